Context: an optimization exercise on an open-source flow, tuned for small area and a short achievable clock period. The choices shown serve that exercise and are no tape-out recipe. The RTL was checked by simulation tests, not by an equivalence proof against the original design. Runs are listed by start time; runs that overlapped did not see each other's results, and the first one shown may already differ from the original design. Not every run is shown, and edits may drop behaviour that the tests do not exercise. Power figures rest on the tool's default switching activity, not on a simulated workload.

## flow/config.mk

```make
export PLATFORM = sky130hd
export DESIGN_NAME = gemm_arr
export DESIGN_NICKNAME = gemm_arr
export VERILOG_FILES = /design/flow/design.v
export SDC_FILE = /design/flow/constraint.sdc
export NUM_CORES = 4
export LEC_CHECK = 0
export CAP_MARGIN = 20
export CORE_MARGIN = 2
export CORE_UTILIZATION = 40
export SLEW_MARGIN = 20
```

## flow/design.v

```verilog
module bf16_class # (
    parameter NUM_WIDTH = 16,
    parameter EXP_WIDTH = 8,
    parameter SIG_WIDTH = 7,
    parameter FLAG_WIDTH = 4
) (
    input [NUM_WIDTH-1:0] i_data,
    output [FLAG_WIDTH-1:0] o_flag,
    output [SIG_WIDTH-1:0] o_sig,
    output signed [EXP_WIDTH-1:0] o_exp_out,
    output o_sign
);
wire signed [EXP_WIDTH-1:0] o_exp;
wire nan, zero, inf, norm;
assign o_sign = i_data[NUM_WIDTH-1];
assign o_exp = i_data[NUM_WIDTH-2:SIG_WIDTH];
assign o_sig = i_data[SIG_WIDTH-1:0];
assign nan = &o_exp && |o_sig;
assign zero = &(~o_exp);
assign inf = &o_exp && &(~o_sig);
assign norm = ~nan && ~zero && ~inf;
assign o_flag = {nan, zero, inf, norm};
assign o_exp_out = o_exp - 'd127;
endmodule
(*use_dsp = "yes"*) module bf16_mul # (
    parameter EXP_WIDTH = 8,
    parameter SIG_WIDTH = 7,
    parameter FLAG_WIDTH = 4
) (
    input [EXP_WIDTH+SIG_WIDTH:0] i_data_a,
    input [EXP_WIDTH+SIG_WIDTH:0] i_data_b,
    output reg [EXP_WIDTH+SIG_WIDTH:0] o_data,
    output reg [FLAG_WIDTH-1:0] o_flag
);
wire [FLAG_WIDTH-1:0] flag_a, flag_b;
wire signed [EXP_WIDTH-1:0] exp_a, exp_b;
wire [SIG_WIDTH-1:0] sig_a, sig_b;
wire sign_a, sign_b;
reg sign;
reg [2*SIG_WIDTH+1:0] sig_raw;
reg [SIG_WIDTH-1:0] sig;
reg signed [EXP_WIDTH+1:0] exp_raw, exp, exp_out;
bf16_class m_class_a (
    i_data_a,
    flag_a,
    sig_a,
    exp_a,
    sign_a
);
bf16_class m_class_b (
    i_data_b,
    flag_b,
    sig_b,
    exp_b,
    sign_b
);
always @(*) begin
    o_flag = 4'b0000;
    o_data = 'd0;
    sig_raw = 'd0; sig = 'd0;
    exp_raw = 'd0; exp = 'd0; exp_out = 'd0;
    sign = i_data_a[15]^i_data_b[15];
    if(flag_a[3] | flag_b[3]) begin
        o_data = {16'b0_11111111_1000000};
        o_flag[3] = 1'b1;
    end
    else if(flag_a[2] | flag_b[2]) begin
        if(flag_a[1] | flag_b[1]) begin
            o_data = {16'b1_11111111_1000000};
            o_flag[3] = 1'b1;
        end
        else begin
            o_data = {sign, 15'b00000000_0000000};
            o_flag[2] = 1'b1;
        end
    end  
    else if(flag_a[1] | flag_b[1]) begin
        o_data = {sign, 15'b11111111_0000000};
        o_flag[1] = 1'b1;
    end
    else begin
        exp_raw = exp_a + exp_b;  
        sig_raw = {1'b1, sig_a} * {1'b1, sig_b};  
        if(sig_raw[15] == 1'b1) begin
            sig = sig_raw[14:8];
            exp = exp_raw + 'd1;
        end
        else begin
            sig = sig_raw[13:7];
            exp = exp_raw;
        end
        if(exp < -126) begin
            o_data = {sign, 15'b00000000_0000000};
            o_flag[2] = 1'b1;
        end
        else if(exp > 127) begin
            o_data = {sign, 15'b11111111_0000000};
            o_flag[1] = 1'b1;
        end
        else begin
            exp_out = exp + 127;
            o_data = {sign, exp_out[7:0], sig[6:0]};
            o_flag[0] = 1'b1;
        end
    end
end
endmodule
module bf16_add #(
    parameter EXP_WIDTH = 8,
    parameter SIG_WIDTH = 7, 
    parameter FLAG_WIDTH = 4
) (
    input [EXP_WIDTH+SIG_WIDTH:0] i_data_a,
    input [EXP_WIDTH+SIG_WIDTH:0] i_data_b,
    output reg [EXP_WIDTH+SIG_WIDTH:0] o_data,
    output reg [FLAG_WIDTH-1:0] o_flag
);
wire [FLAG_WIDTH-1:0] flag_a, flag_b;
wire signed [EXP_WIDTH-1:0] exp_a, exp_b;
wire [SIG_WIDTH-1:0] sig_a, sig_b;
wire sign_a, sign_b;
bf16_class m_class_a (
    i_data_a,
    flag_a,
    sig_a,
    exp_a,
    sign_a
);
bf16_class m_class_b (
    i_data_b,
    flag_b,
    sig_b,
    exp_b,
    sign_b
);
reg [SIG_WIDTH-1:0] sig_augend, sig_addend, sig_norm;
reg signed [EXP_WIDTH:0] exp_augend, exp_addend, exp_norm;
reg sign_augend, sign_addend;
reg signed [EXP_WIDTH+1:0] shift_count;
reg [SIG_WIDTH:0] sig_sum;
reg sub;
reg signed [SIG_WIDTH+2:0] adder_op_a;
reg signed [SIG_WIDTH+2:0] adder_op_b;
reg signed [SIG_WIDTH+2:0] adder_out;
always @(*) begin
    o_flag = 4'b0000;
    o_data = 'd0;
    sig_augend = 'd0; sig_addend = 'd0; sig_norm = 'd0;
    exp_augend = 'd0; exp_addend = 'd0; exp_norm = 'd0;
    sign_augend = 1'b0; sign_addend = 1'b0; shift_count = 'd0;
    sig_sum = 'd0;
    adder_op_a = 'd0; adder_op_b = 'd0; adder_out = 'd0;
    sub = sign_a^sign_b;
    if(flag_a[3] | flag_b[3]) begin
        o_data = flag_b[3] ? i_data_b : i_data_a;
        o_flag[3] = 1'b1;
    end
    else if(flag_a[2] & flag_b[2]) begin
        o_data = {sign_a&sign_b, 15'b0000000_00000000};
        o_flag[2] = 1'b1; 
    end
    else if(flag_a[2] | flag_b[2]) begin
        o_data = flag_b[2] ? i_data_a : i_data_b;
        o_flag[2] = 1'b1; 
    end
    else if(flag_a[1] | flag_b[1]) begin
        if(flag_a[1] & flag_b[1] && sign_a^sign_b) begin
            o_data = {sign_a^sign_b, 15'b11111111_1000000};
            o_flag[3] = 1'b1;
        end
        else begin
            o_data = flag_a[1] ? i_data_a : i_data_b;
            o_flag[1] = 1'b1;
        end
    end
    else begin
        if(i_data_a[14:0] < i_data_b[14:0]) begin
            sig_augend = sig_b;
            sig_addend = sig_a;
            exp_augend = exp_b;
            exp_addend = exp_a;
            sign_augend = sign_b;
            sign_addend = sign_a;
            shift_count = exp_b - exp_a;
        end
        else begin
            sig_augend = sig_a;
            sig_addend = sig_b;
            exp_augend = exp_a;
            exp_addend = exp_b;
            sign_augend = sign_a;
            sign_addend = sign_b;
            shift_count = exp_a - exp_b;
        end
        adder_op_a = {1'b1, sig_augend, 1'b0};
        adder_op_b = ({1'b1, sig_addend, 1'b0} >> shift_count);
        adder_out = adder_op_a + adder_op_b;
        if(!sub) begin  
            if(adder_out[SIG_WIDTH+2]) begin
                exp_norm = exp_augend+'d128;
                o_data = {sign_augend, exp_norm[EXP_WIDTH-1:0], adder_out[SIG_WIDTH+1:2]};
            end
            else begin
                exp_norm = exp_augend+'d127;
                o_data = {sign_augend, exp_norm[EXP_WIDTH-1:0], adder_out[SIG_WIDTH:1]};
            end
            if(exp_norm[EXP_WIDTH-1:0] == 8'b11111111) begin
                o_data[SIG_WIDTH-1:0] = 7'b0000000;
                o_flag[1] = 1'b1;
            end
            else 
                o_flag[0] = 1'b1;        
        end
        else begin         
            adder_out = adder_op_a - adder_op_b;
            sig_norm = 'd0;
            if(adder_out[8]) begin
                sig_norm[6:0] = adder_out[7:1];
                exp_norm = exp_augend + 'd127;
            end
            else if(adder_out[7]) begin
                sig_norm[6:0] = adder_out[6:0];
                exp_norm = exp_augend + 'd126;
            end
            else if(adder_out[6]) begin
                sig_norm[6:1] = adder_out[5:0];
                exp_norm = exp_augend + 'd125;
            end
            else if(adder_out[5]) begin
                sig_norm[6:2] = adder_out[4:0];
                exp_norm = exp_augend + 'd124;
            end
            else if(adder_out[4]) begin
                sig_norm[6:3] = adder_out[3:0];
                exp_norm = exp_augend + 'd123;
            end
            else if(adder_out[3]) begin
                sig_norm[6:4] = adder_out[2:0];
                exp_norm = exp_augend + 'd122;
            end
            else if(adder_out[2]) begin
                sig_norm[6:5] = adder_out[1:0];
                exp_norm = exp_augend + 'd121;
            end
            else if(adder_out[1]) begin
                sig_norm[6] = adder_out[0];
                exp_norm = exp_augend + 'd120;
            end
            else if(adder_out[0]) begin
                sig_norm = 'd0;
                exp_norm = exp_augend + 'd119;
            end
            else begin
                sig_norm = 'd0;
                exp_norm = 'd0;
                sign_augend = 0;
            end
            o_data = {sign_augend, exp_norm[EXP_WIDTH-1:0], sig_norm[SIG_WIDTH-1:0]};
            if(exp_norm[EXP_WIDTH-1:0] == 8'b00000000) begin
                o_data[SIG_WIDTH-1:0] = 7'b0000000;
                o_flag[2] = 1'b1;
            end
            else 
                o_flag[0] = 1'b1;
        end
    end
end
endmodule
module gemm_pe #(
    parameter DATA_WIDTH = 16,
    parameter FLAG_WIDTH = 4
) (
    input i_clk,
    input i_rst,
    input i_valid,
    input [DATA_WIDTH-1:0] i_data_x,
    input [DATA_WIDTH-1:0] i_data_w,
    output reg [DATA_WIDTH-1:0] o_data_x,
    output reg [DATA_WIDTH-1:0] o_data_w,
    output reg [DATA_WIDTH-1:0] o_data_acc,
    output reg [FLAG_WIDTH-1:0] o_flag_acc
);
wire [DATA_WIDTH-1:0] o_mul_data, o_add_data;
wire [FLAG_WIDTH-1:0] o_mul_flag, o_add_flag;
bf16_mul m_mul(
    .i_data_a(i_data_x),
    .i_data_b(i_data_w),
    .o_data(o_mul_data),
    .o_flag(o_mul_flag)
);
bf16_add m_add(
    .i_data_a(o_data_acc),
    .i_data_b(o_mul_data),
    .o_data(o_add_data),
    .o_flag(o_add_flag)
);
always @(posedge i_clk) begin
    if(i_rst) begin
        o_data_acc <= 'd0;
        o_flag_acc <= 'd0;
        o_data_x <= 'd0;
        o_data_w <= 'd0;
    end
    else if(i_valid) begin
        o_data_acc <= o_add_data;
        o_flag_acc <= o_add_flag;
        o_data_x <= i_data_x;
        o_data_w <= i_data_w;
    end
end
endmodule
module gemm_arr #(
    parameter ROWS = 4,
    parameter COLS = 4,
    parameter N_ROWS = 2,  
    parameter N_COLS = 2,  
    parameter DATA_WIDTH = 16,
    parameter FLAG_WIDTH = 4
) (
    input i_clk,
    input i_rst,
    input i_valid,
    input [COLS*DATA_WIDTH-1:0] i_data_w,
    input [ROWS*DATA_WIDTH-1:0] i_data_x,
    input [N_COLS-1:0] i_addr,
    output [ROWS*DATA_WIDTH-1:0] o_data_acc,  
    output [ROWS*FLAG_WIDTH-1:0] o_data_flag
);
    wire [DATA_WIDTH-1:0] conn_w [ROWS*COLS-1:0]; 
    wire [DATA_WIDTH-1:0] conn_x [ROWS*COLS-1:0];
    wire [ROWS*DATA_WIDTH-1:0] conn_acc [COLS-1:0];  
    wire [ROWS*FLAG_WIDTH-1:0] conn_flag [COLS-1:0];
    genvar i;
    genvar j;
    generate
        for(i=0; i<ROWS; i=i+1) begin
            for(j=0; j<COLS; j=j+1) begin
                if(i==0 && j==0) begin
                    gemm_pe m_pe (
                        .i_clk(i_clk),
                        .i_rst(i_rst),
                        .i_valid(i_valid),
                        .i_data_x(i_data_x[ROWS*DATA_WIDTH-1:(ROWS-1)*DATA_WIDTH]),  
                        .i_data_w(i_data_w[COLS*DATA_WIDTH-1:(COLS-1)*DATA_WIDTH]),  
                        .o_data_x(conn_x[0]),
                        .o_data_w(conn_w[0]),
                        .o_data_acc(conn_acc[0][ROWS*DATA_WIDTH-1:(ROWS-1)*DATA_WIDTH]),  
                        .o_flag_acc(conn_flag[0][ROWS*FLAG_WIDTH-1:(ROWS-1)*FLAG_WIDTH])
                    );
                end
                else if(i==0) begin
                    gemm_pe m_pe (
                        .i_clk(i_clk),
                        .i_rst(i_rst),
                        .i_valid(i_valid),
                        .i_data_x(conn_x[j-1]),
                        .i_data_w(i_data_w[(COLS-j)*DATA_WIDTH-1:(COLS-1-j)*DATA_WIDTH]),   
                        .o_data_x(conn_x[j]),
                        .o_data_w(conn_w[j]),
                        .o_data_acc(conn_acc[j][ROWS*DATA_WIDTH-1:(ROWS-1)*DATA_WIDTH]),
                        .o_flag_acc(conn_flag[j][ROWS*FLAG_WIDTH-1:(ROWS-1)*FLAG_WIDTH])
                    );
                end
                else if(j==0) begin
                    gemm_pe m_pe (
                        .i_clk(i_clk),
                        .i_rst(i_rst),
                        .i_valid(i_valid),
                        .i_data_x(i_data_x[(ROWS-i)*DATA_WIDTH-1:(ROWS-1-i)*DATA_WIDTH]),  
                        .i_data_w(conn_w[(i-1)*COLS]),
                        .o_data_x(conn_x[i*COLS]),
                        .o_data_w(conn_w[i*COLS]),
                        .o_data_acc(conn_acc[0][(ROWS-i)*DATA_WIDTH-1:(ROWS-1-i)*DATA_WIDTH]),
                        .o_flag_acc(conn_flag[0][(ROWS-i)*FLAG_WIDTH-1:(ROWS-1-i)*FLAG_WIDTH])
                    );
                end
                else begin
                    gemm_pe m_pe (
                        .i_clk(i_clk),
                        .i_rst(i_rst),
                        .i_valid(i_valid),
                        .i_data_x(conn_x[i*COLS+j-1]),
                        .i_data_w(conn_w[(i-1)*COLS+j]),
                        .o_data_x(conn_x[i*COLS+j]),
                        .o_data_w(conn_w[i*COLS+j]),
                        .o_data_acc(conn_acc[j][(ROWS-i)*DATA_WIDTH-1:(ROWS-1-i)*DATA_WIDTH]),
                        .o_flag_acc(conn_flag[j][(ROWS-i)*FLAG_WIDTH-1:(ROWS-1-i)*FLAG_WIDTH])
                    );
                end
            end
        end
    endgenerate
    assign o_data_acc = conn_acc[i_addr];
    assign o_data_flag = conn_flag[i_addr];
endmodule
```

## flow/run.sh

```bash
#!/bin/bash
# synth_recipe.tcl (not shown) runs the flow's synth.tcl, then flattens the netlist and writes it again
# the make line also repeats each setting of config.mk as NAME=value (left out here)
make -C /OpenROAD-flow-scripts/flow DESIGN_CONFIG=/design/flow/config.mk WORK_HOME=/design/flow/orfs CLKGATE_MAP_FILE= SYNTH_SCRIPT=/design/flow/synth_recipe.tcl finish
```

## flow/constraint.sdc

```tcl
create_clock -name core_clock -period 16.0 [get_ports {i_clk}]
set_input_delay 3.2000 -clock core_clock [delete_from_list [all_inputs] [get_ports {i_clk}]]
set_output_delay 3.2000 -clock core_clock [all_outputs]
set_load 0.01 [all_outputs]
```

==> results of run 1 <==
==> sequential cells by signal, summed over array words and instances, names as in the netlist <==
signal	count
genblk1.genblk1.genblk1.genblk1.m_pe.o_data_x	32
genblk1.genblk1.genblk1.m_pe.o_data_x	16
genblk1.genblk1.genblk1.m_pe.o_data_w	16
genblk1.genblk1.genblk1.m_pe.o_data_acc	16
genblk1.genblk1.genblk1.genblk1.m_pe.o_flag_acc	12
genblk1.genblk1.genblk1.genblk1.genblk1.m_pe.o_data_acc	192
genblk1.genblk1.genblk1.genblk1.m_pe.o_data_acc	48
genblk1.genblk1.genblk1.genblk1.genblk1.m_pe.o_data_x	144
genblk1.genblk1.genblk1.genblk1.genblk1.m_pe.o_data_w	128
genblk1.genblk1.genblk1.genblk1.m_pe.o_data_w	48
genblk1.genblk1.genblk1.m_pe.o_flag_acc	4
genblk1.genblk1.genblk1.genblk1.genblk1.m_pe.o_flag_acc	48
==> cell usage after synthesis, types with 94 or more instances <==
cell                       instances
sky130_fd_sc_hd__a211o_1         105
sky130_fd_sc_hd__a211oi_1        308
sky130_fd_sc_hd__a21o_1          431
sky130_fd_sc_hd__a21oi_1        1511
sky130_fd_sc_hd__a22oi_1          94
sky130_fd_sc_hd__a311oi_1         94
sky130_fd_sc_hd__a31oi_1         317
sky130_fd_sc_hd__and2_1          738
sky130_fd_sc_hd__and3_1          269
sky130_fd_sc_hd__buf_1           136
sky130_fd_sc_hd__clkbuf_1        978
sky130_fd_sc_hd__dfxtp_1         704
sky130_fd_sc_hd__fa_1            640
sky130_fd_sc_hd__ha_1           1744
sky130_fd_sc_hd__inv_1          2030
sky130_fd_sc_hd__mux2_2          115
sky130_fd_sc_hd__mux2i_1         787
sky130_fd_sc_hd__mux4_2          105
sky130_fd_sc_hd__nand2_1        2035
sky130_fd_sc_hd__nand2b_1        236
sky130_fd_sc_hd__nand3_1         780
sky130_fd_sc_hd__nand4_1         259
sky130_fd_sc_hd__nor2_1         2348
sky130_fd_sc_hd__nor2b_1         193
sky130_fd_sc_hd__nor3_1          688
sky130_fd_sc_hd__nor4_1          231
sky130_fd_sc_hd__o211ai_1        315
sky130_fd_sc_hd__o21a_1          164
sky130_fd_sc_hd__o21ai_0        1335
sky130_fd_sc_hd__o221ai_1        126
sky130_fd_sc_hd__o22ai_1         137
sky130_fd_sc_hd__o31ai_1         158
sky130_fd_sc_hd__or2_2           148
sky130_fd_sc_hd__or3_1           167
sky130_fd_sc_hd__xnor2_1         844
sky130_fd_sc_hd__xor2_1          530
==> worst min-delay path by stage <==
stage,startpoint,end,slack (ns),cells after the start
3_5_place_dp,flip-flop,flip-flop,0.44,2
6_report,flip-flop,flip-flop,0.46,2
4_1_cts,flip-flop,flip-flop,0.46,2
5_1_grt,flip-flop,flip-flop,0.48,2
3_3_place_gp,flip-flop,flip-flop,0.44,2
2_1_floorplan,flip-flop,flip-flop,0.41,2
==> routing by layer <==
layer  vias to the layer above  track usage (%)  part of all wire, %
met2                      7594            46.72                   43
li1                      87590                -                    -
met4                        28            12.27                  4.6
met1                     88890            42.05                   44
met5                         -                0                0.025
met3                      1272            4.580                  8.1
==> repair_timing <==
item,CTS,global route
setup buffers,0,7
gates resized for setup,0,87
endpoints found under the setup margin,0,120
hold buffers,0,0
==> per-stage QoR <==
stage	setup TNS [ns]	cells	cell area, µm²	hold WS, ns	setup WS [ns]
2_1_floorplan	0	23810	170800	0.4145	0.05823
3_3_place_gp	-0.6729	30330	189700	0.4356	-0.1953
3_5_place_dp	-3.980	30330	189800	0.4366	-0.3149
4_1_cts	0	30510	193300	0.4587	0.5287
5_1_grt	-0.3303	30530	193700	0.4789	-0.1707
6_report	0	30550	193700	0.4569	0.6086
==> worst min-delay path, delay by kind of cell, from the launching register on <==
family | cells | cell delay, ns
DFF | 1 | 0.32
and+or+nand+nor | 1 | 0.05
AOI/OAI and AO/OA | 1 | 0.05
==> area by class of cell <==
class / instances / share of cell area [%]
clock buffers: 120 / 1.410
well taps: 5663 / 3.657
multi-input cells: 19840 / 74.80
clock inverters: 61 / 0.3707
inverters: 2056 / 3.987
flip-flops and latches: 704 / 7.275
repair buffers: 2073 / 8.468
diodes: 26 / 0.03358
==> cell families after synthesis <==
logic type,count (synthesis),synth area share (%)
compound gates,6497,25.67
simple gates,8552,24.47
xor+xnor,1389,7.236
fa+ha+maj,2394,20.33
buf+inv,3258,7.251
mux,1011,6.791
flops,704,8.251
==> results.json, run 1 <==
{
  "path_clk_slew_ns": 0.06,
  "grt_max_degree": 103,
  "most-common-layout-cells": "sky130_fd_sc_hd__nor2_1, sky130_fd_sc_hd__nand2_1, sky130_fd_sc_hd__inv_1",
  "post_drt_antenna_nets": 0,
  "crit_top_cell": "sky130_fd_sc_hd__buf_4",
  "r2r_slack_ns": 0.69,
  "sequential_cell_area_um2": 14090,
  "setup-violations-final": 0,
  "final_util_pct": 45.66,
  "slew-limit-headroom_pct": 23.80,
  "critPathBufInv": 15,
  "drive_gt1_share_pct": 11.24,
  "tritoncts": "yes",
  "cp_num_cells": 55,
  "clock-skew-final_ns": 0.05413,
  "setup.worst_path.start_class": "primary input",
  "grt_setup_unrepaired": "yes",
  "outcome": "no timing/DRC/antenna violations",
  "final_net_count": 27300,
  "initial_utilization_pct": 40.25,
  "row_count": 239,
  "finalHoldViolations": 0,
  "post_synth.cell_area_avg_um2": 7.175,
  "route.detailed.drc": 0,
  "crit_fanout": 24,
  "synth-edff-count": 0,
  "boundaryPins": 213,
  "cap_violations": 0,
  "hold_class": "reg -> reg",
  "place.port_buffers": 212,
  "die_h_um": 657.5,
  "drv_slew": 0,
  "yosys.area.top_type": "sky130_fd_sc_hd__ha_1",
  "antenna_found_initial": 55,
  "routed_via_density": 6.068,
  "clock_sink_count": 704,
  "fraction_of_registers_with_async_set_or_reset_after_synthesis_pct": 0,
  "cts-root-buf": "sky130_fd_sc_hd__clkbuf_16",
  "totalWireLength_um": 689200,
  "worst_r2r_path_depth": 57,
  "multiInputGateArea_um2": 144900,
  "syn_to_layout_area_delta_pct": 13.42,
  "synth_top_flop_cell": "sky130_fd_sc_hd__dfxtp_1",
  "seq_area_frac_synth_pct": 8.251,
  "routedWlPerCell_um": 22.56,
  "synthesis.instances": 23810,
  "critPathSlowestCell": "sky130_fd_sc_hd__fa_1",
  "chipWidth_um": 657.5,
  "critical_path_class": "in -> reg",
  "core_region_area_um2": 424300,
  "synth_largest_type_area_fraction_pct": 12.78,
  "critPathLaunch": "i_data_w[36]",
  "tritoncts.num_buffers": 102,
  "synthesis.area_um2": 170800,
  "worstSetupEndpointType": "flip-flop",
  "ys_seq_elements": 704,
  "ctsHtreeMaxLevel": 3,
  "detailedRoute.firstPassIterationCount": 9,
  "vias": 185400,
  "final_min_period_over_clock_period_pct": 96.20,
  "critical_path_arrival_ns": 16.07,
  "critical_path_required_time_ns": 16.68,
  "grt_remaining_overflow": 0,
  "layout_commonest_cell": "sky130_fd_sc_hd__nor2_1",
  "worst_slew_pin_slew_ns": 1.125,
  "dpl.hpwl_um": 558900,
  "groute.usage.overall_pct": 30.30,
  "global_placement_routability_congestion": 1.015,
  "cpLargestDelayFamily": "compound AO/OA/AOI/OAI gates",
  "dr.first_iter.drc_count": 19260,
  "filler_cell_count": 43280,
  "grt_pass1_wl_um": 1046000,
  "synth_area_leaders": "sky130_fd_sc_hd__ha_1, sky130_fd_sc_hd__dfxtp_1, sky130_fd_sc_hd__fa_1",
  "yosys.cell_types.count": 139,
  "synth_warnings": 4,
  "postSynthNetCount": 26320,
  "fin_crit_period_ns": 15.39,
  "cpPeakStageDelay_ns": 0.57,
  "floorplan.die_area_um2": 432300,
  "clockBufferDepth": 4,
  "grt_pass1_vias": 171800,
  "max_clock_freq_ghz": 0.06497,
  "worst_skew_pair.late_latency_ns": 0.89
}
Power of run 1 is not shown: default switching activity piles up to over one toggle a cycle in this logic, so the estimate is an artifact.
==> inputs of run 2 (changes only) <==
==> flow/design.v (replaced) <==
module bf16_class (
    input  [15:0] i_data,
    output        o_zero,
    output        o_max,    
    output        o_nan,
    output        o_inf
);
assign o_zero = ~|i_data[14:7];
assign o_max  = &i_data[14:7];
assign o_nan  = o_max & (|i_data[6:0]);
assign o_inf  = o_max & ~(|i_data[6:0]);
endmodule
module bf16_mul (
    input  [15:0] i_data_a,
    input  [15:0] i_data_b,
    output [15:0] o_data,
    output        o_nan,
    output        o_zero,
    output        o_inf
);
wire za, ma, na, ia, zb, mb, nb, ib;
bf16_class m_ca (.i_data(i_data_a), .o_zero(za), .o_max(ma), .o_nan(na), .o_inf(ia));
bf16_class m_cb (.i_data(i_data_b), .o_zero(zb), .o_max(mb), .o_nan(nb), .o_inf(ib));
wire        sign = i_data_a[15] ^ i_data_b[15];
wire [15:0] m    = {1'b1, i_data_a[6:0]} * {1'b1, i_data_b[6:0]};
wire        c    = m[15];
wire [6:0]  frac = c ? m[14:8] : m[13:7];
wire [9:0]  esum = {2'b0, i_data_a[14:7]} + {2'b0, i_data_b[14:7]} + {9'b0, c};
wire        uf   = esum < 10'd128;
wire        of   = esum > 10'd381;
wire [7:0]  eout = esum[7:0] + 8'd129;
wire any_nan  = na | nb;
wire any_zero = za | zb;
wire any_inf  = ia | ib;
assign o_nan  = any_nan | (any_zero & any_inf);
assign o_zero = ~any_nan & any_zero & ~any_inf | ~any_nan & ~any_zero & ~any_inf & uf;
assign o_inf  = ~any_nan & ~any_zero & (any_inf | of);
assign o_data = any_nan  ? 16'h7FC0 :
                any_zero ? (any_inf ? 16'hFFC0 : {sign, 15'd0}) :
                any_inf  ? {sign, 8'hFF, 7'd0} :
                uf       ? {sign, 15'd0} :
                of       ? {sign, 8'hFF, 7'd0} :
                           {sign, eout, frac};
endmodule
module bf16_add (
    input  [15:0] i_data_a,
    input  [15:0] i_data_b,
    output reg [15:0] o_data,
    output reg [3:0]  o_flag
);
wire za, ma, na, ia, zb, mb, nb, ib;
bf16_class m_ca (.i_data(i_data_a), .o_zero(za), .o_max(ma), .o_nan(na), .o_inf(ia));
bf16_class m_cb (.i_data(i_data_b), .o_zero(zb), .o_max(mb), .o_nan(nb), .o_inf(ib));
wire sa = i_data_a[15], sb = i_data_b[15];
wire swap = i_data_a[14:0] < i_data_b[14:0];
wire [15:0] big   = swap ? i_data_b : i_data_a;
wire [15:0] sml = swap ? i_data_a : i_data_b;
wire [7:0]  d     = big[14:7] - sml[14:7];
wire [8:0]  opa   = {1'b1, big[6:0], 1'b0};
wire [8:0]  opb   = (d > 8'd8) ? 9'd0 : ({1'b1, sml[6:0], 1'b0} >> d[3:0]);
wire        sub   = sa ^ sb;
wire [9:0]  sum   = opa + opb;
wire [7:0]  e_add = big[14:7] + {7'd0, sum[9]};
wire [6:0]  f_add = sum[9] ? sum[8:2] : sum[7:1];
wire        add_inf = &e_add;
wire [8:0]  diff  = opa - opb;
reg  [3:0]  lz;
always @(*) begin
    casez (diff)
        9'b1????????: lz = 4'd0;
        9'b01???????: lz = 4'd1;
        9'b001??????: lz = 4'd2;
        9'b0001?????: lz = 4'd3;
        9'b00001????: lz = 4'd4;
        9'b000001???: lz = 4'd5;
        9'b0000001??: lz = 4'd6;
        9'b00000001?: lz = 4'd7;
        default:      lz = 4'd8;
    endcase
end
wire [8:0]  dnorm = diff << lz;
wire [7:0]  e_sub = big[14:7] - {4'd0, lz};
wire        cancel = ~|diff;
wire        sub_zero = cancel | ~|e_sub;
always @(*) begin
    o_flag = 4'b0000;
    if (na | nb) begin
        o_data = nb ? i_data_b : i_data_a;
        o_flag[3] = 1'b1;
    end else if (za & zb) begin
        o_data = {sa & sb, 15'd0};
        o_flag[2] = 1'b1;
    end else if (za | zb) begin
        o_data = zb ? i_data_a : i_data_b;
        o_flag[2] = 1'b1;
    end else if (ia | ib) begin
        if (ia & ib & sub) begin
            o_data = 16'hFFC0;
            o_flag[3] = 1'b1;
        end else begin
            o_data = ia ? i_data_a : i_data_b;
            o_flag[1] = 1'b1;
        end
    end else if (!sub) begin
        o_data = {big[15], e_add, add_inf ? 7'd0 : f_add};
        o_flag[1] = add_inf;
        o_flag[0] = ~add_inf;
    end else begin
        o_data = cancel ? 16'd0 : sub_zero ? {big[15], 15'd0} : {big[15], e_sub, dnorm[7:1]};
        o_flag[2] = sub_zero;
        o_flag[0] = ~sub_zero;
    end
end
endmodule
module gemm_pe #(
    parameter DATA_WIDTH = 16,
    parameter FLAG_WIDTH = 4
) (
    input i_clk,
    input i_rst,
    input i_valid,
    input [DATA_WIDTH-1:0] i_data_x,
    input [DATA_WIDTH-1:0] i_data_w,
    output reg [DATA_WIDTH-1:0] o_data_x,
    output reg [DATA_WIDTH-1:0] o_data_w,
    output reg [DATA_WIDTH-1:0] o_data_acc,
    output reg [FLAG_WIDTH-1:0] o_flag_acc
);
wire [15:0] mul_data, add_data;
wire [3:0]  add_flag;
wire        mul_nan, mul_zero, mul_inf;
bf16_mul m_mul (
    .i_data_a(i_data_x),
    .i_data_b(i_data_w),
    .o_data(mul_data),
    .o_nan(mul_nan),
    .o_zero(mul_zero),
    .o_inf(mul_inf)
);
bf16_add m_add (
    .i_data_a(o_data_acc),
    .i_data_b(mul_data),
    .o_data(add_data),
    .o_flag(add_flag)
);
always @(posedge i_clk) begin
    if (i_rst) begin
        o_data_acc <= 16'd0;
        o_flag_acc <= 4'd0;
    end else if (i_valid) begin
        o_data_acc <= add_data;
        o_flag_acc <= add_flag;
    end
end
always @(posedge i_clk) begin
    if (i_rst) begin
        o_data_x[15:7] <= 9'd0;
        o_data_w[15:7] <= 9'd0;
    end else if (i_valid) begin
        o_data_x[15:7] <= i_data_x[15:7];
        o_data_w[15:7] <= i_data_w[15:7];
    end
end
always @(posedge i_clk) begin
    if (i_valid) begin
        o_data_x[6:0] <= i_data_x[6:0];
        o_data_w[6:0] <= i_data_w[6:0];
    end
end
endmodule
module gemm_arr #(
    parameter ROWS = 4,
    parameter COLS = 4,
    parameter N_ROWS = 2,  
    parameter N_COLS = 2,  
    parameter DATA_WIDTH = 16,
    parameter FLAG_WIDTH = 4
) (
    input i_clk,
    input i_rst,
    input i_valid,
    input [COLS*DATA_WIDTH-1:0] i_data_w,
    input [ROWS*DATA_WIDTH-1:0] i_data_x,
    input [N_COLS-1:0] i_addr,
    output [ROWS*DATA_WIDTH-1:0] o_data_acc,  
    output [ROWS*FLAG_WIDTH-1:0] o_data_flag
);
    wire [DATA_WIDTH-1:0] conn_w [ROWS*COLS-1:0]; 
    wire [DATA_WIDTH-1:0] conn_x [ROWS*COLS-1:0];
    wire [ROWS*DATA_WIDTH-1:0] conn_acc [COLS-1:0];  
    wire [ROWS*FLAG_WIDTH-1:0] conn_flag [COLS-1:0];
    genvar i;
    genvar j;
    generate
        for(i=0; i<ROWS; i=i+1) begin
            for(j=0; j<COLS; j=j+1) begin
                if(i==0 && j==0) begin
                    gemm_pe m_pe (
                        .i_clk(i_clk),
                        .i_rst(i_rst),
                        .i_valid(i_valid),
                        .i_data_x(i_data_x[ROWS*DATA_WIDTH-1:(ROWS-1)*DATA_WIDTH]),  
                        .i_data_w(i_data_w[COLS*DATA_WIDTH-1:(COLS-1)*DATA_WIDTH]),  
                        .o_data_x(conn_x[0]),
                        .o_data_w(conn_w[0]),
                        .o_data_acc(conn_acc[0][ROWS*DATA_WIDTH-1:(ROWS-1)*DATA_WIDTH]),  
                        .o_flag_acc(conn_flag[0][ROWS*FLAG_WIDTH-1:(ROWS-1)*FLAG_WIDTH])
                    );
                end
                else if(i==0) begin
                    gemm_pe m_pe (
                        .i_clk(i_clk),
                        .i_rst(i_rst),
                        .i_valid(i_valid),
                        .i_data_x(conn_x[j-1]),
                        .i_data_w(i_data_w[(COLS-j)*DATA_WIDTH-1:(COLS-1-j)*DATA_WIDTH]),   
                        .o_data_x(conn_x[j]),
                        .o_data_w(conn_w[j]),
                        .o_data_acc(conn_acc[j][ROWS*DATA_WIDTH-1:(ROWS-1)*DATA_WIDTH]),
                        .o_flag_acc(conn_flag[j][ROWS*FLAG_WIDTH-1:(ROWS-1)*FLAG_WIDTH])
                    );
                end
                else if(j==0) begin
                    gemm_pe m_pe (
                        .i_clk(i_clk),
                        .i_rst(i_rst),
                        .i_valid(i_valid),
                        .i_data_x(i_data_x[(ROWS-i)*DATA_WIDTH-1:(ROWS-1-i)*DATA_WIDTH]),  
                        .i_data_w(conn_w[(i-1)*COLS]),
                        .o_data_x(conn_x[i*COLS]),
                        .o_data_w(conn_w[i*COLS]),
                        .o_data_acc(conn_acc[0][(ROWS-i)*DATA_WIDTH-1:(ROWS-1-i)*DATA_WIDTH]),
                        .o_flag_acc(conn_flag[0][(ROWS-i)*FLAG_WIDTH-1:(ROWS-1-i)*FLAG_WIDTH])
                    );
                end
                else begin
                    gemm_pe m_pe (
                        .i_clk(i_clk),
                        .i_rst(i_rst),
                        .i_valid(i_valid),
                        .i_data_x(conn_x[i*COLS+j-1]),
                        .i_data_w(conn_w[(i-1)*COLS+j]),
                        .o_data_x(conn_x[i*COLS+j]),
                        .o_data_w(conn_w[i*COLS+j]),
                        .o_data_acc(conn_acc[j][(ROWS-i)*DATA_WIDTH-1:(ROWS-1-i)*DATA_WIDTH]),
                        .o_flag_acc(conn_flag[j][(ROWS-i)*FLAG_WIDTH-1:(ROWS-1-i)*FLAG_WIDTH])
                    );
                end
            end
        end
    endgenerate
    assign o_data_acc = conn_acc[i_addr];
    assign o_data_flag = conn_flag[i_addr];
endmodule
==> results.json, run 2 <==
{
  "layout_commonest_cell": "sky130_fd_sc_hd__buf_4",
  "synth_warnings": 3,
  "r2r_slack_ns": 0.65,
  "cap_violations": 0,
  "synth-edff-count": 168,
  "ctsHtreeMaxLevel": 3,
  "synthesis.area_um2": 132900,
  "hold_class": "reg -> reg",
  "cts-root-buf": "sky130_fd_sc_hd__clkbuf_16",
  "drv_slew": 0,
  "yosys.area.top_type": "sky130_fd_sc_hd__ha_1",
  "fraction_of_registers_with_async_set_or_reset_after_synthesis_pct": 0,
  "setup.worst_path.start_class": "primary input",
  "max_clock_freq_ghz": 0.05972,
  "dpl.hpwl_um": 431600,
  "final.hold.worst_slack_ns": 0.4649,
  "yosys.cell_types.count": 136,
  "place.port_buffers": 212,
  "boundaryPins": 213,
  "critical_path_arrival_ns": 17.42,
  "final_net_count": 22140,
  "groute.usage.overall_pct": 30.24,
  "critical_path_required_time_ns": 16.68,
  "ys_seq_elements": 704,
  "cpLargestDelayFamily": "compound AO/OA/AOI/OAI gates",
  "floorplan.die_area_um2": 336800,
  "grt_setup_unrepaired": "yes",
  "tritoncts": "yes",
  "final_min_period_over_clock_period_pct": 104.7,
  "chipWidth_um": 580.4,
  "global_placement_routability_congestion": 0.9856,
  "synth_top_flop_cell": "sky130_fd_sc_hd__dfxtp_1",
  "totalWireLength_um": 536000,
  "fin_crit_period_ns": 16.74,
  "postSynthNetCount": 19670,
  "crit_fanout": 5,
  "clockBufferDepth": 3,
  "worst_r2r_path_depth": 64,
  "core_region_area_um2": 330500,
  "route.detailed.drc": 0,
  "critical_path_class": "in -> reg",
  "critPathSlowestCell": "sky130_fd_sc_hd__fa_1",
  "grt_remaining_overflow": 0,
  "path_clk_slew_ns": 0.07,
  "synthesis.instances": 17610,
  "vias": 144600,
  "violations": "setup timing",
  "setup-violations-final": 56,
  "antenna_found_initial": 66,
  "layout_setup_ws_ns": -0.7442,
  "die_h_um": 580.4,
  "grt_max_degree": 120,
  "drive_gt1_share_pct": 24.18,
  "finalHoldViolations": 0,
  "reg_top3": "genblk1.genblk1.genblk1.genblk1.genblk1.m_pe.o_data_acc: 192 flops, genblk1.genblk1.genblk1.genblk1.genblk1.m_pe.o_data_x: 144 flops, genblk1.genblk1.genblk1.genblk1.genblk1.m_pe.o_data_w: 128 flops",
  "worst_skew_pair.late_latency_ns": 0.79,
  "clock_sink_count": 704,
  "routedWlPerCell_um": 21.83,
  "post_drt_antenna_nets": 0,
  "grt_pass1_vias": 137500,
  "synth_area_leaders": "sky130_fd_sc_hd__ha_1, sky130_fd_sc_hd__fa_1, sky130_fd_sc_hd__dfxtp_1",
  "cpPeakStageDelay_ns": 0.54,
  "clock-skew-final_ns": 0.03743,
  "most-common-layout-cells": "sky130_fd_sc_hd__buf_4, sky130_fd_sc_hd__inv_1, sky130_fd_sc_hd__nor2_1",
  "synth_largest_type_area_fraction_pct": 12.05,
  "whs_path_depth": 2,
  "regMostFlops": "genblk1.genblk1.genblk1.genblk1.genblk1.m_pe.o_data_acc",
  "largest_register_ff_count": 192,
  "detailedRoute.firstPassIterationCount": 6,
  "seq_area_frac_synth_pct": 11.87,
  "tritoncts.num_buffers": 96,
  "row_count": 211,
  "grt_pass1_wl_um": 810400,
  "slew-limit-headroom_pct": 17.22,
  "worstSetupEndpointType": "flip-flop",
  "ys_top_cells_by_count": "sky130_fd_sc_hd__inv_1, sky130_fd_sc_hd__nor2_1, sky130_fd_sc_hd__nand2_1, sky130_fd_sc_hd__ha_1, sky130_fd_sc_hd__a21oi_1",
  "syn_to_layout_area_delta_pct": 28.59,
  "crit_top_cell": "sky130_fd_sc_hd__a21o_1",
  "worst_slew_pin_slew_ns": 1.233,
  "critPathBufInv": 12,
  "outcome": "complete, but fails checks",
  "post_synth.cell_area_avg_um2": 7.544,
  "post-synth-top-count-cell": "sky130_fd_sc_hd__inv_1",
  "dr.first_iter.drc_count": 12510,
  "routed_via_density": 5.890,
  "initial_utilization_pct": 40.20
}
-- run 2: cell count changes in the layout (fill, tap and decap cells not counted), sizes merged, moves of 357 or more --
cell,previous run,this run
o21ai,1393,1018
nand2,2037,1448
nand3,780,423
xnor2,846,391
nor2,2351,1679
buf,1864,2844
a21oi,1527,1095
ha,1744,1280
-- run 2: cells by family (layout without fill, tap and decap cells) --
kind of cell             Yosys count  count (layout)  share of synthesized area (%)
adder cells (fa/ha/maj)         1921            1921                          21.70
other                              0              20                              0
buffers and inverters           2428            4982                          6.930
flip-flops                       704             704                          11.87
XOR/XNOR                         679             679                          4.498
AND/OR/NAND/NOR                 6452            6452                          24.35
AO/OA/AOI/OAI                   4681            4681                          23.95
multiplexers                     748             748                          6.689
-- run 2: cell type report --
type	count	area, µm²
sequential	704	15780
clock buffer	122	2738
antenna	20	50.05
timing repair buffer	3019	23790
tap	4366	5463
clock inverter	58	605.6
inverter	1783	6719
fill	31970	159700
multi-input combinational	14480	115700
-- run 2: tightest hold or removal path: stages (launching register included) --
cell and delay, ns:
sky130_fd_sc_hd__dfxtp_1 0.31, sky130_fd_sc_hd__nand2_1 0.06, sky130_fd_sc_hd__a21oi_1 0.05
-- run 2: how the worst max path moves through the flow --
stage / start / to / slack, ns / cells after the start
floorplan: i_data_w[2] / flip-flop / -1.45 / 71
global placement: i_data_w[6] / flip-flop / -2.54 / 70
detailed placement: i_data_w[6] / flip-flop / -2.48 / 69
CTS: i_data_w[2] / flip-flop / -0.52 / 69
global route: i_data_w[2] / flip-flop / -1.39 / 71
finish: i_data_w[2] / flip-flop / -0.74 / 71
-- run 2: through the flow --
stage          TNS, ns  cells  worst slack (ns)  utilization [%]  instance area (µm²)
2_1_floorplan   -66.00  17610            -1.447                -               135500
3_3_place_gp   -193.05  23890            -2.545            47.82               158100
3_5_place_dp   -204.02  23890            -2.478            47.83               158100
4_1_cts         -11.76  24260           -0.5249            49.79               164600
5_1_grt         -81.12  24540            -1.391            51.69               170800
6_report        -11.81  24550           -0.7442            51.69               170900
-- run 2: metal layers --
metal	part of all wire, %	GRT usage [%]	vias up
met1	42	38.73	69450
met3	7.7	5.624	1117
met2	46	49.76	5259
met5	0.052	0	-
met4	4.7	12.46	46
li1	-	-	68750
-- run 2: timing repair --
item,CTS,global route
setup buffers,196,312
pin swaps,352,651
endpoints found under the hold margin,0,0
gates resized for setup,502,1020
hold buffers,0,0
cloned,0,0
endpoints found under the setup margin,150,279
Power of run 2 is left out for the same reason.
==> inputs of run 3 (changes only) <==
==> flow/design.v (replaced) <==
module bf16_class (
    input  [15:0] i_data,
    output        o_zero,
    output        o_nan,
    output        o_inf
);
wire emax = &i_data[14:7];
wire fnz  = |i_data[6:0];
assign o_zero = ~|i_data[14:7];
assign o_nan  = emax & fnz;
assign o_inf  = emax & ~fnz;
endmodule
module bf16_sigmul (
    input  [6:0]  a,
    input  [6:0]  b,
    output [15:0] p
);
wire t1 = (a[0] & b[6]) ^ (a[1] & b[5]);
wire t2 = (a[0] & b[6]) & (a[1] & b[5]);
wire t3 = a[0] ^ (a[1] & b[6]) ^ (a[2] & b[5]);
wire t4 = (a[0] & (a[1] & b[6])) | ((a[2] & b[5]) & (a[0] ^ (a[1] & b[6])));
wire t5 = (a[3] & b[4]) ^ (a[4] & b[3]);
wire t6 = (a[3] & b[4]) & (a[4] & b[3]);
wire t7 = a[1] ^ (a[2] & b[6]) ^ (a[3] & b[5]);
wire t8 = (a[1] & (a[2] & b[6])) | ((a[3] & b[5]) & (a[1] ^ (a[2] & b[6])));
wire t9 = (a[4] & b[4]) ^ (a[5] & b[3]);
wire t10 = (a[4] & b[4]) & (a[5] & b[3]);
wire t11 = a[2] ^ (a[3] & b[6]) ^ (a[4] & b[5]);
wire t12 = (a[2] & (a[3] & b[6])) | ((a[4] & b[5]) & (a[2] ^ (a[3] & b[6])));
wire t13 = (a[0] & b[4]) ^ (a[1] & b[3]);
wire t14 = (a[0] & b[4]) & (a[1] & b[3]);
wire t15 = (a[0] & b[5]) ^ (a[1] & b[4]) ^ (a[2] & b[3]);
wire t16 = ((a[0] & b[5]) & (a[1] & b[4])) | ((a[2] & b[3]) & ((a[0] & b[5]) ^ (a[1] & b[4])));
wire t17 = (a[3] & b[2]) ^ (a[4] & b[1]);
wire t18 = (a[3] & b[2]) & (a[4] & b[1]);
wire t19 = t1 ^ (a[2] & b[4]) ^ (a[3] & b[3]);
wire t20 = (t1 & (a[2] & b[4])) | ((a[3] & b[3]) & (t1 ^ (a[2] & b[4])));
wire t21 = (a[4] & b[2]) ^ (a[5] & b[1]) ^ (a[6] & b[0]);
wire t22 = ((a[4] & b[2]) & (a[5] & b[1])) | ((a[6] & b[0]) & ((a[4] & b[2]) ^ (a[5] & b[1])));
wire t23 = t2 ^ t3 ^ t5;
wire t24 = (t2 & t3) | (t5 & (t2 ^ t3));
wire t25 = (a[5] & b[2]) ^ (a[6] & b[1]) ^ b[0];
wire t26 = ((a[5] & b[2]) & (a[6] & b[1])) | (b[0] & ((a[5] & b[2]) ^ (a[6] & b[1])));
wire t27 = t4 ^ t6 ^ t7;
wire t28 = (t4 & t6) | (t7 & (t4 ^ t6));
wire t29 = t9 ^ (a[6] & b[2]) ^ b[1];
wire t30 = (t9 & (a[6] & b[2])) | (b[1] & (t9 ^ (a[6] & b[2])));
wire t31 = t8 ^ t10 ^ t11;
wire t32 = (t8 & t10) | (t11 & (t8 ^ t10));
wire t33 = (a[5] & b[4]) ^ (a[6] & b[3]) ^ b[2];
wire t34 = ((a[5] & b[4]) & (a[6] & b[3])) | (b[2] & ((a[5] & b[4]) ^ (a[6] & b[3])));
wire t35 = t12 ^ a[3] ^ (a[4] & b[6]);
wire t36 = (t12 & a[3]) | ((a[4] & b[6]) & (t12 ^ a[3]));
wire t37 = (a[5] & b[5]) ^ (a[6] & b[4]) ^ b[3];
wire t38 = ((a[5] & b[5]) & (a[6] & b[4])) | (b[3] & ((a[5] & b[5]) ^ (a[6] & b[4])));
wire t39 = a[4] ^ (a[5] & b[6]) ^ (a[6] & b[5]);
wire t40 = (a[4] & (a[5] & b[6])) | ((a[6] & b[5]) & (a[4] ^ (a[5] & b[6])));
wire t41 = (a[0] & b[3]) ^ (a[1] & b[2]);
wire t42 = (a[0] & b[3]) & (a[1] & b[2]);
wire t43 = t13 ^ (a[2] & b[2]) ^ (a[3] & b[1]);
wire t44 = (t13 & (a[2] & b[2])) | ((a[3] & b[1]) & (t13 ^ (a[2] & b[2])));
wire t45 = t14 ^ t15 ^ t17;
wire t46 = (t14 & t15) | (t17 & (t14 ^ t15));
wire t47 = t16 ^ t18 ^ t19;
wire t48 = (t16 & t18) | (t19 & (t16 ^ t18));
wire t49 = t20 ^ t22 ^ t23;
wire t50 = (t20 & t22) | (t23 & (t20 ^ t22));
wire t51 = t24 ^ t26 ^ t27;
wire t52 = (t24 & t26) | (t27 & (t24 ^ t26));
wire t53 = t28 ^ t30 ^ t31;
wire t54 = (t28 & t30) | (t31 & (t28 ^ t30));
wire t55 = t32 ^ t34 ^ t35;
wire t56 = (t32 & t34) | (t35 & (t32 ^ t34));
wire t57 = t36 ^ t38 ^ t39;
wire t58 = (t36 & t38) | (t39 & (t36 ^ t38));
wire t59 = t40 ^ a[5] ^ (a[6] & b[6]);
wire t60 = (t40 & a[5]) | ((a[6] & b[6]) & (t40 ^ a[5]));
wire t61 = (a[0] & b[2]) ^ (a[1] & b[1]);
wire t62 = (a[0] & b[2]) & (a[1] & b[1]);
wire t63 = t41 ^ (a[2] & b[1]) ^ (a[3] & b[0]);
wire t64 = (t41 & (a[2] & b[1])) | ((a[3] & b[0]) & (t41 ^ (a[2] & b[1])));
wire t65 = t42 ^ t43 ^ (a[4] & b[0]);
wire t66 = (t42 & t43) | ((a[4] & b[0]) & (t42 ^ t43));
wire t67 = t44 ^ t45 ^ (a[5] & b[0]);
wire t68 = (t44 & t45) | ((a[5] & b[0]) & (t44 ^ t45));
wire t69 = t46 ^ t47 ^ t21;
wire t70 = (t46 & t47) | (t21 & (t46 ^ t47));
wire t71 = t48 ^ t49 ^ t25;
wire t72 = (t48 & t49) | (t25 & (t48 ^ t49));
wire t73 = t50 ^ t51 ^ t29;
wire t74 = (t50 & t51) | (t29 & (t50 ^ t51));
wire t75 = t52 ^ t53 ^ t33;
wire t76 = (t52 & t53) | (t33 & (t52 ^ t53));
wire t77 = t54 ^ t55 ^ t37;
wire t78 = (t54 & t55) | (t37 & (t54 ^ t55));
wire t79 = t56 ^ t57 ^ b[4];
wire t80 = (t56 & t57) | (b[4] & (t56 ^ t57));
wire t81 = t58 ^ t59 ^ b[5];
wire t82 = (t58 & t59) | (b[5] & (t58 ^ t59));
wire t83 = t60 ^ a[6] ^ b[6];
wire t84 = (t60 & a[6]) | (b[6] & (t60 ^ a[6]));
wire [15:0] r0 = {1'b0, t84, t82, t80, t78, t76, t74, t72, t70, t68, t66, t64, t62, t61, (a[0] & b[1]), (a[0] & b[0])};
wire [15:0] r1 = {1'b0, 1'b1, t83, t81, t79, t77, t75, t73, t71, t69, t67, t65, t63, (a[2] & b[0]), (a[1] & b[0]), 1'b0};
assign p = r0 + r1;
endmodule
module bf16_add_far (
    input  [9:0]  i_x,
    input  [9:0]  i_y,
    input         i_sub,
    output [6:0]  o_frac,
    output [1:0]  o_pos      
);
wire [11:0] rx = {1'b0, i_x, i_sub} + {i_sub, i_y ^ {10{i_sub}}, i_sub};
wire [10:0] r  = rx[11:1];
assign o_pos  = r[10] ? 2'd3 : r[9] ? 2'd2 : r[8] ? 2'd1 : 2'd0;
assign o_frac = r[10] ? r[9:3] : r[9] ? r[8:2] : r[8] ? r[7:1] : r[6:0];
endmodule
module bf16_add_near (
    input  [9:0]  i_x,
    input  [9:0]  i_y,
    output [6:0]  o_frac,
    output [3:0]  o_lz,      
    output        o_neg,     
    output        o_zero     
);
wire [10:0] d1 = {1'b0, i_x} - {1'b0, i_y};
wire [10:0] d2 = {1'b0, i_y} - {1'b0, i_x};
assign o_neg = d1[10];
wire [9:0]  r  = o_neg ? d2[9:0] : d1[9:0];
bf16_norm10 m_norm (.i_r(r), .o_frac(o_frac), .o_lz(o_lz), .o_zero(o_zero));
endmodule
module bf16_add_single (
    input  [9:0]  i_x,
    input  [9:0]  i_y,
    input         i_sub,
    output [6:0]  o_frac,
    output [3:0]  o_lz,      
    output        o_neg,
    output        o_zero
);
wire [11:0] rx = {1'b0, i_x, i_sub} + {i_sub, i_y ^ {10{i_sub}}, i_sub};
wire [10:0] d  = rx[11:1];
assign o_neg = i_sub & d[10];
wire [10:0] r  = o_neg ? (~d + 11'd1) : d;
reg  [3:0]  lz;
always @(*) begin
    casez (r)
        11'b1??????????: lz = 4'd0;
        11'b01?????????: lz = 4'd1;
        11'b001????????: lz = 4'd2;
        11'b0001???????: lz = 4'd3;
        11'b00001??????: lz = 4'd4;
        11'b000001?????: lz = 4'd5;
        11'b0000001????: lz = 4'd6;
        11'b00000001???: lz = 4'd7;
        11'b000000001??: lz = 4'd8;
        11'b0000000001?: lz = 4'd9;
        default:         lz = 4'd10;
    endcase
end
wire [10:0] rs = r << lz;
assign o_lz   = lz;
assign o_frac = rs[9:3];
assign o_zero = ~|r;
endmodule
module bf16_norm10 (
    input  [9:0]  i_r,
    output [6:0]  o_frac,
    output [3:0]  o_lz,
    output        o_zero
);
reg  [3:0]  lz;
always @(*) begin
    casez (i_r)
        10'b1?????????: lz = 4'd0;
        10'b01????????: lz = 4'd1;
        10'b001???????: lz = 4'd2;
        10'b0001??????: lz = 4'd3;
        10'b00001?????: lz = 4'd4;
        10'b000001????: lz = 4'd5;
        10'b0000001???: lz = 4'd6;
        10'b00000001??: lz = 4'd7;
        10'b000000001?: lz = 4'd8;
        10'b0000000001: lz = 4'd9;
        default:        lz = 4'd10;
    endcase
end
wire [9:0]  rs = i_r << lz;
assign o_lz   = lz;
assign o_frac = rs[8:2];
assign o_zero = ~|i_r;
endmodule
module bf16_fma #(
    parameter FAST = 1       
) (
    input  [15:0] i_x,
    input  [15:0] i_w,
    input  [15:0] i_acc,
    output reg [15:0] o_data,
    output reg [3:0]  o_flag
);
wire [15:0] x = i_x, w = i_w, a = i_acc;
wire xz, xn, xi, wz, wn, wi, az, an, ai;
bf16_class m_cx (.i_data(x), .o_zero(xz), .o_nan(xn), .o_inf(xi));
bf16_class m_cw (.i_data(w), .o_zero(wz), .o_nan(wn), .o_inf(wi));
bf16_class m_ca (.i_data(a), .o_zero(az), .o_nan(an), .o_inf(ai));
wire        sa  = a[15];
wire [7:0]  ea  = a[14:7];
wire [8:0]  ma  = {1'b1, a[6:0], 1'b0};
wire        ps  = x[15] ^ w[15];
wire        sub = sa ^ ps;
wire [15:0] m;
bf16_sigmul m_sig (.a(x[6:0]), .b(w[6:0]), .p(m));
wire        c   = m[15];
wire [9:0]  W   = {m[15:8], m[7] & ~c, 1'b0};
wire [8:0]  esum = {1'b0, x[14:7]} + {1'b0, w[14:7]};
wire [7:0]  pe0  = esum[7:0] + 8'd129;             
wire        uf   = c ? (esum < 9'd127) : (esum < 9'd128);
wire        of   = c ? (esum > 9'd380) : (esum > 9'd381);
wire        p_any_nan  = xn | wn;
wire        p_any_zero = xz | wz;
wire        p_any_inf  = xi | wi;
wire        p_nan  = p_any_nan | (p_any_zero & p_any_inf);
wire        p_zero = ~p_nan & (p_any_zero | (~p_any_inf & uf));
wire        p_inf  = ~p_nan & ~p_any_zero & (p_any_inf | of);
wire [15:0] p_nan_val = {~p_any_nan, 15'h7FC0};
wire [15:0] p_inf_val = {ps, 8'hFF, 7'd0};
wire [9:0]  t0   = {2'b0, ea} + 10'd127 - {1'b0, esum};
wire        tneg = t0[9];
wire        fra  = ~tneg & ~az;
wire [7:0]  base = fra ? ea : pe0;                 
wire        shz  = |t0[8:4] | (t0[3] & |t0[2:1]);
wire [9:0]  ysh  = shz ? 10'd0 : (W >> t0[3:0]);
wire [9:0]  nt   = ~t0;                            
wire        shz2 = |nt[8:3] | az;
wire [8:0]  ash  = shz2 ? 9'd0 : ({1'b0, ma[8:1]} >> nt[2:0]);
wire [9:0]  ysm  = {1'b0, ash[8:1], ash[0] & ~c};
wire [9:0]  fx   = fra ? {1'b0, ma} : W;
wire [9:0]  fy   = fra ? ysh : ysm;
wire        sx   = fra ? sa : ps;                  
wire        near_t = c ? (t0 == 10'd0 || t0 == 10'd1 || t0 == 10'd2)
                       : (t0 == 10'h3FF || t0 == 10'd0 || t0 == 10'd1);
wire        near   = sub & ~az & near_t;
reg  [15:0] s_data;
reg         s_inf, s_zero;
generate
    if (FAST) begin : g_fast
        wire [6:0] f_far;
        wire [1:0] p_far;
        bf16_add_far m_far (.i_x(fx), .i_y(fy), .i_sub(sub), .o_frac(f_far), .o_pos(p_far));
        wire [7:0] e_far    = base + {{6{p_far == 2'd0}}, p_far - 2'd1};
        wire       far_inf  = ~sub & (&e_far);
        wire       far_zero = sub & ~|e_far;
        wire [9:0] nx = tneg ? W : {1'b0, ma};
        wire [9:0] ny = tneg ? {2'b0, ma[8:1]} : t0[1] ? {2'b0, W[9:2]} : t0[0] ? {1'b0, W[9:1]} : W;
        wire [6:0] f_near;
        wire [3:0] lz_near;
        wire       n_neg, n_cancel;
        bf16_add_near m_near (.i_x(nx), .i_y(ny), .o_frac(f_near), .o_lz(lz_near),
                              .o_neg(n_neg), .o_zero(n_cancel));
        wire [7:0] e_near    = base + 8'd1 - {4'd0, lz_near};
        wire       near_zero = n_cancel | ~|e_near;
        wire       s_near    = (tneg ? ps : sa) ^ n_neg;
        always @(*) begin
            if (near) begin
                s_inf  = 1'b0;
                s_zero = near_zero;
                s_data = near_zero ? {s_near & ~n_cancel, 15'd0} : {s_near, e_near, f_near};
            end else begin
                s_inf  = far_inf;
                s_zero = far_zero;
                s_data = far_inf ? {sx, 8'hFF, 7'd0} : far_zero ? {sx, 15'd0} : {sx, e_far, f_far};
            end
        end
    end else begin : g_small
        wire [6:0] f_s;
        wire [3:0] lz_s;
        wire       s_neg, s_cancel;
        bf16_add_single m_add (.i_x(fx), .i_y(fy), .i_sub(sub), .o_frac(f_s), .o_lz(lz_s),
                               .o_neg(s_neg), .o_zero(s_cancel));
        wire [7:0] e_s   = base + 8'd2 - {4'd0, lz_s};
        wire       sgn   = sx ^ s_neg;
        wire       zr    = sub & (s_cancel | ~|e_s);
        wire       inf   = ~sub & (&e_s);
        always @(*) begin
            s_inf  = inf;
            s_zero = zr;
            s_data = inf ? {sgn, 8'hFF, 7'd0} : zr ? {sgn & ~s_cancel, 15'd0} : {sgn, e_s, f_s};
        end
    end
endgenerate
always @(*) begin
    if (p_nan) begin
        o_data = p_nan_val;
        o_flag = 4'b1000;
    end else if (an) begin
        o_data = a;
        o_flag = 4'b1000;
    end else if (p_zero) begin
        o_data = az ? {sa & ps, 15'd0} : a;
        o_flag = 4'b0100;
    end else if (ai & p_inf & sub) begin
        o_data = 16'hFFC0;
        o_flag = 4'b1000;
    end else if (ai) begin
        o_data = a;
        o_flag = 4'b0010;
    end else if (p_inf) begin
        o_data = p_inf_val;
        o_flag = az ? 4'b0100 : 4'b0010;
    end else if (az) begin
        o_data = s_data;
        o_flag = 4'b0100;
    end else begin
        o_data = s_data;
        o_flag = {1'b0, s_zero, s_inf, ~s_zero & ~s_inf};
    end
end
endmodule
module gemm_pe #(
    parameter FAST = 1,           
    parameter DATA_WIDTH = 16,
    parameter FLAG_WIDTH = 4
) (
    input i_clk,
    input i_rst,
    input i_valid,
    input [DATA_WIDTH-1:0] i_data_x,
    input [DATA_WIDTH-1:0] i_data_w,
    output reg [DATA_WIDTH-1:0] o_data_x,
    output reg [DATA_WIDTH-1:0] o_data_w,
    output reg [DATA_WIDTH-1:0] o_data_acc,
    output reg [FLAG_WIDTH-1:0] o_flag_acc
);
wire [15:0] n_data;
wire [3:0]  n_flag;
bf16_fma #(.FAST(FAST)) m_fma (
    .i_x(i_data_x), .i_w(i_data_w), .i_acc(o_data_acc),
    .o_data(n_data), .o_flag(n_flag)
);
always @(posedge i_clk) begin
    if (i_rst) begin
        o_data_acc <= 16'd0;
        o_flag_acc <= 4'd0;
    end else if (i_valid) begin
        o_data_acc <= n_data;
        o_flag_acc <= n_flag;
    end
end
always @(posedge i_clk) begin
    if (i_rst) begin
        o_data_x[15:7] <= 9'd0;
        o_data_w[15:7] <= 9'd0;
    end else if (i_valid) begin
        o_data_x[15:7] <= i_data_x[15:7];
        o_data_w[15:7] <= i_data_w[15:7];
    end
end
always @(posedge i_clk) begin
    if (i_valid) begin
        o_data_x[6:0] <= i_data_x[6:0];
        o_data_w[6:0] <= i_data_w[6:0];
    end
end
endmodule
module gemm_arr #(
    parameter ROWS = 4,
    parameter COLS = 4,
    parameter N_ROWS = 2,  
    parameter N_COLS = 2,  
    parameter DATA_WIDTH = 16,
    parameter FLAG_WIDTH = 4
) (
    input i_clk,
    input i_rst,
    input i_valid,
    input [COLS*DATA_WIDTH-1:0] i_data_w,
    input [ROWS*DATA_WIDTH-1:0] i_data_x,
    input [N_COLS-1:0] i_addr,
    output [ROWS*DATA_WIDTH-1:0] o_data_acc,  
    output [ROWS*FLAG_WIDTH-1:0] o_data_flag
);
    wire [DATA_WIDTH-1:0] conn_w [ROWS*COLS-1:0]; 
    wire [DATA_WIDTH-1:0] conn_x [ROWS*COLS-1:0];
    wire [ROWS*DATA_WIDTH-1:0] conn_acc [COLS-1:0];  
    wire [ROWS*FLAG_WIDTH-1:0] conn_flag [COLS-1:0];
    genvar i;
    genvar j;
    generate
        for(i=0; i<ROWS; i=i+1) begin
            for(j=0; j<COLS; j=j+1) begin
                if(i==0 && j==0) begin
                    gemm_pe m_pe (
                        .i_clk(i_clk),
                        .i_rst(i_rst),
                        .i_valid(i_valid),
                        .i_data_x(i_data_x[ROWS*DATA_WIDTH-1:(ROWS-1)*DATA_WIDTH]),  
                        .i_data_w(i_data_w[COLS*DATA_WIDTH-1:(COLS-1)*DATA_WIDTH]),  
                        .o_data_x(conn_x[0]),
                        .o_data_w(conn_w[0]),
                        .o_data_acc(conn_acc[0][ROWS*DATA_WIDTH-1:(ROWS-1)*DATA_WIDTH]),  
                        .o_flag_acc(conn_flag[0][ROWS*FLAG_WIDTH-1:(ROWS-1)*FLAG_WIDTH])
                    );
                end
                else if(i==0) begin
                    gemm_pe m_pe (
                        .i_clk(i_clk),
                        .i_rst(i_rst),
                        .i_valid(i_valid),
                        .i_data_x(conn_x[j-1]),
                        .i_data_w(i_data_w[(COLS-j)*DATA_WIDTH-1:(COLS-1-j)*DATA_WIDTH]),   
                        .o_data_x(conn_x[j]),
                        .o_data_w(conn_w[j]),
                        .o_data_acc(conn_acc[j][ROWS*DATA_WIDTH-1:(ROWS-1)*DATA_WIDTH]),
                        .o_flag_acc(conn_flag[j][ROWS*FLAG_WIDTH-1:(ROWS-1)*FLAG_WIDTH])
                    );
                end
                else if(j==0) begin
                    gemm_pe m_pe (
                        .i_clk(i_clk),
                        .i_rst(i_rst),
                        .i_valid(i_valid),
                        .i_data_x(i_data_x[(ROWS-i)*DATA_WIDTH-1:(ROWS-1-i)*DATA_WIDTH]),  
                        .i_data_w(conn_w[(i-1)*COLS]),
                        .o_data_x(conn_x[i*COLS]),
                        .o_data_w(conn_w[i*COLS]),
                        .o_data_acc(conn_acc[0][(ROWS-i)*DATA_WIDTH-1:(ROWS-1-i)*DATA_WIDTH]),
                        .o_flag_acc(conn_flag[0][(ROWS-i)*FLAG_WIDTH-1:(ROWS-1-i)*FLAG_WIDTH])
                    );
                end
                else begin
                    gemm_pe #(.FAST(0)) m_pe (
                        .i_clk(i_clk),
                        .i_rst(i_rst),
                        .i_valid(i_valid),
                        .i_data_x(conn_x[i*COLS+j-1]),
                        .i_data_w(conn_w[(i-1)*COLS+j]),
                        .o_data_x(conn_x[i*COLS+j]),
                        .o_data_w(conn_w[i*COLS+j]),
                        .o_data_acc(conn_acc[j][(ROWS-i)*DATA_WIDTH-1:(ROWS-1-i)*DATA_WIDTH]),
                        .o_flag_acc(conn_flag[j][(ROWS-i)*FLAG_WIDTH-1:(ROWS-1-i)*FLAG_WIDTH])
                    );
                end
            end
        end
    endgenerate
    assign o_data_acc = conn_acc[i_addr];
    assign o_data_flag = conn_flag[i_addr];
endmodule
==> results.json, run 3 <==
{
  "outcome": "no timing/DRC/antenna violations",
  "cpPeakStageDelay_ns": 0.67,
  "dr_wl_met3_um": 32020,
  "row_count": 203,
  "synthesis.instances": 16180,
  "tritoncts.num_buffers": 91,
  "final_net_count": 18090,
  "yosys.area.top_type": "sky130_fd_sc_hd__ha_1",
  "drv_slew": 0,
  "cts-root-buf": "sky130_fd_sc_hd__clkbuf_16",
  "place.port_buffers": 212,
  "postCtsSetupRepairBufs": 0,
  "antenna_found_initial": 34,
  "critical_path_required_time_ns": 16.69,
  "most-common-layout-cells": "sky130_fd_sc_hd__inv_1, sky130_fd_sc_hd__nor2_1, sky130_fd_sc_hd__nand2_1",
  "final_min_period_over_clock_period_pct": 91.90,
  "worstSetupEndpointType": "flip-flop",
  "initial_utilization_pct": 40.20,
  "fin_crit_period_ns": 14.70,
  "ys_seq_elements": 704,
  "met2_wirelength_um": 185800,
  "reg_top3": "genblk1.genblk1.genblk1.genblk1.genblk1.m_pe.o_data_acc: 192 flops, genblk1.genblk1.genblk1.genblk1.genblk1.m_pe.o_data_x: 144 flops, genblk1.genblk1.genblk1.genblk1.genblk1.m_pe.o_data_w: 128 flops",
  "synth_warnings": 7,
  "critical_path_class": "in -> reg",
  "cpLargestDelayFamily": "compound AO/OA/AOI/OAI gates",
  "detailedRoute.firstPassIterationCount": 6,
  "non_filler_instance_count_after_layout": 20270,
  "regMostFlops": "genblk1.genblk1.genblk1.genblk1.genblk1.m_pe.o_data_acc",
  "core_region_area_um2": 305800,
  "r2r_slack_ns": 1.48,
  "synthesis.area_um2": 122900,
  "fraction_of_registers_with_async_set_or_reset_after_synthesis_pct": 0,
  "synth_area_leaders": "sky130_fd_sc_hd__ha_1, sky130_fd_sc_hd__fa_1, sky130_fd_sc_hd__dfxtp_1",
  "grt_remaining_overflow": 0,
  "grt_max_degree": 126,
  "worst_slew_pin_slew_ns": 1.151,
  "detail_route.wirelength.met1_um": 192500,
  "max_clock_freq_ghz": 0.06801,
  "post_synth.cell_area_avg_um2": 7.596,
  "crit_fanout": 12,
  "synth_largest_type_area_fraction_pct": 12.71,
  "post-synth-top-count-cell": "sky130_fd_sc_hd__inv_1",
  "critPathBufInv": 8,
  "critPathSlowestCell": "sky130_fd_sc_hd__a311oi_1",
  "ys_top_cells_by_count": "sky130_fd_sc_hd__inv_1, sky130_fd_sc_hd__nor2_1, sky130_fd_sc_hd__nand2_1, sky130_fd_sc_hd__ha_1, sky130_fd_sc_hd__a21oi_1",
  "grt_pass1_vias": 110400,
  "yosys.cell_types.count": 138,
  "filler_cell_count": 31550,
  "setup-violations-final": 0,
  "synth_top_flop_cell": "sky130_fd_sc_hd__dfxtp_1",
  "post_drt_antenna_nets": 0,
  "setup.worst_path.start_class": "primary input",
  "postSynthNetCount": 18190,
  "layout_commonest_cell": "sky130_fd_sc_hd__inv_1",
  "groute.usage.overall_pct": 26.47,
  "dr.max_layer_used": "met5",
  "routedWlPerCell_um": 20.98,
  "holdBufCountCts": 0,
  "synth-edff-count": 168,
  "floorplan.die_area_um2": 311800,
  "tritoncts": "yes",
  "critical_path_arrival_ns": 15.40,
  "global_placement_routability_congestion": 0.9660,
  "path_clk_slew_ns": 0.06,
  "cts_resized": 0,
  "chipWidth_um": 558.4,
  "hold_class": "reg -> reg",
  "seq_area_frac_synth_pct": 12.83,
  "ctsHtreeMaxLevel": 3,
  "routed_via_density": 5.815,
  "finalHoldViolations": 0,
  "worst_skew_pair.late_latency_ns": 0.80,
  "dpl.hpwl_um": 343400,
  "die_h_um": 558.4,
  "clock_sink_count": 704,
  "grt_pass1_wl_um": 654900,
  "dr.first_iter.drc_count": 10220,
  "drive_gt1_share_pct": 4.736,
  "route.detailed.drc": 0,
  "clock-skew-final_ns": 0.06087,
  "slew-limit-headroom_pct": 22.71,
  "crit_top_cell": "sky130_fd_sc_hd__a21oi_1",
  "cap_violations": 0,
  "vias": 117900,
  "totalWireLength_um": 425100,
  "place_inst": 20090,
  "setup-tns-final_ns": 0,
  "boundaryPins": 213,
  "grt_setup_unrepaired": "no",
  "clockBufferDepth": 3,
  "final.hold.worst_slack_ns": 0.4616,
  "syn_to_layout_area_delta_pct": 7.780,
  "largest_register_ff_count": 192
}
## run 3: cell count changes in the layout (fill, tap and decap cells not counted), moves of 121 or more
cell / previous run / this run
sky130_fd_sc_hd__nand2_1: 1412 / 1629
sky130_fd_sc_hd__buf_4: 2685 / 146
sky130_fd_sc_hd__nand3_1: 382 / 251
sky130_fd_sc_hd__a21oi_1: 941 / 1100
sky130_fd_sc_hd__and2_1: 617 / 374
sky130_fd_sc_hd__buf_6: 122 / 1
sky130_fd_sc_hd__xnor2_1: 359 / 590
## run 3: final cells by class
type / count / area, µm² / area share [%]
multi-input cells: 13140 / 98400 / 74.27
flip-flops and latches: 704 / 15780 / 11.91
inverters: 1782 / 6693 / 5.052
well taps: 4100 / 5130 / 3.872
repair buffers: 359 / 3259 / 2.460
clock buffers: 116 / 2555 / 1.928
clock inverters: 53 / 649.4 / 0.4901
diodes: 12 / 30.03 / 0.02267
## run 3: cells by family (layout without fill, tap and decap cells)
group                    Yosys count  after routing  synth area share, %
AO/OA/AOI/OAI                   4029           4029                21.58
XOR/XNOR                         940            940                6.755
other                              0             12                    0
multiplexers                     775            775                7.480
AND/OR/NAND/NOR                 5518           5518                21.21
adder cells (fa/ha/maj)         1878           1878                22.96
buffers and inverters           2339           2310                7.187
flip-flops                       704            704                12.83
## run 3: per-layer routing
layer	track usage (%)	up-vias
met1	36.69	56350
met5	0	-
met2	41.76	3964
li1	-	56860
met3	4.273	648
met4	8.370	26
## run 3: final timing paths
check | from | end | cells past startpoint
setup / recovery | i_data_w[22] | flip-flop | 50
hold / removal | flip-flop | flip-flop | 2
setup reg to reg | flip-flop | flip-flop | 50
hold reg to reg | flip-flop | flip-flop | 2
## run 3: worst register-to-register path: cells and delay by family (launching register included)
| kind | cells | cell delay [ns] |
|---|---|---|
| DFF | 1 | 0.67 |
| and+or+nand+nor | 9 | 2.28 |
| buffers and inverters | 5 | 0.82 |
| AOI/OAI and AO/OA | 23 | 6.10 |
| adders and majority gates | 10 | 3.69 |
| xor gates and xnor gates | 3 | 0.83 |
## run 3: through the flow
step	setup slack (ns)	cell area, µm²	utilization, %
detailed placement	0.6638	129300	42.27
global route	0.3775	132500	43.32
CTS	1.477	132500	43.31
floorplan	2.607	122900	-
global placement	0.7939	129200	42.26
finish	1.297	132500	43.32
Power of run 3 is left out for the same reason.
==> inputs of run 4 (changes only) <==
--- a/flow/config.mk
+++ b/flow/config.mk
@@ -8,4 +8,5 @@
 export CAP_MARGIN = 20
 export CORE_MARGIN = 2
 export CORE_UTILIZATION = 40
+export SETUP_SLACK_MARGIN = 4
 export SLEW_MARGIN = 20
==> results.json, run 4 <==
{
  "outcome": "no timing/DRC/antenna violations",
  "final_net_count": 18900,
  "synthesis.area_um2": 122900,
  "tritoncts": "yes",
  "groute.usage.overall_pct": 27.15,
  "largest_register_ff_count": 192,
  "synthesis.instances": 16180,
  "totalWireLength_um": 444900,
  "worst_skew_pair.late_latency_ns": 0.78,
  "postSynthNetCount": 18190,
  "fin_crit_period_ns": 12.33,
  "whs_path_depth": 2,
  "synth-edff-count": 168,
  "post_drt_antenna_nets": 0,
  "routedWlPerCell_um": 21.10,
  "global_placement_routability_congestion": 0.9636,
  "r2r_slack_ns": 4.50,
  "die_h_um": 558.4,
  "grt_pass1_wl_um": 673900,
  "routed_via_density": 5.851,
  "syn_to_layout_area_delta_pct": 20.07,
  "critPathSlowestCell": "sky130_fd_sc_hd__fa_1",
  "synth_top_flop_cell": "sky130_fd_sc_hd__dfxtp_1",
  "yosys.cell_types.count": 138,
  "slew-limit-headroom_pct": 21.49,
  "crit_top_cell": "sky130_fd_sc_hd__a21oi_2",
  "most-common-layout-cells": "sky130_fd_sc_hd__inv_1, sky130_fd_sc_hd__nand2_1, sky130_fd_sc_hd__nor2_1",
  "dpl.hpwl_um": 343400,
  "grt_setup_unrepaired": "yes",
  "setup.worst_path.start_class": "primary input",
  "clock-skew-final_ns": 0.04671,
  "clockBufferDepth": 3,
  "post_synth.cell_area_avg_um2": 7.596,
  "antenna_found_initial": 35,
  "reg_top3": "genblk1.genblk1.genblk1.genblk1.genblk1.m_pe.o_data_acc: 192 flops, genblk1.genblk1.genblk1.genblk1.genblk1.m_pe.o_data_x: 144 flops, genblk1.genblk1.genblk1.genblk1.genblk1.m_pe.o_data_w: 128 flops",
  "setup-tns-final_ns": 0,
  "ctsHtreeMaxLevel": 3,
  "synth_warnings": 7,
  "fraction_of_registers_with_async_set_or_reset_after_synthesis_pct": 0,
  "regMostFlops": "genblk1.genblk1.genblk1.genblk1.genblk1.m_pe.o_data_acc",
  "detailedRoute.firstPassIterationCount": 7,
  "setup-violations-final": 0,
  "finalHoldViolations": 0,
  "place.port_buffers": 212,
  "yosys.area.top_type": "sky130_fd_sc_hd__ha_1",
  "ys_top_cells_by_count": "sky130_fd_sc_hd__inv_1, sky130_fd_sc_hd__nor2_1, sky130_fd_sc_hd__nand2_1, sky130_fd_sc_hd__ha_1, sky130_fd_sc_hd__a21oi_1",
  "critical_path_class": "in -> reg",
  "synth_area_leaders": "sky130_fd_sc_hd__ha_1, sky130_fd_sc_hd__fa_1, sky130_fd_sc_hd__dfxtp_1",
  "critical_path_required_time_ns": 16.63,
  "grt_pass1_vias": 115000,
  "cts-root-buf": "sky130_fd_sc_hd__clkbuf_16",
  "clock_sink_count": 704,
  "seq_area_frac_synth_pct": 12.83,
  "worst_r2r_path_depth": 57,
  "floorplan.die_area_um2": 311800,
  "cpPeakStageDelay_ns": 0.53,
  "vias": 123400,
  "row_count": 203,
  "cap_violations": 0,
  "chipWidth_um": 558.4,
  "final_min_period_over_clock_period_pct": 77.06,
  "hold_class": "reg -> reg",
  "worstSetupEndpointType": "flip-flop",
  "tritoncts.num_buffers": 93,
  "layout_commonest_cell": "sky130_fd_sc_hd__inv_1",
  "synth_largest_type_area_fraction_pct": 12.71,
  "grt_remaining_overflow": 0,
  "core_region_area_um2": 305800,
  "critPathLaunch": "i_data_w[21]",
  "drive_gt1_share_pct": 17.57,
  "path_clk_slew_ns": 0.06,
  "boundaryPins": 213,
  "critical_path_arrival_ns": 12.96,
  "worst_slew_pin_slew_ns": 1.168,
  "initial_utilization_pct": 40.20,
  "route.detailed.drc": 0,
  "dr.first_iter.drc_count": 11060,
  "drv_slew": 0,
  "ys_seq_elements": 704,
  "max_clock_freq_ghz": 0.08110,
  "grt_max_degree": 120,
  "post-synth-top-count-cell": "sky130_fd_sc_hd__inv_1",
  "crit_fanout": 6
}
## run 4: cell counts after synthesis
No cell type changed its count.
## run 4: how the worst max path moves through the flow
stage | cells past startpoint | slack, ns | end
floorplan | 51 | 3.54 | flip-flop
global placement | 43 | 1.37 | flip-flop
detailed placement | 43 | 1.27 | flip-flop
CTS | 52 | 3.92 | flip-flop
global route | 56 | 3.27 | flip-flop
finish | 52 | 3.67 | flip-flop
## run 4: cells by family after synthesis
| group | Yosys count | share of synthesized area, % |
|---|---|---|
| muxes | 775 | 7.480 |
| buffers and inverters | 2339 | 7.187 |
| adders and majority gates | 1878 | 22.96 |
| and+or+nand+nor | 5518 | 21.21 |
| DFF | 704 | 12.83 |
| xor gates and xnor gates | 940 | 6.755 |
| AOI/OAI and AO/OA | 4029 | 21.58 |
## run 4: area by class of cell
cell class / instances / area [µm²]
fill: 30080 / 158200
timing repair buffer: 1166 / 9658
sequential: 704 / 15780
clock buffer: 120 / 2629
multi-input combinational: 13150 / 106900
inverter: 1782 / 6773
clock inverter: 55 / 689.4
tap: 4100 / 5130
antenna: 15 / 37.54
## run 4: layer usage
metal  GRT usage (%)  routed length (µm)  up-vias
li1                -                   -    58560
met1           36.96              193200    59270
met2           43.91              200700     4654
met3           4.077               34470      885
met4           8.556               16390       18
met5               0                 127        -
## run 4: stage by stage
step | utilization [%] | std cells | area [µm²] | hold slack, ns | setup slack [ns]
after CTS | 45.68 | 20620 | 139700 | 0.4623 | 3.922
after detailed placement | 42.74 | 20060 | 130700 | 0.4572 | 1.269
after global routing | 48.25 | 21070 | 147600 | 0.4799 | 3.273
final | 48.26 | 21090 | 147600 | 0.4634 | 3.670
after floorplan | - | 16180 | 124800 | 0.4206 | 3.539
after global placement | 42.74 | 20060 | 130700 | 0.4487 | 1.370
## run 4: what timing repair did
item                                    4_1_cts  5_1_grt
hold buffers                                  0        0
resized for setup                           787     1097
cloned                                        4        3
pin swaps                                   311      727
buffers inserted                            378      448
endpoints found under the setup margin      288      285
## run 4: critical path: cells and delay by family
family / cells / cell delay (ns)
AOI/OAI and AO/OA: 21 / 3.50
xor gates and xnor gates: 2 / 0.32
adders and majority gates: 8 / 2.72
buffers and inverters: 9 / 0.71
muxes: 2 / 0.54
and+or+nand+nor: 10 / 1.92
Power of run 4 is left out for the same reason.
==> inputs of run 5 (changes only) <==
--- a/flow/design.v
+++ b/flow/design.v
@@ -103,48 +103,79 @@
 wire [15:0] r1 = {1'b0, 1'b1, t83, t81, t79, t77, t75, t73, t71, t69, t67, t65, t63, (a[2] & b[0]), (a[1] & b[0]), 1'b0};
 assign p = r0 + r1;
 endmodule
+module bf16_mul (
+    input  [15:0] i_data_a,
+    input  [15:0] i_data_b,
+    output [15:0] o_data
+);
+wire za, na, ia, zb, nb, ib;
+bf16_class m_ca (.i_data(i_data_a), .o_zero(za), .o_nan(na), .o_inf(ia));
+bf16_class m_cb (.i_data(i_data_b), .o_zero(zb), .o_nan(nb), .o_inf(ib));
+wire        ps   = i_data_a[15] ^ i_data_b[15];
+wire [15:0] m;
+bf16_sigmul m_sig (.a(i_data_a[6:0]), .b(i_data_b[6:0]), .p(m));
+wire        c    = m[15];
+wire [6:0]  pf   = c ? m[14:8] : m[13:7];
+wire [8:0]  esum = {1'b0, i_data_a[14:7]} + {1'b0, i_data_b[14:7]};
+wire [7:0]  pe0  = esum[7:0] + 8'd129;
+wire [7:0]  pe1  = esum[7:0] + 8'd130;
+wire        uf   = c ? (esum < 9'd127) : (esum < 9'd128);
+wire        of   = c ? (esum > 9'd380) : (esum > 9'd381);
+wire        any_nan  = na | nb;
+wire        any_zero = za | zb;
+wire        any_inf  = ia | ib;
+assign o_data = any_nan  ? 16'h7FC0 :
+                any_zero ? (any_inf ? 16'hFFC0 : {ps, 15'd0}) :
+                any_inf  ? {ps, 8'hFF, 7'd0} :
+                uf       ? {ps, 15'd0} :
+                of       ? {ps, 8'hFF, 7'd0} :
+                           {ps, c ? pe1 : pe0, pf};
+endmodule
 module bf16_add_far (
     input  [9:0]  i_x,
     input  [9:0]  i_y,
     input         i_sub,
-    output [6:0]  o_frac,
-    output [1:0]  o_pos      
+    output [10:0] o_r
 );
 wire [11:0] rx = {1'b0, i_x, i_sub} + {i_sub, i_y ^ {10{i_sub}}, i_sub};
-wire [10:0] r  = rx[11:1];
-assign o_pos  = r[10] ? 2'd3 : r[9] ? 2'd2 : r[8] ? 2'd1 : 2'd0;
-assign o_frac = r[10] ? r[9:3] : r[9] ? r[8:2] : r[8] ? r[7:1] : r[6:0];
+assign o_r = rx[11:1];
 endmodule
 module bf16_add_near (
     input  [9:0]  i_x,
     input  [9:0]  i_y,
-    output [6:0]  o_frac,
-    output [3:0]  o_lz,      
-    output        o_neg,     
-    output        o_zero     
+    output [9:0]  o_r,       
+    output        o_neg      
 );
 wire [10:0] d1 = {1'b0, i_x} - {1'b0, i_y};
 wire [10:0] d2 = {1'b0, i_y} - {1'b0, i_x};
 assign o_neg = d1[10];
-wire [9:0]  r  = o_neg ? d2[9:0] : d1[9:0];
-bf16_norm10 m_norm (.i_r(r), .o_frac(o_frac), .o_lz(o_lz), .o_zero(o_zero));
+assign o_r   = o_neg ? d2[9:0] : d1[9:0];
 endmodule
 module bf16_add_single (
     input  [9:0]  i_x,
     input  [9:0]  i_y,
     input         i_sub,
-    output [6:0]  o_frac,
-    output [3:0]  o_lz,      
-    output        o_neg,
-    output        o_zero
+    output [10:0] o_r,       
+    output        o_neg
 );
 wire [11:0] rx = {1'b0, i_x, i_sub} + {i_sub, i_y ^ {10{i_sub}}, i_sub};
 wire [10:0] d  = rx[11:1];
 assign o_neg = i_sub & d[10];
-wire [10:0] r  = o_neg ? (~d + 11'd1) : d;
+assign o_r   = o_neg ? (~d + 11'd1) : d;
+endmodule
+module bf16_acc_norm (
+    input         i_final,
+    input         i_fz,
+    input         i_sign,
+    input         i_sub,
+    input  [7:0]  i_base,
+    input  [10:0] i_r,
+    output [15:0] o_data,
+    output [2:0]  o_flag
+);
 reg  [3:0]  lz;
 always @(*) begin
-    casez (r)
+    casez (i_r)
         11'b1??????????: lz = 4'd0;
         11'b01?????????: lz = 4'd1;
         11'b001????????: lz = 4'd2;
@@ -158,37 +189,20 @@
         default:         lz = 4'd10;
     endcase
 end
-wire [10:0] rs = r << lz;
-assign o_lz   = lz;
-assign o_frac = rs[9:3];
-assign o_zero = ~|r;
-endmodule
-module bf16_norm10 (
-    input  [9:0]  i_r,
-    output [6:0]  o_frac,
-    output [3:0]  o_lz,
-    output        o_zero
-);
-reg  [3:0]  lz;
-always @(*) begin
-    casez (i_r)
-        10'b1?????????: lz = 4'd0;
-        10'b01????????: lz = 4'd1;
-        10'b001???????: lz = 4'd2;
-        10'b0001??????: lz = 4'd3;
-        10'b00001?????: lz = 4'd4;
-        10'b000001????: lz = 4'd5;
-        10'b0000001???: lz = 4'd6;
-        10'b00000001??: lz = 4'd7;
-        10'b000000001?: lz = 4'd8;
-        10'b0000000001: lz = 4'd9;
-        default:        lz = 4'd10;
-    endcase
-end
-wire [9:0]  rs = i_r << lz;
-assign o_lz   = lz;
-assign o_frac = rs[8:2];
-assign o_zero = ~|i_r;
+wire [10:0] rs     = i_r << lz;
+wire [6:0]  frac   = rs[9:3];
+wire [7:0]  e      = i_base + 8'd2 - {4'd0, lz};    
+wire        cancel = ~|i_r;
+wire        inf    = ~i_sub & (&e);
+wire        zero   = i_sub & (cancel | ~|e);
+assign o_data = i_final ? {i_sign, i_base, i_r[6:0]} :
+                inf     ? {i_sign, 8'hFF, 7'd0} :
+                zero    ? {i_sign & ~cancel, 15'd0} :
+                          {i_sign, e, frac};
+assign o_flag = i_final ? i_r[9:7] :
+                i_fz    ? 3'b100 :
+                inf     ? 3'b010 :
+                zero    ? 3'b100 : 3'b001;
 endmodule
 module bf16_fma #(
     parameter FAST = 1       
@@ -196,19 +210,13 @@
     input  [15:0] i_x,
     input  [15:0] i_w,
     input  [15:0] i_acc,
-    output reg [15:0] o_data,
-    output reg [3:0]  o_flag
+    output [22:0] o_state    
 );
 wire [15:0] x = i_x, w = i_w, a = i_acc;
-wire xz, xn, xi, wz, wn, wi, az, an, ai;
+wire xz, xn, xi, wz, wn, wi;
 bf16_class m_cx (.i_data(x), .o_zero(xz), .o_nan(xn), .o_inf(xi));
 bf16_class m_cw (.i_data(w), .o_zero(wz), .o_nan(wn), .o_inf(wi));
-bf16_class m_ca (.i_data(a), .o_zero(az), .o_nan(an), .o_inf(ai));
-wire        sa  = a[15];
-wire [7:0]  ea  = a[14:7];
-wire [8:0]  ma  = {1'b1, a[6:0], 1'b0};
 wire        ps  = x[15] ^ w[15];
-wire        sub = sa ^ ps;
 wire [15:0] m;
 bf16_sigmul m_sig (.a(x[6:0]), .b(w[6:0]), .p(m));
 wire        c   = m[15];
@@ -224,8 +232,43 @@
 wire        p_zero = ~p_nan & (p_any_zero | (~p_any_inf & uf));
 wire        p_inf  = ~p_nan & ~p_any_zero & (p_any_inf | of);
 wire [15:0] p_nan_val = {~p_any_nan, 15'h7FC0};
+wire [9:0]  t0   = {2'b0, a[14:7]} + 10'd127 - {1'b0, esum};
+bf16_fma_core #(.FAST(FAST)) m_core (
+    .i_acc(a), .i_W(W), .i_c(c), .i_pe0(pe0), .i_t0(t0), .i_ps(ps),
+    .i_p_nan(p_nan), .i_p_zero(p_zero), .i_p_inf(p_inf), .i_p_nan_val(p_nan_val),
+    .o_state(o_state)
+);
+endmodule
+module bf16_fma_core #(
+    parameter FAST = 1       
+) (
+    input  [15:0] i_acc,
+    input  [9:0]  i_W,
+    input         i_c,
+    input  [7:0]  i_pe0,
+    input  [9:0]  i_t0,      
+    input         i_ps,
+    input         i_p_nan,
+    input         i_p_zero,
+    input         i_p_inf,
+    input  [15:0] i_p_nan_val,
+    output [22:0] o_state
+);
+wire [15:0] a = i_acc;
+wire az, an, ai;
+bf16_class m_ca (.i_data(a), .o_zero(az), .o_nan(an), .o_inf(ai));
+wire        sa  = a[15];
+wire [7:0]  ea  = a[14:7];
+wire [8:0]  ma  = {1'b1, a[6:0], 1'b0};
+wire        ps  = i_ps;
+wire        sub = sa ^ ps;
+wire        c   = i_c;
+wire [9:0]  W   = i_W;
+wire [7:0]  pe0 = i_pe0;
+wire        p_nan = i_p_nan, p_zero = i_p_zero, p_inf = i_p_inf;
+wire [15:0] p_nan_val = i_p_nan_val;
 wire [15:0] p_inf_val = {ps, 8'hFF, 7'd0};
-wire [9:0]  t0   = {2'b0, ea} + 10'd127 - {1'b0, esum};
+wire [9:0]  t0   = i_t0;
 wire        tneg = t0[9];
 wire        fra  = ~tneg & ~az;
 wire [7:0]  base = fra ? ea : pe0;                 
@@ -241,81 +284,56 @@
 wire        near_t = c ? (t0 == 10'd0 || t0 == 10'd1 || t0 == 10'd2)
                        : (t0 == 10'h3FF || t0 == 10'd0 || t0 == 10'd1);
 wire        near   = sub & ~az & near_t;
-reg  [15:0] s_data;
-reg         s_inf, s_zero;
+wire [10:0] s_r;
+wire        s_sign;
 generate
     if (FAST) begin : g_fast
-        wire [6:0] f_far;
-        wire [1:0] p_far;
-        bf16_add_far m_far (.i_x(fx), .i_y(fy), .i_sub(sub), .o_frac(f_far), .o_pos(p_far));
-        wire [7:0] e_far    = base + {{6{p_far == 2'd0}}, p_far - 2'd1};
-        wire       far_inf  = ~sub & (&e_far);
-        wire       far_zero = sub & ~|e_far;
+        wire [10:0] r_far;
+        bf16_add_far m_far (.i_x(fx), .i_y(fy), .i_sub(sub), .o_r(r_far));
         wire [9:0] nx = tneg ? W : {1'b0, ma};
         wire [9:0] ny = tneg ? {2'b0, ma[8:1]} : t0[1] ? {2'b0, W[9:2]} : t0[0] ? {1'b0, W[9:1]} : W;
-        wire [6:0] f_near;
-        wire [3:0] lz_near;
-        wire       n_neg, n_cancel;
-        bf16_add_near m_near (.i_x(nx), .i_y(ny), .o_frac(f_near), .o_lz(lz_near),
-                              .o_neg(n_neg), .o_zero(n_cancel));
-        wire [7:0] e_near    = base + 8'd1 - {4'd0, lz_near};
-        wire       near_zero = n_cancel | ~|e_near;
-        wire       s_near    = (tneg ? ps : sa) ^ n_neg;
-        always @(*) begin
-            if (near) begin
-                s_inf  = 1'b0;
-                s_zero = near_zero;
-                s_data = near_zero ? {s_near & ~n_cancel, 15'd0} : {s_near, e_near, f_near};
-            end else begin
-                s_inf  = far_inf;
-                s_zero = far_zero;
-                s_data = far_inf ? {sx, 8'hFF, 7'd0} : far_zero ? {sx, 15'd0} : {sx, e_far, f_far};
-            end
-        end
+        wire [9:0] r_near;
+        wire       n_neg;
+        bf16_add_near m_near (.i_x(nx), .i_y(ny), .o_r(r_near), .o_neg(n_neg));
+        assign s_r    = near ? {1'b0, r_near} : r_far;
+        assign s_sign = sx ^ (near & n_neg);
     end else begin : g_small
-        wire [6:0] f_s;
-        wire [3:0] lz_s;
-        wire       s_neg, s_cancel;
-        bf16_add_single m_add (.i_x(fx), .i_y(fy), .i_sub(sub), .o_frac(f_s), .o_lz(lz_s),
-                               .o_neg(s_neg), .o_zero(s_cancel));
-        wire [7:0] e_s   = base + 8'd2 - {4'd0, lz_s};
-        wire       sgn   = sx ^ s_neg;
-        wire       zr    = sub & (s_cancel | ~|e_s);
-        wire       inf   = ~sub & (&e_s);
-        always @(*) begin
-            s_inf  = inf;
-            s_zero = zr;
-            s_data = inf ? {sgn, 8'hFF, 7'd0} : zr ? {sgn & ~s_cancel, 15'd0} : {sgn, e_s, f_s};
-        end
+        wire s_neg;
+        bf16_add_single m_add (.i_x(fx), .i_y(fy), .i_sub(sub), .o_r(s_r), .o_neg(s_neg));
+        assign s_sign = sx ^ s_neg;
     end
 endgenerate
+reg  [15:0] sp_data;
+reg  [2:0]  sp_flag;
+reg         sp_sel;
 always @(*) begin
+    sp_sel = 1'b1;
     if (p_nan) begin
-        o_data = p_nan_val;
-        o_flag = 4'b1000;
+        sp_data = p_nan_val;
+        sp_flag = 3'b011;
     end else if (an) begin
-        o_data = a;
-        o_flag = 4'b1000;
+        sp_data = a;
+        sp_flag = 3'b011;
     end else if (p_zero) begin
-        o_data = az ? {sa & ps, 15'd0} : a;
-        o_flag = 4'b0100;
+        sp_data = az ? {sa & ps, 15'd0} : a;
+        sp_flag = 3'b100;
     end else if (ai & p_inf & sub) begin
-        o_data = 16'hFFC0;
-        o_flag = 4'b1000;
+        sp_data = 16'hFFC0;
+        sp_flag = 3'b011;
     end else if (ai) begin
-        o_data = a;
-        o_flag = 4'b0010;
+        sp_data = a;
+        sp_flag = 3'b010;
     end else if (p_inf) begin
-        o_data = p_inf_val;
-        o_flag = az ? 4'b0100 : 4'b0010;
-    end else if (az) begin
-        o_data = s_data;
-        o_flag = 4'b0100;
+        sp_data = p_inf_val;
+        sp_flag = az ? 3'b100 : 3'b010;
     end else begin
-        o_data = s_data;
-        o_flag = {1'b0, s_zero, s_inf, ~s_zero & ~s_inf};
+        sp_sel  = 1'b0;
+        sp_data = p_inf_val;
+        sp_flag = 3'b100;
     end
 end
+assign o_state = sp_sel ? {1'b1, 1'b0, sp_data[15], 1'b0, sp_data[14:7], 1'b0, sp_flag, sp_data[6:0]}
+                        : {1'b0, az, s_sign, sub, base, s_r};
 endmodule
 module gemm_pe #(
     parameter FAST = 1,           
@@ -329,23 +347,25 @@
     input [DATA_WIDTH-1:0] i_data_w,
     output reg [DATA_WIDTH-1:0] o_data_x,
     output reg [DATA_WIDTH-1:0] o_data_w,
-    output reg [DATA_WIDTH-1:0] o_data_acc,
-    output reg [FLAG_WIDTH-1:0] o_flag_acc
+    output     [DATA_WIDTH-1:0] o_data_acc,
+    output     [2:0]            o_flag_acc    
+);
+reg  [22:0] acc_q;
+wire [22:0] acc_d;
+bf16_acc_norm m_norm (
+    .i_final(acc_q[22]), .i_fz(acc_q[21]), .i_sign(acc_q[20]), .i_sub(acc_q[19]),
+    .i_base(acc_q[18:11]), .i_r(acc_q[10:0]),
+    .o_data(o_data_acc), .o_flag(o_flag_acc)
 );
-wire [15:0] n_data;
-wire [3:0]  n_flag;
 bf16_fma #(.FAST(FAST)) m_fma (
     .i_x(i_data_x), .i_w(i_data_w), .i_acc(o_data_acc),
-    .o_data(n_data), .o_flag(n_flag)
+    .o_state(acc_d)
 );
 always @(posedge i_clk) begin
-    if (i_rst) begin
-        o_data_acc <= 16'd0;
-        o_flag_acc <= 4'd0;
-    end else if (i_valid) begin
-        o_data_acc <= n_data;
-        o_flag_acc <= n_flag;
-    end
+    if (i_rst)
+        acc_q <= 23'h400000;
+    else if (i_valid)
+        acc_q <= acc_d;
 end
 always @(posedge i_clk) begin
     if (i_rst) begin
@@ -383,7 +403,7 @@
     wire [DATA_WIDTH-1:0] conn_w [ROWS*COLS-1:0]; 
     wire [DATA_WIDTH-1:0] conn_x [ROWS*COLS-1:0];
     wire [ROWS*DATA_WIDTH-1:0] conn_acc [COLS-1:0];  
-    wire [ROWS*FLAG_WIDTH-1:0] conn_flag [COLS-1:0];
+    wire [ROWS*3-1:0] conn_flag [COLS-1:0];    
     genvar i;
     genvar j;
     generate
@@ -399,7 +419,7 @@
                         .o_data_x(conn_x[0]),
                         .o_data_w(conn_w[0]),
                         .o_data_acc(conn_acc[0][ROWS*DATA_WIDTH-1:(ROWS-1)*DATA_WIDTH]),  
-                        .o_flag_acc(conn_flag[0][ROWS*FLAG_WIDTH-1:(ROWS-1)*FLAG_WIDTH])
+                        .o_flag_acc(conn_flag[0][ROWS*3-1:(ROWS-1)*3])
                     );
                 end
                 else if(i==0) begin
@@ -412,7 +432,7 @@
                         .o_data_x(conn_x[j]),
                         .o_data_w(conn_w[j]),
                         .o_data_acc(conn_acc[j][ROWS*DATA_WIDTH-1:(ROWS-1)*DATA_WIDTH]),
-                        .o_flag_acc(conn_flag[j][ROWS*FLAG_WIDTH-1:(ROWS-1)*FLAG_WIDTH])
+                        .o_flag_acc(conn_flag[j][ROWS*3-1:(ROWS-1)*3])
                     );
                 end
                 else if(j==0) begin
@@ -425,7 +445,7 @@
                         .o_data_x(conn_x[i*COLS]),
                         .o_data_w(conn_w[i*COLS]),
                         .o_data_acc(conn_acc[0][(ROWS-i)*DATA_WIDTH-1:(ROWS-1-i)*DATA_WIDTH]),
-                        .o_flag_acc(conn_flag[0][(ROWS-i)*FLAG_WIDTH-1:(ROWS-1-i)*FLAG_WIDTH])
+                        .o_flag_acc(conn_flag[0][(ROWS-i)*3-1:(ROWS-1-i)*3])
                     );
                 end
                 else begin
@@ -438,12 +458,20 @@
                         .o_data_x(conn_x[i*COLS+j]),
                         .o_data_w(conn_w[i*COLS+j]),
                         .o_data_acc(conn_acc[j][(ROWS-i)*DATA_WIDTH-1:(ROWS-1-i)*DATA_WIDTH]),
-                        .o_flag_acc(conn_flag[j][(ROWS-i)*FLAG_WIDTH-1:(ROWS-1-i)*FLAG_WIDTH])
+                        .o_flag_acc(conn_flag[j][(ROWS-i)*3-1:(ROWS-1-i)*3])
                     );
                 end
             end
         end
     endgenerate
     assign o_data_acc = conn_acc[i_addr];
-    assign o_data_flag = conn_flag[i_addr];
+    wire [ROWS*3-1:0] sel_flag = conn_flag[i_addr];
+    genvar r;
+    generate
+        for (r = 0; r < ROWS; r = r + 1) begin : g_flag
+            wire [2:0] fc = sel_flag[r*3 +: 3];
+            assign o_data_flag[r*FLAG_WIDTH +: FLAG_WIDTH] =
+                {fc[1] & fc[0], fc[2], fc[1] & ~fc[0], fc[0] & ~fc[1]};
+        end
+    endgenerate
 endmodule
==> results.json, run 5 <==
{
  "outcome": "no timing/DRC/antenna violations",
  "initial_utilization_pct": 40.28,
  "ctsHtreeMaxLevel": 3,
  "critical_path_arrival_ns": 12.07,
  "synthesis.instances": 17050,
  "routedWlPerCell_um": 22.85,
  "vias": 130300,
  "power.density_nw_per_um2": 193.1,
  "synth_area_leaders": "sky130_fd_sc_hd__ha_1, sky130_fd_sc_hd__fa_1, sky130_fd_sc_hd__dfxtp_1",
  "regMostFlops": "genblk1.genblk1.genblk1.genblk1.genblk1.m_pe.acc_q",
  "crit_top_cell": "sky130_fd_sc_hd__fa_1",
  "dr.first_iter.drc_count": 13390,
  "critical_path_required_time_ns": 16.79,
  "dpl.hpwl_um": 384800,
  "post-synth-top-count-cell": "sky130_fd_sc_hd__inv_1",
  "hold_class": "reg -> reg",
  "critical_path_class": "in -> reg",
  "ys_seq_elements": 752,
  "worst_skew_pair.late_latency_ns": 0.93,
  "post_drt_antenna_nets": 0,
  "synth-edff-count": 168,
  "reg_top3": "genblk1.genblk1.genblk1.genblk1.genblk1.m_pe.acc_q: 276 flops, genblk1.genblk1.genblk1.genblk1.genblk1.m_pe.o_data_x: 144 flops, genblk1.genblk1.genblk1.genblk1.genblk1.m_pe.o_data_w: 128 flops",
  "tritoncts.num_buffers": 110,
  "cts-root-buf": "sky130_fd_sc_hd__clkbuf_16",
  "cpPeakStageDelay_ns": 0.84,
  "routed_via_density": 6.127,
  "die_h_um": 573.1,
  "drive_gt1_share_pct": 5.597,
  "yosys.cell_types.count": 123,
  "floorplan.die_area_um2": 328500,
  "grt_remaining_overflow": 0,
  "chipWidth_um": 573.1,
  "critPathSlowestCell": "sky130_fd_sc_hd__a2111oi_1",
  "final_net_count": 18760,
  "slew-limit-headroom_pct": 8.596,
  "synth_largest_type_area_fraction_pct": 11.32,
  "global_placement_routability_congestion": 0.9832,
  "boundaryPins": 213,
  "post_synth.cell_area_avg_um2": 7.597,
  "row_count": 208,
  "antenna_found_initial": 53,
  "synthesis.area_um2": 129600,
  "grt_pass1_wl_um": 738500,
  "critPathBufInv": 2,
  "finalHoldViolations": 0,
  "setup-violations-final": 0,
  "cap_violations": 0,
  "worst_slew_pin_slew_ns": 1.357,
  "postSynthNetCount": 18980,
  "yosys.area.top_type": "sky130_fd_sc_hd__ha_1",
  "route.detailed.drc": 0,
  "fin_crit_period_ns": 11.28,
  "most-common-layout-cells": "sky130_fd_sc_hd__inv_1, sky130_fd_sc_hd__nand2_1, sky130_fd_sc_hd__nor2_1",
  "syn_to_layout_area_delta_pct": 8.121,
  "crit_fanout": 10,
  "seq_area_frac_synth_pct": 12.92,
  "groute.usage.overall_pct": 28.32,
  "grt_setup_unrepaired": "no",
  "final.hold.worst_slack_ns": 0.4679,
  "clock-skew-final_ns": 0.1197,
  "max_clock_freq_ghz": 0.08869,
  "cpLargestDelayFamily": "compound AO/OA/AOI/OAI gates",
  "detailedRoute.firstPassIterationCount": 9,
  "grt_pass1_vias": 120500,
  "tritoncts": "yes",
  "fraction_of_registers_with_async_set_or_reset_after_synthesis_pct": 0,
  "synth_warnings": 6,
  "core_region_area_um2": 321700,
  "layout_commonest_cell": "sky130_fd_sc_hd__inv_1",
  "largest_register_ff_count": 276,
  "setup-tns-final_ns": 0,
  "clock_sink_count": 752,
  "clockBufferDepth": 4,
  "path_clk_slew_ns": 0.07,
  "grt_max_degree": 136,
  "place.port_buffers": 212,
  "ir_worst_vdd_uv": 198.7,
  "synth_top_flop_cell": "sky130_fd_sc_hd__dfxtp_1",
  "power.leakage_uw": 0.06023,
  "drv_slew": 0,
  "final_min_period_over_clock_period_pct": 70.47,
  "worstSetupEndpointType": "flip-flop",
  "setup.worst_path.start_class": "primary input",
  "ys_top_cells_by_count": "sky130_fd_sc_hd__inv_1, sky130_fd_sc_hd__nand2_1, sky130_fd_sc_hd__nor2_1, sky130_fd_sc_hd__ha_1, sky130_fd_sc_hd__a21oi_1",
  "totalWireLength_um": 485800
}
==> run 5: cell types whose count changed in the layout (fill, tap and decap cells not counted), moves of 89 or more <==
cell,change
sky130_fd_sc_hd__nand3_1,+114
sky130_fd_sc_hd__o21ai_0,+140
sky130_fd_sc_hd__a211oi_1,+147
sky130_fd_sc_hd__ha_4,-110
sky130_fd_sc_hd__o31ai_1,+119
sky130_fd_sc_hd__and2_1,+171
sky130_fd_sc_hd__xnor2_2,-89
sky130_fd_sc_hd__buf_4,-661
sky130_fd_sc_hd__mux2i_1,-100
sky130_fd_sc_hd__a21oi_2,-188
==> run 5: report_power, final <==
group          leakage, µW  switching [µW]  internal [µW]
Clock              0.00185            1080           1550
Sequential         0.00642             424           2100
Combinational       0.0520           13300           8580
Total               0.0602           14800          12200
==> run 5: worst paths after layout <==
path	slack (ns)	startpoint	cells after the start	endpoint
min reg2reg	0.47	flip-flop	2	flip-flop
min	0.47	flip-flop	2	flip-flop
max	4.72	i_data_w[37]	26	flip-flop
max reg2reg	4.84	flip-flop	42	flip-flop
==> run 5: stage by stage <==
| stage | area [µm²] | power, µW | utilization, % | setup slack (ns) | std cells |
|---|---|---|---|---|---|
| floorplan | 129600 | 18710 | - | 5.420 | 17050 |
| global placement | 136100 | 23960 | 42.32 | 4.008 | 21020 |
| detailed placement | 136100 | 23940 | 42.32 | 3.843 | 21020 |
| CTS | 139900 | 26700 | 43.50 | 4.611 | 21230 |
| global route | 140000 | 29470 | 43.54 | 4.008 | 21250 |
| finish | 140100 | 27040 | 43.55 | 4.725 | 21260 |
==> run 5: kinds of logic (layout without fill, tap and decap cells) <==
kind of cell / Yosys count / count (layout) / share of synthesized area [%]
buffers and inverters: 2486 / 2354 / 7.247
muxes: 628 / 628 / 5.838
AOI/OAI and AO/OA: 4733 / 4733 / 25.37
DFF: 752 / 752 / 12.92
other: 0 / 32 / 0
adders and majority gates: 1798 / 1798 / 20.96
and+or+nand+nor: 5828 / 5828 / 22.07
xor gates and xnor gates: 828 / 828 / 5.598
==> run 5: tightest hold or removal path, delay by kind of cell (launching register included) <==
family             cells  cell delay (ns)
DFF                    1             0.33
AOI/OAI and AO/OA      1             0.06
and+or+nand+nor        1             0.05
==> run 5: final cells by class <==
class / count / area, µm²
well taps: 4305 / 5386
flip-flops and latches: 752 / 16740
multi-input cells: 13820 / 103700
clock inverters: 54 / 655.6
inverters: 1704 / 6409
repair buffers: 448 / 3934
diodes: 32 / 80.08
clock buffers: 148 / 3143
fillers: 32940 / 181600
==> run 5: timing repair <==
action | in CTS | in global routing
gates resized for setup | 0 | 8
buffers inserted | 0 | 0
hold buffers | 0 | 0
setup endpoints to repair | 0 | 33
==> run 5: per-layer routing <==
| layer | part of all wire [%] | wire, µm | vias to the layer above | global-route usage, % |
|---|---|---|---|---|
| met2 | 43 | 211200 | 5374 | 43.88 |
| met1 | 43 | 209500 | 62610 | 38.29 |
| met3 | 8.3 | 40250 | 885 | 4.781 |
| li1 | - | - | 61370 | - |
| met5 | 0.030 | 145 | - | 0 |
| met4 | 5.1 | 24590 | 24 | 13.08 |
==> inputs of run 6 (changes only) <==
--- a/flow/config.mk
+++ b/flow/config.mk
@@ -8,5 +8,5 @@
 export CAP_MARGIN = 20
 export CORE_MARGIN = 2
 export CORE_UTILIZATION = 40
-export SETUP_SLACK_MARGIN = 4
+export SETUP_SLACK_MARGIN = 5
 export SLEW_MARGIN = 20
==> results.json, run 6 <==
{
  "outcome": "no timing/DRC/antenna violations",
  "initial_utilization_pct": 40.28,
  "place.port_buffers": 212,
  "vias": 130200,
  "row_count": 208,
  "ys_top_cells_by_count": "sky130_fd_sc_hd__inv_1, sky130_fd_sc_hd__nand2_1, sky130_fd_sc_hd__nor2_1, sky130_fd_sc_hd__ha_1, sky130_fd_sc_hd__a21oi_1",
  "seq_area_frac_synth_pct": 12.92,
  "regMostFlops": "genblk1.genblk1.genblk1.genblk1.genblk1.m_pe.acc_q",
  "crit_top_cell": "sky130_fd_sc_hd__fa_1",
  "final_design_area_no_fill_um2": 140800,
  "most-common-layout-cells": "sky130_fd_sc_hd__inv_1, sky130_fd_sc_hd__nand2_1, sky130_fd_sc_hd__nor2_1",
  "grt_remaining_overflow": 0,
  "clockBufferDepth": 4,
  "final_net_count": 18780,
  "critical_path_class": "in -> reg",
  "path_clk_slew_ns": 0.06,
  "finalHoldViolations": 0,
  "post_drt_antenna_nets": 0,
  "chipWidth_um": 573.1,
  "synth-edff-count": 168,
  "worst_skew_pair.late_latency_ns": 0.94,
  "setup.worst_path.start_class": "primary input",
  "groute.usage.overall_pct": 28.34,
  "sequential_cell_area_um2": 16740,
  "route.detailed.drc": 0,
  "setup-violations-final": 0,
  "fraction_of_registers_with_async_set_or_reset_after_synthesis_pct": 0,
  "routedWlPerCell_um": 22.90,
  "filler_cell_count": 32900,
  "worst_r2r_path_depth": 38,
  "tritoncts": "yes",
  "detail_route.wirelength.met1_um": 210200,
  "global_placement_routability_congestion": 0.9832,
  "layout_commonest_cell": "sky130_fd_sc_hd__inv_1",
  "ys_seq_elements": 752,
  "synth_area_leaders": "sky130_fd_sc_hd__ha_1, sky130_fd_sc_hd__fa_1, sky130_fd_sc_hd__dfxtp_1",
  "grt_pass1_vias": 120500,
  "final_min_period_over_clock_period_pct": 66.25,
  "clock_sink_count": 752,
  "dr.first_iter.drc_count": 13130,
  "holdBufCountCts": 0,
  "yosys.area.top_type": "sky130_fd_sc_hd__ha_1",
  "reg_top3": "genblk1.genblk1.genblk1.genblk1.genblk1.m_pe.acc_q: 276 flops, genblk1.genblk1.genblk1.genblk1.genblk1.m_pe.o_data_x: 144 flops, genblk1.genblk1.genblk1.genblk1.genblk1.m_pe.o_data_w: 128 flops",
  "routed_via_density": 6.120,
  "synth_warnings": 6,
  "grt_max_degree": 136,
  "dr_wl_met3_um": 39870,
  "synth_largest_type_area_fraction_pct": 11.32,
  "power.leakage_uw": 0.06056,
  "syn_to_layout_area_delta_pct": 8.669,
  "cpPeakStageDelay_ns": 0.63,
  "setup-tns-final_ns": 0,
  "critical_path_arrival_ns": 11.37,
  "met2_wirelength_um": 212200,
  "largest_register_ff_count": 276,
  "postSynthNetCount": 18980,
  "synthesis.area_um2": 129600,
  "dpl.hpwl_um": 384800,
  "whs_path_depth": 2,
  "dr.max_layer_used": "met5",
  "drive_gt1_share_pct": 6.223,
  "critPathSlowestCell": "sky130_fd_sc_hd__clkdlybuf4s50_1",
  "totalWireLength_um": 487200,
  "grt_setup_unrepaired": "yes",
  "clock-skew-final_ns": 0.1271,
  "detailed_place.area_um2": 136100,
  "worst_slew_pin_slew_ns": 1.286,
  "ctsHtreeMaxLevel": 3,
  "grt_pass1_wl_um": 738700,
  "drv_slew": 0,
  "fin_crit_period_ns": 10.60,
  "crit_fanout": 10,
  "hold_class": "reg -> reg",
  "multiInputGateArea_um2": 104300,
  "ir_worst_vdd_uv": 198.2,
  "synthesis.instances": 17050,
  "cts-root-buf": "sky130_fd_sc_hd__clkbuf_16",
  "slew-limit-headroom_pct": 13.35,
  "max_clock_freq_ghz": 0.09434,
  "worstSetupEndpointType": "flip-flop",
  "detailedRoute.firstPassIterationCount": 8,
  "die_h_um": 573.1,
  "post_synth.cell_area_avg_um2": 7.597,
  "synth_top_flop_cell": "sky130_fd_sc_hd__dfxtp_1",
  "cap_violations": 0,
  "antenna_found_initial": 53,
  "boundaryPins": 213,
  "core_region_area_um2": 321700,
  "floorplan.die_area_um2": 328500,
  "r2r_slack_ns": 5.47,
  "power.density_nw_per_um2": 193.6,
  "tritoncts.num_buffers": 110,
  "critical_path_required_time_ns": 16.77,
  "yosys.cell_types.count": 123,
  "post-synth-top-count-cell": "sky130_fd_sc_hd__inv_1"
}
[run 6: cell count changes in the layout (fill, tap and decap cells not counted), sizes merged]
| cell | before | now |
|---|---|---|
| clkbuf | 148 | 149 |
| clkdlybuf4s50 | 208 | 199 |
| dlymetal6s2s | 0 | 9 |
| buf | 240 | 256 |
[run 6: routing by layer]
layer / vias to the layer above / global-route usage, %
met1: 62670 / 38.32
met2: 5282 / 43.93
met4: 22 / 13.01
met3: 866 / 4.752
li1: 61370 / -
met5: - / 0
[run 6: through the flow]
stage               total power, µW  hold WS (ns)  util [%]  setup slack (ns)  std cells
floorplan                     18710        0.4187         -             5.420      17050
CTS                           26720        0.4650     43.53             5.000      21230
finish                        27260        0.4677     43.77             5.400      21280
global route                  29670        0.4867     43.76             4.868      21260
global placement              23960        0.4313     42.32             4.008      21020
detailed placement            23940        0.4515     42.32             3.843      21020
[run 6: worst max-delay path, delay by kind of cell]
kind | cells | cell delay (ns)
compound gates | 12 | 2.76
buf+inv | 4 | 0.95
simple gates | 6 | 1.31
mux | 2 | 0.29
fa+ha+maj | 6 | 2.81
[run 6: cells by family (layout without fill, tap and decap cells)]
| logic type | after synthesis | count (layout) | share of synthesized area [%] |
|---|---|---|---|
| buffers and inverters | 2486 | 2371 | 7.247 |
| and+or+nand+nor | 5828 | 5828 | 22.07 |
| adders and majority gates | 1798 | 1798 | 20.96 |
| muxes | 628 | 628 | 5.838 |
| xor gates and xnor gates | 828 | 828 | 5.598 |
| AOI/OAI and AO/OA | 4733 | 4733 | 25.37 |
| other | 0 | 32 | 0 |
| DFF | 752 | 752 | 12.92 |
[run 6: worst max-delay path by stage]
| stage | from | to | slack (ns) | cells after the start |
|---|---|---|---|---|
| 6_report | i_data_x[35] | flip-flop | 5.40 | 30 |
| 5_1_grt | flip-flop | flip-flop | 4.87 | 42 |
| 4_1_cts | i_data_x[32] | flip-flop | 5.00 | 30 |
| 3_5_place_dp | i_data_w[37] | flip-flop | 3.84 | 26 |
| 3_3_place_gp | i_data_w[53] | genblk1[0].genblk1[0].genblk1.m_pe.acc_q[7] | 4.01 | 31 |
| 2_1_floorplan | i_data_x[32] | flip-flop | 5.42 | 29 |
[run 6: timing repair]
| action | 4_1_cts | 5_1_grt |
|---|---|---|
| resized for setup | 14 | 133 |
| endpoints found under the setup margin | 39 | 158 |
| pin swaps | 1 | 6 |
| buffers inserted | 3 | 14 |
[run 6: area by class of cell]
class | count | area share, %
antenna | 32 | 0.05688
clock buffer | 148 | 2.232
clock inverter | 54 | 0.4657
inverter | 1704 | 4.552
multi-input combinational | 13820 | 74.08
sequential | 752 | 11.89
tap | 4305 | 3.826
timing repair buffer | 465 | 2.899
[run 6: report_power, final]
| part | leakage (µW) | total, µW | internal, µW | switching [µW] |
|---|---|---|---|---|
| clock network | 0.00185 | 2630 | 1550 | 1090 |
| registers | 0.00642 | 2530 | 2100 | 424 |
| logic | 0.0523 | 22100 | 8670 | 13400 |
==> inputs of run 7 (changes only) <==
==> flow/flow/run.sh (new file) <==
#!/bin/bash
set -euo pipefail
cd "$(dirname "${BASH_SOURCE[0]}")/.."
bash standard.sh SETUP_SLACK_MARGIN=7 finish > standard_flow.log 2>&1
==> flow/standard.sh (new file) <==
#!/bin/bash
# synth_recipe.tcl (not shown) runs the flow's synth.tcl, then flattens the netlist and writes it again
# the make line also repeats each setting of config.mk as NAME=value (left out here)
make -C /OpenROAD-flow-scripts/flow DESIGN_CONFIG=/design/flow/config.mk WORK_HOME=/design/flow/orfs CLKGATE_MAP_FILE= SYNTH_SCRIPT=/design/flow/synth_recipe.tcl "${@:-finish}"
--- a/flow/config.mk
+++ b/flow/config.mk
@@ -8,5 +8,4 @@
 export CAP_MARGIN = 20
 export CORE_MARGIN = 2
 export CORE_UTILIZATION = 40
-export SETUP_SLACK_MARGIN = 5
 export SLEW_MARGIN = 20
removed: flow/run.sh
==> results.json, run 7 <==
{
  "synthesis.area_um2": 129600,
  "ys_top_cells_by_count": "sky130_fd_sc_hd__inv_1, sky130_fd_sc_hd__nand2_1, sky130_fd_sc_hd__nor2_1, sky130_fd_sc_hd__ha_1, sky130_fd_sc_hd__a21oi_1",
  "detailed_place.area_um2": 137900,
  "synth_largest_type_area_fraction_pct": 11.32,
  "worst_slew_pin_slew_ns": 1.276,
  "dpl_worst_slack_ns": 4.033,
  "routed_via_density": 6.100,
  "grt_remaining_overflow": 0,
  "postSynthNetCount": 18980,
  "layout_commonest_cell": "sky130_fd_sc_hd__inv_1",
  "routedWlPerCell_um": 22.95,
  "yosys.area.top_type": "sky130_fd_sc_hd__ha_1",
  "largest_register_ff_count": 276,
  "grt_pass1_wl_um": 760100,
  "cts-root-buf": "sky130_fd_sc_hd__clkbuf_16",
  "place.port_buffers": 212,
  "critPathLaunch": "i_data_w[37]",
  "tritoncts.num_buffers": 99,
  "fraction_of_registers_with_async_set_or_reset_after_synthesis_pct": 0,
  "most-common-layout-cells": "sky130_fd_sc_hd__inv_1, sky130_fd_sc_hd__nand2_1, sky130_fd_sc_hd__nor2_1",
  "dpl.hpwl_um": 389100,
  "route.detailed.drc": 0,
  "vias": 134900,
  "fin_crit_period_ns": 9.644,
  "sequential_cell_area_um2": 17040,
  "boundaryPins": 213,
  "grt_setup_unrepaired": "yes",
  "clockPowerShare_pct": 7.5,
  "holdBufCountCts": 0,
  "grt_pass1_vias": 125300,
  "clock_sink_count": 752,
  "synth_area_leaders": "sky130_fd_sc_hd__ha_1, sky130_fd_sc_hd__fa_1, sky130_fd_sc_hd__dfxtp_1",
  "outcome": "no timing/DRC/antenna violations",
  "core_region_area_um2": 321700,
  "synth_warnings": 6,
  "switching_share_pct": 52.49,
  "dr.first_iter.drc_count": 13350,
  "critical_path_required_time_ns": 16.69,
  "drv_slew": 0,
  "setup.worst_path.start_class": "primary input",
  "worstSetupEndpointType": "flip-flop",
  "detailedRoute.firstPassIterationCount": 10,
  "sequentialPowerShare_pct": 7.6,
  "finalHoldViolations": 0,
  "internal_power_uw": 15820,
  "setup-tns-final_ns": 0,
  "crit_fanout": 7,
  "post_drt_antenna_nets": 0,
  "reg_top3": "genblk1.genblk1.genblk1.genblk1.genblk1.m_pe.acc_q: 276 flops, genblk1.genblk1.genblk1.genblk1.genblk1.m_pe.o_data_x: 144 flops, genblk1.genblk1.genblk1.genblk1.genblk1.m_pe.o_data_w: 128 flops",
  "critical_path_class": "in -> reg",
  "floorplan.die_area_um2": 328500,
  "critical_path_arrival_ns": 10.34,
  "report.power.total_uw": 33300,
  "seq_area_frac_synth_pct": 12.92,
  "layout_setup_ws_ns": 6.356,
  "multiInputGateArea_um2": 112800,
  "path_clk_slew_ns": 0.07,
  "combPwrFrac_pct": 84.9,
  "post-synth-top-count-cell": "sky130_fd_sc_hd__inv_1",
  "power.leakage_uw": 0.06695,
  "tritoncts": "yes",
  "initial_utilization_pct": 40.28,
  "regMostFlops": "genblk1.genblk1.genblk1.genblk1.genblk1.m_pe.acc_q",
  "clockBufferDepth": 3,
  "final_net_count": 19640,
  "filler_cell_count": 31690,
  "hold_class": "reg -> reg",
  "non_filler_instance_count_after_layout": 22110,
  "yosys.cell_types.count": 123,
  "r2r_slack_ns": 6.81,
  "syn_to_layout_area_delta_pct": 20.83,
  "setup-violations-final": 0,
  "final_min_period_over_clock_period_pct": 60.27,
  "whs_path_depth": 2,
  "groute.usage.overall_pct": 29.10,
  "synthesis.instances": 17050,
  "power.density_nw_per_um2": 212.7,
  "global_placement_routability_congestion": 0.9738,
  "clock-skew-final_ns": 0.04215,
  "ir_worst_vdd_uv": 210.5,
  "ys_seq_elements": 752,
  "grt_max_degree": 116,
  "antenna_found_initial": 31,
  "synth_top_flop_cell": "sky130_fd_sc_hd__dfxtp_1",
  "final_design_area_no_fill_um2": 156500,
  "drive_gt1_share_pct": 19.07,
  "synth-edff-count": 168,
  "max_clock_freq_ghz": 0.1037,
  "cap_violations": 0,
  "chipWidth_um": 573.1,
  "ctsHtreeMaxLevel": 3,
  "post_synth.cell_area_avg_um2": 7.597,
  "slew-limit-headroom_pct": 14.14,
  "place_inst": 21060,
  "totalWireLength_um": 507500,
  "worst_skew_pair.late_latency_ns": 0.78,
  "row_count": 208,
  "die_h_um": 573.1,
  "power_switching_uw": 17480,
  "worst_r2r_path_depth": 39
}
## run 7: cell counts after synthesis
No cell type changed its count.
## run 7: logic make-up (layout without fill, tap and decap cells)
logic type      after synthesis  after routing  synth area share, %
simple gates               5828           5828                22.07
buf+inv                    2486           3226                7.247
flops                       752            752                12.92
xor+xnor                    828            828                5.598
other cells                   0             15                    0
fa+ha+maj                  1798           1798                20.96
compound gates             4733           4734                25.37
mux                         628            628                5.838
## run 7: worst max-delay path: stages
cell                        delay, ns
sky130_fd_sc_hd__buf_12          0.11
sky130_fd_sc_hd__and2_4          0.15
sky130_fd_sc_hd__fa_1            0.51
sky130_fd_sc_hd__fa_1            0.43
sky130_fd_sc_hd__fa_1            0.51
sky130_fd_sc_hd__fa_1            0.45
sky130_fd_sc_hd__ha_4            0.20
sky130_fd_sc_hd__or4_4           0.43
sky130_fd_sc_hd__nor3_4          0.27
sky130_fd_sc_hd__buf_6           0.15
sky130_fd_sc_hd__o211ai_1        0.20
sky130_fd_sc_hd__a2111oi_4       0.41
sky130_fd_sc_hd__a221o_1         0.26
sky130_fd_sc_hd__nand2_2         0.08
sky130_fd_sc_hd__fa_2            0.38
sky130_fd_sc_hd__a21o_1          0.20
sky130_fd_sc_hd__a21oi_4         0.17
sky130_fd_sc_hd__o21ai_2         0.08
sky130_fd_sc_hd__o41a_1          0.34
sky130_fd_sc_hd__a221o_1         0.40
sky130_fd_sc_hd__buf_4           0.16
sky130_fd_sc_hd__a211o_4         0.34
sky130_fd_sc_hd__a211oi_2        0.19
sky130_fd_sc_hd__a21oi_2         0.05
sky130_fd_sc_hd__xor2_1          0.16
sky130_fd_sc_hd__a211o_1         0.28
sky130_fd_sc_hd__a221oi_2        0.21
## run 7: through the flow
stage	hold WS [ns]	util (%)
after CTS	0.4599	46.46
after detailed placement	0.4448	42.87
after global placement	0.4376	42.87
after global routing	0.4957	48.65
final	0.4612	48.66
after floorplan	0.4187	-
## run 7: power groups by stage
stage | logic (µW) | clock network, µW | registers, µW
2_1_floorplan | 17400 | 0 | 2270
3_3_place_gp | 22400 | 0 | 2540
3_5_place_dp | 22400 | 0 | 2540
4_1_cts | 24900 | 2540 | 2510
5_1_grt | 30600 | 2600 | 2550
6_report | 28300 | 2500 | 2530
## run 7: what timing repair did
action,CTS,global route
cloned,2,2
resized for setup,1402,978
buffers inserted,460,388
setup endpoints to repair,281,238
pin swaps,447,622
## run 7: cell type report
| class | count | share of cell area, % |
|---|---|---|
| sequential | 752 | 10.89 |
| multi-input combinational | 13820 | 72.06 |
| timing repair inverter | 1 | 0.003197 |
| tap | 4305 | 3.441 |
| clock buffer | 127 | 1.761 |
| timing repair buffer | 1334 | 7.163 |
| antenna | 15 | 0.02398 |
| clock inverter | 60 | 0.5275 |
| inverter | 1704 | 4.136 |
## run 7: worst min path at each step
stage	start	end	slack [ns]
global placement	flip-flop	flip-flop	0.44
finish	flip-flop	flip-flop	0.46
global route	flip-flop	flip-flop	0.50
detailed placement	flip-flop	flip-flop	0.44
floorplan	flip-flop	flip-flop	0.42
CTS	flip-flop	flip-flop	0.46
## run 7: layer usage
layer / up-vias / track usage, % / part of all wire (%)
li1: 63160 / - / -
met2: 5369 / 45.80 / 44
met1: 65310 / 38.77 / 42
met3: 1048 / 3.631 / 7.4
met4: 8 / 15.49 / 6.3
met5: - / 0 / 0.017
==> inputs of run 8 (changes only) <==
--- a/flow/design.v
+++ b/flow/design.v
@@ -191,10 +191,14 @@
 end
 wire [10:0] rs     = i_r << lz;
 wire [6:0]  frac   = rs[9:3];
-wire [7:0]  e      = i_base + 8'd2 - {4'd0, lz};    
+wire [7:0]  b2     = i_base + 8'd2;
+wire [7:0]  b3     = i_base + 8'd3;
+wire [3:0]  b2_hm  = b2[7:4] - 4'd1;
+wire [4:0]  e_lo   = {1'b0, b2[3:0]} - {1'b0, lz};
+wire [7:0]  e      = {e_lo[4] ? b2_hm : b2[7:4], e_lo[3:0]};
 wire        cancel = ~|i_r;
-wire        inf    = ~i_sub & (&e);
-wire        zero   = i_sub & (cancel | ~|e);
+wire        inf    = ~i_sub & (b3[7:4] == 4'd0) & (b3[3:0] == lz);
+wire        zero   = i_sub & (cancel | ((b2[7:4] == 4'd0) & (b2[3:0] == lz)));
 assign o_data = i_final ? {i_sign, i_base, i_r[6:0]} :
                 inf     ? {i_sign, 8'hFF, 7'd0} :
                 zero    ? {i_sign & ~cancel, 15'd0} :
==> flow/run.sh (new file) <==
#!/bin/bash
# synth_recipe.tcl (not shown) runs the flow's synth.tcl, then flattens the netlist and writes it again
# the make line also repeats each setting of config.mk as NAME=value (left out here)
make -C /OpenROAD-flow-scripts/flow DESIGN_CONFIG=/design/flow/config.mk WORK_HOME=/design/flow/orfs CLKGATE_MAP_FILE= SYNTH_SCRIPT=/design/flow/synth_recipe.tcl finish
--- a/flow/config.mk
+++ b/flow/config.mk
@@ -8,4 +8,5 @@
 export CAP_MARGIN = 20
 export CORE_MARGIN = 2
 export CORE_UTILIZATION = 40
+export SETUP_SLACK_MARGIN = 5
 export SLEW_MARGIN = 20
removed: flow/flow/run.sh
removed: flow/standard.sh
==> results.json, run 8 <==
{
  "grt_pass1_vias": 121200,
  "dpl_worst_slack_ns": 3.790,
  "post_drt_antenna_nets": 0,
  "grt_remaining_overflow": 0,
  "finalHoldViolations": 0,
  "setup-violations-final": 0,
  "ys_seq_elements": 752,
  "hold_class": "reg -> reg",
  "final_net_count": 18920,
  "ctsHtreeMaxLevel": 3,
  "clock-skew-final_ns": 0.05903,
  "largest_register_ff_count": 276,
  "critical_path_class": "in -> reg",
  "detailedRoute.firstPassIterationCount": 9,
  "setup-tns-final_ns": 0,
  "cpLargestDelayFamily": "compound AO/OA/AOI/OAI gates",
  "reg_top3": "genblk1.genblk1.genblk1.genblk1.genblk1.m_pe.acc_q: 276 flops, genblk1.genblk1.genblk1.genblk1.genblk1.m_pe.o_data_x: 144 flops, genblk1.genblk1.genblk1.genblk1.genblk1.m_pe.o_data_w: 128 flops",
  "ir_worst_vdd_uv": 165.2,
  "worst_skew_pair.late_latency_ns": 0.89,
  "die_h_um": 573.9,
  "crit_top_cell": "sky130_fd_sc_hd__ha_1",
  "boundaryPins": 213,
  "row_count": 209,
  "max_clock_freq_ghz": 0.09330,
  "synth_warnings": 6,
  "synth_largest_type_area_fraction_pct": 10.89,
  "hold_path_startpoint": "genblk1[0].genblk1[0].genblk1.m_pe.acc_q[20]",
  "core_region_area_um2": 323700,
  "regMostFlops": "genblk1.genblk1.genblk1.genblk1.genblk1.m_pe.acc_q",
  "cap_violations": 0,
  "layout_commonest_cell": "sky130_fd_sc_hd__inv_1",
  "syn_to_layout_area_delta_pct": 8.112,
  "tritoncts.num_buffers": 106,
  "synth-edff-count": 168,
  "slew-limit-headroom_pct": 15.84,
  "grt_max_degree": 117,
  "clockBufferDepth": 4,
  "floorplan.die_area_um2": 329400,
  "routed_via_density": 6.100,
  "grt_setup_unrepaired": "yes",
  "post_synth.cell_area_avg_um2": 7.517,
  "setup.worst_path.start_class": "primary input",
  "tritoncts": "yes",
  "synthesis.area_um2": 129900,
  "cpPeakStageDelay_ns": 0.69,
  "synth_area_leaders": "sky130_fd_sc_hd__ha_1, sky130_fd_sc_hd__fa_1, sky130_fd_sc_hd__dfxtp_1",
  "place.port_buffers": 212,
  "route.detailed.drc": 0,
  "holdBufCountCts": 0,
  "r2r_slack_ns": 5.60,
  "holdPathEnd": "genblk1[0].genblk1[0].genblk1.m_pe.acc_q[20]",
  "ys_top_cells_by_count": "sky130_fd_sc_hd__inv_1, sky130_fd_sc_hd__nand2_1, sky130_fd_sc_hd__nor2_1, sky130_fd_sc_hd__ha_1, sky130_fd_sc_hd__a21oi_1",
  "synthesis.instances": 17290,
  "critical_path_required_time_ns": 16.77,
  "grt_pass1_wl_um": 749200,
  "vias": 131000,
  "path_clk_slew_ns": 0.07,
  "dpl.hpwl_um": 389500,
  "crit_fanout": 14,
  "clock_sink_count": 752,
  "power.density_nw_per_um2": 187.1,
  "postSynthNetCount": 19170,
  "most-common-layout-cells": "sky130_fd_sc_hd__inv_1, sky130_fd_sc_hd__nand2_1, sky130_fd_sc_hd__nor2_1",
  "critPathSlowestCell": "sky130_fd_sc_hd__nor4bb_1",
  "worst_r2r_path_depth": 36,
  "initial_utilization_pct": 40.13,
  "fin_crit_period_ns": 10.72,
  "cts-root-buf": "sky130_fd_sc_hd__clkbuf_16",
  "critPathBufInv": 3,
  "power.leakage_uw": 0.06068,
  "groute.usage.overall_pct": 28.71,
  "dr.first_iter.drc_count": 14010,
  "final_min_period_over_clock_period_pct": 66.99,
  "fraction_of_registers_with_async_set_or_reset_after_synthesis_pct": 0,
  "chipWidth_um": 573.9,
  "seq_area_frac_synth_pct": 12.88,
  "worstSetupEndpointType": "flip-flop",
  "drv_slew": 0,
  "layout_setup_ws_ns": 5.282,
  "synth_top_flop_cell": "sky130_fd_sc_hd__dfxtp_1",
  "drive_gt1_share_pct": 5.386,
  "yosys.area.top_type": "sky130_fd_sc_hd__ha_1",
  "yosys.cell_types.count": 114,
  "whs_path_depth": 2,
  "critical_path_arrival_ns": 11.49,
  "routedWlPerCell_um": 22.98,
  "global_placement_routability_congestion": 0.9691,
  "worst_slew_pin_slew_ns": 1.249,
  "outcome": "no timing/DRC/antenna violations",
  "totalWireLength_um": 493400,
  "antenna_found_initial": 49
}
[run 8: cells by family (layout without fill, tap and decap cells)]
group	count (synthesis)	in the layout	share of synthesized area (%)
buf+inv	2486	2318	7.229
flops	752	752	12.88
xor+xnor	1035	1035	6.977
mux	643	643	5.865
other cells	0	28	0
compound gates	4704	4704	24.44
fa+ha+maj	1757	1757	20.51
simple gates	5908	5908	22.10
[run 8: final cells by class]
class	instances	area, µm²
Fill cell	33400	183300
Multi-Input combinational cell	14050	104300
Sequential cell	752	16740
Inverter	1654	6220
Tap cell	4325	5411
Timing Repair Buffer	471	4168
Clock buffer	144	3062
Clock inverter	49	530.5
Antenna cell	28	70.07
[run 8: power by group]
group,switching (µW),internal [µW]
Sequential,456,2110
Combinational,12800,8340
Clock,1070,1470
[run 8: stage by stage]
| step | total power, µW | std cells | area, µm² | util [%] | hold slack [ns] |
|---|---|---|---|---|---|
| floorplan | 18040 | 17290 | 129900 | - | 0.4244 |
| global placement | 23140 | 21240 | 136500 | 42.15 | 0.4531 |
| detailed placement | 23150 | 21240 | 136500 | 42.15 | 0.4573 |
| CTS | 25840 | 21430 | 140100 | 43.27 | 0.4733 |
| global route | 28600 | 21460 | 140400 | 43.38 | 0.4984 |
| finish | 26290 | 21470 | 140500 | 43.39 | 0.4695 |
[run 8: worst max path at each step]
stage | start | to | cells after the start
CTS | i_data_x[34] | flip-flop | 26
finish | i_data_w[23] | flip-flop | 34
global route | i_data_w[38] | flip-flop | 31
detailed placement | i_data_x[34] | flip-flop | 26
global placement | i_data_x[34] | flip-flop | 26
floorplan | i_data_w[22] | flip-flop | 28
[run 8: per-layer routing]
layer  vias to the layer above  routed length [µm]  GRT usage, %
li1                      61510                   -             -
met1                     63150              216400         39.80
met2                      5410              212200         43.71
met3                       874               39990         4.347
met4                        16               24650         13.17
met5                         -                 121             0
[run 8: repair_timing]
action	4_1_cts	5_1_grt
setup endpoints to repair	10	76
pin swaps	0	3
buffers inserted	0	8
gates resized for setup	2	48
[run 8: worst reg2reg max path, delay by kind of cell (launching register included)]
kind	cells	cell delay, ns
buffers and inverters	1	0.19
AND/OR/NAND/NOR	7	2.33
AO/OA/AOI/OAI	20	4.65
XOR/XNOR	2	0.34
adder cells (fa/ha/maj)	6	2.33
flip-flops	1	0.44
==> inputs of run 9 (changes only) <==
--- a/flow/design.v
+++ b/flow/design.v
@@ -191,14 +191,10 @@
 end
 wire [10:0] rs     = i_r << lz;
 wire [6:0]  frac   = rs[9:3];
-wire [7:0]  b2     = i_base + 8'd2;
-wire [7:0]  b3     = i_base + 8'd3;
-wire [3:0]  b2_hm  = b2[7:4] - 4'd1;
-wire [4:0]  e_lo   = {1'b0, b2[3:0]} - {1'b0, lz};
-wire [7:0]  e      = {e_lo[4] ? b2_hm : b2[7:4], e_lo[3:0]};
+wire [7:0]  e      = i_base + 8'd2 - {4'd0, lz};    
 wire        cancel = ~|i_r;
-wire        inf    = ~i_sub & (b3[7:4] == 4'd0) & (b3[3:0] == lz);
-wire        zero   = i_sub & (cancel | ((b2[7:4] == 4'd0) & (b2[3:0] == lz)));
+wire        inf    = ~i_sub & (&e);
+wire        zero   = i_sub & (cancel | ~|e);
 assign o_data = i_final ? {i_sign, i_base, i_r[6:0]} :
                 inf     ? {i_sign, 8'hFF, 7'd0} :
                 zero    ? {i_sign & ~cancel, 15'd0} :
@@ -414,7 +410,7 @@
         for(i=0; i<ROWS; i=i+1) begin
             for(j=0; j<COLS; j=j+1) begin
                 if(i==0 && j==0) begin
-                    gemm_pe m_pe (
+                    gemm_pe #(.FAST(0)) m_pe (
                         .i_clk(i_clk),
                         .i_rst(i_rst),
                         .i_valid(i_valid),
@@ -427,7 +423,7 @@
                     );
                 end
                 else if(i==0) begin
-                    gemm_pe m_pe (
+                    gemm_pe #(.FAST(0)) m_pe (
                         .i_clk(i_clk),
                         .i_rst(i_rst),
                         .i_valid(i_valid),
@@ -440,7 +436,7 @@
                     );
                 end
                 else if(j==0) begin
-                    gemm_pe m_pe (
+                    gemm_pe #(.FAST(0)) m_pe (
                         .i_clk(i_clk),
                         .i_rst(i_rst),
                         .i_valid(i_valid),
==> results.json, run 9 <==
{
  "drv_slew": 0,
  "outcome": "no timing/DRC/antenna violations",
  "most-common-layout-cells": "sky130_fd_sc_hd__nand2_1, sky130_fd_sc_hd__inv_1, sky130_fd_sc_hd__nor2_1",
  "die_h_um": 558.3,
  "r2r_slack_ns": 5.53,
  "critical_path_arrival_ns": 7.51,
  "post_synth.cell_area_avg_um2": 7.648,
  "detailedRoute.firstPassIterationCount": 8,
  "largest_register_ff_count": 276,
  "core_region_area_um2": 305800,
  "synth-edff-count": 168,
  "ys_seq_elements": 752,
  "setup-tns-final_ns": 0,
  "worst_skew_pair.late_latency_ns": 0.90,
  "fraction_of_registers_with_async_set_or_reset_after_synthesis_pct": 0,
  "critPathSlowestCell": "sky130_fd_sc_hd__o21ai_1",
  "global_placement_routability_congestion": 0.9694,
  "floorplan.die_area_um2": 311700,
  "vias": 122400,
  "critical_path_class": "reg -> out",
  "fin_crit_period_ns": 10.71,
  "dr.first_iter.drc_count": 12210,
  "yosys.cell_types.count": 124,
  "crit_top_cell": "sky130_fd_sc_hd__ha_1",
  "max_clock_freq_ghz": 0.09338,
  "routed_via_density": 6.088,
  "setup.worst_path.start_class": "flip-flop",
  "routedWlPerCell_um": 22.41,
  "critPathBufInv": 3,
  "setup-violations-final": 0,
  "cap_violations": 0,
  "final_min_period_over_clock_period_pct": 66.93,
  "clockBufferDepth": 4,
  "clock_sink_count": 752,
  "final_net_count": 17720,
  "yosys.area.top_type": "sky130_fd_sc_hd__ha_1",
  "chipWidth_um": 558.3,
  "synth_top_flop_cell": "sky130_fd_sc_hd__dfxtp_1",
  "boundaryPins": 213,
  "grt_pass1_wl_um": 682200,
  "synth_area_leaders": "sky130_fd_sc_hd__ha_1, sky130_fd_sc_hd__fa_1, sky130_fd_sc_hd__dfxtp_1",
  "grt_setup_unrepaired": "yes",
  "crit_fanout": 13,
  "slew-limit-headroom_pct": 19.03,
  "synth_warnings": 4,
  "whs_path_depth": 2,
  "critical_path.cell_chain": "or4_1, nor3_2, a22oi_2, inv_2, ha_1, inv_1, ha_1, fa_1, a211oi_1, nor2_1, a31o_2, or2_2, o21ai_1, o31ai_1, mux4_2, clkdlybuf4s50_1",
  "row_count": 203,
  "postSynthNetCount": 17900,
  "synthesis.area_um2": 122900,
  "drive_gt1_share_pct": 6.635,
  "worst_r2r_path_depth": 38,
  "cts-root-buf": "sky130_fd_sc_hd__clkbuf_16",
  "ctsHtreeMaxLevel": 3,
  "seq_area_frac_synth_pct": 13.62,
  "grt_pass1_vias": 112400,
  "place.port_buffers": 212,
  "worst_slew_pin_slew_ns": 1.199,
  "holdBufCountCts": 0,
  "regMostFlops": "genblk1.genblk1.genblk1.genblk1.genblk1.m_pe.acc_q",
  "syn_to_layout_area_delta_pct": 8.836,
  "filler_cell_count": 31240,
  "groute.usage.overall_pct": 27.69,
  "worstSetupEndpointType": "output port",
  "grt_remaining_overflow": 0,
  "reg_top3": "genblk1.genblk1.genblk1.genblk1.genblk1.m_pe.acc_q: 276 flops, genblk1.genblk1.genblk1.genblk1.genblk1.m_pe.o_data_x: 144 flops, genblk1.genblk1.genblk1.genblk1.genblk1.m_pe.o_data_w: 128 flops",
  "ys_top_cells_by_count": "sky130_fd_sc_hd__nand2_1, sky130_fd_sc_hd__inv_1, sky130_fd_sc_hd__nor2_1, sky130_fd_sc_hd__ha_1, sky130_fd_sc_hd__o21ai_0",
  "initial_utilization_pct": 40.19,
  "clock-skew-final_ns": 0.04640,
  "dpl.hpwl_um": 356900,
  "grt_max_degree": 146,
  "layout_commonest_cell": "sky130_fd_sc_hd__nand2_1",
  "tritoncts.num_buffers": 105,
  "cpLargestDelayFamily": "compound AO/OA/AOI/OAI gates",
  "cpPeakStageDelay_ns": 0.80,
  "post-synth-top-count-cell": "sky130_fd_sc_hd__nand2_1",
  "synthesis.instances": 16070,
  "hold_class": "reg -> reg",
  "critical_path_required_time_ns": 12.80,
  "tritoncts": "yes",
  "totalWireLength_um": 450400,
  "finalHoldViolations": 0,
  "synth_largest_type_area_fraction_pct": 11.08,
  "post_drt_antenna_nets": 0,
  "antenna_found_initial": 40,
  "route.detailed.drc": 0,
  "path_clk_slew_ns": 0.06
}
run 9: worst max-delay path by stage:
stage | endpoint | slack (ns) | cells after the start
6_report | o_data_acc[49] | 5.29 | 16
3_3_place_gp | flip-flop | 3.80 | 33
3_5_place_dp | flip-flop | 3.74 | 33
4_1_cts | flip-flop | 5.02 | 42
5_1_grt | o_data_acc[51] | 4.94 | 16
2_1_floorplan | flip-flop | 5.30 | 34
run 9: per-stage QoR:
| stage | setup slack, ns | instance area, µm² | hold WS, ns | util [%] | instances |
|---|---|---|---|---|---|
| final | 5.291 | 133800 | 0.4765 | 43.74 | 20100 |
| after global routing | 4.939 | 133700 | 0.4888 | 43.73 | 20100 |
| after CTS | 5.025 | 132800 | 0.4757 | 43.43 | 20060 |
| after detailed placement | 3.742 | 129100 | 0.4569 | 42.22 | 19870 |
| after global placement | 3.797 | 129100 | 0.4537 | 42.22 | 19870 |
| after floorplan | 5.299 | 122900 | 0.4244 | - | 16070 |
run 9: layout make-up:
| cell class | instances | area [µm²] | share of cell area, % |
|---|---|---|---|
| tap | 4100 | 5130 | 3.835 |
| clock buffer | 134 | 2910 | 2.176 |
| antenna | 24 | 60.06 | 0.04490 |
| clock inverter | 55 | 666.9 | 0.4986 |
| multi-input combinational | 13080 | 98690 | 73.79 |
| inverter | 1534 | 5788 | 4.327 |
| timing repair buffer | 418 | 3756 | 2.808 |
| sequential | 752 | 16750 | 12.52 |
run 9: cell families (layout without fill, tap and decap cells):
logic type | Yosys count | after routing | share of synthesized area [%]
simple gates | 5704 | 5704 | 22.92
compound gates | 4298 | 4298 | 24.18
buf+inv | 2232 | 2141 | 6.868
fa+ha+maj | 1696 | 1696 | 20.98
xor+xnor | 819 | 819 | 5.837
flops | 752 | 752 | 13.62
mux | 567 | 567 | 5.600
other cells | 0 | 24 | 0
run 9: what timing repair did:
action                                  in CTS  in global routing
buffers inserted                             0                 15
resized for setup                           26                177
pin swaps                                    0                 14
endpoints found under the setup margin      88                170
run 9: metal layers:
metal	global-route usage, %	vias to the layer above	part of all wire (%)
li1	-	57870	-
met5	0	-	0.0047
met3	3.798	775	7.7
met4	11.84	4	4.5
met2	43.37	4835	44
met1	37.92	58880	44
run 9: worst register-to-register path: cells and delay by family, from the launching register on:
kind            cells  cell delay [ns]
flops               1             0.41
buf+inv             2             0.17
fa+ha+maj           6             1.79
compound gates     16             3.75
xor+xnor            4             0.59
simple gates       10             3.67
Power of run 9 is not shown: the default activity estimate is doubtful for this run.
==> inputs of run 10 (changes only) <==
--- a/flow/config.mk
+++ b/flow/config.mk
@@ -7,6 +7,7 @@
 export LEC_CHECK = 0
 export CAP_MARGIN = 20
 export CORE_MARGIN = 2
-export CORE_UTILIZATION = 40
+export CORE_UTILIZATION = 55
+export PLACE_DENSITY = 0.7
 export SETUP_SLACK_MARGIN = 5
 export SLEW_MARGIN = 20
==> results.json, run 10 <==
{
  "finalHoldViolations": 0,
  "fin_crit_period_ns": 10.64,
  "synth_warnings": 4,
  "dpl.hpwl_um": 339200,
  "reg_top3": "genblk1.genblk1.genblk1.genblk1.genblk1.m_pe.acc_q: 276 flops, genblk1.genblk1.genblk1.genblk1.genblk1.m_pe.o_data_x: 144 flops, genblk1.genblk1.genblk1.genblk1.genblk1.m_pe.o_data_w: 128 flops",
  "largest_register_ff_count": 276,
  "regMostFlops": "genblk1.genblk1.genblk1.genblk1.genblk1.m_pe.acc_q",
  "groute.layer.met2.usage_pct": 55.42,
  "routed_via_density": 6.511,
  "globalRouteMet3Util_pct": 6.948,
  "synth_area_leaders": "sky130_fd_sc_hd__ha_1, sky130_fd_sc_hd__fa_1, sky130_fd_sc_hd__dfxtp_1",
  "route.detailed.drc": 0,
  "groute.usage.overall_pct": 36.35,
  "fraction_of_registers_with_async_set_or_reset_after_synthesis_pct": 0,
  "post_synth.cell_area_avg_um2": 7.648,
  "totalWireLength_um": 432700,
  "yosys.area.top_type": "sky130_fd_sc_hd__ha_1",
  "row_count": 173,
  "global_placement_routability_congestion": 1.022,
  "grt_max_degree": 135,
  "place.port_buffers": 212,
  "gr-max-usage-layer": "met2",
  "final_net_count": 17720,
  "synth_largest_type_area_fraction_pct": 11.08,
  "routedWlPerCell_um": 22.80,
  "synth-edff-count": 168,
  "ctsHtreeMaxLevel": 3,
  "most-common-layout-cells": "sky130_fd_sc_hd__nand2_1, sky130_fd_sc_hd__inv_1, sky130_fd_sc_hd__nor2_1",
  "dr.first_iter.drc_count": 12620,
  "core_region_area_um2": 222100,
  "setup-violations-final": 0,
  "drv_slew": 0,
  "worst_skew_pair.late_latency_ns": 0.77,
  "synth_top_flop_cell": "sky130_fd_sc_hd__dfxtp_1",
  "initial_utilization_pct": 55.34,
  "critPathSlowestCell": "sky130_fd_sc_hd__clkdlybuf4s50_1",
  "yosys.cell_types.count": 124,
  "postSynthNetCount": 17900,
  "chipWidth_um": 476.7,
  "post-synth-top-count-cell": "sky130_fd_sc_hd__nand2_1",
  "cpPeakStageDelay_ns": 0.58,
  "critical_path_class": "in -> reg",
  "grt_pass1_vias": 113100,
  "tritoncts.num_buffers": 97,
  "final_min_period_over_clock_period_pct": 66.49,
  "critical_path_required_time_ns": 16.64,
  "clock-skew-final_ns": 0.02491,
  "holdBufCountCts": 0,
  "detailedRoute.firstPassIterationCount": 9,
  "drive_gt1_share_pct": 6.474,
  "die_h_um": 476.7,
  "synthesis.area_um2": 122900,
  "grt_pass1_wl_um": 662700,
  "ys_seq_elements": 752,
  "setup-tns-final_ns": 0,
  "clockBufferDepth": 3,
  "crit_top_cell": "sky130_fd_sc_hd__fa_1",
  "post_drt_antenna_nets": 0,
  "ys_top_cells_by_count": "sky130_fd_sc_hd__nand2_1, sky130_fd_sc_hd__inv_1, sky130_fd_sc_hd__nor2_1, sky130_fd_sc_hd__ha_1, sky130_fd_sc_hd__o21ai_0",
  "seq_area_frac_synth_pct": 13.62,
  "tritoncts": "yes",
  "hold_class": "reg -> reg",
  "crit_fanout": 8,
  "slew-limit-headroom_pct": 13.02,
  "grt_use_met1_pct": 48.70,
  "floorplan.die_area_um2": 227200,
  "synthesis.instances": 16070,
  "syn_to_layout_area_delta_pct": 7.437,
  "outcome": "no timing/DRC/antenna violations",
  "grt_remaining_overflow": 0,
  "antenna_found_initial": 40,
  "vias": 123600,
  "critical_path_arrival_ns": 11.28,
  "cts-root-buf": "sky130_fd_sc_hd__clkbuf_16",
  "layout_commonest_cell": "sky130_fd_sc_hd__nand2_1",
  "cap_violations": 0,
  "worst_slew_pin_slew_ns": 1.288,
  "boundaryPins": 213,
  "max_clock_freq_ghz": 0.09400,
  "setup.worst_path.start_class": "primary input",
  "grt_setup_unrepaired": "yes",
  "worstSetupEndpointType": "flip-flop",
  "clock_sink_count": 752,
  "path_clk_slew_ns": 0.06
}
run 10: logic make-up after synthesis:
family	count (synthesis)	synth area share, %
buffers and inverters	2232	6.868
adder cells (fa/ha/maj)	1696	20.98
AND/OR/NAND/NOR	5704	22.92
XOR/XNOR	819	5.837
multiplexers	567	5.600
flip-flops	752	13.62
AO/OA/AOI/OAI	4298	24.18
run 10: what timing repair did:
item                       in CTS  in global routing
hold endpoints to repair        0                  0
setup buffers                   0                 19
gates resized for setup        11                188
pin swaps                       0                 15
setup endpoints to repair      45                165
run 10: path summary, 6_finish.rpt:
check | from | end | slack [ns] | depth (start not counted)
worst max-delay path | i_data_w[54] | genblk1[0].genblk1[0].genblk1.m_pe.acc_q[10] | 5.36 | 31
worst min-delay path | flip-flop | flip-flop | 0.47 | 2
worst max register to register | flip-flop | flip-flop | 5.52 | 39
worst min register to register | flip-flop | flip-flop | 0.47 | 2
run 10: stage by stage:
stage / cells / util (%) / cell area, µm² / setup slack [ns] / hold WS [ns]
6_report: 18980 / 59.45 / 132000 / 5.362 / 0.4707
5_1_grt: 18970 / 59.44 / 132000 / 4.916 / 0.4972
4_1_cts: 18920 / 58.96 / 131000 / 5.011 / 0.4663
3_5_place_dp: 18740 / 57.46 / 127600 / 3.892 / 0.4583
3_3_place_gp: 18740 / 57.45 / 127600 / 4.043 / 0.4517
2_1_floorplan: 16070 / - / 122900 / 5.299 / 0.4244
run 10: area by class of cell:
cell class,count,area [µm²]
repair buffers,418,3789
diodes,33,82.58
inverters,1534,5784
well taps,2975,3722
multi-input cells,13080,98630
fillers,20780,90050
clock inverters,56,544.3
clock buffers,127,2735
flip-flops and latches,752,16750
run 10: critical path: cells and delay by family:
| family | cells | cell delay, ns |
|---|---|---|
| adder cells (fa/ha/maj) | 6 | 2.64 |
| buffers and inverters | 3 | 0.68 |
| XOR/XNOR | 3 | 0.44 |
| AND/OR/NAND/NOR | 6 | 1.59 |
| multiplexers | 1 | 0.10 |
| AO/OA/AOI/OAI | 12 | 2.64 |
run 10: layer usage:
layer / wire length [µm] / share of wire [%]
met5: 41 / 0.0095
met3: 41220 / 9.5
met1: 179800 / 42
met4: 25400 / 5.9
met2: 186200 / 43
Power of run 10 is not shown: the default activity estimate is doubtful for this run.
==> inputs of run 11 (changes only) <==
--- a/flow/config.mk
+++ b/flow/config.mk
@@ -11,3 +11,4 @@
 export PLACE_DENSITY = 0.7
 export SETUP_SLACK_MARGIN = 5
 export SLEW_MARGIN = 20
+export TNS_END_PERCENT = 10
==> results.json, run 11 <==
{
  "final_min_period_over_clock_period_pct": 66.84,
  "boundaryPins": 213,
  "cap_violations": 0,
  "synthesis.instances": 16070,
  "worst_slew_pin_slew_ns": 1.325,
  "reg_top3": "genblk1.genblk1.genblk1.genblk1.genblk1.m_pe.acc_q: 276 flops, genblk1.genblk1.genblk1.genblk1.genblk1.m_pe.o_data_x: 144 flops, genblk1.genblk1.genblk1.genblk1.genblk1.m_pe.o_data_w: 128 flops",
  "whs_path_depth": 2,
  "drive_gt1_share_pct": 6.257,
  "routed_via_density": 6.503,
  "largest_register_ff_count": 276,
  "initial_utilization_pct": 55.34,
  "post-synth-top-count-cell": "sky130_fd_sc_hd__nand2_1",
  "syn_to_layout_area_delta_pct": 7.189,
  "cts-root-buf": "sky130_fd_sc_hd__clkbuf_16",
  "setup-violations-final": 0,
  "synth-edff-count": 168,
  "detailedRoute.firstPassIterationCount": 8,
  "setup-tns-final_ns": 0,
  "critical_path_required_time_ns": 16.60,
  "route.detailed.drc": 0,
  "worst_skew_pair.late_latency_ns": 0.77,
  "post_synth.cell_area_avg_um2": 7.648,
  "ys_top_cells_by_count": "sky130_fd_sc_hd__nand2_1, sky130_fd_sc_hd__inv_1, sky130_fd_sc_hd__nor2_1, sky130_fd_sc_hd__ha_1, sky130_fd_sc_hd__o21ai_0",
  "synth_top_flop_cell": "sky130_fd_sc_hd__dfxtp_1",
  "crit_top_cell": "sky130_fd_sc_hd__fa_1",
  "seq_area_frac_synth_pct": 13.62,
  "antenna_found_initial": 41,
  "most-common-layout-cells": "sky130_fd_sc_hd__nand2_1, sky130_fd_sc_hd__inv_1, sky130_fd_sc_hd__nor2_1",
  "synth_largest_type_area_fraction_pct": 11.08,
  "fin_crit_period_ns": 10.69,
  "floorplan.die_area_um2": 227200,
  "regMostFlops": "genblk1.genblk1.genblk1.genblk1.genblk1.m_pe.acc_q",
  "fraction_of_registers_with_async_set_or_reset_after_synthesis_pct": 0,
  "worstSetupEndpointType": "flip-flop",
  "clockBufferDepth": 3,
  "max_clock_freq_ghz": 0.09351,
  "grt_remaining_overflow": 0,
  "chipWidth_um": 476.7,
  "worst_r2r_path_depth": 45,
  "row_count": 173,
  "place.port_buffers": 212,
  "drv_slew": 0,
  "core_region_area_um2": 222100,
  "post_drt_antenna_nets": 0,
  "outcome": "no timing/DRC/antenna violations",
  "critPathSlowestCell": "sky130_fd_sc_hd__fa_1",
  "synth_warnings": 4,
  "cpPeakStageDelay_ns": 0.56,
  "path_clk_slew_ns": 0.06,
  "finalHoldViolations": 0,
  "yosys.area.top_type": "sky130_fd_sc_hd__ha_1",
  "groute.usage.overall_pct": 36.35,
  "ctsHtreeMaxLevel": 3,
  "grt_pass1_vias": 113000,
  "hold_class": "reg -> reg",
  "critical_path_arrival_ns": 11.29,
  "die_h_um": 476.7,
  "vias": 123400,
  "crit_fanout": 10,
  "grt_setup_unrepaired": "yes",
  "grt_pass1_wl_um": 662600,
  "global_placement_routability_congestion": 1.022,
  "routedWlPerCell_um": 22.77,
  "ys_seq_elements": 752,
  "tritoncts.num_buffers": 97,
  "dpl.hpwl_um": 339200,
  "final_net_count": 17710,
  "synthesis.area_um2": 122900,
  "setup.worst_path.start_class": "primary input",
  "totalWireLength_um": 432000,
  "postSynthNetCount": 17900,
  "clock_sink_count": 752,
  "clock-skew-final_ns": 0.02471,
  "tritoncts": "yes",
  "slew-limit-headroom_pct": 10.86,
  "layout_commonest_cell": "sky130_fd_sc_hd__nand2_1",
  "synth_area_leaders": "sky130_fd_sc_hd__ha_1, sky130_fd_sc_hd__fa_1, sky130_fd_sc_hd__dfxtp_1",
  "grt_max_degree": 135,
  "dr.first_iter.drc_count": 12770,
  "yosys.cell_types.count": 124,
  "critical_path_class": "in -> reg"
}
## run 11: logic make-up after synthesis
logic type               count (synthesis)  share of synthesized area [%]
buffers and inverters                 2232                          6.868
flip-flops                             752                          13.62
AO/OA/AOI/OAI                         4298                          24.18
adder cells (fa/ha/maj)               1696                          20.98
XOR/XNOR                               819                          5.837
multiplexers                           567                          5.600
AND/OR/NAND/NOR                       5704                          22.92
## run 11: routing by layer
metal	vias to the layer above	routed length (µm)	track usage, %
met5	-	81	0
met4	12	25950	19.01
met3	1029	41280	6.985
met2	5813	185000	55.43
met1	58660	179700	48.67
li1	57870	-	-
## run 11: critical path, delay by kind of cell
kind                     cells  cell delay, ns
adder cells (fa/ha/maj)      7            3.02
AO/OA/AOI/OAI               11            2.40
AND/OR/NAND/NOR             11            1.76
buffers and inverters        4            0.76
XOR/XNOR                     1            0.15
## run 11: cell type report
| class | count | area [µm²] |
|---|---|---|
| diodes | 33 | 82.58 |
| repair buffers | 413 | 3734 |
| inverters | 1534 | 5781 |
| multi-input cells | 13080 | 98380 |
| flip-flops and latches | 752 | 16750 |
| clock inverters | 56 | 544.3 |
| well taps | 2975 | 3722 |
| clock buffers | 127 | 2735 |
| fillers | 20800 | 90360 |
## run 11: worst paths after layout
kind	from	endpoint	slack, ns
setup / recovery	i_data_x[20]	flip-flop	5.31
hold reg to reg	flip-flop	flip-flop	0.47
setup reg to reg	flip-flop	flip-flop	5.39
hold / removal	flip-flop	flip-flop	0.47
## run 11: what timing repair did
item,in CTS,in global routing
cloned,0,0
setup endpoints to repair,45,165
pin swaps,0,12
hold endpoints to repair,0,0
setup buffers,0,14
resized for setup,7,135
hold buffers,0,0
## run 11: stage by stage
stage / instances / utilization, % / worst slack, ns / cell area, µm² / hold WS, ns
6_report: 18970 / 59.31 / 5.306 / 131700 / 0.4716
5_1_grt: 18960 / 59.30 / 4.761 / 131700 / 0.4972
4_1_cts: 18920 / 58.95 / 4.789 / 130900 / 0.4663
3_5_place_dp: 18740 / 57.46 / 3.892 / 127600 / 0.4583
3_3_place_gp: 18740 / 57.45 / 4.043 / 127600 / 0.4517
2_1_floorplan: 16070 / - / 5.299 / 122900 / 0.4244
Power of run 11 is not shown: the default activity estimate is doubtful for this run.
==> inputs of run 12 (changes only) <==
--- a/flow/config.mk
+++ b/flow/config.mk
@@ -5,10 +5,10 @@
 export SDC_FILE = /design/flow/constraint.sdc
 export NUM_CORES = 4
 export LEC_CHECK = 0
+export ABC_AREA = 1
 export CAP_MARGIN = 20
 export CORE_MARGIN = 2
 export CORE_UTILIZATION = 55
 export PLACE_DENSITY = 0.7
 export SETUP_SLACK_MARGIN = 5
 export SLEW_MARGIN = 20
-export TNS_END_PERCENT = 10
==> results.json, run 12 <==
{
  "outcome": "no timing/DRC/antenna violations",
  "clock-skew-final_ns": 0.04301,
  "synthesis.area_um2": 124500,
  "place.port_buffers": 212,
  "cap_violations": 0,
  "synthesis.instances": 19850,
  "postSynthNetCount": 21680,
  "routedWlPerCell_um": 19.00,
  "vias": 130200,
  "synth-edff-count": 168,
  "fin_crit_period_ns": 10.38,
  "max_clock_freq_ghz": 0.09630,
  "post_synth.cell_area_avg_um2": 6.273,
  "yosys.cell_types.count": 93,
  "clock_sink_count": 752,
  "tritoncts.num_buffers": 98,
  "row_count": 174,
  "largest_register_ff_count": 276,
  "dpl.hpwl_um": 343800,
  "most-common-layout-cells": "sky130_fd_sc_hd__nand2_1, sky130_fd_sc_hd__inv_1, sky130_fd_sc_hd__nand3_1",
  "worstSetupEndpointType": "flip-flop",
  "cts-root-buf": "sky130_fd_sc_hd__clkbuf_16",
  "global_placement_routability_congestion": 1.015,
  "route.detailed.drc": 0,
  "setup.worst_path.start_class": "primary input",
  "path_clk_slew_ns": 0.07,
  "synth_warnings": 4,
  "final_net_count": 21330,
  "cpPeakStageDelay_ns": 0.65,
  "dr.first_iter.drc_count": 12090,
  "totalWireLength_um": 429300,
  "yosys.area.top_type": "sky130_fd_sc_hd__nand2_1",
  "layout_commonest_cell": "sky130_fd_sc_hd__nand2_1",
  "clockBufferDepth": 3,
  "crit_fanout": 10,
  "grt_setup_unrepaired": "yes",
  "die_h_um": 479.8,
  "fraction_of_registers_with_async_set_or_reset_after_synthesis_pct": 0,
  "floorplan.die_area_um2": 230200,
  "synth_area_leaders": "sky130_fd_sc_hd__nand2_1, sky130_fd_sc_hd__ha_1, sky130_fd_sc_hd__inv_1",
  "setup-tns-final_ns": 0,
  "slew-limit-headroom_pct": 18.90,
  "worst_r2r_path_depth": 58,
  "critical_path_arrival_ns": 11.08,
  "grt_pass1_wl_um": 671000,
  "syn_to_layout_area_delta_pct": 5.532,
  "ys_seq_elements": 752,
  "worst_skew_pair.late_latency_ns": 0.80,
  "detailed_place.area_um2": 127700,
  "worst_slew_pin_slew_ns": 1.205,
  "tritoncts": "yes",
  "reg_top3": "genblk1.genblk1.genblk1.genblk1.genblk1.m_pe.acc_q: 276 flops, genblk1.genblk1.genblk1.genblk1.genblk1.m_pe.o_data_x: 144 flops, genblk1.genblk1.genblk1.genblk1.genblk1.m_pe.o_data_w: 128 flops",
  "post_drt_antenna_nets": 0,
  "critical_path_required_time_ns": 16.70,
  "grt_remaining_overflow": 0,
  "final_design_area_no_fill_um2": 131400,
  "seq_area_frac_synth_pct": 13.44,
  "drv_slew": 0,
  "whs_path_depth": 2,
  "routed_via_density": 5.763,
  "detailedRoute.firstPassIterationCount": 9,
  "ctsHtreeMaxLevel": 3,
  "drive_gt1_share_pct": 4.406,
  "finalHoldViolations": 0,
  "r2r_slack_ns": 5.84,
  "synth_largest_type_area_fraction_pct": 14.67,
  "grt_pass1_vias": 120600,
  "groute.usage.overall_pct": 36.28,
  "antenna_found_initial": 35,
  "boundaryPins": 213,
  "hold_class": "reg -> reg",
  "chipWidth_um": 479.8,
  "ys_top_cells_by_count": "sky130_fd_sc_hd__nand2_1, sky130_fd_sc_hd__inv_1, sky130_fd_sc_hd__nand3_1, sky130_fd_sc_hd__nor2_1, sky130_fd_sc_hd__o21ai_0",
  "synth_top_flop_cell": "sky130_fd_sc_hd__dfxtp_1",
  "initial_utilization_pct": 55.36,
  "post-synth-top-count-cell": "sky130_fd_sc_hd__nand2_1",
  "regMostFlops": "genblk1.genblk1.genblk1.genblk1.genblk1.m_pe.acc_q",
  "critPathSlowestCell": "sky130_fd_sc_hd__clkdlybuf4s50_1",
  "grt_max_degree": 124,
  "final_min_period_over_clock_period_pct": 64.90,
  "core_region_area_um2": 224900,
  "critical_path_class": "in -> reg",
  "setup-violations-final": 0
}
==> run 12: what timing repair did <==
item,4_1_cts,5_1_grt
buffers inserted,0,0
endpoints found under the hold margin,0,0
resized for setup,0,33
hold buffers,0,0
setup endpoints to repair,0,39
==> run 12: per-layer routing <==
layer  vias to the layer above  part of all wire (%)  GRT usage [%]
met5                         -                 0.051              0
li1                      63960                     -              -
met1                     60300                    42          47.15
met4                        28                   5.8          18.13
met3                       931                   7.9          5.715
met2                      4985                    44          58.35
==> run 12: cell type report <==
type | instances | area (µm²)
multi-input cells | 15000 | 91980
flip-flops and latches | 752 | 16740
clock inverters | 73 | 887.1
diodes | 17 | 42.54
clock buffers | 112 | 2629
inverters | 3373 | 12690
well taps | 2992 | 3744
repair buffers | 281 | 2690
fillers | 22710 | 93490
==> run 12: through the flow <==
| step | hold WS (ns) | cells | utilization (%) | setup WS (ns) |
|---|---|---|---|---|
| after CTS | 0.4669 | 22580 | 58.36 | 5.350 |
| after global routing | 0.4900 | 22580 | 58.41 | 4.944 |
| after global placement | 0.4505 | 22390 | 56.80 | 4.665 |
| after detailed placement | 0.4559 | 22390 | 56.80 | 4.519 |
| after floorplan | 0.4206 | 19850 | - | 6.056 |
| final | 0.4635 | 22600 | 58.43 | 5.616 |
==> run 12: worst max-delay path by stage <==
stage,to,start,cells after the start
finish,flip-flop,i_data_x[34],40
global route,flip-flop,flip-flop,57
CTS,flip-flop,i_data_x[19],47
detailed placement,flip-flop,i_data_x[19],47
global placement,flip-flop,i_data_w[5],42
floorplan,genblk1[0].genblk1[0].genblk1.m_pe.acc_q[8],i_data_x[51],43
==> run 12: critical path, delay by kind of cell <==
| family | cells | cell delay [ns] |
|---|---|---|
| adders and majority gates | 7 | 2.86 |
| and+or+nand+nor | 13 | 1.67 |
| AOI/OAI and AO/OA | 9 | 1.57 |
| buffers and inverters | 8 | 1.19 |
| xor gates and xnor gates | 3 | 0.60 |
==> run 12: cell families (layout without fill, tap and decap cells) <==
kind of cell	Yosys count	count (layout)	share of synthesized area [%]
XOR/XNOR	724	724	5.105
AO/OA/AOI/OAI	3563	3563	16.34
multiplexers	1	1	0.008039
flip-flops	752	752	13.44
AND/OR/NAND/NOR	9011	9011	31.63
buffers and inverters	4102	3839	12.77
adder cells (fa/ha/maj)	1696	1696	20.71
other	0	17	0
Power of run 12 is not shown: the default activity estimate is doubtful for this run.
==> inputs of run 13 (changes only) <==
--- a/flow/design.v
+++ b/flow/design.v
@@ -191,10 +191,14 @@
 end
 wire [10:0] rs     = i_r << lz;
 wire [6:0]  frac   = rs[9:3];
-wire [7:0]  e      = i_base + 8'd2 - {4'd0, lz};    
+wire [7:0]  b2     = i_base + 8'd2;
+wire [7:0]  b3     = i_base + 8'd3;
+wire [3:0]  b2_hm  = b2[7:4] - 4'd1;
+wire [4:0]  e_lo   = {1'b0, b2[3:0]} - {1'b0, lz};
+wire [7:0]  e      = {e_lo[4] ? b2_hm : b2[7:4], e_lo[3:0]};
 wire        cancel = ~|i_r;
-wire        inf    = ~i_sub & (&e);
-wire        zero   = i_sub & (cancel | ~|e);
+wire        inf    = ~i_sub & (b3[7:4] == 4'd0) & (b3[3:0] == lz);
+wire        zero   = i_sub & (cancel | ((b2[7:4] == 4'd0) & (b2[3:0] == lz)));
 assign o_data = i_final ? {i_sign, i_base, i_r[6:0]} :
                 inf     ? {i_sign, 8'hFF, 7'd0} :
                 zero    ? {i_sign & ~cancel, 15'd0} :
==> flow/flow/run.sh (new file) <==
#!/bin/bash
set -euo pipefail
cd "$(dirname "${BASH_SOURCE[0]}")/.."
bash standard.sh SETUP_SLACK_MARGIN=6 finish > standard_flow.log 2>&1
==> flow/standard.sh (new file) <==
#!/bin/bash
# synth_recipe.tcl (not shown) runs the flow's synth.tcl, then flattens the netlist and writes it again
# the make line also repeats each setting of config.mk as NAME=value (left out here)
make -C /OpenROAD-flow-scripts/flow DESIGN_CONFIG=/design/flow/config.mk WORK_HOME=/design/flow/orfs CLKGATE_MAP_FILE= SYNTH_SCRIPT=/design/flow/synth_recipe.tcl "${@:-finish}"
--- a/flow/config.mk
+++ b/flow/config.mk
@@ -5,10 +5,8 @@
 export SDC_FILE = /design/flow/constraint.sdc
 export NUM_CORES = 4
 export LEC_CHECK = 0
-export ABC_AREA = 1
 export CAP_MARGIN = 20
 export CORE_MARGIN = 2
 export CORE_UTILIZATION = 55
 export PLACE_DENSITY = 0.7
-export SETUP_SLACK_MARGIN = 5
 export SLEW_MARGIN = 20
removed: flow/run.sh
==> results.json, run 13 <==
{
  "fin_crit_period_ns": 10.05,
  "crit_fanout": 8,
  "clock-skew-final_ns": 0.02929,
  "tritoncts.num_buffers": 99,
  "dr.first_iter.drc_count": 13590,
  "seq_area_frac_synth_pct": 13.43,
  "dr.max_layer_used": "met5",
  "reg_top3": "genblk1.genblk1.genblk1.genblk1.genblk1.m_pe.acc_q: 276 flops, genblk1.genblk1.genblk1.genblk1.genblk1.m_pe.o_data_x: 144 flops, genblk1.genblk1.genblk1.genblk1.genblk1.m_pe.o_data_w: 128 flops",
  "detail_route.wirelength.met1_um": 182000,
  "worst_skew_pair.late_latency_ns": 0.78,
  "synthesis.area_um2": 124600,
  "ys_top_cells_by_count": "sky130_fd_sc_hd__inv_1, sky130_fd_sc_hd__nand2_1, sky130_fd_sc_hd__nor2_1, sky130_fd_sc_hd__ha_1, sky130_fd_sc_hd__a21oi_1",
  "met2_wirelength_um": 194400,
  "place.port_buffers": 212,
  "grt_setup_unrepaired": "yes",
  "ctsHtreeMaxLevel": 3,
  "yosys.area.top_type": "sky130_fd_sc_hd__ha_1",
  "post_drt_antenna_nets": 0,
  "drive_gt1_share_pct": 8.218,
  "grt_pass1_wl_um": 681600,
  "worstSetupEndpointType": "flip-flop",
  "floorplan.die_area_um2": 230400,
  "most-common-layout-cells": "sky130_fd_sc_hd__inv_1, sky130_fd_sc_hd__nand2_1, sky130_fd_sc_hd__nor2_1",
  "clock_sink_count": 752,
  "boundaryPins": 213,
  "synth_top_flop_cell": "sky130_fd_sc_hd__dfxtp_1",
  "critPathSlowestCell": "sky130_fd_sc_hd__fa_1",
  "yosys.cell_types.count": 126,
  "regMostFlops": "genblk1.genblk1.genblk1.genblk1.genblk1.m_pe.acc_q",
  "chipWidth_um": 480.0,
  "die_h_um": 480.0,
  "global_placement_routability_congestion": 1.022,
  "postSynthNetCount": 18050,
  "cts-root-buf": "sky130_fd_sc_hd__clkbuf_16",
  "finalHoldViolations": 0,
  "slew-limit-headroom_pct": 17.29,
  "route.detailed.drc": 0,
  "synth_largest_type_area_fraction_pct": 10.64,
  "setup-violations-final": 0,
  "drv_slew": 0,
  "fraction_of_registers_with_async_set_or_reset_after_synthesis_pct": 0,
  "layout_commonest_cell": "sky130_fd_sc_hd__inv_1",
  "power.density_nw_per_um2": 177.1,
  "critical_path_class": "in -> reg",
  "antenna_found_initial": 41,
  "initial_utilization_pct": 55.37,
  "post_synth.cell_area_avg_um2": 7.671,
  "tritoncts": "yes",
  "cpPeakStageDelay_ns": 0.60,
  "routed_via_density": 6.542,
  "detailedRoute.firstPassIterationCount": 8,
  "power.leakage_uw": 0.05865,
  "synth_warnings": 4,
  "syn_to_layout_area_delta_pct": 9.006,
  "path_clk_slew_ns": 0.07,
  "grt_max_degree": 136,
  "routedWlPerCell_um": 23.25,
  "worst_slew_pin_slew_ns": 1.241,
  "critical_path_arrival_ns": 10.76,
  "max_clock_freq_ghz": 0.09946,
  "final_net_count": 17890,
  "setup-tns-final_ns": 0,
  "vias": 125500,
  "final.hold.worst_slack_ns": 0.4608,
  "synth-edff-count": 168,
  "non_filler_instance_count_after_layout": 19180,
  "dpl.hpwl_um": 348500,
  "cap_violations": 0,
  "filler_cell_count": 20740,
  "hold_class": "reg -> reg",
  "clockBufferDepth": 3,
  "synth_area_leaders": "sky130_fd_sc_hd__ha_1, sky130_fd_sc_hd__fa_1, sky130_fd_sc_hd__dfxtp_1",
  "core_region_area_um2": 225100,
  "grt_pass1_vias": 115100,
  "grt_remaining_overflow": 0,
  "dr_wl_met3_um": 41210,
  "report.power.total_uw": 24060,
  "largest_register_ff_count": 276,
  "totalWireLength_um": 445900,
  "row_count": 174,
  "ys_seq_elements": 752,
  "synthesis.instances": 16250,
  "outcome": "no timing/DRC/antenna violations",
  "setup.worst_path.start_class": "primary input",
  "ir_worst_vdd_uv": 329.7,
  "place_inst": 18850,
  "critical_path_required_time_ns": 16.71,
  "final_min_period_over_clock_period_pct": 62.84,
  "groute.usage.overall_pct": 37.03,
  "post-synth-top-count-cell": "sky130_fd_sc_hd__inv_1"
}
==> run 13: path summary, 6_finish.rpt <==
path	slack, ns	from	depth (start not counted)	end
worst min register to register	0.46	flip-flop	2	flip-flop
worst min-delay path	0.46	flip-flop	2	flip-flop
worst max-delay path	5.95	i_data_w[37]	34	flip-flop
worst max register to register	6.25	flip-flop	37	flip-flop
==> run 13: through the flow <==
stage	worst slack (ns)	area, µm²	utilization (%)
after floorplan	5.703	125100	-
after global placement	4.380	129400	57.47
after detailed placement	4.295	129400	57.47
after CTS	6.000	133500	59.29
after global routing	5.657	135800	60.34
final	5.946	135900	60.35
==> run 13: final cells by class <==
type	instances	area, µm²	area share (%)
Inverter	1544	5813	4.279
Sequential cell	752	16740	12.32
Clock buffer	128	2800	2.061
Multi-Input combinational cell	13170	101500	74.69
Clock inverter	56	733.2	0.5397
Tap cell	2992	3744	2.755
Antenna cell	17	42.54	0.03131
Timing Repair Buffer	527	4522	3.328
==> run 13: cells by family (layout without fill, tap and decap cells) <==
logic type / after synthesis / after routing / synth area share (%)
adders and majority gates: 1668 / 1668 / 20.41
muxes: 584 / 584 / 5.715
buffers and inverters: 2330 / 2255 / 7.093
AOI/OAI and AO/OA: 4380 / 4380 / 24.25
xor gates and xnor gates: 1010 / 1010 / 7.131
and+or+nand+nor: 5523 / 5523 / 21.97
DFF: 752 / 752 / 13.43
other: 0 / 17 / 0
==> run 13: power breakdown <==
part / leakage (µW) / switching [µW] / internal [µW] / total [µW]
Combinational: 0.0505 / 11200 / 7800 / 19000
Sequential: 0.00642 / 495 / 2120 / 2610
Clock: 0.00171 / 1020 / 1450 / 2480
==> run 13: critical path, delay by kind of cell <==
| kind | cells | cell delay (ns) |
|---|---|---|
| and+or+nand+nor | 5 | 0.83 |
| adders and majority gates | 7 | 2.76 |
| buffers and inverters | 4 | 0.34 |
| AOI/OAI and AO/OA | 16 | 3.28 |
| xor gates and xnor gates | 2 | 0.35 |
==> run 13: what timing repair did <==
action                                  4_1_cts  5_1_grt
hold buffers                                  0        0
pin swaps                                    19      193
endpoints found under the setup margin       96      181
buffers inserted                             33       99
hold endpoints to repair                      0        0
resized for setup                           160      520
==> run 13: metal layers <==
layer | up-vias | GRT usage (%)
met5 | - | 0
met4 | 26 | 19.65
met3 | 1165 | 6.399
met2 | 5924 | 57.52
met1 | 59850 | 49.05
li1 | 58510 | -
==> inputs of run 14 (changes only) <==
--- a/flow/design.v
+++ b/flow/design.v
@@ -191,14 +191,10 @@
 end
 wire [10:0] rs     = i_r << lz;
 wire [6:0]  frac   = rs[9:3];
-wire [7:0]  b2     = i_base + 8'd2;
-wire [7:0]  b3     = i_base + 8'd3;
-wire [3:0]  b2_hm  = b2[7:4] - 4'd1;
-wire [4:0]  e_lo   = {1'b0, b2[3:0]} - {1'b0, lz};
-wire [7:0]  e      = {e_lo[4] ? b2_hm : b2[7:4], e_lo[3:0]};
+wire [7:0]  e      = i_base + 8'd2 - {4'd0, lz};    
 wire        cancel = ~|i_r;
-wire        inf    = ~i_sub & (b3[7:4] == 4'd0) & (b3[3:0] == lz);
-wire        zero   = i_sub & (cancel | ((b2[7:4] == 4'd0) & (b2[3:0] == lz)));
+wire        inf    = ~i_sub & (&e);
+wire        zero   = i_sub & (cancel | ~|e);
 assign o_data = i_final ? {i_sign, i_base, i_r[6:0]} :
                 inf     ? {i_sign, 8'hFF, 7'd0} :
                 zero    ? {i_sign & ~cancel, 15'd0} :
--- a/flow/config.mk
+++ b/flow/config.mk
@@ -5,6 +5,7 @@
 export SDC_FILE = /design/flow/constraint.sdc
 export NUM_CORES = 4
 export LEC_CHECK = 0
+export ABC_AREA = 1
 export CAP_MARGIN = 20
 export CORE_MARGIN = 2
 export CORE_UTILIZATION = 55
==> results.json, run 14 <==
{
  "core_region_area_um2": 224900,
  "tritoncts.num_buffers": 98,
  "dpl.hpwl_um": 343800,
  "critical_path_class": "in -> out",
  "routed_via_density": 5.768,
  "yosys.area.top_type": "sky130_fd_sc_hd__nand2_1",
  "regMostFlops": "genblk1.genblk1.genblk1.genblk1.genblk1.m_pe.acc_q",
  "seq_area_frac_synth_pct": 13.44,
  "antenna_found_initial": 37,
  "floorplan.die_area_um2": 230200,
  "global_placement_routability_congestion": 1.015,
  "synth_largest_type_area_fraction_pct": 14.67,
  "boundaryPins": 213,
  "max_clock_freq_ghz": 0.09999,
  "finalHoldViolations": 0,
  "reg_top3": "genblk1.genblk1.genblk1.genblk1.genblk1.m_pe.acc_q: 276 flops, genblk1.genblk1.genblk1.genblk1.genblk1.m_pe.o_data_x: 144 flops, genblk1.genblk1.genblk1.genblk1.genblk1.m_pe.o_data_w: 128 flops",
  "grt_max_degree": 124,
  "synth-xor-area-share_pct": 5.105,
  "filler_cell_count": 22610,
  "ys_top_cells_by_count": "sky130_fd_sc_hd__nand2_1, sky130_fd_sc_hd__inv_1, sky130_fd_sc_hd__nand3_1, sky130_fd_sc_hd__nor2_1, sky130_fd_sc_hd__o21ai_0",
  "worstSetupEndpointType": "output port",
  "synthesis.area_um2": 124500,
  "largest_register_ff_count": 276,
  "worst_skew_pair.late_latency_ns": 0.80,
  "final_net_count": 21380,
  "holdBufCountCts": 0,
  "setup-violations-final": 0,
  "drive_gt1_share_pct": 5.505,
  "grt_pass1_wl_um": 671300,
  "row_count": 174,
  "critical_path_required_time_ns": 12.80,
  "dr.first_iter.drc_count": 12530,
  "whs_path_depth": 2,
  "synth_top_flop_cell": "sky130_fd_sc_hd__dfxtp_1",
  "clock_sink_count": 752,
  "crit_fanout": 25,
  "postSynthNetCount": 21680,
  "ctsHtreeMaxLevel": 3,
  "syn_to_layout_area_delta_pct": 6.370,
  "vias": 130600,
  "place_inst": 22390,
  "sequential_cell_area_um2": 16740,
  "muxShareOfSynthArea_pct": 0.008039,
  "grt_pass1_vias": 120600,
  "grt_remaining_overflow": 0,
  "post_synth.cell_area_avg_um2": 6.273,
  "synth_warnings": 4,
  "chipWidth_um": 479.8,
  "clockBufferDepth": 3,
  "setup.worst_path.start_class": "primary input",
  "worst_slew_pin_slew_ns": 1.305,
  "cap_violations": 0,
  "post_drt_antenna_nets": 0,
  "critical_path_arrival_ns": 6.80,
  "detailed_place.area_um2": 127700,
  "die_h_um": 479.8,
  "drv_slew": 0,
  "critPathLaunch": "i_addr[1]",
  "post-synth-top-count-cell": "sky130_fd_sc_hd__nand2_1",
  "clock-skew-final_ns": 0.04648,
  "synthesis.instances": 19850,
  "tritoncts": "yes",
  "synth_area_leaders": "sky130_fd_sc_hd__nand2_1, sky130_fd_sc_hd__ha_1, sky130_fd_sc_hd__inv_1",
  "route.detailed.drc": 0,
  "routedWlPerCell_um": 19.01,
  "yosys.area_share.simple_pct": 31.63,
  "place.port_buffers": 212,
  "path_clk_slew_ns": 0.06,
  "fin_crit_period_ns": 10.00,
  "groute.usage.overall_pct": 36.30,
  "totalWireLength_um": 430500,
  "ys_seq_elements": 752,
  "main_combinational_cell_family_by_area_after_synthesis": "simple AND/OR/NAND/NOR gates",
  "synth_area_in_adders_pct": 20.71,
  "non_filler_instance_count_after_layout": 22640,
  "initial_utilization_pct": 55.36,
  "final_design_area_no_fill_um2": 132400,
  "fraction_of_registers_with_async_set_or_reset_after_synthesis_pct": 0,
  "outcome": "no timing/DRC/antenna violations",
  "synth-edff-count": 168,
  "synth-compound-area-share_pct": 16.34,
  "final_min_period_over_clock_period_pct": 62.51,
  "layout_commonest_cell": "sky130_fd_sc_hd__nand2_1",
  "multiInputGateArea_um2": 92770,
  "setup-tns-final_ns": 0,
  "hold_class": "reg -> reg",
  "slew-limit-headroom_pct": 12.18,
  "worst_r2r_path_depth": 53,
  "most-common-layout-cells": "sky130_fd_sc_hd__nand2_1, sky130_fd_sc_hd__inv_1, sky130_fd_sc_hd__nand3_1",
  "detailedRoute.firstPassIterationCount": 8,
  "cts-root-buf": "sky130_fd_sc_hd__clkbuf_16",
  "yosys.cell_types.count": 93,
  "grt_setup_unrepaired": "yes"
}
-- run 14: changes by cell type after synthesis, sizes merged, moves of 408 or more --
cell / before / now
xnor2: 624 / 171
inv: 1518 / 3339
mux2i: 409 / 1
and2: 471 / 27
nand2: 1464 / 4983
nand3: 412 / 1484
o21ai: 815 / 1479
-- run 14: final cells by class --
| type | instances | share of cell area (%) |
|---|---|---|
| clock inverter | 73 | 0.6698 |
| tap | 2992 | 2.827 |
| multi-input combinational | 15000 | 70.05 |
| timing repair buffer | 329 | 2.205 |
| antenna | 14 | 0.02645 |
| sequential | 752 | 12.64 |
| inverter | 3373 | 9.603 |
| clock buffer | 112 | 1.985 |
-- run 14: path summary, 6_finish.rpt --
check	endpoint	slack (ns)
max	o_data_acc[0]	6.00
min	flip-flop	0.46
max reg2reg	flip-flop	6.63
min reg2reg	flip-flop	0.46
-- run 14: what timing repair did --
item | 4_1_cts | 5_1_grt
pin swaps | 1 | 34
gates resized for setup | 60 | 291
buffers inserted | 2 | 46
endpoints found under the setup margin | 83 | 168
cloned | 0 | 1
-- run 14: critical path, cell delays in order --
cell                              delay [ns]
sky130_fd_sc_hd__clkdlybuf4s50_1        0.66
sky130_fd_sc_hd__nand2_2                0.36
sky130_fd_sc_hd__inv_4                  0.38
sky130_fd_sc_hd__buf_4                  0.52
sky130_fd_sc_hd__nand2_1                0.27
sky130_fd_sc_hd__o21ai_0                0.15
sky130_fd_sc_hd__a21oi_1                0.07
sky130_fd_sc_hd__o21ai_0                0.38
sky130_fd_sc_hd__clkdlybuf4s50_1        0.71
-- run 14: cell families after synthesis --
logic type               count (synthesis)
AO/OA/AOI/OAI                         3563
XOR/XNOR                               724
adder cells (fa/ha/maj)               1696
buffers and inverters                 4102
flip-flops                             752
multiplexers                             1
AND/OR/NAND/NOR                       9011
-- run 14: stage by stage --
stage / hold WS [ns] / utilization, % / setup slack, ns
2_1_floorplan: 0.4206 / - / 6.056
3_3_place_gp: 0.4505 / 56.80 / 4.665
3_5_place_dp: 0.4559 / 56.80 / 4.519
4_1_cts: 0.4669 / 58.39 / 5.903
5_1_grt: 0.4900 / 58.88 / 5.900
6_report: 0.4638 / 58.89 / 5.999
-- run 14: metal layers --
| layer | track usage, % | vias to the layer above | share of wire [%] |
|---|---|---|---|
| met1 | 47.17 | 60480 | 42 |
| met4 | 18.13 | 32 | 5.8 |
| met3 | 5.718 | 938 | 8.1 |
| li1 | - | 64030 | - |
| met5 | 0 | - | 0.047 |
| met2 | 58.38 | 5113 | 44 |
Power of run 14 is not shown: the default activity estimate is doubtful for this run.
==> inputs of run 15 (changes only) <==
--- a/flow/design.v
+++ b/flow/design.v
@@ -191,10 +191,14 @@
 end
 wire [10:0] rs     = i_r << lz;
 wire [6:0]  frac   = rs[9:3];
-wire [7:0]  e      = i_base + 8'd2 - {4'd0, lz};    
+wire [7:0]  b2     = i_base + 8'd2;
+wire [7:0]  b3     = i_base + 8'd3;
+wire [3:0]  b2_hm  = b2[7:4] - 4'd1;
+wire [4:0]  e_lo   = {1'b0, b2[3:0]} - {1'b0, lz};
+wire [7:0]  e      = {e_lo[4] ? b2_hm : b2[7:4], e_lo[3:0]};
 wire        cancel = ~|i_r;
-wire        inf    = ~i_sub & (&e);
-wire        zero   = i_sub & (cancel | ~|e);
+wire        inf    = ~i_sub & (b3[7:4] == 4'd0) & (b3[3:0] == lz);
+wire        zero   = i_sub & (cancel | ((b2[7:4] == 4'd0) & (b2[3:0] == lz)));
 assign o_data = i_final ? {i_sign, i_base, i_r[6:0]} :
                 inf     ? {i_sign, 8'hFF, 7'd0} :
                 zero    ? {i_sign & ~cancel, 15'd0} :
==> results.json, run 15 <==
{
  "crit_fanout": 29,
  "detailedRoute.firstPassIterationCount": 20,
  "dr_wl_met3_um": 36990,
  "ys_seq_elements": 752,
  "yosys.cell_types.count": 82,
  "outcome": "no timing/DRC/antenna violations",
  "worst_skew_pair.late_latency_ns": 0.80,
  "synth-xor-area-share_pct": 5.809,
  "critical_path_required_time_ns": 12.80,
  "postSynthNetCount": 22200,
  "finalHoldViolations": 0,
  "post_drt_antenna_nets": 0,
  "post_synth.cell_area_avg_um2": 6.207,
  "antenna_found_initial": 43,
  "reg_top3": "genblk1.genblk1.genblk1.genblk1.genblk1.m_pe.acc_q: 276 flops, genblk1.genblk1.genblk1.genblk1.genblk1.m_pe.o_data_x: 144 flops, genblk1.genblk1.genblk1.genblk1.genblk1.m_pe.o_data_w: 128 flops",
  "vias": 133900,
  "critical_path_arrival_ns": 6.88,
  "routed_via_density": 5.776,
  "detailed_place.area_um2": 129700,
  "synth_top_flop_cell": "sky130_fd_sc_hd__dfxtp_1",
  "largest_register_ff_count": 276,
  "core_region_area_um2": 229500,
  "fraction_of_registers_with_async_set_or_reset_after_synthesis_pct": 0,
  "max_clock_freq_ghz": 0.09919,
  "synth-compound-area-share_pct": 16.21,
  "setup-violations-final": 0,
  "clockBufferDepth": 3,
  "ys_top_cells_by_count": "sky130_fd_sc_hd__nand2_1, sky130_fd_sc_hd__inv_1, sky130_fd_sc_hd__nor2_1, sky130_fd_sc_hd__o21ai_0, sky130_fd_sc_hd__nand3_1",
  "grt_max_degree": 177,
  "final_net_count": 21840,
  "synthesis.instances": 20390,
  "grt_setup_unrepaired": "yes",
  "floorplan.die_area_um2": 234000,
  "setup-tns-final_ns": 0,
  "sequential_cell_area_um2": 16740,
  "synth_area_leaders": "sky130_fd_sc_hd__nand2_1, sky130_fd_sc_hd__ha_1, sky130_fd_sc_hd__fa_1",
  "filler_cell_count": 23420,
  "met2_wirelength_um": 199000,
  "regMostFlops": "genblk1.genblk1.genblk1.genblk1.genblk1.m_pe.acc_q",
  "drive_gt1_share_pct": 4.908,
  "grt_pass1_vias": 124000,
  "most-common-layout-cells": "sky130_fd_sc_hd__nand2_1, sky130_fd_sc_hd__inv_1, sky130_fd_sc_hd__nor2_1",
  "ctsHtreeMaxLevel": 3,
  "route.detailed.drc": 0,
  "slew-limit-headroom_pct": 19.92,
  "clock-skew-final_ns": 0.03787,
  "hold_class": "reg -> reg",
  "totalWireLength_um": 456600,
  "dpl_worst_slack_ns": 4.339,
  "cts-root-buf": "sky130_fd_sc_hd__clkbuf_16",
  "clock_sink_count": 752,
  "initial_utilization_pct": 55.16,
  "setup.worst_path.start_class": "primary input",
  "synth_area_in_adders_pct": 20.09,
  "dr.max_layer_used": "met5",
  "drv_slew": 0,
  "layout_setup_ws_ns": 5.918,
  "synth_largest_type_area_fraction_pct": 14.96,
  "fin_crit_period_ns": 10.08,
  "tritoncts.num_buffers": 101,
  "synth-edff-count": 168,
  "whs_path_depth": 2,
  "routedWlPerCell_um": 19.70,
  "boundaryPins": 213,
  "layout_commonest_cell": "sky130_fd_sc_hd__nand2_1",
  "final_min_period_over_clock_period_pct": 63.01,
  "tritoncts": "yes",
  "yosys.area.top_type": "sky130_fd_sc_hd__nand2_1",
  "worst_slew_pin_slew_ns": 1.197,
  "dpl.hpwl_um": 365300,
  "worst_r2r_path_depth": 44,
  "multiInputGateArea_um2": 94400,
  "dr.first_iter.drc_count": 12970,
  "row_count": 176,
  "seq_area_frac_synth_pct": 13.22,
  "yosys.area_share.simple_pct": 31.86,
  "place.port_buffers": 212,
  "groute.usage.overall_pct": 37.80,
  "die_h_um": 483.7,
  "synth_warnings": 4,
  "chipWidth_um": 483.7,
  "cap_violations": 0,
  "detail_route.wirelength.met1_um": 189100,
  "final_design_area_no_fill_um2": 134100,
  "grt_pass1_wl_um": 707500,
  "post-synth-top-count-cell": "sky130_fd_sc_hd__nand2_1",
  "critical_path_class": "in -> out",
  "global_placement_routability_congestion": 1.038,
  "syn_to_layout_area_delta_pct": 5.973,
  "path_clk_slew_ns": 0.06,
  "synthesis.area_um2": 126600,
  "main_combinational_cell_family_by_area_after_synthesis": "simple AND/OR/NAND/NOR gates",
  "grt_remaining_overflow": 0,
  "muxShareOfSynthArea_pct": 0.06326,
  "worstSetupEndpointType": "output port"
}
-- run 15: cell types whose count changed in the layout (fill, tap and decap cells not counted), sizes merged, moves of 29 or more --
cell,before,now
o21ai,1479,1597
or2,114,85
nand2,4984,5172
nand4,435,338
nor2,1455,1753
xnor2,171,204
xor2,553,633
nor3,264,225
-- run 15: path summary, 6_finish.rpt --
check                                                                  start                                           end  slack, ns
worst max-delay path                                               i_addr[1]                                 o_data_acc[4]       5.92
worst min-delay path            genblk1[0].genblk1[0].genblk1.m_pe.acc_q[21]  genblk1[0].genblk1[0].genblk1.m_pe.acc_q[21]       0.47
worst max register to register                                     flip-flop                                     flip-flop       6.72
worst min register to register  genblk1[0].genblk1[0].genblk1.m_pe.acc_q[21]  genblk1[0].genblk1[0].genblk1.m_pe.acc_q[21]       0.47
-- run 15: cell type report --
cell class,count,area share (%)
Clock buffer,124,2.063
Clock inverter,66,0.6165
Antenna cell,23,0.04291
Timing Repair Buffer,328,2.180
Inverter,3356,9.426
Sequential cell,752,12.48
Multi-Input combinational cell,15500,70.37
Tap cell,3026,2.823
-- run 15: metal layers --
| layer | vias up | track usage, % |
|---|---|---|
| met4 | 24 | 22.59 |
| met1 | 61960 | 49.06 |
| li1 | 65350 | - |
| met5 | - | 0 |
| met3 | 1097 | 5.378 |
| met2 | 5445 | 59.64 |
-- run 15: worst max-delay path, cell delays in order --
cell                              delay [ns]
sky130_fd_sc_hd__clkdlybuf4s50_1        0.69
sky130_fd_sc_hd__inv_1                  0.15
sky130_fd_sc_hd__nor2_4                 0.28
sky130_fd_sc_hd__inv_4                  0.28
sky130_fd_sc_hd__buf_6                  0.31
sky130_fd_sc_hd__o21ai_0                0.48
sky130_fd_sc_hd__a21oi_1                0.13
sky130_fd_sc_hd__o21ai_0                0.39
sky130_fd_sc_hd__clkdlybuf4s50_1        0.88
-- run 15: what timing repair did --
item / 4_1_cts / 5_1_grt
hold buffers: 0 / 0
pin swaps: 1 / 25
endpoints found under the setup margin: 96 / 108
resized for setup: 86 / 240
buffers inserted: 2 / 33
-- run 15: logic make-up after synthesis --
logic type / count (synthesis)
AO/OA/AOI/OAI: 3671
XOR/XNOR: 837
adder cells (fa/ha/maj): 1668
buffers and inverters: 4138
flip-flops: 752
multiplexers: 8
AND/OR/NAND/NOR: 9320
-- run 15: metrics by stage --
step,hold slack [ns],utilization (%),instances
5_1_grt,0.4758,58.45,23170
6_report,0.4677,58.46,23180
2_1_floorplan,0.4244,-,20390
4_1_cts,0.4663,58.12,23120
3_5_place_dp,0.4569,56.52,22930
3_3_place_gp,0.4564,56.52,22930
Power of run 15 is not shown: the default activity estimate is doubtful for this run.
==> inputs of run 16 (changes only) <==
--- a/flow/design.v
+++ b/flow/design.v
@@ -191,14 +191,10 @@
 end
 wire [10:0] rs     = i_r << lz;
 wire [6:0]  frac   = rs[9:3];
-wire [7:0]  b2     = i_base + 8'd2;
-wire [7:0]  b3     = i_base + 8'd3;
-wire [3:0]  b2_hm  = b2[7:4] - 4'd1;
-wire [4:0]  e_lo   = {1'b0, b2[3:0]} - {1'b0, lz};
-wire [7:0]  e      = {e_lo[4] ? b2_hm : b2[7:4], e_lo[3:0]};
+wire [7:0]  e      = i_base + 8'd2 - {4'd0, lz};    
 wire        cancel = ~|i_r;
-wire        inf    = ~i_sub & (b3[7:4] == 4'd0) & (b3[3:0] == lz);
-wire        zero   = i_sub & (cancel | ((b2[7:4] == 4'd0) & (b2[3:0] == lz)));
+wire        inf    = ~i_sub & (&e);
+wire        zero   = i_sub & (cancel | ~|e);
 assign o_data = i_final ? {i_sign, i_base, i_r[6:0]} :
                 inf     ? {i_sign, 8'hFF, 7'd0} :
                 zero    ? {i_sign & ~cancel, 15'd0} :
==> flow/flow/run.sh (replaced) <==
#!/bin/bash
set -euo pipefail
cd "$(dirname "${BASH_SOURCE[0]}")/.."
bash standard.sh SETUP_SLACK_MARGIN=7 finish > standard_flow.log 2>&1
==> results.json, run 16 <==
{
  "dpl_worst_slack_ns": 4.978,
  "post_synth.cell_area_avg_um2": 6.273,
  "groute.usage.overall_pct": 37.00,
  "cts-root-buf": "sky130_fd_sc_hd__clkbuf_16",
  "non_filler_instance_count_after_layout": 22970,
  "routed_via_density": 5.827,
  "final_design_area_no_fill_um2": 140400,
  "crit_top_cell": "sky130_fd_sc_hd__nand2_1",
  "grt_remaining_overflow": 0,
  "chipWidth_um": 479.8,
  "sequential_cell_area_um2": 16790,
  "critical_path_required_time_ns": 16.60,
  "floorplan.die_area_um2": 230200,
  "regMostFlops": "genblk1.genblk1.genblk1.genblk1.genblk1.m_pe.acc_q",
  "totalWireLength_um": 449300,
  "yosys.area.top_type": "sky130_fd_sc_hd__nand2_1",
  "layout_commonest_cell": "sky130_fd_sc_hd__nand2_1",
  "globalRouteMet3Util_pct": 5.201,
  "dpl.hpwl_um": 348300,
  "cpPeakStageDelay_ns": 0.54,
  "path_clk_slew_ns": 0.06,
  "setup-tns-final_ns": 0,
  "holdBufCountCts": 0,
  "gr-max-usage-layer": "met2",
  "clock_sink_count": 752,
  "setup-violations-final": 0,
  "critPathBufInv": 11,
  "initial_utilization_pct": 55.36,
  "fin_crit_period_ns": 9.193,
  "grt_pass1_wl_um": 684000,
  "worst_slew_pin_slew_ns": 1.194,
  "layout_setup_ws_ns": 6.807,
  "global_placement_routability_congestion": 1.018,
  "grt_setup_unrepaired": "yes",
  "hold_class": "reg -> reg",
  "ctsHtreeMaxLevel": 3,
  "post_drt_antenna_nets": 0,
  "cap_violations": 0,
  "slew-limit-headroom_pct": 20.43,
  "whs_path_depth": 2,
  "routedWlPerCell_um": 19.56,
  "vias": 133800,
  "ys_top_cells_by_count": "sky130_fd_sc_hd__nand2_1, sky130_fd_sc_hd__inv_1, sky130_fd_sc_hd__nand3_1, sky130_fd_sc_hd__nor2_1, sky130_fd_sc_hd__o21ai_0",
  "final_min_period_over_clock_period_pct": 57.46,
  "seq_area_frac_synth_pct": 13.44,
  "grt_max_degree": 183,
  "clockBufferDepth": 3,
  "reg_top3": "genblk1.genblk1.genblk1.genblk1.genblk1.m_pe.acc_q: 276 flops, genblk1.genblk1.genblk1.genblk1.genblk1.m_pe.o_data_x: 144 flops, genblk1.genblk1.genblk1.genblk1.genblk1.m_pe.o_data_w: 128 flops",
  "multiInputGateArea_um2": 97680,
  "postSynthNetCount": 21680,
  "setup.worst_path.start_class": "primary input",
  "syn_to_layout_area_delta_pct": 12.78,
  "fraction_of_registers_with_async_set_or_reset_after_synthesis_pct": 0,
  "place.port_buffers": 212,
  "critPathSlowestCell": "sky130_fd_sc_hd__fa_1",
  "synth_warnings": 4,
  "r2r_start": "genblk1[0].genblk1[0].genblk1.m_pe.acc_q[9]",
  "final_net_count": 21710,
  "critical_path_class": "in -> reg",
  "grt_use_met1_pct": 47.91,
  "boundaryPins": 213,
  "drv_slew": 0,
  "grt_pass1_vias": 122400,
  "synth_top_flop_cell": "sky130_fd_sc_hd__dfxtp_1",
  "worst_skew_pair.late_latency_ns": 0.76,
  "max_clock_freq_ghz": 0.1088,
  "synthesis.instances": 19850,
  "core_region_area_um2": 224900,
  "dr.first_iter.drc_count": 13360,
  "die_h_um": 479.8,
  "r2r_slack_ns": 7.21,
  "synth_area_leaders": "sky130_fd_sc_hd__nand2_1, sky130_fd_sc_hd__ha_1, sky130_fd_sc_hd__inv_1",
  "worst_r2r_endpoint": "genblk1[0].genblk1[0].genblk1.m_pe.acc_q[9]",
  "worst_r2r_path_depth": 50,
  "crit_fanout": 6,
  "groute.layer.met2.usage_pct": 59.64,
  "largest_register_ff_count": 276,
  "synth-edff-count": 168,
  "outcome": "no timing/DRC/antenna violations",
  "row_count": 174,
  "yosys.cell_types.count": 93,
  "tritoncts": "yes",
  "drive_gt1_share_pct": 11.52,
  "worstSetupEndpointType": "flip-flop",
  "cpLargestDelayFamily": "adder cells",
  "synthesis.area_um2": 124500,
  "place_inst": 22390,
  "tritoncts.num_buffers": 97,
  "ys_seq_elements": 752,
  "finalHoldViolations": 0,
  "critical_path_arrival_ns": 9.80,
  "detailed_place.area_um2": 128600,
  "antenna_found_initial": 28,
  "filler_cell_count": 21920,
  "most-common-layout-cells": "sky130_fd_sc_hd__nand2_1, sky130_fd_sc_hd__inv_1, sky130_fd_sc_hd__nand3_1",
  "detailedRoute.firstPassIterationCount": 9,
  "route.detailed.drc": 0,
  "synth_largest_type_area_fraction_pct": 14.67,
  "post-synth-top-count-cell": "sky130_fd_sc_hd__nand2_1",
  "clock-skew-final_ns": 0.03537
}
run 16: what timing repair did:
item | in CTS | in global routing
cloned | 5 | 8
setup buffers | 90 | 279
pin swaps | 97 | 530
endpoints found under the setup margin | 238 | 254
gates resized for setup | 544 | 1142
run 16: routing by layer:
layer / wire length, µm / vias up
met4: 27770 / 26
met1: 182800 / 62380
met2: 201800 / 5598
li1: - / 64710
met5: 188 / -
met3: 36820 / 1127
run 16: area by class of cell:
class | count | area share, %
flip-flops and latches | 752 | 11.96
clock buffers | 116 | 1.913
multi-input cells | 15000 | 69.56
clock inverters | 65 | 0.5177
well taps | 2992 | 2.666
inverters | 3373 | 9.133
repair inverters | 1 | 0.008019
repair buffers | 654 | 4.224
diodes | 13 | 0.02317
run 16: worst reg2reg max path, delay by kind of cell, from the launching register on:
kind | cells | cell delay (ns)
compound gates | 14 | 2.05
fa+ha+maj | 8 | 2.53
xor+xnor | 4 | 0.77
simple gates | 21 | 2.66
flops | 1 | 0.38
buf+inv | 3 | 0.25
run 16: stage by stage:
step	hold WS [ns]	util (%)
2_1_floorplan	0.4206	-
3_3_place_gp	0.4515	57.20
3_5_place_dp	0.4541	57.20
4_1_cts	0.4627	59.60
5_1_grt	0.4778	62.43
6_report	0.4647	62.44
run 16: how the worst max path moves through the flow:
stage                       from            end  slack [ns]  cells after the start
floorplan           i_data_x[20]      flip-flop        6.43                     47
global placement    i_data_x[20]      flip-flop        5.09                     47
detailed placement  i_data_x[20]      flip-flop        4.98                     47
CTS                    flip-flop  o_data_acc[1]        6.89                     23
global route        i_data_x[18]      flip-flop        6.39                     46
finish              i_data_x[18]      flip-flop        6.81                     46
run 16: logic make-up (layout without fill, tap and decap cells):
family / count (synthesis) / after routing / synth area share, %
XOR/XNOR: 724 / 724 / 5.105
other: 0 / 13 / 0
AO/OA/AOI/OAI: 3563 / 3563 / 16.34
multiplexers: 1 / 1 / 0.008039
adder cells (fa/ha/maj): 1696 / 1696 / 20.71
AND/OR/NAND/NOR: 9011 / 9017 / 31.63
flip-flops: 752 / 752 / 13.44
buffers and inverters: 4102 / 4209 / 12.77
Power of run 16 is not shown: the default activity estimate is doubtful for this run.
==> inputs of run 17 (changes only) <==
==> flow/flow/run.sh (replaced) <==
#!/bin/bash
set -euo pipefail
cd "$(dirname "${BASH_SOURCE[0]}")/.."
bash standard.sh SETUP_SLACK_MARGIN=8 finish > standard_flow.log 2>&1
==> results.json, run 17 <==
{
  "synth_top_flop_cell": "sky130_fd_sc_hd__dfxtp_1",
  "totalWireLength_um": 483700,
  "setup-violations-final": 0,
  "critical_path_required_time_ns": 16.64,
  "initial_utilization_pct": 55.36,
  "outcome": "no timing/DRC/antenna violations",
  "boundaryPins": 213,
  "clock_sink_count": 752,
  "yosys.area.top_type": "sky130_fd_sc_hd__nand2_1",
  "core_region_area_um2": 224900,
  "worstSetupEndpointType": "flip-flop",
  "tritoncts": "yes",
  "place.port_buffers": 212,
  "antenna_found_initial": 31,
  "synth_warnings": 4,
  "synth-xor-area-share_pct": 5.105,
  "final_net_count": 22460,
  "worst_slew_pin_slew_ns": 1.184,
  "hold_class": "reg -> reg",
  "routedWlPerCell_um": 20.39,
  "critical_path_class": "in -> reg",
  "grt_max_degree": 178,
  "groute.usage.overall_pct": 39.33,
  "postSynthNetCount": 21680,
  "post-synth-top-count-cell": "sky130_fd_sc_hd__nand2_1",
  "critPathSlowestCell": "sky130_fd_sc_hd__fa_2",
  "dr.first_iter.drc_count": 14070,
  "ctsHtreeMaxLevel": 3,
  "post_drt_antenna_nets": 0,
  "final_util_pct": 68.32,
  "cap_violations": 0,
  "vias": 139000,
  "final.hold.worst_slack_ns": 0.4672,
  "synth_area_leaders": "sky130_fd_sc_hd__nand2_1, sky130_fd_sc_hd__ha_1, sky130_fd_sc_hd__inv_1",
  "main_combinational_cell_family_by_area_after_synthesis": "simple AND/OR/NAND/NOR gates",
  "worst_skew_pair.late_latency_ns": 0.77,
  "non_filler_instance_count_after_layout": 23730,
  "global_placement_routability_congestion": 1.012,
  "chipWidth_um": 479.8,
  "drive_gt1_share_pct": 20.29,
  "ys_top_cells_by_count": "sky130_fd_sc_hd__nand2_1, sky130_fd_sc_hd__inv_1, sky130_fd_sc_hd__nand3_1, sky130_fd_sc_hd__nor2_1, sky130_fd_sc_hd__o21ai_0",
  "crit_fanout": 8,
  "grt_remaining_overflow": 0,
  "most-common-layout-cells": "sky130_fd_sc_hd__nand2_1, sky130_fd_sc_hd__inv_1, sky130_fd_sc_hd__nand3_1",
  "tritoncts.num_buffers": 100,
  "row_count": 174,
  "synthesis.area_um2": 124500,
  "layout_commonest_cell": "sky130_fd_sc_hd__nand2_1",
  "max_clock_freq_ghz": 0.1087,
  "clock-skew-final_ns": 0.02321,
  "final_min_period_over_clock_period_pct": 57.50,
  "regMostFlops": "genblk1.genblk1.genblk1.genblk1.genblk1.m_pe.acc_q",
  "cts-root-buf": "sky130_fd_sc_hd__clkbuf_16",
  "yosys.area_share.simple_pct": 31.63,
  "path_clk_slew_ns": 0.06,
  "post_synth.cell_area_avg_um2": 6.273,
  "clockBufferDepth": 3,
  "filler_cell_count": 20020,
  "fraction_of_registers_with_async_set_or_reset_after_synthesis_pct": 0,
  "grt_setup_unrepaired": "yes",
  "floorplan.die_area_um2": 230200,
  "syn_to_layout_area_delta_pct": 23.41,
  "yosys.cell_types.count": 93,
  "seq_area_frac_synth_pct": 13.44,
  "routed_via_density": 5.858,
  "synth-edff-count": 168,
  "setup.worst_path.start_class": "primary input",
  "setup-tns-final_ns": 0,
  "ys_seq_elements": 752,
  "synth_largest_type_area_fraction_pct": 14.67,
  "grt_pass1_vias": 126700,
  "muxShareOfSynthArea_pct": 0.008039,
  "cpPeakStageDelay_ns": 0.56,
  "slew-limit-headroom_pct": 20.36,
  "fin_crit_period_ns": 9.200,
  "reg_top3": "genblk1.genblk1.genblk1.genblk1.genblk1.m_pe.acc_q: 276 flops, genblk1.genblk1.genblk1.genblk1.genblk1.m_pe.o_data_x: 144 flops, genblk1.genblk1.genblk1.genblk1.genblk1.m_pe.o_data_w: 128 flops",
  "drv_slew": 0,
  "synth-compound-area-share_pct": 16.34,
  "place_inst": 22390,
  "largest_register_ff_count": 276,
  "dpl.hpwl_um": 351900,
  "synthesis.instances": 19850,
  "detailedRoute.firstPassIterationCount": 9,
  "route.detailed.drc": 0,
  "critPathLaunch": "i_data_x[20]",
  "finalHoldViolations": 0,
  "die_h_um": 479.8,
  "critical_path_arrival_ns": 9.84,
  "synth_area_in_adders_pct": 20.71,
  "grt_pass1_wl_um": 720900
}
[run 17: cell counts after synthesis]
No cell type changed its count.
[run 17: worst max-delay path: cells and delay by family]
kind	cells	cell delay (ns)
adder cells (fa/ha/maj)	7	2.69
AND/OR/NAND/NOR	20	1.88
buffers and inverters	8	0.60
AO/OA/AOI/OAI	10	1.44
[run 17: cells by family (layout without fill, tap and decap cells)]
family | after synthesis | count (layout)
other | 0 | 20
AND/OR/NAND/NOR | 9011 | 9020
AO/OA/AOI/OAI | 3563 | 3563
multiplexers | 1 | 1
XOR/XNOR | 724 | 724
buffers and inverters | 4102 | 4960
flip-flops | 752 | 752
adder cells (fa/ha/maj) | 1696 | 1696
[run 17: stage by stage]
step                      worst slack [ns]  instance area, µm²
after CTS                            7.001              143200
after floorplan                      6.429              125700
after global routing                 6.469              153600
final                                6.800              153700
after global placement               5.124              128700
after detailed placement             5.076              128700
[run 17: metal layers]
layer / part of all wire (%) / global-route usage (%) / vias to the layer above
met2: 43 / 61.15 / 6496
met3: 9.5 / 6.958 / 1295
li1: - / - / 66210
met1: 40 / 51.37 / 64980
met5: 0.018 / 0 / -
met4: 7.0 / 22.29 / 12
[run 17: repair_timing]
item,CTS,global route
pin swaps,667,1012
hold buffers,0,0
cloned,20,8
buffers inserted,575,530
gates resized for setup,2152,1636
setup endpoints to repair,279,272
[run 17: path summary, 6_finish.rpt]
check | to | slack [ns] | depth (start not counted)
hold / removal | flip-flop | 0.47 | 2
setup / recovery | flip-flop | 6.80 | 45
setup reg to reg | flip-flop | 7.45 | 54
hold reg to reg | flip-flop | 0.47 | 2
[run 17: final cells by class]
class / count / area (µm²) / area share, %
Sequential cell: 752 / 16980 / 11.05
Clock buffer: 144 / 2988 / 1.945
Timing Repair inverter: 1 / 5.005 / 0.003257
Timing Repair Buffer: 1402 / 12480 / 8.122
Inverter: 3373 / 12980 / 8.448
Multi-Input combinational cell: 15000 / 104000 / 67.65
Clock inverter: 40 / 469.2 / 0.3054
Antenna cell: 20 / 50.05 / 0.03257
Tap cell: 2992 / 3744 / 2.436
Power of run 17 is not shown: the default activity estimate is doubtful for this run.
==> inputs of run 18 (changes only) <==
--- a/flow/design.v
+++ b/flow/design.v
@@ -191,10 +191,14 @@
 end
 wire [10:0] rs     = i_r << lz;
 wire [6:0]  frac   = rs[9:3];
-wire [7:0]  e      = i_base + 8'd2 - {4'd0, lz};    
+wire [7:0]  b2     = i_base + 8'd2;
+wire [7:0]  b3     = i_base + 8'd3;
+wire [3:0]  b2_hm  = b2[7:4] - 4'd1;
+wire [4:0]  e_lo   = {1'b0, b2[3:0]} - {1'b0, lz};
+wire [7:0]  e      = {e_lo[4] ? b2_hm : b2[7:4], e_lo[3:0]};
 wire        cancel = ~|i_r;
-wire        inf    = ~i_sub & (&e);
-wire        zero   = i_sub & (cancel | ~|e);
+wire        inf    = ~i_sub & (b3[7:4] == 4'd0) & (b3[3:0] == lz);
+wire        zero   = i_sub & (cancel | ((b2[7:4] == 4'd0) & (b2[3:0] == lz)));
 assign o_data = i_final ? {i_sign, i_base, i_r[6:0]} :
                 inf     ? {i_sign, 8'hFF, 7'd0} :
                 zero    ? {i_sign & ~cancel, 15'd0} :
==> results.json, run 18 <==
{
  "outcome": "no timing/DRC/antenna violations",
  "layout_commonest_cell": "sky130_fd_sc_hd__nand2_1",
  "routedWlPerCell_um": 20.08,
  "regMostFlops": "genblk1.genblk1.genblk1.genblk1.genblk1.m_pe.acc_q",
  "most-common-layout-cells": "sky130_fd_sc_hd__nand2_1, sky130_fd_sc_hd__inv_1, sky130_fd_sc_hd__nor2_1",
  "postSynthNetCount": 22200,
  "filler_cell_count": 21480,
  "worst_slew_pin_slew_ns": 1.237,
  "routed_via_density": 5.805,
  "initial_utilization_pct": 55.16,
  "max_clock_freq_ghz": 0.1073,
  "floorplan.die_area_um2": 234000,
  "clock_sink_count": 752,
  "layout_setup_ws_ns": 6.677,
  "synth_largest_type_area_fraction_pct": 14.96,
  "finalHoldViolations": 0,
  "ctsHtreeMaxLevel": 3,
  "chipWidth_um": 483.7,
  "critical_path_class": "in -> reg",
  "synthesis.area_um2": 126600,
  "grt_use_met1_pct": 50.46,
  "clock-skew-final_ns": 0.03753,
  "critPathSlowestCell": "sky130_fd_sc_hd__fa_2",
  "die_h_um": 483.7,
  "grt_max_degree": 148,
  "grt_pass1_wl_um": 723900,
  "hold_class": "reg -> reg",
  "antenna_found_initial": 34,
  "synth_warnings": 4,
  "synth_area_leaders": "sky130_fd_sc_hd__nand2_1, sky130_fd_sc_hd__ha_1, sky130_fd_sc_hd__fa_1",
  "post_synth.cell_area_avg_um2": 6.207,
  "dpl.hpwl_um": 362500,
  "ys_seq_elements": 752,
  "whs_path_depth": 2,
  "fin_crit_period_ns": 9.323,
  "clockBufferDepth": 3,
  "final_net_count": 22550,
  "tritoncts.num_buffers": 101,
  "yosys.cell_types.count": 82,
  "groute.layer.met2.usage_pct": 60.04,
  "r2r_slack_ns": 7.48,
  "row_count": 176,
  "globalRouteMet3Util_pct": 6.491,
  "setup.worst_path.start_class": "primary input",
  "dr.first_iter.drc_count": 13530,
  "global_placement_routability_congestion": 1.018,
  "grt_pass1_vias": 126900,
  "fraction_of_registers_with_async_set_or_reset_after_synthesis_pct": 0,
  "core_region_area_um2": 229500,
  "worst_r2r_path_depth": 46,
  "synth_top_flop_cell": "sky130_fd_sc_hd__dfxtp_1",
  "place.port_buffers": 212,
  "cts-root-buf": "sky130_fd_sc_hd__clkbuf_16",
  "drive_gt1_share_pct": 15.09,
  "holdBufCountCts": 0,
  "vias": 138600,
  "groute.usage.overall_pct": 38.79,
  "cap_violations": 0,
  "critical_path_required_time_ns": 16.60,
  "yosys.area.top_type": "sky130_fd_sc_hd__nand2_1",
  "post-synth-top-count-cell": "sky130_fd_sc_hd__nand2_1",
  "worstSetupEndpointType": "flip-flop",
  "tritoncts": "yes",
  "ys_top_cells_by_count": "sky130_fd_sc_hd__nand2_1, sky130_fd_sc_hd__inv_1, sky130_fd_sc_hd__nor2_1, sky130_fd_sc_hd__o21ai_0, sky130_fd_sc_hd__nand3_1",
  "setup-tns-final_ns": 0,
  "post_drt_antenna_nets": 0,
  "syn_to_layout_area_delta_pct": 17.32,
  "totalWireLength_um": 479600,
  "cpPeakStageDelay_ns": 0.56,
  "synth-edff-count": 168,
  "route.detailed.drc": 0,
  "grt_remaining_overflow": 0,
  "reg_top3": "genblk1.genblk1.genblk1.genblk1.genblk1.m_pe.acc_q: 276 flops, genblk1.genblk1.genblk1.genblk1.genblk1.m_pe.o_data_x: 144 flops, genblk1.genblk1.genblk1.genblk1.genblk1.m_pe.o_data_w: 128 flops",
  "final_min_period_over_clock_period_pct": 58.27,
  "worst_skew_pair.late_latency_ns": 0.78,
  "gr-max-usage-layer": "met2",
  "seq_area_frac_synth_pct": 13.22,
  "boundaryPins": 213,
  "grt_setup_unrepaired": "yes",
  "dpl_worst_slack_ns": 4.997,
  "largest_register_ff_count": 276,
  "drv_slew": 0,
  "critical_path_arrival_ns": 9.92,
  "crit_fanout": 6,
  "synthesis.instances": 20390,
  "path_clk_slew_ns": 0.06,
  "slew-limit-headroom_pct": 16.75,
  "detailedRoute.firstPassIterationCount": 8,
  "setup-violations-final": 0
}
-- run 18: final cells by class --
| class | instances | area [µm²] | area share, % |
|---|---|---|---|
| clock buffer | 132 | 2798 | 1.884 |
| clock inverter | 56 | 708.2 | 0.4769 |
| tap | 3026 | 3786 | 2.550 |
| sequential | 752 | 16830 | 11.33 |
| antenna | 17 | 42.54 | 0.02865 |
| multi-input combinational | 15510 | 102200 | 68.84 |
| timing repair inverter | 3 | 20.02 | 0.01348 |
| timing repair buffer | 1024 | 9233 | 6.217 |
| inverter | 3356 | 12860 | 8.659 |
-- run 18: worst max-delay path by stage --
| stage | depth (start not counted) | slack [ns] | end | start |
|---|---|---|---|---|
| finish | 35 | 6.68 | flip-flop | i_data_x[39] |
| global route | 41 | 6.40 | flip-flop | i_data_x[35] |
| CTS | 41 | 7.07 | flip-flop | i_data_x[19] |
| detailed placement | 37 | 5.00 | flip-flop | i_data_x[2] |
| global placement | 37 | 5.06 | flip-flop | i_data_x[2] |
| floorplan | 40 | 6.46 | flip-flop | i_data_x[35] |
-- run 18: what timing repair did --
action,CTS,global route
pin swaps,433,578
endpoints found under the setup margin,290,258
setup buffers,326,396
cloned,15,8
resized for setup,1489,1175
-- run 18: logic make-up after synthesis --
family / after synthesis / synth area share [%]
adder cells (fa/ha/maj): 1668 / 20.09
multiplexers: 8 / 0.06326
buffers and inverters: 4138 / 12.74
XOR/XNOR: 837 / 5.809
flip-flops: 752 / 13.22
AO/OA/AOI/OAI: 3671 / 16.21
AND/OR/NAND/NOR: 9320 / 31.86
-- run 18: worst max-delay path: cells and delay by family --
kind	cells	cell delay [ns]
adder cells (fa/ha/maj)	6	2.04
AND/OR/NAND/NOR	12	1.75
buffers and inverters	7	1.19
AO/OA/AOI/OAI	7	0.93
XOR/XNOR	3	0.79
-- run 18: per-stage QoR --
| step | util (%) | instance area (µm²) | instances | hold slack, ns |
|---|---|---|---|---|
| floorplan | - | 127800 | 20390 | 0.4244 |
| global placement | 56.94 | 130600 | 22930 | 0.4535 |
| detailed placement | 56.94 | 130700 | 22930 | 0.4569 |
| CTS | 61.56 | 141200 | 23460 | 0.4658 |
| global route | 64.71 | 148500 | 23870 | 0.4808 |
| finish | 64.72 | 148500 | 23880 | 0.4640 |
-- run 18: layer usage --
layer | wire length, µm | up-vias
li1 | - | 66780
met1 | 193100 | 64190
met2 | 206300 | 6317
met3 | 44060 | 1323
met4 | 36090 | 6
met5 | 37 | -
Power of run 18 is not shown: the default activity estimate is doubtful for this run.

-- static timing again, ports no longer ideal --
How much do the figures lean on ideal ports? The routed layouts below were timed once more, with nothing changed but the port constraints. Step 1 assumes that a clkbuf_16 drives the clock port and a buf_2 every other input. Step 2 adds t to the input delays and takes it off the output delays; t is the mean of the earliest and latest rising clock arrival at the registers after step 1. Input paths then give back, and output paths get back, about the clock's delay inside the block. Slacks: ideal ports / drivers / drivers and shift; pairs: ideal ports / drivers.
run | shift t [ns] | slack for setup (ns) | hold slack, ns | pins driven straight from the clock port
run 1 | 0.968 | 0.609 / 0.665 / -0.304 | 0.457 / 0.457 / 0.457 | 1
run 2 | 0.879 | -0.744 / -0.780 / -1.658 | 0.465 / 0.465 / 0.465 | 1
run 3 | 0.873 | 1.297 / 1.262 / 0.389 | 0.462 / 0.462 / 0.462 | 1
run 4 | 0.860 | 3.670 / 3.619 / 2.759 | 0.463 / 0.463 / 0.463 | 1
run 5 | 0.975 | 4.725 / 4.789 / 3.814 | 0.468 / 0.468 / 0.468 | 1
run 6 | 0.977 | 5.400 / 5.346 / 4.428 | 0.468 / 0.468 / 0.468 | 1
run 7 | 0.855 | 6.356 / 6.403 / 5.548 | 0.461 / 0.461 / 0.461 | 1
run 8 | 0.967 | 5.282 / 5.286 / 4.320 | 0.470 / 0.470 / 0.470 | 1
run 9 | 0.964 | 5.291 / 5.202 / 4.631 | 0.477 / 0.477 / 0.477 | 1
run 10 | 0.853 | 5.362 / 5.404 / 4.585 | 0.471 / 0.471 / 0.471 | 1
run 11 | 0.854 | 5.306 / 5.336 / 4.528 | 0.472 / 0.472 / 0.472 | 1
run 12 | 0.881 | 5.616 / 5.639 / 4.759 | 0.463 / 0.463 / 0.463 | 1
run 13 | 0.874 | 5.946 / 6.006 / 5.132 | 0.461 / 0.461 / 0.461 | 1
run 14 | 0.881 | 5.999 / 5.971 / 5.574 | 0.464 / 0.464 / 0.464 | 1
run 15 | 0.876 | 5.918 / 5.896 / 5.508 | 0.468 / 0.468 / 0.468 | 1
run 16 | 0.853 | 6.807 / 6.798 / 5.987 | 0.465 / 0.465 / 0.465 | 1
run 17 | 0.869 | 6.800 / 6.862 / 5.994 | 0.467 / 0.467 / 0.467 | 1
run 18 | 0.862 | 6.677 / 6.729 / 5.867 | 0.464 / 0.464 / 0.464 | 1
Met with ideal ports but missed after step 2: setup timing in run 1. The setup slack of run 6, which loses most, moves by -0.054 ns with the drivers and by -0.972 ns with both steps.
